This design comes from an exercise in tuning for small area and a short achievable clock period on the open sky130 flow, not from production work. At most, simulation tests tie the RTL to the original design; equivalence was not proved. Runs are listed by start time; runs that overlapped did not see each other's results, and the first one shown may already differ from the original design. Some runs may be left out. An edit can pass the tests and still lose a function that they never use. The RTL of runs 10 and 11 was laid out without a check of its function. No activity file was given, so power comes from the tool's default toggle rates.

--- flow/constraint.sdc ---
create_clock -name core_clock -period 6.5 [get_ports {clk}]
set_input_delay 1.3000 -clock core_clock [delete_from_list [all_inputs] [get_ports {clk}]]
set_output_delay 1.3000 -clock core_clock [all_outputs]
set_load 0.01 [all_outputs]
--- flow/config.mk ---
export PLATFORM = sky130hd
export DESIGN_NAME = dcache_hit_path
export DESIGN_NICKNAME = dcache_hit_path
export VERILOG_FILES = /design/flow/design.v
export SDC_FILE = /design/flow/constraint.sdc
export NUM_CORES = 4
export LEC_CHECK = 0
export CAP_MARGIN = 20
export CORE_MARGIN = 2
export CORE_UTILIZATION = 30
export SETUP_SLACK_MARGIN = 0.2
export SLEW_MARGIN = 20
--- flow/design.v ---
package cache_pkg;
  parameter ADDR_WIDTH      = 40;  
  parameter DATA_WIDTH      = 64;  
  parameter CACHE_SIZE      = 64;  
  parameter CACHE_WAY_N     = 4;
  parameter CACHE_WAY_IDX_W = $clog2(CACHE_WAY_N);
  parameter CACHE_BANK_N    = 8;
  parameter LINE_SIZE       = 512;   
  parameter CACHE_BANK_W    = 64;
  parameter CACHE_SET_N     = CACHE_SIZE*1024/(LINE_SIZE/8)/CACHE_WAY_N;
  parameter BYTE_OFFSET     = $clog2(DATA_WIDTH/8);   
  parameter BANK_OFFSET     = $clog2(CACHE_BANK_N);       
  parameter LINE_OFFSET     = $clog2(LINE_SIZE/8);   
  parameter LINE_ADDR_WIDTH = ADDR_WIDTH-LINE_OFFSET;    
  parameter CACHE_IDX_W     = $clog2(CACHE_SET_N);
  parameter CACHE_TAG_PA_W  = ADDR_WIDTH-LINE_OFFSET-CACHE_IDX_W;
  parameter BANK_LSB        = BYTE_OFFSET;
  parameter BANK_MSB        = BYTE_OFFSET+BANK_OFFSET-1;
  parameter IDX_LSB         = LINE_OFFSET;
  parameter IDX_MSB         = IDX_LSB+CACHE_IDX_W-1;
  parameter TAG_LSB         = IDX_MSB+1;
  parameter TAG_MSB         = ADDR_WIDTH-1;
  typedef struct packed {
    logic   dirty;
    logic   valid;
    logic[CACHE_TAG_PA_W-1:0] addr;
  } cache_tag_t;
  parameter CACHE_TAG_W = CACHE_TAG_PA_W+2;   
  parameter TAG_ECC_W   = 7;                  
  parameter BANK_ECC_W  = 8;                  
  typedef enum logic[1:0] {BYTE, HALFWORD, WORD, DWORD} inst_size_t;
  function automatic logic[63:0] load_data_gen(logic[2:0]  addr_offset,
                                               logic       inst_signed,
                                               logic[1:0]  inst_size,
                                               logic[63:0] data_in);
    logic[63:0] data_gen;
    unique case(inst_size)
      2'd0: begin   
        unique case(addr_offset)
          3'h0: data_gen = {{56{data_in[7]  & inst_signed}}, data_in[7:0]};
          3'h1: data_gen = {{56{data_in[15] & inst_signed}}, data_in[15:8]};
          3'h2: data_gen = {{56{data_in[23] & inst_signed}}, data_in[23:16]};
          3'h3: data_gen = {{56{data_in[31] & inst_signed}}, data_in[31:24]};
          3'h4: data_gen = {{56{data_in[39] & inst_signed}}, data_in[39:32]};
          3'h5: data_gen = {{56{data_in[47] & inst_signed}}, data_in[47:40]};
          3'h6: data_gen = {{56{data_in[55] & inst_signed}}, data_in[55:48]};
          3'h7: data_gen = {{56{data_in[63] & inst_signed}}, data_in[63:56]};
          default: data_gen = 64'b0;
        endcase
      end
      2'd1: begin   
        unique case(addr_offset[2:1])
          2'h0: data_gen = {{48{data_in[15] & inst_signed}}, data_in[15:0]};
          2'h1: data_gen = {{48{data_in[31] & inst_signed}}, data_in[31:16]};
          2'h2: data_gen = {{48{data_in[47] & inst_signed}}, data_in[47:32]};
          2'h3: data_gen = {{48{data_in[63] & inst_signed}}, data_in[63:48]};
          default: data_gen = 64'b0;
        endcase
      end
      2'd2: begin   
        unique case(addr_offset[2])
          1'b0: data_gen = {{32{data_in[31] & inst_signed}}, data_in[31:0]};
          1'b1: data_gen = {{32{data_in[63] & inst_signed}}, data_in[63:32]};
          default: data_gen = 64'b0;
        endcase
      end
      2'd3: begin   
        data_gen = data_in;
      end
      default: data_gen = 64'b0;
    endcase
    load_data_gen = data_gen;
  endfunction
endpackage
module oh_logic_mux #(
  parameter NUM   = 0,
  parameter WIDTH = 0
)(
  input  logic[NUM-1:0]    oh_sel_i,
  input  logic[NUM-1:0][WIDTH-1:0] data_i,
  output logic[WIDTH-1:0]  data_o
);
  logic[WIDTH-1:0][NUM-1:0] matrix;
  generate
    for(genvar i=0; i<WIDTH; i++) begin: g_matrix_i
      for(genvar j=0; j<NUM; j++) begin: g_matrix_j
        assign matrix[i][j] = data_i[j][i];
      end
      assign data_o[i] = |(oh_sel_i & matrix[i]);
    end
  endgenerate
endmodule
module sec_ded_decoder_28(
  input  logic[27:0]  data_i,
  input  logic[6:0]   ecc_i,
  output logic[27:0]  corrected_data_o,
  output logic        single_error_o,
  output logic        double_error_o
);
  logic[5:0]  syndrome;
  logic       parity_bit;
  logic[33:0] error_mask;
  logic[33:0] data_i_plus_parity;
  logic[33:0] dout_plus_parity;
  assign syndrome[0] = ecc_i[0]^data_i[0]^data_i[1]^data_i[3]^data_i[4]^data_i[6]^data_i[8]^data_i[10]^data_i[11]^data_i[13]^data_i[15]^data_i[17]^data_i[19]^data_i[21]^data_i[23]^data_i[25]^data_i[26];
  assign syndrome[1] = ecc_i[1]^data_i[0]^data_i[2]^data_i[3]^data_i[5]^data_i[6]^data_i[9]^data_i[10]^data_i[12]^data_i[13]^data_i[16]^data_i[17]^data_i[20]^data_i[21]^data_i[24]^data_i[25]^data_i[27];
  assign syndrome[2] = ecc_i[2]^data_i[1]^data_i[2]^data_i[3]^data_i[7]^data_i[8]^data_i[9]^data_i[10]^data_i[14]^data_i[15]^data_i[16]^data_i[17]^data_i[22]^data_i[23]^data_i[24]^data_i[25];
  assign syndrome[3] = ecc_i[3]^data_i[4]^data_i[5]^data_i[6]^data_i[7]^data_i[8]^data_i[9]^data_i[10]^data_i[18]^data_i[19]^data_i[20]^data_i[21]^data_i[22]^data_i[23]^data_i[24]^data_i[25];
  assign syndrome[4] = ecc_i[4]^data_i[11]^data_i[12]^data_i[13]^data_i[14]^data_i[15]^data_i[16]^data_i[17]^data_i[18]^data_i[19]^data_i[20]^data_i[21]^data_i[22]^data_i[23]^data_i[24]^data_i[25];
  assign syndrome[5] = ecc_i[5]^data_i[26]^data_i[27];
  assign parity_bit = (^data_i) ^ (^ecc_i);
  assign single_error_o = parity_bit;
  assign double_error_o = ~parity_bit & (syndrome != 0);   
  generate
    for(genvar i=1; i<35; i++) begin: g_error_mask
      assign error_mask[i-1] = (syndrome == i);
    end
  endgenerate
  assign data_i_plus_parity = {data_i[27:26], ecc_i[5], data_i[25:11], ecc_i[4], data_i[10:4], ecc_i[3], data_i[3:1], ecc_i[2], data_i[0], ecc_i[1:0]};
  assign dout_plus_parity = single_error_o ? (error_mask ^ data_i_plus_parity) : data_i_plus_parity;
  assign corrected_data_o = {dout_plus_parity[33:32], dout_plus_parity[30:16], dout_plus_parity[14:8], dout_plus_parity[6:4], dout_plus_parity[2]};
endmodule
module sec_ded_daec_decoder_64(
  input  logic        clk,
  input  logic[63:0]  data_i,
  input  logic[7:0]   ecc_i,
  output logic[63:0]  corrected_data_o,
  output logic        uncorrectable_error_o
);
  logic[7:0]  syndrome;
  logic[7:0]  syndrome_next;
  logic[63:0] data_next;
  logic[63:0] error_mask;
  assign syndrome[0] = ecc_i[0]^data_i[0]^data_i[3]^data_i[5]^data_i[7]^data_i[8]^data_i[9]^data_i[11]^data_i[13]^data_i[14]^data_i[17]^data_i[19]^data_i[22]^data_i[25]^data_i[30]^data_i[32]^data_i[33]^data_i[37]^data_i[40]^data_i[41]^data_i[44]^data_i[48]^data_i[49]^data_i[51]^data_i[56]^data_i[57]^data_i[58];
  assign syndrome[1] = ecc_i[1]^data_i[0]^data_i[2]^data_i[3]^data_i[4]^data_i[7]^data_i[8]^data_i[14]^data_i[16]^data_i[18]^data_i[21]^data_i[24]^data_i[29]^data_i[31]^data_i[32]^data_i[36]^data_i[39]^data_i[40]^data_i[43]^data_i[47]^data_i[48]^data_i[50]^data_i[55]^data_i[56]^data_i[57]^data_i[63];
  assign syndrome[2] = ecc_i[2]^data_i[1]^data_i[2]^data_i[4]^data_i[6]^data_i[8]^data_i[10]^data_i[11]^data_i[12]^data_i[14]^data_i[16]^data_i[17]^data_i[20]^data_i[23]^data_i[28]^data_i[30]^data_i[31]^data_i[35]^data_i[38]^data_i[39]^data_i[42]^data_i[46]^data_i[47]^data_i[49]^data_i[54]^data_i[55]^data_i[56]^data_i[62]^data_i[63];
  assign syndrome[3] = ecc_i[3]^data_i[0]^data_i[1]^data_i[2]^data_i[3]^data_i[5]^data_i[6]^data_i[9]^data_i[11]^data_i[12]^data_i[15]^data_i[16]^data_i[19]^data_i[22]^data_i[24]^data_i[27]^data_i[29]^data_i[30]^data_i[34]^data_i[37]^data_i[38]^data_i[41]^data_i[45]^data_i[46]^data_i[48]^data_i[53]^data_i[54]^data_i[61]^data_i[62]^data_i[63];
  assign syndrome[4] = ecc_i[4]^data_i[0]^data_i[3]^data_i[5]^data_i[6]^data_i[10]^data_i[11]^data_i[12]^data_i[13]^data_i[15]^data_i[16]^data_i[18]^data_i[21]^data_i[23]^data_i[26]^data_i[28]^data_i[29]^data_i[33]^data_i[36]^data_i[37]^data_i[40]^data_i[44]^data_i[45]^data_i[52]^data_i[53]^data_i[55]^data_i[60]^data_i[61]^data_i[62];
  assign syndrome[5] = ecc_i[5]^data_i[0]^data_i[1]^data_i[2]^data_i[4]^data_i[5]^data_i[8]^data_i[9]^data_i[10]^data_i[11]^data_i[12]^data_i[13]^data_i[15]^data_i[16]^data_i[17]^data_i[20]^data_i[22]^data_i[25]^data_i[27]^data_i[28]^data_i[32]^data_i[35]^data_i[36]^data_i[43]^data_i[44]^data_i[47]^data_i[51]^data_i[52]^data_i[54]^data_i[59]^data_i[60]^data_i[61];
  assign syndrome[6] = ecc_i[6]^data_i[1]^data_i[2]^data_i[4]^data_i[6]^data_i[7]^data_i[9]^data_i[10]^data_i[12]^data_i[13]^data_i[14]^data_i[15]^data_i[19]^data_i[21]^data_i[24]^data_i[26]^data_i[27]^data_i[34]^data_i[35]^data_i[39]^data_i[42]^data_i[43]^data_i[46]^data_i[50]^data_i[51]^data_i[53]^data_i[58]^data_i[59]^data_i[60];
  assign syndrome[7] = ecc_i[7]^data_i[1]^data_i[3]^data_i[4]^data_i[5]^data_i[6]^data_i[8]^data_i[9]^data_i[10]^data_i[13]^data_i[14]^data_i[15]^data_i[18]^data_i[20]^data_i[23]^data_i[25]^data_i[26]^data_i[31]^data_i[33]^data_i[34]^data_i[38]^data_i[41]^data_i[42]^data_i[45]^data_i[49]^data_i[50]^data_i[52]^data_i[57]^data_i[58]^data_i[59];
  always_ff @(posedge clk) begin
    syndrome_next <= syndrome;
    data_next     <= data_i;
  end
  always_comb begin
    error_mask = 64'b0;
    uncorrectable_error_o = 1'b0;
    unique case(syndrome_next)
      8'b00111011: error_mask = 64'b0000_0000_0000_0000_0000_0000_0000_0000_0000_0000_0000_0000_0000_0000_0000_0001;
      8'b11101100: error_mask = 64'b0000_0000_0000_0000_0000_0000_0000_0000_0000_0000_0000_0000_0000_0000_0000_0010;
      8'b01101110: error_mask = 64'b0000_0000_0000_0000_0000_0000_0000_0000_0000_0000_0000_0000_0000_0000_0000_0100;
      8'b10011011: error_mask = 64'b0000_0000_0000_0000_0000_0000_0000_0000_0000_0000_0000_0000_0000_0000_0000_1000;
      8'b11100110: error_mask = 64'b0000_0000_0000_0000_0000_0000_0000_0000_0000_0000_0000_0000_0000_0000_0001_0000;
      8'b10111001: error_mask = 64'b0000_0000_0000_0000_0000_0000_0000_0000_0000_0000_0000_0000_0000_0000_0010_0000;
      8'b11011100: error_mask = 64'b0000_0000_0000_0000_0000_0000_0000_0000_0000_0000_0000_0000_0000_0000_0100_0000;
      8'b01000011: error_mask = 64'b0000_0000_0000_0000_0000_0000_0000_0000_0000_0000_0000_0000_0000_0000_1000_0000;
      8'b10100111: error_mask = 64'b0000_0000_0000_0000_0000_0000_0000_0000_0000_0000_0000_0000_0000_0001_0000_0000;
      8'b11101001: error_mask = 64'b0000_0000_0000_0000_0000_0000_0000_0000_0000_0000_0000_0000_0000_0010_0000_0000;
      8'b11110100: error_mask = 64'b0000_0000_0000_0000_0000_0000_0000_0000_0000_0000_0000_0000_0000_0100_0000_0000;
      8'b00111101: error_mask = 64'b0000_0000_0000_0000_0000_0000_0000_0000_0000_0000_0000_0000_0000_1000_0000_0000;
      8'b01111100: error_mask = 64'b0000_0000_0000_0000_0000_0000_0000_0000_0000_0000_0000_0000_0001_0000_0000_0000;
      8'b11110001: error_mask = 64'b0000_0000_0000_0000_0000_0000_0000_0000_0000_0000_0000_0000_0010_0000_0000_0000;
      8'b11000111: error_mask = 64'b0000_0000_0000_0000_0000_0000_0000_0000_0000_0000_0000_0000_0100_0000_0000_0000;
      8'b11111000: error_mask = 64'b0000_0000_0000_0000_0000_0000_0000_0000_0000_0000_0000_0000_1000_0000_0000_0000;
      8'b00111110: error_mask = 64'b0000_0000_0000_0000_0000_0000_0000_0000_0000_0000_0000_0001_0000_0000_0000_0000;
      8'b00100101: error_mask = 64'b0000_0000_0000_0000_0000_0000_0000_0000_0000_0000_0000_0010_0000_0000_0000_0000;
      8'b10010010: error_mask = 64'b0000_0000_0000_0000_0000_0000_0000_0000_0000_0000_0000_0100_0000_0000_0000_0000;
      8'b01001001: error_mask = 64'b0000_0000_0000_0000_0000_0000_0000_0000_0000_0000_0000_1000_0000_0000_0000_0000;
      8'b10100100: error_mask = 64'b0000_0000_0000_0000_0000_0000_0000_0000_0000_0000_0001_0000_0000_0000_0000_0000;
      8'b01010010: error_mask = 64'b0000_0000_0000_0000_0000_0000_0000_0000_0000_0000_0010_0000_0000_0000_0000_0000;
      8'b00101001: error_mask = 64'b0000_0000_0000_0000_0000_0000_0000_0000_0000_0000_0100_0000_0000_0000_0000_0000;
      8'b10010100: error_mask = 64'b0000_0000_0000_0000_0000_0000_0000_0000_0000_0000_1000_0000_0000_0000_0000_0000;
      8'b01001010: error_mask = 64'b0000_0000_0000_0000_0000_0000_0000_0000_0000_0001_0000_0000_0000_0000_0000_0000;
      8'b10100001: error_mask = 64'b0000_0000_0000_0000_0000_0000_0000_0000_0000_0010_0000_0000_0000_0000_0000_0000;
      8'b11010000: error_mask = 64'b0000_0000_0000_0000_0000_0000_0000_0000_0000_0100_0000_0000_0000_0000_0000_0000;
      8'b01101000: error_mask = 64'b0000_0000_0000_0000_0000_0000_0000_0000_0000_1000_0000_0000_0000_0000_0000_0000;
      8'b00110100: error_mask = 64'b0000_0000_0000_0000_0000_0000_0000_0000_0001_0000_0000_0000_0000_0000_0000_0000;
      8'b00011010: error_mask = 64'b0000_0000_0000_0000_0000_0000_0000_0000_0010_0000_0000_0000_0000_0000_0000_0000;
      8'b00001101: error_mask = 64'b0000_0000_0000_0000_0000_0000_0000_0000_0100_0000_0000_0000_0000_0000_0000_0000;
      8'b10000110: error_mask = 64'b0000_0000_0000_0000_0000_0000_0000_0000_1000_0000_0000_0000_0000_0000_0000_0000;
      8'b00100011: error_mask = 64'b0000_0000_0000_0000_0000_0000_0000_0001_0000_0000_0000_0000_0000_0000_0000_0000;
      8'b10010001: error_mask = 64'b0000_0000_0000_0000_0000_0000_0000_0010_0000_0000_0000_0000_0000_0000_0000_0000;
      8'b11001000: error_mask = 64'b0000_0000_0000_0000_0000_0000_0000_0100_0000_0000_0000_0000_0000_0000_0000_0000;
      8'b01100100: error_mask = 64'b0000_0000_0000_0000_0000_0000_0000_1000_0000_0000_0000_0000_0000_0000_0000_0000;
      8'b00110010: error_mask = 64'b0000_0000_0000_0000_0000_0000_0001_0000_0000_0000_0000_0000_0000_0000_0000_0000;
      8'b00011001: error_mask = 64'b0000_0000_0000_0000_0000_0000_0010_0000_0000_0000_0000_0000_0000_0000_0000_0000;
      8'b10001100: error_mask = 64'b0000_0000_0000_0000_0000_0000_0100_0000_0000_0000_0000_0000_0000_0000_0000_0000;
      8'b01000110: error_mask = 64'b0000_0000_0000_0000_0000_0000_1000_0000_0000_0000_0000_0000_0000_0000_0000_0000;
      8'b00010011: error_mask = 64'b0000_0000_0000_0000_0000_0001_0000_0000_0000_0000_0000_0000_0000_0000_0000_0000;
      8'b10001001: error_mask = 64'b0000_0000_0000_0000_0000_0010_0000_0000_0000_0000_0000_0000_0000_0000_0000_0000;
      8'b11000100: error_mask = 64'b0000_0000_0000_0000_0000_0100_0000_0000_0000_0000_0000_0000_0000_0000_0000_0000;
      8'b01100010: error_mask = 64'b0000_0000_0000_0000_0000_1000_0000_0000_0000_0000_0000_0000_0000_0000_0000_0000;
      8'b00110001: error_mask = 64'b0000_0000_0000_0000_0001_0000_0000_0000_0000_0000_0000_0000_0000_0000_0000_0000;
      8'b10011000: error_mask = 64'b0000_0000_0000_0000_0010_0000_0000_0000_0000_0000_0000_0000_0000_0000_0000_0000;
      8'b01001100: error_mask = 64'b0000_0000_0000_0000_0100_0000_0000_0000_0000_0000_0000_0000_0000_0000_0000_0000;
      8'b00100110: error_mask = 64'b0000_0000_0000_0000_1000_0000_0000_0000_0000_0000_0000_0000_0000_0000_0000_0000;
      8'b00001011: error_mask = 64'b0000_0000_0000_0001_0000_0000_0000_0000_0000_0000_0000_0000_0000_0000_0000_0000;
      8'b10000101: error_mask = 64'b0000_0000_0000_0010_0000_0000_0000_0000_0000_0000_0000_0000_0000_0000_0000_0000;
      8'b11000010: error_mask = 64'b0000_0000_0000_0100_0000_0000_0000_0000_0000_0000_0000_0000_0000_0000_0000_0000;
      8'b01100001: error_mask = 64'b0000_0000_0000_1000_0000_0000_0000_0000_0000_0000_0000_0000_0000_0000_0000_0000;
      8'b10110000: error_mask = 64'b0000_0000_0001_0000_0000_0000_0000_0000_0000_0000_0000_0000_0000_0000_0000_0000;
      8'b01011000: error_mask = 64'b0000_0000_0010_0000_0000_0000_0000_0000_0000_0000_0000_0000_0000_0000_0000_0000;
      8'b00101100: error_mask = 64'b0000_0000_0100_0000_0000_0000_0000_0000_0000_0000_0000_0000_0000_0000_0000_0000;
      8'b00010110: error_mask = 64'b0000_0000_1000_0000_0000_0000_0000_0000_0000_0000_0000_0000_0000_0000_0000_0000;
      8'b00000111: error_mask = 64'b0000_0001_0000_0000_0000_0000_0000_0000_0000_0000_0000_0000_0000_0000_0000_0000;
      8'b10000011: error_mask = 64'b0000_0010_0000_0000_0000_0000_0000_0000_0000_0000_0000_0000_0000_0000_0000_0000;
      8'b11000001: error_mask = 64'b0000_0100_0000_0000_0000_0000_0000_0000_0000_0000_0000_0000_0000_0000_0000_0000;
      8'b11100000: error_mask = 64'b0000_1000_0000_0000_0000_0000_0000_0000_0000_0000_0000_0000_0000_0000_0000_0000;
      8'b01110000: error_mask = 64'b0001_0000_0000_0000_0000_0000_0000_0000_0000_0000_0000_0000_0000_0000_0000_0000;
      8'b00111000: error_mask = 64'b0010_0000_0000_0000_0000_0000_0000_0000_0000_0000_0000_0000_0000_0000_0000_0000;
      8'b00011100: error_mask = 64'b0100_0000_0000_0000_0000_0000_0000_0000_0000_0000_0000_0000_0000_0000_0000_0000;
      8'b00001110: error_mask = 64'b1000_0000_0000_0000_0000_0000_0000_0000_0000_0000_0000_0000_0000_0000_0000_0000;
      8'b11010111: error_mask = 64'b0000_0000_0000_0000_0000_0000_0000_0000_0000_0000_0000_0000_0000_0000_0000_0011;
      8'b10000010: error_mask = 64'b0000_0000_0000_0000_0000_0000_0000_0000_0000_0000_0000_0000_0000_0000_0000_0110;
      8'b11110101: error_mask = 64'b0000_0000_0000_0000_0000_0000_0000_0000_0000_0000_0000_0000_0000_0000_0000_1100;
      8'b01111101: error_mask = 64'b0000_0000_0000_0000_0000_0000_0000_0000_0000_0000_0000_0000_0000_0000_0001_1000;
      8'b01011111: error_mask = 64'b0000_0000_0000_0000_0000_0000_0000_0000_0000_0000_0000_0000_0000_0000_0011_0000;
      8'b01100101: error_mask = 64'b0000_0000_0000_0000_0000_0000_0000_0000_0000_0000_0000_0000_0000_0000_0110_0000;
      8'b10011111: error_mask = 64'b0000_0000_0000_0000_0000_0000_0000_0000_0000_0000_0000_0000_0000_0000_1100_0000;
      8'b11100100: error_mask = 64'b0000_0000_0000_0000_0000_0000_0000_0000_0000_0000_0000_0000_0000_0001_1000_0000;
      8'b01001110: error_mask = 64'b0000_0000_0000_0000_0000_0000_0000_0000_0000_0000_0000_0000_0000_0011_0000_0000;
      8'b00011101: error_mask = 64'b0000_0000_0000_0000_0000_0000_0000_0000_0000_0000_0000_0000_0000_0110_0000_0000;
      8'b11001001: error_mask = 64'b0000_0000_0000_0000_0000_0000_0000_0000_0000_0000_0000_0000_0000_1100_0000_0000;
      8'b01000001: error_mask = 64'b0000_0000_0000_0000_0000_0000_0000_0000_0000_0000_0000_0000_0001_1000_0000_0000;
      8'b10001101: error_mask = 64'b0000_0000_0000_0000_0000_0000_0000_0000_0000_0000_0000_0000_0011_0000_0000_0000;
      8'b00110110: error_mask = 64'b0000_0000_0000_0000_0000_0000_0000_0000_0000_0000_0000_0000_0110_0000_0000_0000;
      8'b00111111: error_mask = 64'b0000_0000_0000_0000_0000_0000_0000_0000_0000_0000_0000_0000_1100_0000_0000_0000;
      8'b11000110: error_mask = 64'b0000_0000_0000_0000_0000_0000_0000_0000_0000_0000_0000_0001_1000_0000_0000_0000;
      8'b00011011: error_mask = 64'b0000_0000_0000_0000_0000_0000_0000_0000_0000_0000_0000_0011_0000_0000_0000_0000;
      8'b10110111: error_mask = 64'b0000_0000_0000_0000_0000_0000_0000_0000_0000_0000_0000_0110_0000_0000_0000_0000;
      8'b11011011: error_mask = 64'b0000_0000_0000_0000_0000_0000_0000_0000_0000_0000_0000_1100_0000_0000_0000_0000;
      8'b11101101: error_mask = 64'b0000_0000_0000_0000_0000_0000_0000_0000_0000_0000_0001_1000_0000_0000_0000_0000;
      8'b11110110: error_mask = 64'b0000_0000_0000_0000_0000_0000_0000_0000_0000_0000_0011_0000_0000_0000_0000_0000;
      8'b01111011: error_mask = 64'b0000_0000_0000_0000_0000_0000_0000_0000_0000_0000_0110_0000_0000_0000_0000_0000;
      8'b10111101: error_mask = 64'b0000_0000_0000_0000_0000_0000_0000_0000_0000_0000_1100_0000_0000_0000_0000_0000;
      8'b11011110: error_mask = 64'b0000_0000_0000_0000_0000_0000_0000_0000_0000_0001_1000_0000_0000_0000_0000_0000;
      8'b11101011: error_mask = 64'b0000_0000_0000_0000_0000_0000_0000_0000_0000_0011_0000_0000_0000_0000_0000_0000;
      8'b01110001: error_mask = 64'b0000_0000_0000_0000_0000_0000_0000_0000_0000_0110_0000_0000_0000_0000_0000_0000;
      8'b10111000: error_mask = 64'b0000_0000_0000_0000_0000_0000_0000_0000_0000_1100_0000_0000_0000_0000_0000_0000;
      8'b01011100: error_mask = 64'b0000_0000_0000_0000_0000_0000_0000_0000_0001_1000_0000_0000_0000_0000_0000_0000;
      8'b00101110: error_mask = 64'b0000_0000_0000_0000_0000_0000_0000_0000_0011_0000_0000_0000_0000_0000_0000_0000;
      8'b00010111: error_mask = 64'b0000_0000_0000_0000_0000_0000_0000_0000_0110_0000_0000_0000_0000_0000_0000_0000;
      8'b10001011: error_mask = 64'b0000_0000_0000_0000_0000_0000_0000_0000_1100_0000_0000_0000_0000_0000_0000_0000;
      8'b10100101: error_mask = 64'b0000_0000_0000_0000_0000_0000_0000_0001_1000_0000_0000_0000_0000_0000_0000_0000;
      8'b10110010: error_mask = 64'b0000_0000_0000_0000_0000_0000_0000_0011_0000_0000_0000_0000_0000_0000_0000_0000;
      8'b01011001: error_mask = 64'b0000_0000_0000_0000_0000_0000_0000_0110_0000_0000_0000_0000_0000_0000_0000_0000;
      8'b10101100: error_mask = 64'b0000_0000_0000_0000_0000_0000_0000_1100_0000_0000_0000_0000_0000_0000_0000_0000;
      8'b01010110: error_mask = 64'b0000_0000_0000_0000_0000_0000_0001_1000_0000_0000_0000_0000_0000_0000_0000_0000;
      8'b00101011: error_mask = 64'b0000_0000_0000_0000_0000_0000_0011_0000_0000_0000_0000_0000_0000_0000_0000_0000;
      8'b10010101: error_mask = 64'b0000_0000_0000_0000_0000_0000_0110_0000_0000_0000_0000_0000_0000_0000_0000_0000;
      8'b11001010: error_mask = 64'b0000_0000_0000_0000_0000_0000_1100_0000_0000_0000_0000_0000_0000_0000_0000_0000;
      8'b01010101: error_mask = 64'b0000_0000_0000_0000_0000_0001_1000_0000_0000_0000_0000_0000_0000_0000_0000_0000;
      8'b10011010: error_mask = 64'b0000_0000_0000_0000_0000_0011_0000_0000_0000_0000_0000_0000_0000_0000_0000_0000;
      8'b01001101: error_mask = 64'b0000_0000_0000_0000_0000_0110_0000_0000_0000_0000_0000_0000_0000_0000_0000_0000;
      8'b10100110: error_mask = 64'b0000_0000_0000_0000_0000_1100_0000_0000_0000_0000_0000_0000_0000_0000_0000_0000;
      8'b01010011: error_mask = 64'b0000_0000_0000_0000_0001_1000_0000_0000_0000_0000_0000_0000_0000_0000_0000_0000;
      8'b10101001: error_mask = 64'b0000_0000_0000_0000_0011_0000_0000_0000_0000_0000_0000_0000_0000_0000_0000_0000;
      8'b11010100: error_mask = 64'b0000_0000_0000_0000_0110_0000_0000_0000_0000_0000_0000_0000_0000_0000_0000_0000;
      8'b01101010: error_mask = 64'b0000_0000_0000_0000_1100_0000_0000_0000_0000_0000_0000_0000_0000_0000_0000_0000;
      8'b00101101: error_mask = 64'b0000_0000_0000_0001_1000_0000_0000_0000_0000_0000_0000_0000_0000_0000_0000_0000;
      8'b10001110: error_mask = 64'b0000_0000_0000_0011_0000_0000_0000_0000_0000_0000_0000_0000_0000_0000_0000_0000;
      8'b01000111: error_mask = 64'b0000_0000_0000_0110_0000_0000_0000_0000_0000_0000_0000_0000_0000_0000_0000_0000;
      8'b10100011: error_mask = 64'b0000_0000_0000_1100_0000_0000_0000_0000_0000_0000_0000_0000_0000_0000_0000_0000;
      8'b11010001: error_mask = 64'b0000_0000_0001_1000_0000_0000_0000_0000_0000_0000_0000_0000_0000_0000_0000_0000;
      8'b11101000: error_mask = 64'b0000_0000_0011_0000_0000_0000_0000_0000_0000_0000_0000_0000_0000_0000_0000_0000;
      8'b01110100: error_mask = 64'b0000_0000_0110_0000_0000_0000_0000_0000_0000_0000_0000_0000_0000_0000_0000_0000;
      8'b00111010: error_mask = 64'b0000_0000_1100_0000_0000_0000_0000_0000_0000_0000_0000_0000_0000_0000_0000_0000;
      8'b00010001: error_mask = 64'b0000_0001_1000_0000_0000_0000_0000_0000_0000_0000_0000_0000_0000_0000_0000_0000;
      8'b10000100: error_mask = 64'b0000_0011_0000_0000_0000_0000_0000_0000_0000_0000_0000_0000_0000_0000_0000_0000;
      8'b01000010: error_mask = 64'b0000_0110_0000_0000_0000_0000_0000_0000_0000_0000_0000_0000_0000_0000_0000_0000;
      8'b00100001: error_mask = 64'b0000_1100_0000_0000_0000_0000_0000_0000_0000_0000_0000_0000_0000_0000_0000_0000;
      8'b10010000: error_mask = 64'b0001_1000_0000_0000_0000_0000_0000_0000_0000_0000_0000_0000_0000_0000_0000_0000;
      8'b01001000: error_mask = 64'b0011_0000_0000_0000_0000_0000_0000_0000_0000_0000_0000_0000_0000_0000_0000_0000;
      8'b00100100: error_mask = 64'b0110_0000_0000_0000_0000_0000_0000_0000_0000_0000_0000_0000_0000_0000_0000_0000;
      8'b00010010: error_mask = 64'b1100_0000_0000_0000_0000_0000_0000_0000_0000_0000_0000_0000_0000_0000_0000_0000;
      default: begin
        error_mask = 64'b0;
        uncorrectable_error_o = (syndrome_next == 8'b0) ? 1'b0 : 1'b1;
      end
    endcase
  end
  assign corrected_data_o = data_next ^ error_mask;
endmodule
import cache_pkg::*;
module dcache_hit_path(
    input  logic                              clk,
    input  logic [CACHE_TAG_PA_W-1:0]         req_tag_i,       
    input  logic [BYTE_OFFSET-1:0]            req_offset_i,    
    input  logic [1:0]                        req_size_i,      
    input  logic                              req_signed_i,
    input  logic [CACHE_WAY_N*CACHE_TAG_W-1:0]  tag_i,
    input  logic [CACHE_WAY_N*TAG_ECC_W-1:0]    tag_ecc_i,
    input  logic [CACHE_WAY_N*CACHE_BANK_W-1:0] data_i,
    input  logic [CACHE_WAY_N*BANK_ECC_W-1:0]   data_ecc_i,
    output logic                              hit_o,
    output logic [CACHE_WAY_N-1:0]            hit_way_o,
    output logic [CACHE_WAY_N-1:0]            way_valid_o,
    output logic [CACHE_WAY_N-1:0]            way_dirty_o,
    output logic [CACHE_TAG_W-1:0]            hit_tag_o,
    output logic [CACHE_WAY_N-1:0]            tag_single_err_o,
    output logic [CACHE_WAY_N-1:0]            tag_double_err_o,
    output logic [CACHE_WAY_N-1:0]            data_uncorr_err_o,
    output logic [DATA_WIDTH-1:0]             load_data_o
);
  logic [CACHE_WAY_N-1:0][CACHE_TAG_W-1:0] tag_rd;
  logic [CACHE_WAY_N-1:0][TAG_ECC_W-1:0]    tag_ecc_rd;
  logic [CACHE_WAY_N-1:0][CACHE_BANK_W-1:0] data_rd;
  logic [CACHE_WAY_N-1:0][BANK_ECC_W-1:0]   data_ecc_rd;
  logic [CACHE_WAY_N-1:0][CACHE_TAG_W-1:0] corrected_tag;   
  logic [CACHE_WAY_N-1:0][CACHE_BANK_W-1:0] corrected_data;
  logic [CACHE_WAY_N-1:0]  tag_single_error;
  logic [CACHE_WAY_N-1:0]  tag_double_error;
  logic [CACHE_WAY_N-1:0]  data_uncorrectable_error;
  logic [CACHE_WAY_N-1:0]  tag_match;
  logic [CACHE_WAY_N-1:0]  cache_line_valid;
  logic [CACHE_WAY_N-1:0]  cache_line_dirty;
  logic [CACHE_WAY_N-1:0]  cache_hit_way_tc0;
  logic                    cache_hit_tc0;
  logic [CACHE_TAG_W-1:0]  cache_hit_tag;
  logic [CACHE_BANK_W-1:0] cache_hit_data;
  logic [CACHE_WAY_N-1:0]  cache_hit_way_r;
  logic                    cache_hit_r;
  logic [CACHE_WAY_N-1:0]  cache_line_valid_r;
  logic [CACHE_WAY_N-1:0]  cache_line_dirty_r;
  logic [CACHE_TAG_W-1:0]  cache_hit_tag_r;
  logic [CACHE_WAY_N-1:0]  tag_single_error_r;
  logic [CACHE_WAY_N-1:0]  tag_double_error_r;
  logic [BYTE_OFFSET-1:0]  req_offset_r;
  logic [1:0]              req_size_r;
  logic                    req_signed_r;
  generate
    for(genvar i=0; i<CACHE_WAY_N; i++) begin: g_unpack
      assign tag_rd[i]      = tag_i[i*CACHE_TAG_W +: CACHE_TAG_W];
      assign tag_ecc_rd[i]  = tag_ecc_i[i*TAG_ECC_W +: TAG_ECC_W];
      assign data_rd[i]     = data_i[i*CACHE_BANK_W +: CACHE_BANK_W];
      assign data_ecc_rd[i] = data_ecc_i[i*BANK_ECC_W +: BANK_ECC_W];
    end
  endgenerate
  generate
    for(genvar i=0; i<CACHE_WAY_N; i++) begin: g_tag_ecc_decoder
     sec_ded_decoder_28 u_tag_ecc_decoder(
            .data_i           (tag_rd[i]),
            .ecc_i            (tag_ecc_rd[i]),
            .corrected_data_o (corrected_tag[i]),
            .single_error_o   (tag_single_error[i]),
            .double_error_o   (tag_double_error[i])
     );
    end
  endgenerate
  generate
      for(genvar i= 0;i<CACHE_WAY_N;i++) begin:g_hit
        assign tag_match[i] = (corrected_tag[i][CACHE_TAG_PA_W-1:0] == req_tag_i);
        assign cache_line_valid[i] = corrected_tag[i][CACHE_TAG_PA_W];
        assign cache_line_dirty[i] = corrected_tag[i][CACHE_TAG_PA_W+1];
      end
  endgenerate
  assign cache_hit_way_tc0 = tag_match & cache_line_valid;
  assign cache_hit_tc0 = |cache_hit_way_tc0;
  oh_logic_mux #(
    .NUM(CACHE_WAY_N),
    .WIDTH(CACHE_TAG_W)
  ) tag_hit_oh_logic_mux(
    .oh_sel_i(cache_hit_way_tc0),
    .data_i(corrected_tag),
    .data_o(cache_hit_tag)
  );
  always_ff @(posedge clk) begin
    cache_hit_way_r    <= cache_hit_way_tc0;
    cache_hit_r        <= cache_hit_tc0;
    cache_line_dirty_r <= cache_line_dirty;
    cache_hit_tag_r    <= cache_hit_tag;
    cache_line_valid_r <= cache_line_valid;
    tag_single_error_r <= tag_single_error;
    tag_double_error_r <= tag_double_error;
    req_offset_r       <= req_offset_i;
    req_size_r         <= req_size_i;
    req_signed_r       <= req_signed_i;
  end
  generate
    for(genvar i=0; i<CACHE_WAY_N; i++) begin: g_data_ecc_decoder
     sec_ded_daec_decoder_64 u_data_ecc_decoder(
            .clk                   (clk),
            .data_i                (data_rd[i]),
            .ecc_i                 (data_ecc_rd[i]),
            .corrected_data_o      (corrected_data[i]),
            .uncorrectable_error_o (data_uncorrectable_error[i])
     );
    end
  endgenerate
  oh_logic_mux #(
    .NUM(CACHE_WAY_N),
    .WIDTH(CACHE_BANK_W)
  ) data_oh_logic_mux(
    .oh_sel_i(cache_hit_way_r),
    .data_i(corrected_data),
    .data_o(cache_hit_data)
  );
  assign load_data_o = cache_pkg::load_data_gen(req_offset_r,
                                     req_signed_r,
                                     req_size_r,
                                     cache_hit_data);
  assign hit_o             = cache_hit_r;
  assign hit_way_o         = cache_hit_way_r;
  assign way_valid_o       = cache_line_valid_r;
  assign way_dirty_o       = cache_line_dirty_r;
  assign hit_tag_o         = cache_hit_tag_r;
  assign tag_single_err_o  = tag_single_error_r;
  assign tag_double_err_o  = tag_double_error_r;
  assign data_uncorr_err_o = data_uncorrectable_error;
endmodule
--- flow/run.sh ---
#!/bin/bash
# synth_recipe.tcl (not shown) runs the flow's synth.tcl, then flattens the netlist and writes it again
# the make line also repeats each setting of config.mk as NAME=value (left out here)
make -C /OpenROAD-flow-scripts/flow DESIGN_CONFIG=/design/flow/config.mk WORK_HOME=/design/flow/orfs CLKGATE_MAP_FILE= SYNTH_SCRIPT=/design/flow/synth_recipe.tcl finish
==> flow_results.xml, run 1 <==
<?xml version="1.0" encoding="UTF-8"?>
<metrics>
  <group name="finish">
    <metric name="area_growth_syn_to_layout" unit="%">28.7</metric>
    <metric name="drive_above_1_share" unit="">0.101</metric>
    <metric name="final_net_count" unit="">5375</metric>
    <metric name="post-route-cell-area" unit="um^2">45200</metric>
    <metric name="layout_fillers" unit="">12000</metric>
  </group>
  <group name="timing">
    <metric name="timing_max_transition_violations_final" unit="">0</metric>
    <metric name="min_period_over_period" unit="">0.961</metric>
    <metric name="fmaxAchievable" unit="MHz">160</metric>
    <metric name="final_hold_viol_count" unit="">0</metric>
    <metric name="tns" unit="ps">0</metric>
    <metric name="max-slew-margin-rel" unit="">0.231</metric>
    <metric name="timing.final.crit_period" unit="ps">6250</metric>
    <metric name="setup_viol" unit="">0</metric>
    <metric name="slew_of_the_pin_with_the_lowest_slew_margin" unit="ps">1150</metric>
    <metric name="grt_setup_unrepaired" unit="">true</metric>
  </group>
  <group name="yosys">
    <metric name="yosys-mux-area-fraction" unit="">0.0185</metric>
    <metric name="synth_compound_area_frac" unit="">0.167</metric>
    <metric name="postSynthCellCount" unit="">4388</metric>
    <metric name="ys_types" unit="">97</metric>
    <metric name="number_of_warnings_printed_during_yosys_synthesis" unit="">2</metric>
    <metric name="mappedNetlistArea" unit="um^2">35100</metric>
    <metric name="basic_gate_share_of_the_synthesized_area_counting_and_or_nand_and_nor_cells" unit="">0.225</metric>
    <metric name="synth_xor_xnor_area_share" unit="">0.344</metric>
    <metric name="dominant_combinational_cell_family_by_area_after_synthesis" unit="">XOR/XNOR gates</metric>
    <metric name="synthAdderAreaFrac" unit="">0</metric>
    <metric name="synth_async_sr_flop_share" unit="">0</metric>
    <metric name="avgSynthCellArea" unit="um^2">8.00</metric>
    <metric name="synth.net_count" unit="">4849</metric>
    <metric name="synth-seq-area-share" unit="">0.196</metric>
    <metric name="number_of_enable_type_register_cells_in_the_synthesized_netlist" unit="">0</metric>
    <metric name="dominantRegCellSynth" unit="">dfxtp_1</metric>
    <metric name="flops_latches_synth" unit="">343</metric>
  </group>
  <group name="floorplan">
    <metric name="rows" unit="">125</metric>
    <metric name="die_x" unit="um">346</metric>
    <metric name="die_height" unit="um">346</metric>
    <metric name="floorplan.core_area" unit="um^2">116000</metric>
    <metric name="start_util" unit="">0.302</metric>
    <metric name="die_area" unit="um^2">120000</metric>
    <metric name="io_pins" unit="">578</metric>
  </group>
  <group name="power">
    <metric name="post-layout-total-power" unit="W">0.0149</metric>
    <metric name="power.clock.fraction" unit="">0.178</metric>
    <metric name="power.static_leakage" unit="nW">15.9</metric>
    <metric name="combinationalPowerShare" unit="">0.635</metric>
    <metric name="p_per_area" unit="nW/um^2">329</metric>
    <metric name="internal_cell_power" unit="W">0.00749</metric>
    <metric name="sequential_cell_fraction_of_total_power" unit="">0.187</metric>
    <metric name="vdd.ir_drop.worst" unit="V">0.000279</metric>
    <metric name="power.switching" unit="W">0.00739</metric>
    <metric name="switching_share" unit="">0.497</metric>
  </group>
  <group name="global_routing">
    <metric name="grt-ovfl-total" unit="">0</metric>
    <metric name="maximum_number_of_pins_on_one_net_before_global_route_repair" unit="">49</metric>
    <metric name="grt_util_all_layers" unit="">0.334</metric>
    <metric name="antenna_found_initial" unit="">30</metric>
    <metric name="grt_pass1_vias" unit="">36100</metric>
    <metric name="grt_first_pass_wirelength" unit="mm">287</metric>
  </group>
  <group name="run">
    <metric name="drv_cap" unit="">0</metric>
  </group>
  <group name="placed_design">
    <metric name="final_hpwl_from_detailed_placement" unit="mm">171</metric>
    <metric name="gp_routability_congestion" unit="">1.06</metric>
    <metric name="portBuffers" unit="">577</metric>
    <metric name="detailed_place.area" unit="um^2">43300</metric>
  </group>
  <group name="min_path">
    <metric name="min-delay-path-class" unit="">input port to flop</metric>
  </group>
  <group name="setup_path">
    <metric name="max_stage_delay" unit="ps">880</metric>
    <metric name="max_fo_critical_path" unit="">13</metric>
    <metric name="critical_path.endpoint_type" unit="">primary output</metric>
    <metric name="critPathRequiredTime" unit="ps">5200</metric>
    <metric name="slowest_stage" unit="">nor3_1</metric>
    <metric name="worst_ep_arrival_time" unit="ps">4950</metric>
    <metric name="startpoint_type" unit="">flop</metric>
    <metric name="crit_chain" unit="">buf_4, nand2b_1, nor3_1, a21oi_1, xnor2_1, a22oi_1, nand2_1, mux4_2, o211ai_1, o21ai_0, clkdlybuf4s50_1</metric>
    <metric name="timing_worst_setup_path_type" unit="">flop to primary output</metric>
  </group>
  <group name="routing">
    <metric name="detail-route-antenna-nets" unit="">0</metric>
    <metric name="routed_wirelength_normalized_by_instance_count" unit="um">32.5</metric>
    <metric name="post_drt_via_cell_ratio" unit="">5.91</metric>
    <metric name="detail_route.first_pass.iterations" unit="">8</metric>
    <metric name="routed_wirelength" unit="mm">211</metric>
    <metric name="first_iter_violations" unit="">5756</metric>
    <metric name="drt_drc_violations_left" unit="">0</metric>
    <metric name="via_count" unit="">38200</metric>
  </group>
  <group name="clocking">
    <metric name="path_clk_slew" unit="ps">60</metric>
    <metric name="tritoncts.num_buffers" unit="">45</metric>
    <metric name="clock_tree.htree_level_count" unit="">2</metric>
    <metric name="clockBufferDepth" unit="">3</metric>
    <metric name="cts.root.buffer_cell" unit="">clkbuf_16</metric>
    <metric name="cts_num_sinks" unit="">343</metric>
    <metric name="tritoncts" unit="">yes</metric>
    <metric name="hold_buffers" unit="">0</metric>
  </group>
  <group name="outcome">
    <metric name="outcome" unit="">complete, no violations</metric>
  </group>
</metrics>
## synthesized netlist by cell type, types with 36 or more instances
| master | number | area (um^2) |
|---|---|---|
| nand2_1 | 198 | 743 |
| clkbuf_1 | 281 | 1050 |
| nor2_1 | 470 | 1760 |
| nor4_1 | 88 | 551 |
| xnor2_1 | 919 | 8050 |
| a21oi_1 | 169 | 846 |
| nand4b_1 | 37 | 324 |
| nand4bb_1 | 44 | 495 |
| dfxtp_1 | 343 | 6870 |
| nand4_1 | 57 | 357 |
| xor2_1 | 198 | 1730 |
| buf_2 | 47 | 235 |
| a22oi_1 | 97 | 728 |
| o221ai_1 | 36 | 315 |
| o22ai_1 | 121 | 757 |
| o21ai_0 | 165 | 826 |
| or3_1 | 42 | 263 |
| nand3_1 | 135 | 676 |
| xnor3_1 | 75 | 1690 |
| nor3_1 | 144 | 721 |
| inv_1 | 52 | 195 |
| nand2b_1 | 49 | 307 |
## cell usage in the layout (no fill, tap or decap), types with 28 or more instances in the layout
cell type	Yosys	routed
a21oi_1	169	169
a22oi_1	97	93
a31oi_1	29	29
a41oi_1	28	28
buf_4	11	273
clkbuf_16	0	46
clkdlybuf4s50_1	0	545
dfxtp_1	343	324
inv_1	52	52
mux2i_1	34	33
nand2_1	198	198
nand2b_1	49	49
nand3_1	135	135
nand4_1	57	57
nand4b_1	37	37
nand4bb_1	44	43
nor2_1	470	468
nor3_1	144	143
nor4_1	88	87
o211ai_1	30	30
o21ai_0	165	164
o221ai_1	36	36
o22ai_1	121	119
or3_1	42	42
xnor2_1	919	917
xnor3_1	75	75
xor2_1	198	198
## state kept, by name (all words and copies together) (netlist names), 2 cells and up
register                                             flops
cache_line_valid_r                                       4
cache_hit_way_r                                          4
g_data_ecc_decoder.u_data_ecc_decoder.syndrome_next     32
cache_hit_tag_r                                         28
cache_line_dirty_r                                       4
g_data_ecc_decoder.u_data_ecc_decoder.data_next        256
tag_double_error_r                                       4
tag_single_error_r                                       4
req_size_r                                               2
req_offset_r                                             3
## worst max-delay path: cells and delay by family (launching register included)
kind	cells	cell delay (ps)
xor gates and xnor gates	1	260
DFF	1	400
AOI/OAI and AO/OA	4	1110
and+or+nand+nor	3	1220
muxes	1	560
buffers and inverters	2	730
## repair_timing
action	4_1_cts	5_1_grt
pin swaps	1	5
setup buffers	2	6
gates resized for setup	30	53
setup endpoints to repair	63	64
cloned	0	3
hold endpoints to repair	0	0
## worst paths after layout
| kind | endpoint | startpoint | slack [ps] | cells after the start |
|---|---|---|---|---|
| worst max-delay path | load_data_o[4] | flop | 250 | 11 |
| worst min-delay path | req_size_r[1] | req_size_i[1] | 1080 | 1 |
## metal layers
| layer | share of wire | wire length (um) | up-vias | GRT usage |
|---|---|---|---|---|
| met2 | 0.42 | 87900 | 2695 | 0.495 |
| met3 | 0.12 | 24800 | 473 | 0.0940 |
| met5 | 0.00098 | 207 | - | 0 |
| met1 | 0.41 | 86300 | 18300 | 0.448 |
| li1 | - | - | 16700 | - |
| met4 | 0.054 | 11400 | 34 | 0.150 |
## power by group through the flow
stage / clock (W) / combinational [W] / sequential, W
2_1_floorplan: 0 / 0.00601 / 0.00253
3_3_place_gp: 0 / 0.00918 / 0.00277
3_5_place_dp: 0 / 0.00906 / 0.00277
6_report: 0.00265 / 0.00945 / 0.00278
5_1_grt: 0.00277 / 0.00986 / 0.00280
4_1_cts: 0.00269 / 0.00915 / 0.00274
## stage by stage
stage	std cells	setup slack [ps]	hold WS [ps]	utilization
6_report	6477	253	1080	0.389
5_1_grt	6473	183	1060	0.389
4_1_cts	6462	176	1050	0.386
3_5_place_dp	6380	352	1760	0.373
3_3_place_gp	6380	244	1760	0.373
2_1_floorplan	4388	1500	1330	-
## area by class of cell
cell class,count,area (um^2),share of cell area
Antenna cell,6,15.0,0.000332
Clock inverter,26,335,0.00742
Inverter,54,203,0.00448
Tap cell,1524,1910,0.0422
Sequential cell,343,6900,0.153
Multi-Input combinational cell,3612,26600,0.590
Clock buffer,54,1200,0.0265
Timing Repair Buffer,858,7990,0.177
## logic make-up after synthesis
logic type | after synthesis
AO/OA/AOI/OAI | 870
AND/OR/NAND/NOR | 1468
multiplexers | 54
XOR/XNOR | 1220
buffers and inverters | 433
flip-flops | 343
==> run 2, diff against run 1 <==
==> flow/design.v (replaced) <==
package cache_pkg;
  parameter ADDR_WIDTH      = 40;  
  parameter DATA_WIDTH      = 64;  
  parameter CACHE_SIZE      = 64;  
  parameter CACHE_WAY_N     = 4;
  parameter CACHE_WAY_IDX_W = $clog2(CACHE_WAY_N);
  parameter CACHE_BANK_N    = 8;
  parameter LINE_SIZE       = 512;   
  parameter CACHE_BANK_W    = 64;
  parameter CACHE_SET_N     = CACHE_SIZE*1024/(LINE_SIZE/8)/CACHE_WAY_N;
  parameter BYTE_OFFSET     = $clog2(DATA_WIDTH/8);   
  parameter BANK_OFFSET     = $clog2(CACHE_BANK_N);       
  parameter LINE_OFFSET     = $clog2(LINE_SIZE/8);   
  parameter LINE_ADDR_WIDTH = ADDR_WIDTH-LINE_OFFSET;    
  parameter CACHE_IDX_W     = $clog2(CACHE_SET_N);
  parameter CACHE_TAG_PA_W  = ADDR_WIDTH-LINE_OFFSET-CACHE_IDX_W;
  parameter BANK_LSB        = BYTE_OFFSET;
  parameter BANK_MSB        = BYTE_OFFSET+BANK_OFFSET-1;
  parameter IDX_LSB         = LINE_OFFSET;
  parameter IDX_MSB         = IDX_LSB+CACHE_IDX_W-1;
  parameter TAG_LSB         = IDX_MSB+1;
  parameter TAG_MSB         = ADDR_WIDTH-1;
  typedef struct packed {
    logic   dirty;
    logic   valid;
    logic[CACHE_TAG_PA_W-1:0] addr;
  } cache_tag_t;
  parameter CACHE_TAG_W = CACHE_TAG_PA_W+2;   
  parameter TAG_ECC_W   = 7;                  
  parameter BANK_ECC_W  = 8;                  
  localparam logic [511:0] COL = {
    8'h0e, 8'h1c, 8'h38, 8'h70, 8'he0, 8'hc1, 8'h83, 8'h07,
    8'h16, 8'h2c, 8'h58, 8'hb0, 8'h61, 8'hc2, 8'h85, 8'h0b,
    8'h26, 8'h4c, 8'h98, 8'h31, 8'h62, 8'hc4, 8'h89, 8'h13,
    8'h46, 8'h8c, 8'h19, 8'h32, 8'h64, 8'hc8, 8'h91, 8'h23,
    8'h86, 8'h0d, 8'h1a, 8'h34, 8'h68, 8'hd0, 8'ha1, 8'h4a,
    8'h94, 8'h29, 8'h52, 8'ha4, 8'h49, 8'h92, 8'h25, 8'h3e,
    8'hf8, 8'hc7, 8'hf1, 8'h7c, 8'h3d, 8'hf4, 8'he9, 8'ha7,
    8'h43, 8'hdc, 8'hb9, 8'he6, 8'h9b, 8'h6e, 8'hec, 8'h3b};
  localparam logic [255:0] CORRECTABLE =
    256'h01723b51589307d6238512fa8d377a7c38134536936c77ceed567a7a3ece6881;
  typedef enum logic[1:0] {BYTE, HALFWORD, WORD, DWORD} inst_size_t;
  function automatic logic[63:0] load_data_gen(logic[2:0]  addr_offset,
                                               logic       inst_signed,
                                               logic[1:0]  inst_size,
                                               logic[63:0] data_in);
    logic[63:0] data_gen;
    unique case(inst_size)
      2'd0: begin   
        unique case(addr_offset)
          3'h0: data_gen = {{56{data_in[7]  & inst_signed}}, data_in[7:0]};
          3'h1: data_gen = {{56{data_in[15] & inst_signed}}, data_in[15:8]};
          3'h2: data_gen = {{56{data_in[23] & inst_signed}}, data_in[23:16]};
          3'h3: data_gen = {{56{data_in[31] & inst_signed}}, data_in[31:24]};
          3'h4: data_gen = {{56{data_in[39] & inst_signed}}, data_in[39:32]};
          3'h5: data_gen = {{56{data_in[47] & inst_signed}}, data_in[47:40]};
          3'h6: data_gen = {{56{data_in[55] & inst_signed}}, data_in[55:48]};
          3'h7: data_gen = {{56{data_in[63] & inst_signed}}, data_in[63:56]};
          default: data_gen = 64'b0;
        endcase
      end
      2'd1: begin   
        unique case(addr_offset[2:1])
          2'h0: data_gen = {{48{data_in[15] & inst_signed}}, data_in[15:0]};
          2'h1: data_gen = {{48{data_in[31] & inst_signed}}, data_in[31:16]};
          2'h2: data_gen = {{48{data_in[47] & inst_signed}}, data_in[47:32]};
          2'h3: data_gen = {{48{data_in[63] & inst_signed}}, data_in[63:48]};
          default: data_gen = 64'b0;
        endcase
      end
      2'd2: begin   
        unique case(addr_offset[2])
          1'b0: data_gen = {{32{data_in[31] & inst_signed}}, data_in[31:0]};
          1'b1: data_gen = {{32{data_in[63] & inst_signed}}, data_in[63:32]};
          default: data_gen = 64'b0;
        endcase
      end
      2'd3: begin   
        data_gen = data_in;
      end
      default: data_gen = 64'b0;
    endcase
    load_data_gen = data_gen;
  endfunction
endpackage
module oh_logic_mux #(
  parameter NUM   = 0,
  parameter WIDTH = 0
)(
  input  logic[NUM-1:0]    oh_sel_i,
  input  logic[NUM-1:0][WIDTH-1:0] data_i,
  output logic[WIDTH-1:0]  data_o
);
  logic[WIDTH-1:0][NUM-1:0] matrix;
  generate
    for(genvar i=0; i<WIDTH; i++) begin: g_matrix_i
      for(genvar j=0; j<NUM; j++) begin: g_matrix_j
        assign matrix[i][j] = data_i[j][i];
      end
      assign data_o[i] = |(oh_sel_i & matrix[i]);
    end
  endgenerate
endmodule
module sec_ded_decoder_28(
  input  logic[27:0]  data_i,
  input  logic[6:0]   ecc_i,
  input  logic[25:0]  req_tag_i,
  output logic        match_o,       
  output logic        valid_o,       
  output logic        dirty_o,       
  output logic        single_error_o,
  output logic        double_error_o
);
  logic[5:0]  syndrome;
  logic       parity_bit;
  logic[33:0] error_mask;
  logic[33:0] data_i_plus_parity;
  logic[33:0] dout_plus_parity;
  logic[27:0] corrected;
  assign syndrome[0] = ecc_i[0]^data_i[0]^data_i[1]^data_i[3]^data_i[4]^data_i[6]^data_i[8]^data_i[10]^data_i[11]^data_i[13]^data_i[15]^data_i[17]^data_i[19]^data_i[21]^data_i[23]^data_i[25]^data_i[26];
  assign syndrome[1] = ecc_i[1]^data_i[0]^data_i[2]^data_i[3]^data_i[5]^data_i[6]^data_i[9]^data_i[10]^data_i[12]^data_i[13]^data_i[16]^data_i[17]^data_i[20]^data_i[21]^data_i[24]^data_i[25]^data_i[27];
  assign syndrome[2] = ecc_i[2]^data_i[1]^data_i[2]^data_i[3]^data_i[7]^data_i[8]^data_i[9]^data_i[10]^data_i[14]^data_i[15]^data_i[16]^data_i[17]^data_i[22]^data_i[23]^data_i[24]^data_i[25];
  assign syndrome[3] = ecc_i[3]^data_i[4]^data_i[5]^data_i[6]^data_i[7]^data_i[8]^data_i[9]^data_i[10]^data_i[18]^data_i[19]^data_i[20]^data_i[21]^data_i[22]^data_i[23]^data_i[24]^data_i[25];
  assign syndrome[4] = ecc_i[4]^data_i[11]^data_i[12]^data_i[13]^data_i[14]^data_i[15]^data_i[16]^data_i[17]^data_i[18]^data_i[19]^data_i[20]^data_i[21]^data_i[22]^data_i[23]^data_i[24]^data_i[25];
  assign syndrome[5] = ecc_i[5]^data_i[26]^data_i[27];
  assign parity_bit = (^data_i) ^ (^ecc_i);
  assign single_error_o = parity_bit;
  assign double_error_o = ~parity_bit & (syndrome != 0);
  generate
    for(genvar i=1; i<35; i++) begin: g_error_mask
      assign error_mask[i-1] = (syndrome == i);
    end
  endgenerate
  assign data_i_plus_parity = {data_i[27:26], ecc_i[5], data_i[25:11], ecc_i[4], data_i[10:4], ecc_i[3], data_i[3:1], ecc_i[2], data_i[0], ecc_i[1:0]};
  assign dout_plus_parity = parity_bit ? (error_mask ^ data_i_plus_parity) : data_i_plus_parity;
  assign corrected = {dout_plus_parity[33:32], dout_plus_parity[30:16], dout_plus_parity[14:8], dout_plus_parity[6:4], dout_plus_parity[2]};
  assign match_o = (corrected[25:0] == req_tag_i);
  assign valid_o = corrected[26];
  assign dirty_o = corrected[27];
endmodule
module sec_ded_daec_decoder_64(
  input  logic[63:0]  data_i,
  input  logic[7:0]   ecc_i,
  output logic[7:0]   syndrome_o,
  output logic        uncorrectable_error_o
);
  logic[7:0]  syndrome;
  assign syndrome[0] = ecc_i[0]^data_i[0]^data_i[3]^data_i[5]^data_i[7]^data_i[8]^data_i[9]^data_i[11]^data_i[13]^data_i[14]^data_i[17]^data_i[19]^data_i[22]^data_i[25]^data_i[30]^data_i[32]^data_i[33]^data_i[37]^data_i[40]^data_i[41]^data_i[44]^data_i[48]^data_i[49]^data_i[51]^data_i[56]^data_i[57]^data_i[58];
  assign syndrome[1] = ecc_i[1]^data_i[0]^data_i[2]^data_i[3]^data_i[4]^data_i[7]^data_i[8]^data_i[14]^data_i[16]^data_i[18]^data_i[21]^data_i[24]^data_i[29]^data_i[31]^data_i[32]^data_i[36]^data_i[39]^data_i[40]^data_i[43]^data_i[47]^data_i[48]^data_i[50]^data_i[55]^data_i[56]^data_i[57]^data_i[63];
  assign syndrome[2] = ecc_i[2]^data_i[1]^data_i[2]^data_i[4]^data_i[6]^data_i[8]^data_i[10]^data_i[11]^data_i[12]^data_i[14]^data_i[16]^data_i[17]^data_i[20]^data_i[23]^data_i[28]^data_i[30]^data_i[31]^data_i[35]^data_i[38]^data_i[39]^data_i[42]^data_i[46]^data_i[47]^data_i[49]^data_i[54]^data_i[55]^data_i[56]^data_i[62]^data_i[63];
  assign syndrome[3] = ecc_i[3]^data_i[0]^data_i[1]^data_i[2]^data_i[3]^data_i[5]^data_i[6]^data_i[9]^data_i[11]^data_i[12]^data_i[15]^data_i[16]^data_i[19]^data_i[22]^data_i[24]^data_i[27]^data_i[29]^data_i[30]^data_i[34]^data_i[37]^data_i[38]^data_i[41]^data_i[45]^data_i[46]^data_i[48]^data_i[53]^data_i[54]^data_i[61]^data_i[62]^data_i[63];
  assign syndrome[4] = ecc_i[4]^data_i[0]^data_i[3]^data_i[5]^data_i[6]^data_i[10]^data_i[11]^data_i[12]^data_i[13]^data_i[15]^data_i[16]^data_i[18]^data_i[21]^data_i[23]^data_i[26]^data_i[28]^data_i[29]^data_i[33]^data_i[36]^data_i[37]^data_i[40]^data_i[44]^data_i[45]^data_i[52]^data_i[53]^data_i[55]^data_i[60]^data_i[61]^data_i[62];
  assign syndrome[5] = ecc_i[5]^data_i[0]^data_i[1]^data_i[2]^data_i[4]^data_i[5]^data_i[8]^data_i[9]^data_i[10]^data_i[11]^data_i[12]^data_i[13]^data_i[15]^data_i[16]^data_i[17]^data_i[20]^data_i[22]^data_i[25]^data_i[27]^data_i[28]^data_i[32]^data_i[35]^data_i[36]^data_i[43]^data_i[44]^data_i[47]^data_i[51]^data_i[52]^data_i[54]^data_i[59]^data_i[60]^data_i[61];
  assign syndrome[6] = ecc_i[6]^data_i[1]^data_i[2]^data_i[4]^data_i[6]^data_i[7]^data_i[9]^data_i[10]^data_i[12]^data_i[13]^data_i[14]^data_i[15]^data_i[19]^data_i[21]^data_i[24]^data_i[26]^data_i[27]^data_i[34]^data_i[35]^data_i[39]^data_i[42]^data_i[43]^data_i[46]^data_i[50]^data_i[51]^data_i[53]^data_i[58]^data_i[59]^data_i[60];
  assign syndrome[7] = ecc_i[7]^data_i[1]^data_i[3]^data_i[4]^data_i[5]^data_i[6]^data_i[8]^data_i[9]^data_i[10]^data_i[13]^data_i[14]^data_i[15]^data_i[18]^data_i[20]^data_i[23]^data_i[25]^data_i[26]^data_i[31]^data_i[33]^data_i[34]^data_i[38]^data_i[41]^data_i[42]^data_i[45]^data_i[49]^data_i[50]^data_i[52]^data_i[57]^data_i[58]^data_i[59];
  assign syndrome_o = syndrome;
  assign uncorrectable_error_o = ~cache_pkg::CORRECTABLE[syndrome];
endmodule
module daec_correct_64(
  input  logic[63:0]  data_i,
  input  logic[7:0]   syndrome_i,
  output logic[63:0]  corrected_data_o
);
  logic[63:0] error_mask;
  generate
    for(genvar k=0; k<64; k++) begin: g_mask
      if (k == 0) begin: g_lo
        assign error_mask[k] = (syndrome_i == cache_pkg::COL[(k)*8 +: 8]) |
                               (syndrome_i == (cache_pkg::COL[(k)*8 +: 8] ^ cache_pkg::COL[(k+1)*8 +: 8]));
      end else if (k == 63) begin: g_hi
        assign error_mask[k] = (syndrome_i == cache_pkg::COL[(k)*8 +: 8]) |
                               (syndrome_i == (cache_pkg::COL[(k-1)*8 +: 8] ^ cache_pkg::COL[(k)*8 +: 8]));
      end else begin: g_mid
        assign error_mask[k] = (syndrome_i == cache_pkg::COL[(k)*8 +: 8]) |
                               (syndrome_i == (cache_pkg::COL[(k)*8 +: 8] ^ cache_pkg::COL[(k+1)*8 +: 8])) |
                               (syndrome_i == (cache_pkg::COL[(k-1)*8 +: 8] ^ cache_pkg::COL[(k)*8 +: 8]));
      end
    end
  endgenerate
  assign corrected_data_o = data_i ^ error_mask;
endmodule
import cache_pkg::*;
module dcache_hit_path(
    input  logic                              clk,
    input  logic [CACHE_TAG_PA_W-1:0]         req_tag_i,       
    input  logic [BYTE_OFFSET-1:0]            req_offset_i,    
    input  logic [1:0]                        req_size_i,      
    input  logic                              req_signed_i,
    input  logic [CACHE_WAY_N*CACHE_TAG_W-1:0]  tag_i,
    input  logic [CACHE_WAY_N*TAG_ECC_W-1:0]    tag_ecc_i,
    input  logic [CACHE_WAY_N*CACHE_BANK_W-1:0] data_i,
    input  logic [CACHE_WAY_N*BANK_ECC_W-1:0]   data_ecc_i,
    output logic                              hit_o,
    output logic [CACHE_WAY_N-1:0]            hit_way_o,
    output logic [CACHE_WAY_N-1:0]            way_valid_o,
    output logic [CACHE_WAY_N-1:0]            way_dirty_o,
    output logic [CACHE_TAG_W-1:0]            hit_tag_o,
    output logic [CACHE_WAY_N-1:0]            tag_single_err_o,
    output logic [CACHE_WAY_N-1:0]            tag_double_err_o,
    output logic [CACHE_WAY_N-1:0]            data_uncorr_err_o,
    output logic [DATA_WIDTH-1:0]             load_data_o
);
  logic [CACHE_WAY_N-1:0][CACHE_BANK_W-1:0] data_rd;
  logic [CACHE_WAY_N-1:0][BANK_ECC_W-1:0]   data_syndrome;
  logic [CACHE_WAY_N-1:0]  tag_match;
  logic [CACHE_WAY_N-1:0]  cache_line_valid;
  logic [CACHE_WAY_N-1:0]  cache_line_dirty;
  logic [CACHE_WAY_N-1:0]  tag_single_error;
  logic [CACHE_WAY_N-1:0]  tag_double_error;
  logic [CACHE_WAY_N-1:0]  data_uncorrectable_error;
  logic [CACHE_WAY_N-1:0]  cache_hit_way_tc0;
  logic [CACHE_BANK_W-1:0] hit_data_raw;
  logic [BANK_ECC_W-1:0]   hit_data_syndrome;
  logic [CACHE_BANK_W-1:0] cache_hit_data;
  logic [DATA_WIDTH-1:0]   load_data;
  logic [CACHE_WAY_N-1:0]    cache_hit_way_r;
  logic [CACHE_WAY_N-1:0]    cache_line_valid_r;
  logic [CACHE_WAY_N-1:0]    cache_line_dirty_r;
  logic [CACHE_WAY_N-1:0]    tag_single_error_r;
  logic [CACHE_WAY_N-1:0]    tag_double_error_r;
  logic [CACHE_WAY_N-1:0]    data_uncorrectable_error_r;
  logic [CACHE_TAG_PA_W-1:0] req_tag_r;
  logic [DATA_WIDTH-1:0]     load_data_r;
  assign data_rd = data_i;
  generate
    for(genvar i=0; i<CACHE_WAY_N; i++) begin: g_way
      sec_ded_decoder_28 u_tag_ecc_decoder(
        .data_i         (tag_i[i*CACHE_TAG_W +: CACHE_TAG_W]),
        .ecc_i          (tag_ecc_i[i*TAG_ECC_W +: TAG_ECC_W]),
        .req_tag_i      (req_tag_i),
        .match_o        (tag_match[i]),
        .valid_o        (cache_line_valid[i]),
        .dirty_o        (cache_line_dirty[i]),
        .single_error_o (tag_single_error[i]),
        .double_error_o (tag_double_error[i])
      );
      sec_ded_daec_decoder_64 u_data_ecc_decoder(
        .data_i                (data_rd[i]),
        .ecc_i                 (data_ecc_i[i*BANK_ECC_W +: BANK_ECC_W]),
        .syndrome_o            (data_syndrome[i]),
        .uncorrectable_error_o (data_uncorrectable_error[i])
      );
    end
  endgenerate
  assign cache_hit_way_tc0 = tag_match & cache_line_valid;
  oh_logic_mux #(
    .NUM(CACHE_WAY_N),
    .WIDTH(CACHE_BANK_W)
  ) data_oh_logic_mux(
    .oh_sel_i(cache_hit_way_tc0),
    .data_i(data_rd),
    .data_o(hit_data_raw)
  );
  oh_logic_mux #(
    .NUM(CACHE_WAY_N),
    .WIDTH(BANK_ECC_W)
  ) syndrome_oh_logic_mux(
    .oh_sel_i(cache_hit_way_tc0),
    .data_i(data_syndrome),
    .data_o(hit_data_syndrome)
  );
  daec_correct_64 u_data_correct(
    .data_i           (hit_data_raw),
    .syndrome_i       (hit_data_syndrome),
    .corrected_data_o (cache_hit_data)
  );
  assign load_data = cache_pkg::load_data_gen(req_offset_i,
                                              req_signed_i,
                                              req_size_i,
                                              cache_hit_data);
  always_ff @(posedge clk) begin
    cache_hit_way_r            <= cache_hit_way_tc0;
    cache_line_valid_r         <= cache_line_valid;
    cache_line_dirty_r         <= cache_line_dirty;
    tag_single_error_r         <= tag_single_error;
    tag_double_error_r         <= tag_double_error;
    data_uncorrectable_error_r <= data_uncorrectable_error;
    req_tag_r                  <= req_tag_i;
    load_data_r                <= load_data;
  end
  assign hit_o             = |cache_hit_way_r;
  assign hit_way_o         = cache_hit_way_r;
  assign way_valid_o       = cache_line_valid_r;
  assign way_dirty_o       = cache_line_dirty_r;
  assign hit_tag_o         = {|(cache_hit_way_r & cache_line_dirty_r), hit_o,
                              req_tag_r & {CACHE_TAG_PA_W{hit_o}}};
  assign tag_single_err_o  = tag_single_error_r;
  assign tag_double_err_o  = tag_double_error_r;
  assign data_uncorr_err_o = data_uncorrectable_error_r;
  assign load_data_o       = load_data_r;
endmodule
==> flow_results.xml, run 2 <==
<?xml version="1.0" encoding="UTF-8"?>
<metrics>
  <group name="outcome">
    <metric name="outcome" unit="">failed layout checks</metric>
    <metric name="so.violations" unit="">negative setup slack</metric>
  </group>
  <group name="yosys">
    <metric name="synth_top_cells_by_area" unit="">xnor2_1, dfxtp_1, xor2_1</metric>
    <metric name="synth_largest_type_area_fraction" unit="">0.273</metric>
    <metric name="dominantRegCellSynth" unit="">dfxtp_1</metric>
    <metric name="ys_types" unit="">104</metric>
    <metric name="number_of_enable_type_register_cells_in_the_synthesized_netlist" unit="">0</metric>
    <metric name="synth-seq-area-share" unit="">0.0990</metric>
    <metric name="synth_common_cells" unit="">xnor2_1, nand2_1, xor2_1</metric>
    <metric name="postSynthCellCount" unit="">2906</metric>
    <metric name="post-synth-top-count-cell" unit="">xnor2_1</metric>
    <metric name="number_of_warnings_printed_during_yosys_synthesis" unit="">1</metric>
    <metric name="synth_area_leader_cell" unit="">xnor2_1</metric>
    <metric name="avgSynthCellArea" unit="um^2">7.94</metric>
    <metric name="flops_latches_synth" unit="">114</metric>
    <metric name="mappedNetlistArea" unit="um^2">23100</metric>
    <metric name="synth.net_count" unit="">3395</metric>
    <metric name="synth_async_sr_flop_share" unit="">0</metric>
  </group>
  <group name="min_path">
    <metric name="timing.hold.worst.start" unit="">tag_i[111]</metric>
    <metric name="min_delay_path_depth" unit="">3</metric>
    <metric name="hold_path_end" unit="">cache_line_dirty_r[3]</metric>
    <metric name="min-delay-path-class" unit="">input port to flop</metric>
  </group>
  <group name="placed_design">
    <metric name="portBuffers" unit="">577</metric>
    <metric name="gp_routability_congestion" unit="">1.06</metric>
    <metric name="placement.setup.worst_slack" unit="ps">-1250</metric>
    <metric name="final_hpwl_from_detailed_placement" unit="mm">112</metric>
  </group>
  <group name="power">
    <metric name="p_per_area" unit="nW/um^2">365</metric>
    <metric name="vdd.ir_drop.worst" unit="V">0.000340</metric>
    <metric name="post-layout-total-power" unit="W">0.0148</metric>
    <metric name="power.static_leakage" unit="nW">17.1</metric>
  </group>
  <group name="routing">
    <metric name="detail-route-antenna-nets" unit="">0</metric>
    <metric name="via_count" unit="">29600</metric>
    <metric name="routed_wirelength_normalized_by_instance_count" unit="um">25.8</metric>
    <metric name="post_drt_via_cell_ratio" unit="">5.52</metric>
    <metric name="drt_drc_violations_left" unit="">0</metric>
    <metric name="routed_wirelength" unit="mm">138</metric>
    <metric name="first_iter_violations" unit="">3631</metric>
    <metric name="detail_route.first_pass.iterations" unit="">9</metric>
  </group>
  <group name="global_routing">
    <metric name="grt_pass1_vias" unit="">28500</metric>
    <metric name="antenna_found_initial" unit="">6</metric>
    <metric name="grt_first_pass_wirelength" unit="mm">192</metric>
    <metric name="grt-ovfl-total" unit="">0</metric>
    <metric name="grt_util_all_layers" unit="">0.332</metric>
    <metric name="maximum_number_of_pins_on_one_net_before_global_route_repair" unit="">36</metric>
  </group>
  <group name="finish">
    <metric name="drive_above_1_share" unit="">0.332</metric>
    <metric name="final_net_count" unit="">4794</metric>
    <metric name="area_growth_syn_to_layout" unit="%">75.9</metric>
    <metric name="biggestRegsByFlops" unit="">load_data_r: 64 flops, req_tag_r: 26 flops</metric>
    <metric name="max_flop_register" unit="">load_data_r</metric>
    <metric name="layout_commonest_cell" unit="">buf_4</metric>
    <metric name="highest_count_cells_in_the_layout_ignoring_fill_and_taps" unit="">buf_4, xnor2_1, clkdlybuf4s50_1, nand2_1, xor2_1</metric>
    <metric name="utilization" unit="">0.533</metric>
    <metric name="flip_flop_count_of_the_largest_register_after_layout" unit="">64</metric>
  </group>
  <group name="run">
    <metric name="drv_cap" unit="">0</metric>
  </group>
  <group name="clocking">
    <metric name="clock_tree.htree_level_count" unit="">4</metric>
    <metric name="cts_num_sinks" unit="">114</metric>
    <metric name="cts.root.buffer_cell" unit="">clkbuf_16</metric>
    <metric name="tritoncts.num_buffers" unit="">17</metric>
    <metric name="clockBufferDepth" unit="">2</metric>
    <metric name="path_clk_slew" unit="ps">80</metric>
    <metric name="tritoncts" unit="">yes</metric>
  </group>
  <group name="floorplan">
    <metric name="io_pins" unit="">578</metric>
    <metric name="rows" unit="">101</metric>
    <metric name="start_util" unit="">0.303</metric>
    <metric name="die_area" unit="um^2">79100</metric>
    <metric name="die_height" unit="um">281</metric>
    <metric name="die_x" unit="um">281</metric>
    <metric name="floorplan.core_area" unit="um^2">76100</metric>
  </group>
  <group name="timing">
    <metric name="max-slew-margin-rel" unit="">0.285</metric>
    <metric name="setup_viol" unit="">64</metric>
    <metric name="timing_max_transition_violations_final" unit="">0</metric>
    <metric name="min_period_over_period" unit="">1.09</metric>
    <metric name="final_hold_viol_count" unit="">0</metric>
    <metric name="postLayoutSetupSlackWorst" unit="ps">-589</metric>
    <metric name="grt_setup_unrepaired" unit="">true</metric>
    <metric name="tns" unit="ps">-31450</metric>
    <metric name="timing.final.crit_period" unit="ps">7090</metric>
    <metric name="fmaxAchievable" unit="MHz">141</metric>
    <metric name="slew_of_the_pin_with_the_lowest_slew_margin" unit="ps">1070</metric>
  </group>
  <group name="setup_path">
    <metric name="timing_worst_setup_path_type" unit="">input port to flop</metric>
    <metric name="critical_path.endpoint_type" unit="">flop</metric>
    <metric name="max_fo_critical_path" unit="">7</metric>
    <metric name="startpoint_type" unit="">input port</metric>
    <metric name="worst_ep_arrival_time" unit="ps">7410</metric>
    <metric name="critical_path.startpoint" unit="">tag_i[100]</metric>
    <metric name="critPathRequiredTime" unit="ps">6820</metric>
  </group>
</metrics>
[run 2: cells by family (layout without fill, tap and decap cells)]
| family | Yosys count | after routing | synth area share |
|---|---|---|---|
| xor gates and xnor gates | 1013 | 1013 | 0.428 |
| and+or+nand+nor | 855 | 856 | 0.181 |
| AOI/OAI and AO/OA | 601 | 601 | 0.199 |
| buffers and inverters | 221 | 1632 | 0.0403 |
| DFF | 114 | 114 | 0.0990 |
| muxes | 74 | 74 | 0.0372 |
| adders and majority gates | 28 | 28 | 0.0152 |
| other | 0 | 10 | 0 |
[run 2: critical path: stages]
cell	delay, ps
dlygate4sd2_1	260
xnor3_2	480
xnor2_4	260
xnor2_1	180
buf_4	200
nor3_2	240
or2_2	190
o2111a_1	230
o22ai_2	120
or4_4	590
or4b_4	610
buf_4	190
o32ai_4	280
nor2_2	100
buf_4	190
nor4_4	280
a222oi_1	140
xor2_1	310
nor3_2	100
a21o_1	220
o311ai_4	320
buf_4	170
buf_8	140
clkbuf_16	170
o2111ai_1	120
[run 2: final cells by class]
type                            count  area, um^2
Multi-Input combinational cell   2572       22400
Fill cell                        7023       35500
Clock inverter                     15         164
Inverter                           54         203
Tap cell                         1030        1290
Antenna cell                       10        25.0
Timing Repair Buffer             1546       13800
Clock buffer                       17         425
Sequential cell                   114        2280
[run 2: report_power, final]
part	total (W)	switching (W)	internal, W
sequential	0.000813	0.0000292	0.000784
clock	0.00103	0.000484	0.000545
combinational	0.0129	0.00705	0.00589
total	0.0148	0.00756	0.00722
[run 2: how the worst max path moves through the flow]
| stage | endpoint | slack, ps | cells after the start |
|---|---|---|---|
| floorplan | load_data_r[61] | -310 | 23 |
| global placement | load_data_r[49] | -1290 | 20 |
| detailed placement | load_data_r[59] | -1250 | 20 |
| CTS | load_data_r[59] | -440 | 25 |
| global route | load_data_r[35] | -810 | 25 |
| finish | load_data_r[49] | -590 | 25 |
[run 2: what timing repair did]
action                     4_1_cts  5_1_grt
resized for setup              251      362
setup endpoints to repair       64       64
hold buffers                     0        0
gates cloned                    12        4
buffers inserted                76       97
pin swaps                      111      198
hold endpoints to repair         0        0
[run 2: stage by stage]
| step | hold slack [ps] | instances | instance area (um^2) |
|---|---|---|---|
| after floorplan | 1330 | 2906 | 23400 |
| after global placement | 1920 | 5127 | 35800 |
| after detailed placement | 1940 | 5127 | 35800 |
| after CTS | 1250 | 5247 | 38100 |
| after global routing | 1200 | 5353 | 40500 |
| final | 1190 | 5358 | 40600 |
[run 2: metal layers]
metal,vias up,global-route usage,part of all wire
met5,-,0,0
met3,431,0.0453,0.078
met1,14100,0.398,0.38
met4,0,0.189,0.070
met2,1722,0.566,0.47
li1,13300,-,-
==> run 3, diff against run 2 <==
--- a/flow/design.v
+++ b/flow/design.v
@@ -101,22 +101,37 @@
     end
   endgenerate
 endmodule
+module tag_req_syndrome(
+  input  logic[25:0]  req_tag_i,
+  output logic[5:0]   syndrome_o
+);
+  assign syndrome_o[0] = req_tag_i[0]^req_tag_i[1]^req_tag_i[3]^req_tag_i[4]^req_tag_i[6]^req_tag_i[8]^req_tag_i[10]^req_tag_i[11]^req_tag_i[13]^req_tag_i[15]^req_tag_i[17]^req_tag_i[19]^req_tag_i[21]^req_tag_i[23]^req_tag_i[25];
+  assign syndrome_o[1] = req_tag_i[0]^req_tag_i[2]^req_tag_i[3]^req_tag_i[5]^req_tag_i[6]^req_tag_i[9]^req_tag_i[10]^req_tag_i[12]^req_tag_i[13]^req_tag_i[16]^req_tag_i[17]^req_tag_i[20]^req_tag_i[21]^req_tag_i[24]^req_tag_i[25];
+  assign syndrome_o[2] = req_tag_i[1]^req_tag_i[2]^req_tag_i[3]^req_tag_i[7]^req_tag_i[8]^req_tag_i[9]^req_tag_i[10]^req_tag_i[14]^req_tag_i[15]^req_tag_i[16]^req_tag_i[17]^req_tag_i[22]^req_tag_i[23]^req_tag_i[24]^req_tag_i[25];
+  assign syndrome_o[3] = req_tag_i[4]^req_tag_i[5]^req_tag_i[6]^req_tag_i[7]^req_tag_i[8]^req_tag_i[9]^req_tag_i[10]^req_tag_i[18]^req_tag_i[19]^req_tag_i[20]^req_tag_i[21]^req_tag_i[22]^req_tag_i[23]^req_tag_i[24]^req_tag_i[25];
+  assign syndrome_o[4] = req_tag_i[11]^req_tag_i[12]^req_tag_i[13]^req_tag_i[14]^req_tag_i[15]^req_tag_i[16]^req_tag_i[17]^req_tag_i[18]^req_tag_i[19]^req_tag_i[20]^req_tag_i[21]^req_tag_i[22]^req_tag_i[23]^req_tag_i[24]^req_tag_i[25];
+  assign syndrome_o[5] = 1'b0;
+endmodule
 module sec_ded_decoder_28(
   input  logic[27:0]  data_i,
   input  logic[6:0]   ecc_i,
   input  logic[25:0]  req_tag_i,
-  output logic        match_o,       
-  output logic        valid_o,       
-  output logic        dirty_o,       
+  input  logic[5:0]   req_syndrome_i,   
+  output logic        hit_o,           
+  output logic        valid_o,         
+  output logic        dirty_o,         
   output logic        single_error_o,
   output logic        double_error_o
 );
   logic[5:0]  syndrome;
+  logic[5:0]  sigma;
   logic       parity_bit;
-  logic[33:0] error_mask;
-  logic[33:0] data_i_plus_parity;
-  logic[33:0] dout_plus_parity;
-  logic[27:0] corrected;
+  logic[25:0] diff;
+  logic       diff_zero;
+  logic       diff_one;
+  logic       sigma_flips_addr;
+  logic       hit_parity_ok;
+  logic       hit_parity_fail;
   assign syndrome[0] = ecc_i[0]^data_i[0]^data_i[1]^data_i[3]^data_i[4]^data_i[6]^data_i[8]^data_i[10]^data_i[11]^data_i[13]^data_i[15]^data_i[17]^data_i[19]^data_i[21]^data_i[23]^data_i[25]^data_i[26];
   assign syndrome[1] = ecc_i[1]^data_i[0]^data_i[2]^data_i[3]^data_i[5]^data_i[6]^data_i[9]^data_i[10]^data_i[12]^data_i[13]^data_i[16]^data_i[17]^data_i[20]^data_i[21]^data_i[24]^data_i[25]^data_i[27];
   assign syndrome[2] = ecc_i[2]^data_i[1]^data_i[2]^data_i[3]^data_i[7]^data_i[8]^data_i[9]^data_i[10]^data_i[14]^data_i[15]^data_i[16]^data_i[17]^data_i[22]^data_i[23]^data_i[24]^data_i[25];
@@ -126,17 +141,66 @@
   assign parity_bit = (^data_i) ^ (^ecc_i);
   assign single_error_o = parity_bit;
   assign double_error_o = ~parity_bit & (syndrome != 0);
-  generate
-    for(genvar i=1; i<35; i++) begin: g_error_mask
-      assign error_mask[i-1] = (syndrome == i);
+  assign valid_o = data_i[26] ^ (parity_bit & (syndrome == 6'd33));
+  assign dirty_o = data_i[27] ^ (parity_bit & (syndrome == 6'd34));
+  assign sigma[0] = req_syndrome_i[0] ^ ecc_i[0] ^ data_i[26];
+  assign sigma[1] = req_syndrome_i[1] ^ ecc_i[1] ^ data_i[27];
+  assign sigma[2] = req_syndrome_i[2] ^ ecc_i[2];
+  assign sigma[3] = req_syndrome_i[3] ^ ecc_i[3];
+  assign sigma[4] = req_syndrome_i[4] ^ ecc_i[4];
+  assign sigma[5] = req_syndrome_i[5] ^ ecc_i[5] ^ data_i[26] ^ data_i[27];
+  assign sigma_flips_addr = (sigma[5] == 1'b0) & (sigma[4:0] != 5'd0) &
+                            (sigma[4:0] != 5'd1) & (sigma[4:0] != 5'd2) &
+                            (sigma[4:0] != 5'd4) & (sigma[4:0] != 5'd8) &
+                            (sigma[4:0] != 5'd16);
+  assign diff = data_i[25:0] ^ req_tag_i;
+  one_hot_26 u_one_hot(
+    .d_i    (diff),
+    .zero_o (diff_zero),
+    .one_o  (diff_one)
+  );
+  assign hit_parity_ok   = diff_zero & data_i[26];
+  assign hit_parity_fail = (diff_zero & ~sigma_flips_addr & (data_i[26] ^ (sigma == 6'd33))) |
+                           (diff_one & (sigma == 6'd0) & data_i[26]);
+  assign hit_o = parity_bit ? hit_parity_fail : hit_parity_ok;
+endmodule
+module one_hot_26(
+  input  logic[25:0]  d_i,
+  output logic        zero_o,
+  output logic        one_o
+);
+  logic[12:0] any2, two2;
+  logic[6:0]  any4, two4;
+  logic[3:0]  any8, two8;
+  logic[1:0]  any16, two16;
+  for (genvar i=0; i<13; i++) begin: g2
+    assign any2[i] = d_i[2*i] | d_i[2*i+1];
+    assign two2[i] = d_i[2*i] & d_i[2*i+1];
+  end
+  for (genvar i=0; i<7; i++) begin: g4
+    if (2*i+1 < 13) begin: g_pair
+      assign any4[i] = any2[2*i] | any2[2*i+1];
+      assign two4[i] = two2[2*i] | two2[2*i+1] | (any2[2*i] & any2[2*i+1]);
+    end else begin: g_single
+      assign any4[i] = any2[2*i];
+      assign two4[i] = two2[2*i];
     end
-  endgenerate
-  assign data_i_plus_parity = {data_i[27:26], ecc_i[5], data_i[25:11], ecc_i[4], data_i[10:4], ecc_i[3], data_i[3:1], ecc_i[2], data_i[0], ecc_i[1:0]};
-  assign dout_plus_parity = parity_bit ? (error_mask ^ data_i_plus_parity) : data_i_plus_parity;
-  assign corrected = {dout_plus_parity[33:32], dout_plus_parity[30:16], dout_plus_parity[14:8], dout_plus_parity[6:4], dout_plus_parity[2]};
-  assign match_o = (corrected[25:0] == req_tag_i);
-  assign valid_o = corrected[26];
-  assign dirty_o = corrected[27];
+  end
+  for (genvar i=0; i<4; i++) begin: g8
+    if (2*i+1 < 7) begin: g_pair
+      assign any8[i] = any4[2*i] | any4[2*i+1];
+      assign two8[i] = two4[2*i] | two4[2*i+1] | (any4[2*i] & any4[2*i+1]);
+    end else begin: g_single
+      assign any8[i] = any4[2*i];
+      assign two8[i] = two4[2*i];
+    end
+  end
+  for (genvar i=0; i<2; i++) begin: g16
+    assign any16[i] = any8[2*i] | any8[2*i+1];
+    assign two16[i] = two8[2*i] | two8[2*i+1] | (any8[2*i] & any8[2*i+1]);
+  end
+  assign zero_o = ~(any16[0] | any16[1]);
+  assign one_o  = (any16[0] ^ any16[1]) & ~two16[0] & ~two16[1];
 endmodule
 module sec_ded_daec_decoder_64(
   input  logic[63:0]  data_i,
@@ -202,7 +266,7 @@
 );
   logic [CACHE_WAY_N-1:0][CACHE_BANK_W-1:0] data_rd;
   logic [CACHE_WAY_N-1:0][BANK_ECC_W-1:0]   data_syndrome;
-  logic [CACHE_WAY_N-1:0]  tag_match;
+  logic [5:0]              req_tag_syndrome;
   logic [CACHE_WAY_N-1:0]  cache_line_valid;
   logic [CACHE_WAY_N-1:0]  cache_line_dirty;
   logic [CACHE_WAY_N-1:0]  tag_single_error;
@@ -220,15 +284,24 @@
   logic [CACHE_WAY_N-1:0]    tag_double_error_r;
   logic [CACHE_WAY_N-1:0]    data_uncorrectable_error_r;
   logic [CACHE_TAG_PA_W-1:0] req_tag_r;
-  logic [DATA_WIDTH-1:0]     load_data_r;
+  logic [CACHE_BANK_W-1:0]   hit_data_raw_r;
+  logic [BANK_ECC_W-1:0]     hit_data_syndrome_r;
+  logic [BYTE_OFFSET-1:0]    req_offset_r;
+  logic [1:0]                req_size_r;
+  logic                      req_signed_r;
   assign data_rd = data_i;
+  tag_req_syndrome u_req_syndrome(
+    .req_tag_i  (req_tag_i),
+    .syndrome_o (req_tag_syndrome)
+  );
   generate
     for(genvar i=0; i<CACHE_WAY_N; i++) begin: g_way
       sec_ded_decoder_28 u_tag_ecc_decoder(
         .data_i         (tag_i[i*CACHE_TAG_W +: CACHE_TAG_W]),
         .ecc_i          (tag_ecc_i[i*TAG_ECC_W +: TAG_ECC_W]),
         .req_tag_i      (req_tag_i),
-        .match_o        (tag_match[i]),
+        .req_syndrome_i (req_tag_syndrome),
+        .hit_o          (cache_hit_way_tc0[i]),
         .valid_o        (cache_line_valid[i]),
         .dirty_o        (cache_line_dirty[i]),
         .single_error_o (tag_single_error[i]),
@@ -242,7 +315,6 @@
       );
     end
   endgenerate
-  assign cache_hit_way_tc0 = tag_match & cache_line_valid;
   oh_logic_mux #(
     .NUM(CACHE_WAY_N),
     .WIDTH(CACHE_BANK_W)
@@ -259,15 +331,6 @@
     .data_i(data_syndrome),
     .data_o(hit_data_syndrome)
   );
-  daec_correct_64 u_data_correct(
-    .data_i           (hit_data_raw),
-    .syndrome_i       (hit_data_syndrome),
-    .corrected_data_o (cache_hit_data)
-  );
-  assign load_data = cache_pkg::load_data_gen(req_offset_i,
-                                              req_signed_i,
-                                              req_size_i,
-                                              cache_hit_data);
   always_ff @(posedge clk) begin
     cache_hit_way_r            <= cache_hit_way_tc0;
     cache_line_valid_r         <= cache_line_valid;
@@ -276,8 +339,21 @@
     tag_double_error_r         <= tag_double_error;
     data_uncorrectable_error_r <= data_uncorrectable_error;
     req_tag_r                  <= req_tag_i;
-    load_data_r                <= load_data;
+    hit_data_raw_r             <= hit_data_raw;
+    hit_data_syndrome_r        <= hit_data_syndrome;
+    req_offset_r               <= req_offset_i;
+    req_size_r                 <= req_size_i;
+    req_signed_r               <= req_signed_i;
   end
+  daec_correct_64 u_data_correct(
+    .data_i           (hit_data_raw_r),
+    .syndrome_i       (hit_data_syndrome_r),
+    .corrected_data_o (cache_hit_data)
+  );
+  assign load_data = cache_pkg::load_data_gen(req_offset_r,
+                                              req_signed_r,
+                                              req_size_r,
+                                              cache_hit_data);
   assign hit_o             = |cache_hit_way_r;
   assign hit_way_o         = cache_hit_way_r;
   assign way_valid_o       = cache_line_valid_r;
@@ -287,5 +363,5 @@
   assign tag_single_err_o  = tag_single_error_r;
   assign tag_double_err_o  = tag_double_error_r;
   assign data_uncorr_err_o = data_uncorrectable_error_r;
-  assign load_data_o       = load_data_r;
+  assign load_data_o       = load_data;
 endmodule
==> flow_results.xml, run 3 <==
<?xml version="1.0" encoding="UTF-8"?>
<metrics>
  <group name="outcome">
    <metric name="outcome" unit="">complete, no violations</metric>
  </group>
  <group name="timing">
    <metric name="max-slew-margin-rel" unit="">0.310</metric>
    <metric name="final_hold_viol_count" unit="">0</metric>
    <metric name="timing_max_transition_violations_final" unit="">0</metric>
    <metric name="setup_viol" unit="">0</metric>
    <metric name="min_period_over_period" unit="">0.912</metric>
    <metric name="slew_of_the_pin_with_the_lowest_slew_margin" unit="ps">1030</metric>
    <metric name="hold-worst-slack" unit="ps">1270</metric>
    <metric name="fmaxAchievable" unit="MHz">169</metric>
    <metric name="grt_setup_unrepaired" unit="">false</metric>
    <metric name="timing.final.crit_period" unit="ps">5930</metric>
    <metric name="tns" unit="ps">0</metric>
  </group>
  <group name="power">
    <metric name="p_per_area" unit="nW/um^2">412</metric>
    <metric name="vdd.ir_drop.worst" unit="V">0.000410</metric>
    <metric name="power.static_leakage" unit="nW">11.0</metric>
  </group>
  <group name="yosys">
    <metric name="avgSynthCellArea" unit="um^2">8.25</metric>
    <metric name="ys_types" unit="">97</metric>
    <metric name="dominantRegCellSynth" unit="">dfxtp_1</metric>
    <metric name="flops_latches_synth" unit="">128</metric>
    <metric name="postSynthCellCount" unit="">2708</metric>
    <metric name="synth_largest_type_area_fraction" unit="">0.274</metric>
    <metric name="post-synth-top-count-cell" unit="">xnor2_1</metric>
    <metric name="synth_common_cells" unit="">xnor2_1, nand2_1, nor2_1</metric>
    <metric name="synth_top_cells_by_area" unit="">xnor2_1, dfxtp_1, xnor3_1</metric>
    <metric name="synth_area_leader_cell" unit="">xnor2_1</metric>
    <metric name="synth_async_sr_flop_share" unit="">0</metric>
    <metric name="mappedNetlistArea" unit="um^2">22300</metric>
    <metric name="number_of_warnings_printed_during_yosys_synthesis" unit="">1</metric>
    <metric name="synth-seq-area-share" unit="">0.115</metric>
    <metric name="synth.net_count" unit="">3189</metric>
    <metric name="number_of_enable_type_register_cells_in_the_synthesized_netlist" unit="">0</metric>
  </group>
  <group name="finish">
    <metric name="multiInputGateArea" unit="um^2">18900</metric>
    <metric name="area_growth_syn_to_layout" unit="%">33.6</metric>
    <metric name="utilization" unit="">0.403</metric>
    <metric name="layout_fillers" unit="">7632</metric>
    <metric name="biggestRegsByFlops" unit="">hit_data_raw_r: 64 flops, req_tag_r: 26 flops, hit_data_syndrome_r: 8 flops</metric>
    <metric name="post-route-cell-area" unit="um^2">29900</metric>
    <metric name="final_net_count" unit="">3691</metric>
    <metric name="highest_count_cells_in_the_layout_ignoring_fill_and_taps" unit="">xnor2_1, clkdlybuf4s50_1, nand2_1, nor2_1, xor2_1</metric>
    <metric name="layout_commonest_cell" unit="">xnor2_1</metric>
    <metric name="drive_above_1_share" unit="">0.0717</metric>
    <metric name="sequential_cell_area" unit="um^2">2560</metric>
    <metric name="flip_flop_count_of_the_largest_register_after_layout" unit="">64</metric>
    <metric name="max_flop_register" unit="">hit_data_raw_r</metric>
  </group>
  <group name="setup_path">
    <metric name="slowest_stage" unit="">or4b_2</metric>
    <metric name="max_fo_critical_path" unit="">16</metric>
    <metric name="max_stage_delay" unit="ps">860</metric>
    <metric name="crit_end" unit="">load_data_o[27]</metric>
    <metric name="crit_chain" unit="">or4b_2, nor2_1, nor3_1, xnor2_1, mux2_2, a21oi_1, o21ai_0, o2111ai_1, and2_0, nand2_1, clkdlybuf4s50_1</metric>
    <metric name="critPathRequiredTime" unit="ps">5200</metric>
    <metric name="critical_path.startpoint" unit="">hit_data_syndrome_r[2]</metric>
    <metric name="timing_worst_setup_path_type" unit="">flop to primary output</metric>
    <metric name="critical_path.endpoint_type" unit="">primary output</metric>
    <metric name="startpoint_type" unit="">flop</metric>
    <metric name="worst_ep_arrival_time" unit="ps">4630</metric>
  </group>
  <group name="run">
    <metric name="drv_cap" unit="">0</metric>
  </group>
  <group name="clocking">
    <metric name="cts.repair_timing.setup_buffer_count" unit="">0</metric>
    <metric name="tritoncts.num_buffers" unit="">17</metric>
    <metric name="cts.root.buffer_cell" unit="">clkbuf_16</metric>
    <metric name="cts_resized" unit="">0</metric>
    <metric name="clockBufferDepth" unit="">2</metric>
    <metric name="path_clk_slew" unit="ps">70</metric>
    <metric name="cts_num_sinks" unit="">128</metric>
    <metric name="tritoncts" unit="">yes</metric>
    <metric name="hold_buffers" unit="">0</metric>
    <metric name="clock_tree.htree_level_count" unit="">4</metric>
  </group>
  <group name="placed_design">
    <metric name="detailed_place.area" unit="um^2">29200</metric>
    <metric name="final_hpwl_from_detailed_placement" unit="mm">108</metric>
    <metric name="gp_routability_congestion" unit="">1.02</metric>
    <metric name="portBuffers" unit="">577</metric>
  </group>
  <group name="floorplan">
    <metric name="die_x" unit="um">277</metric>
    <metric name="die_height" unit="um">277</metric>
    <metric name="io_pins" unit="">578</metric>
    <metric name="rows" unit="">100</metric>
    <metric name="floorplan.core_area" unit="um^2">74100</metric>
    <metric name="die_area" unit="um^2">76700</metric>
    <metric name="start_util" unit="">0.302</metric>
  </group>
  <group name="routing">
    <metric name="detail-route-antenna-nets" unit="">0</metric>
    <metric name="via_count" unit="">23600</metric>
    <metric name="routed_wirelength" unit="mm">127</metric>
    <metric name="drt_drc_violations_left" unit="">0</metric>
    <metric name="detail_route.first_pass.iterations" unit="">6</metric>
    <metric name="post_drt_via_cell_ratio" unit="">5.61</metric>
    <metric name="routed_wirelength_normalized_by_instance_count" unit="um">30.3</metric>
    <metric name="first_iter_violations" unit="">2698</metric>
  </group>
  <group name="global_routing">
    <metric name="grt-ovfl-total" unit="">0</metric>
    <metric name="antenna_found_initial" unit="">25</metric>
    <metric name="grt_pass1_vias" unit="">22900</metric>
    <metric name="maximum_number_of_pins_on_one_net_before_global_route_repair" unit="">63</metric>
    <metric name="grt_first_pass_wirelength" unit="mm">176</metric>
    <metric name="grt_util_all_layers" unit="">0.322</metric>
  </group>
  <group name="min_path">
    <metric name="min-delay-path-class" unit="">input port to flop</metric>
    <metric name="min_delay_path_depth" unit="">1</metric>
  </group>
</metrics>
## run 3: cell types whose count changed after synthesis, sizes merged, moves of 42 or more
| cell | previous run | this run |
|---|---|---|
| a222oi | 105 | 1 |
| a22oi | 8 | 92 |
| nand4 | 20 | 73 |
| xor2 | 221 | 179 |
| nand3 | 55 | 152 |
| nand2 | 302 | 215 |
## run 3: how the worst min path moves through the flow
stage,startpoint,to
4_1_cts,req_offset_i[2],req_offset_r[2]
3_5_place_dp,req_offset_i[2],req_offset_r[2]
6_report,req_offset_i[2],req_offset_r[2]
2_1_floorplan,req_offset_i[0],req_offset_r[0]
3_3_place_gp,req_offset_i[1],req_offset_r[1]
5_1_grt,req_offset_i[2],req_offset_r[2]
## run 3: cell families after synthesis
| kind of cell | share of synthesized area |
|---|---|
| compound gates | 0.157 |
| buf+inv | 0.0418 |
| xor+xnor | 0.463 |
| flops | 0.115 |
| simple gates | 0.180 |
| fa+ha+maj | 0.0135 |
| mux | 0.0302 |
## run 3: metal layers
metal  global-route usage  share of wire  wire (um)
met5                    0         0.0018        230
met3               0.0888          0.098      12500
met1                0.387           0.39      48900
met4                0.161          0.058       7410
met2                0.525           0.46      58000
## run 3: power breakdown
part,internal (W),switching [W]
sequential,0.000932,0.000139
clock,0.000592,0.000493
combinational,0.00406,0.00608
total,0.00559,0.00672
## run 3: worst max-delay path, delay by kind of cell, from the launching register on
family,cells,cell delay [ps]
compound gates,3,550
xor+xnor,1,160
buf+inv,1,520
flops,1,670
mux,1,290
simple gates,5,1940
## run 3: final cells by class
type	count	share of cell area
Antenna cell	6	0.000503
Clock buffer	17	0.0142
Clock inverter	15	0.00721
Inverter	46	0.00583
Multi-Input combinational cell	2372	0.633
Sequential cell	128	0.0859
Tap cell	969	0.0406
Timing Repair Buffer	645	0.213
## run 3: per-stage QoR
| step | total power, W | instances | setup WS [ps] |
|---|---|---|---|
| floorplan | 0.00814 | 2708 | 2140 |
| global placement | 0.0110 | 4160 | 489 |
| detailed placement | 0.0110 | 4160 | 506 |
| CTS | 0.0121 | 4192 | 591 |
| global route | 0.0131 | 4193 | 250 |
| finish | 0.0123 | 4198 | 572 |
==> run 4, diff against run 3 <==
==> flow/flow/run.sh (new file) <==
#!/bin/bash
# The standard layout, with plain buffers on the ports instead of the
# delay-cell buffers that buffer_ports picks by default, and a power-recovery
# pass that downsizes gates off the critical paths.
set -euo pipefail
bash standard.sh \
  "BUFFER_PORTS_ARGS=-buffer_cell sky130_fd_sc_hd__buf_1" \
  RECOVER_POWER=100 \
  finish > standard_make.log 2>&1
==> flow/standard.sh (new file) <==
#!/bin/bash
# synth_recipe.tcl (not shown) runs the flow's synth.tcl, then flattens the netlist and writes it again
# the make line also repeats each setting of config.mk as NAME=value (left out here)
make -C /OpenROAD-flow-scripts/flow DESIGN_CONFIG=/design/flow/config.mk WORK_HOME=/design/flow/orfs CLKGATE_MAP_FILE= SYNTH_SCRIPT=/design/flow/synth_recipe.tcl "${@:-finish}"
--- a/flow/config.mk
+++ b/flow/config.mk
@@ -7,6 +7,6 @@
 export LEC_CHECK = 0
 export CAP_MARGIN = 20
 export CORE_MARGIN = 2
-export CORE_UTILIZATION = 30
-export SETUP_SLACK_MARGIN = 0.2
+export CORE_UTILIZATION = 50
+export SETUP_SLACK_MARGIN = 1.5
 export SLEW_MARGIN = 20
removed: flow/run.sh
==> flow_results.xml, run 4 <==
<?xml version="1.0" encoding="UTF-8"?>
<metrics>
  <group name="finish">
    <metric name="biggestRegsByFlops" unit="">hit_data_raw_r: 64 flops, req_tag_r: 26 flops, hit_data_syndrome_r: 8 flops</metric>
    <metric name="post-route-cell-area" unit="um^2">25700</metric>
    <metric name="drive_above_1_share" unit="">0.0614</metric>
    <metric name="area_growth_syn_to_layout" unit="%">14.8</metric>
    <metric name="final_net_count" unit="">3694</metric>
    <metric name="finalNonFillerCells" unit="">3843</metric>
    <metric name="flip_flop_count_of_the_largest_register_after_layout" unit="">64</metric>
    <metric name="layout_commonest_cell" unit="">xnor2_1</metric>
    <metric name="max_flop_register" unit="">hit_data_raw_r</metric>
    <metric name="highest_count_cells_in_the_layout_ignoring_fill_and_taps" unit="">xnor2_1, buf_1, nand2_1, nor2_1, xor2_1</metric>
    <metric name="utilization" unit="">0.581</metric>
  </group>
  <group name="timing">
    <metric name="slew_of_the_pin_with_the_lowest_slew_margin" unit="ps">1940</metric>
    <metric name="final_hold_viol_count" unit="">0</metric>
    <metric name="setup_viol" unit="">0</metric>
    <metric name="timing.final.crit_period" unit="ps">5680</metric>
    <metric name="fmaxAchievable" unit="MHz">176</metric>
    <metric name="grt_setup_unrepaired" unit="">true</metric>
    <metric name="postLayoutSetupSlackWorst" unit="ps">824</metric>
    <metric name="timing_max_transition_violations_final" unit="">17</metric>
    <metric name="tns" unit="ps">0</metric>
    <metric name="max-slew-margin-rel" unit="">-0.305</metric>
    <metric name="min_period_over_period" unit="">0.873</metric>
  </group>
  <group name="global_routing">
    <metric name="grt_first_pass_wirelength" unit="mm">162</metric>
    <metric name="grt_pass1_vias" unit="">23300</metric>
    <metric name="grt_util_met1" unit="">0.608</metric>
    <metric name="gr-usage-met2" unit="">0.710</metric>
    <metric name="antenna_found_initial" unit="">31</metric>
    <metric name="maximum_number_of_pins_on_one_net_before_global_route_repair" unit="">63</metric>
    <metric name="grtUsageMet3" unit="">0.163</metric>
    <metric name="grt_util_all_layers" unit="">0.483</metric>
    <metric name="grt-ovfl-total" unit="">0</metric>
    <metric name="grt_most_used_layer" unit="">met2</metric>
  </group>
  <group name="floorplan">
    <metric name="die_area" unit="um^2">46400</metric>
    <metric name="floorplan.core_area" unit="um^2">44100</metric>
    <metric name="start_util" unit="">0.506</metric>
    <metric name="die_height" unit="um">215</metric>
    <metric name="die_x" unit="um">215</metric>
    <metric name="io_pins" unit="">578</metric>
    <metric name="rows" unit="">77</metric>
  </group>
  <group name="placed_design">
    <metric name="gp_routability_congestion" unit="">1.14</metric>
    <metric name="detailed_place.area" unit="um^2">24900</metric>
    <metric name="final_hpwl_from_detailed_placement" unit="mm">97.4</metric>
    <metric name="portBuffers" unit="">577</metric>
    <metric name="place_inst" unit="">3764</metric>
    <metric name="placement.setup.worst_slack" unit="ps">1200</metric>
  </group>
  <group name="setup_path">
    <metric name="max_fo_critical_path" unit="">62</metric>
    <metric name="worst_ep_arrival_time" unit="ps">6070</metric>
    <metric name="startpoint_type" unit="">input port</metric>
    <metric name="timing_worst_setup_path_type" unit="">input port to flop</metric>
    <metric name="critical_path.endpoint_type" unit="">flop</metric>
    <metric name="critical_path.startpoint" unit="">tag_i[26]</metric>
    <metric name="critPathRequiredTime" unit="ps">6900</metric>
  </group>
  <group name="power">
    <metric name="p_per_area" unit="nW/um^2">475</metric>
    <metric name="power.switching" unit="W">0.00696</metric>
    <metric name="power.clock.fraction" unit="">0.088</metric>
    <metric name="switching_share" unit="">0.571</metric>
    <metric name="internal_cell_power" unit="W">0.00523</metric>
    <metric name="power.static_leakage" unit="nW">9.43</metric>
    <metric name="combinationalPowerShare" unit="">0.823</metric>
    <metric name="vdd.ir_drop.worst" unit="V">0.000336</metric>
    <metric name="sequential_cell_fraction_of_total_power" unit="">0.089</metric>
  </group>
  <group name="yosys">
    <metric name="ys_types" unit="">97</metric>
    <metric name="postSynthCellCount" unit="">2708</metric>
    <metric name="synth-seq-area-share" unit="">0.115</metric>
    <metric name="synth.net_count" unit="">3189</metric>
    <metric name="post-synth-top-count-cell" unit="">xnor2_1</metric>
    <metric name="number_of_enable_type_register_cells_in_the_synthesized_netlist" unit="">0</metric>
    <metric name="dominantRegCellSynth" unit="">dfxtp_1</metric>
    <metric name="synth_top_cells_by_area" unit="">xnor2_1, dfxtp_1, xnor3_1</metric>
    <metric name="number_of_warnings_printed_during_yosys_synthesis" unit="">1</metric>
    <metric name="flops_latches_synth" unit="">128</metric>
    <metric name="synth_common_cells" unit="">xnor2_1, nand2_1, nor2_1</metric>
    <metric name="synth_async_sr_flop_share" unit="">0</metric>
    <metric name="avgSynthCellArea" unit="um^2">8.25</metric>
    <metric name="mappedNetlistArea" unit="um^2">22300</metric>
    <metric name="synth_area_leader_cell" unit="">xnor2_1</metric>
    <metric name="synth_largest_type_area_fraction" unit="">0.274</metric>
  </group>
  <group name="routing">
    <metric name="drt_drc_violations_left" unit="">0</metric>
    <metric name="via_count" unit="">24900</metric>
    <metric name="routed_wirelength_normalized_by_instance_count" unit="um">30.2</metric>
    <metric name="routed_wirelength" unit="mm">116</metric>
    <metric name="detail-route-antenna-nets" unit="">0</metric>
    <metric name="post_drt_via_cell_ratio" unit="">6.48</metric>
    <metric name="detail_route.first_pass.iterations" unit="">12</metric>
    <metric name="first_iter_violations" unit="">4244</metric>
  </group>
  <group name="clocking">
    <metric name="tritoncts.num_buffers" unit="">17</metric>
    <metric name="cts.root.buffer_cell" unit="">clkbuf_16</metric>
    <metric name="clockBufferDepth" unit="">2</metric>
    <metric name="clock_tree.htree_level_count" unit="">4</metric>
    <metric name="hold_buffers" unit="">0</metric>
    <metric name="path_clk_slew" unit="ps">60</metric>
    <metric name="cts_num_sinks" unit="">128</metric>
    <metric name="tritoncts" unit="">yes</metric>
  </group>
  <group name="min_path">
    <metric name="timing.hold.worst.start" unit="">req_size_i[1]</metric>
    <metric name="min-delay-path-class" unit="">input port to flop</metric>
  </group>
  <group name="outcome">
    <metric name="outcome" unit="">failed layout checks</metric>
    <metric name="so.violations" unit="">max-capacitance violations, max-slew violations</metric>
  </group>
  <group name="run">
    <metric name="drv_cap" unit="">1</metric>
  </group>
</metrics>
## run 4: cell counts after synthesis
Identical to the previous run, type by type.
## run 4: path summary, 6_finish.rpt
kind | slack [ps] | depth (start not counted) | end
worst max-delay path | 820 | 12 | hit_data_raw_r[18]
worst min-delay path | 920 | 1 | req_size_r[1]
## run 4: critical path, stage by stage
cell,delay [ps]
clkbuf_1,440
xor2_1,430
xnor3_1,530
xnor3_1,390
xor2_1,160
xnor2_1,670
and2_0,220
a32oi_1,160
o22ai_4,250
clkbuf_2,850
nand3_1,420
nand3_1,210
## run 4: metal layers
metal,up-vias,share of wire
li1,10500,-
met1,11700,0.37
met2,2208,0.41
met3,497,0.15
met4,18,0.072
met5,-,0.0023
## run 4: stage by stage
| step | hold WS (ps) | total power (W) |
|---|---|---|
| CTS | 910 | 0.0118 |
| global route | 925 | 0.0128 |
| floorplan | 1330 | 0.00814 |
| finish | 924 | 0.0122 |
| detailed placement | 1400 | 0.0106 |
| global placement | 1400 | 0.0105 |
## run 4: what timing repair did
item                       in CTS  in global routing
resized for setup              16                 15
pin swaps                       5                  4
setup endpoints to repair      53                102
setup buffers                  14                  8
## run 4: cell type report
type | instances | area (um^2)
Inverter | 46 | 174
Sequential cell | 128 | 2580
Fill cell | 4198 | 18500
Tap cell | 592 | 741
Timing Repair Buffer | 648 | 2720
Antenna cell | 25 | 62.6
Multi-Input combinational cell | 2372 | 18800
Clock inverter | 14 | 194
Clock buffer | 18 | 429
## run 4: kinds of logic after synthesis
kind of cell / count (synthesis) / share of synthesized area
xor+xnor: 997 / 0.463
simple gates: 830 / 0.180
compound gates: 458 / 0.157
buf+inv: 208 / 0.0418
flops: 128 / 0.115
mux: 62 / 0.0302
fa+ha+maj: 25 / 0.0135
## run 4: power by group through the flow
stage / clock network [W] / logic [W] / registers (W)
global placement: 0 / 0.00941 / 0.00108
global route: 0.00109 / 0.0106 / 0.00108
detailed placement: 0 / 0.00957 / 0.00108
CTS: 0.00107 / 0.00964 / 0.00107
floorplan: 0 / 0.00712 / 0.00102
finish: 0.00107 / 0.0100 / 0.00108
==> run 5, diff against run 4 <==
==> flow/run.sh (new file) <==
#!/bin/bash
# synth_recipe.tcl (not shown) runs the flow's synth.tcl, then flattens the netlist and writes it again
# the make line also repeats each setting of config.mk as NAME=value (left out here)
make -C /OpenROAD-flow-scripts/flow DESIGN_CONFIG=/design/flow/config.mk WORK_HOME=/design/flow/orfs CLKGATE_MAP_FILE= SYNTH_SCRIPT=/design/flow/synth_recipe.tcl finish
removed: flow/flow/run.sh
removed: flow/standard.sh
==> flow_results.xml, run 5 <==
<?xml version="1.0" encoding="UTF-8"?>
<metrics>
  <group name="setup_path">
    <metric name="worst_ep_arrival_time" unit="ps">5350</metric>
    <metric name="timing_worst_setup_path_type" unit="">input port to flop</metric>
    <metric name="critPathRequiredTime" unit="ps">6780</metric>
    <metric name="max_fo_critical_path" unit="">36</metric>
    <metric name="startpoint_type" unit="">input port</metric>
    <metric name="critical_path.endpoint_type" unit="">flop</metric>
  </group>
  <group name="power">
    <metric name="power.clock.fraction" unit="">0.081</metric>
    <metric name="switching_share" unit="">0.549</metric>
    <metric name="vdd.ir_drop.worst" unit="V">0.000446</metric>
    <metric name="p_per_area" unit="nW/um^2">417</metric>
    <metric name="post-layout-total-power" unit="W">0.0126</metric>
    <metric name="sequential_cell_fraction_of_total_power" unit="">0.086</metric>
    <metric name="internal_cell_power" unit="W">0.00569</metric>
    <metric name="power.static_leakage" unit="nW">11.9</metric>
    <metric name="combinationalPowerShare" unit="">0.833</metric>
    <metric name="power.switching" unit="W">0.00692</metric>
  </group>
  <group name="timing">
    <metric name="max-slew-margin-rel" unit="">0.277</metric>
    <metric name="timing_max_transition_violations_final" unit="">0</metric>
    <metric name="final_hold_viol_count" unit="">0</metric>
    <metric name="min_period_over_period" unit="">0.779</metric>
    <metric name="setup_viol" unit="">0</metric>
    <metric name="timing.final.crit_period" unit="ps">5070</metric>
    <metric name="postLayoutSetupSlackWorst" unit="ps">1430</metric>
    <metric name="grt_setup_unrepaired" unit="">true</metric>
    <metric name="fmaxAchievable" unit="MHz">197</metric>
    <metric name="slew_of_the_pin_with_the_lowest_slew_margin" unit="ps">1090</metric>
    <metric name="tns" unit="ps">0</metric>
  </group>
  <group name="finish">
    <metric name="final_net_count" unit="">3729</metric>
    <metric name="layout_commonest_cell" unit="">xnor2_1</metric>
    <metric name="biggestRegsByFlops" unit="">hit_data_raw_r: 64 flops, req_tag_r: 26 flops, hit_data_syndrome_r: 8 flops</metric>
    <metric name="max_flop_register" unit="">hit_data_raw_r</metric>
    <metric name="layout_fillers" unit="">3588</metric>
    <metric name="flip_flop_count_of_the_largest_register_after_layout" unit="">64</metric>
    <metric name="highest_count_cells_in_the_layout_ignoring_fill_and_taps" unit="">xnor2_1, clkdlybuf4s50_1, nand2_1, nor2_1, xor2_1</metric>
    <metric name="area_growth_syn_to_layout" unit="%">35.3</metric>
    <metric name="drive_above_1_share" unit="">0.107</metric>
  </group>
  <group name="yosys">
    <metric name="ys_types" unit="">97</metric>
    <metric name="synth.net_count" unit="">3189</metric>
    <metric name="avgSynthCellArea" unit="um^2">8.25</metric>
    <metric name="yosys-mux-area-fraction" unit="">0.0302</metric>
    <metric name="flops_latches_synth" unit="">128</metric>
    <metric name="synth_area_leader_cell" unit="">xnor2_1</metric>
    <metric name="synth_top_cells_by_area" unit="">xnor2_1, dfxtp_1, xnor3_1</metric>
    <metric name="synth-seq-area-share" unit="">0.115</metric>
    <metric name="number_of_warnings_printed_during_yosys_synthesis" unit="">1</metric>
    <metric name="dominant_combinational_cell_family_by_area_after_synthesis" unit="">XOR/XNOR gates</metric>
    <metric name="mappedNetlistArea" unit="um^2">22300</metric>
    <metric name="synth_async_sr_flop_share" unit="">0</metric>
    <metric name="synth_xor_xnor_area_share" unit="">0.463</metric>
    <metric name="number_of_enable_type_register_cells_in_the_synthesized_netlist" unit="">0</metric>
    <metric name="synth_compound_area_frac" unit="">0.157</metric>
    <metric name="post-synth-top-count-cell" unit="">xnor2_1</metric>
    <metric name="postSynthCellCount" unit="">2708</metric>
    <metric name="synthAdderAreaFrac" unit="">0.0135</metric>
    <metric name="basic_gate_share_of_the_synthesized_area_counting_and_or_nand_and_nor_cells" unit="">0.180</metric>
    <metric name="synth_largest_type_area_fraction" unit="">0.274</metric>
    <metric name="synth_common_cells" unit="">xnor2_1, nand2_1, nor2_1</metric>
    <metric name="dominantRegCellSynth" unit="">dfxtp_1</metric>
  </group>
  <group name="routing">
    <metric name="via_count" unit="">25700</metric>
    <metric name="routed_wirelength_normalized_by_instance_count" unit="um">29.9</metric>
    <metric name="post_drt_via_cell_ratio" unit="">6.62</metric>
    <metric name="detail_route.first_pass.iterations" unit="">14</metric>
    <metric name="drt_drc_violations_left" unit="">0</metric>
    <metric name="detail-route-antenna-nets" unit="">0</metric>
    <metric name="routed_wirelength" unit="mm">116</metric>
    <metric name="first_iter_violations" unit="">5035</metric>
  </group>
  <group name="placed_design">
    <metric name="gp_routability_congestion" unit="">1.14</metric>
    <metric name="portBuffers" unit="">577</metric>
    <metric name="placement.setup.worst_slack" unit="ps">531</metric>
    <metric name="final_hpwl_from_detailed_placement" unit="mm">95.1</metric>
  </group>
  <group name="clocking">
    <metric name="clockBufferDepth" unit="">2</metric>
    <metric name="clock_tree.htree_level_count" unit="">4</metric>
    <metric name="cts.root.buffer_cell" unit="">clkbuf_16</metric>
    <metric name="tritoncts" unit="">yes</metric>
    <metric name="path_clk_slew" unit="ps">60</metric>
    <metric name="cts_num_sinks" unit="">128</metric>
    <metric name="hold_buffers" unit="">0</metric>
    <metric name="tritoncts.num_buffers" unit="">17</metric>
  </group>
  <group name="floorplan">
    <metric name="start_util" unit="">0.506</metric>
    <metric name="floorplan.core_area" unit="um^2">44100</metric>
    <metric name="die_height" unit="um">215</metric>
    <metric name="rows" unit="">77</metric>
    <metric name="die_area" unit="um^2">46400</metric>
    <metric name="io_pins" unit="">578</metric>
    <metric name="die_x" unit="um">215</metric>
  </group>
  <group name="global_routing">
    <metric name="grt_util_all_layers" unit="">0.472</metric>
    <metric name="grt_first_pass_wirelength" unit="mm">160</metric>
    <metric name="grt_pass1_vias" unit="">23800</metric>
    <metric name="antenna_found_initial" unit="">27</metric>
    <metric name="grtUsageMet3" unit="">0.184</metric>
    <metric name="grt_most_used_layer" unit="">met2</metric>
    <metric name="grt_util_met1" unit="">0.587</metric>
    <metric name="grt-ovfl-total" unit="">0</metric>
    <metric name="gr-usage-met2" unit="">0.691</metric>
    <metric name="maximum_number_of_pins_on_one_net_before_global_route_repair" unit="">73</metric>
  </group>
  <group name="min_path">
    <metric name="min-delay-path-class" unit="">input port to flop</metric>
  </group>
  <group name="run">
    <metric name="drv_cap" unit="">0</metric>
  </group>
  <group name="outcome">
    <metric name="outcome" unit="">complete, no violations</metric>
  </group>
</metrics>
## run 5: changes by cell type in the layout (fill, tap and decap cells not counted), sizes merged, moves of 4 or more
| cell | change |
|---|---|
| clkbuf | -26 |
| clkdlybuf4s50 | +531 |
| dlygate4sd2 | +5 |
| buf | -512 |
| dlymetal6s2s | +33 |
| inv | -4 |
## run 5: worst max-delay path, stage by stage
cell and delay [ps]:
dlygate4sd2_1 580, xnor3_1 340, xnor3_1 360, xnor3_2 510, xnor2_1 210, nor3_2 320, nand3b_1 230, a221oi_2 390
a221oi_4 120, clkbuf_16 260, a22oi_2 420, o221ai_1 290
## run 5: stage by stage
stage          hold WS [ps]  area [um^2]   util  std cells
2_1_floorplan          1330        22300      -       2708
3_3_place_gp           1760        28600  0.647       3767
3_5_place_dp           1760        28600  0.647       3767
4_1_cts                1270        29500  0.669       3827
5_1_grt                1130        30200  0.685       3878
6_report               1150        30200  0.685       3879
## run 5: kinds of logic after synthesis
| kind of cell | count (synthesis) |
|---|---|
| XOR/XNOR | 997 |
| AND/OR/NAND/NOR | 830 |
| AO/OA/AOI/OAI | 458 |
| buffers and inverters | 208 |
| flip-flops | 128 |
| multiplexers | 62 |
| adder cells (fa/ha/maj) | 25 |
## run 5: area by class of cell
class,count,area [um^2],share of cell area
Sequential cell,128,2590,0.0857
Timing Repair inverter,1,5.00,0.000166
Inverter,46,190,0.00629
Clock buffer,19,433,0.0143
Clock inverter,13,155,0.00513
Multi-Input combinational cell,2375,19300,0.640
Antenna cell,26,65.1,0.00215
Timing Repair Buffer,679,6700,0.222
Tap cell,592,741,0.0245
## run 5: timing repair
item                                    CTS  global route
cloned                                    1             4
pin swaps                                11            15
endpoints found under the setup margin  134           141
buffers inserted                         27            22
gates resized for setup                  54           124
## run 5: routing by layer
| layer | part of all wire | up-vias |
|---|---|---|
| li1 | - | 10600 |
| met1 | 0.35 | 11900 |
| met2 | 0.41 | 2540 |
| met3 | 0.16 | 639 |
| met4 | 0.076 | 6 |
| met5 | 0.00040 | - |
## run 5: power by group through the flow
stage / Combinational [W] / Clock (W) / Sequential (W)
finish: 0.0105 / 0.00102 / 0.00108
global route: 0.0110 / 0.00104 / 0.00109
CTS: 0.00990 / 0.00101 / 0.00106
detailed placement: 0.00978 / 0 / 0.00107
global placement: 0.00958 / 0 / 0.00106
floorplan: 0.00712 / 0 / 0.00102
## run 5: final timing paths
path                  slack, ps  cells past startpoint                endpoint          start
worst max-delay path       1430                     12  hit_data_syndrome_r[5]  req_tag_i[21]
worst min-delay path       1150                      1           req_tag_r[18]  req_tag_i[18]
==> run 6, diff against run 5 <==
==> flow/flow/run.sh (new file) <==
#!/bin/bash
# The standard layout, with plain buffers on the ports instead of the
# delay-cell buffers that buffer_ports picks by default.
set -euo pipefail
bash standard.sh \
  "BUFFER_PORTS_ARGS=-buffer_cell sky130_fd_sc_hd__buf_1" \
  finish > standard_make.log 2>&1
==> flow/standard.sh (new file) <==
#!/bin/bash
# synth_recipe.tcl (not shown) runs the flow's synth.tcl, then flattens the netlist and writes it again
# the make line also repeats each setting of config.mk as NAME=value (left out here)
make -C /OpenROAD-flow-scripts/flow DESIGN_CONFIG=/design/flow/config.mk WORK_HOME=/design/flow/orfs CLKGATE_MAP_FILE= SYNTH_SCRIPT=/design/flow/synth_recipe.tcl "${@:-finish}"
removed: flow/run.sh
==> flow_results.xml, run 6 <==
<?xml version="1.0" encoding="UTF-8"?>
<metrics>
  <group name="finish">
    <metric name="layout_fillers" unit="">4150</metric>
    <metric name="highest_count_cells_in_the_layout_ignoring_fill_and_taps" unit="">xnor2_1, buf_1, nand2_1, nor2_1, xor2_1</metric>
    <metric name="max_flop_register" unit="">hit_data_raw_r</metric>
    <metric name="flip_flop_count_of_the_largest_register_after_layout" unit="">64</metric>
    <metric name="final_net_count" unit="">3694</metric>
    <metric name="biggestRegsByFlops" unit="">hit_data_raw_r: 64 flops, req_tag_r: 26 flops, hit_data_syndrome_r: 8 flops</metric>
    <metric name="area_growth_syn_to_layout" unit="%">16.0</metric>
    <metric name="layout_commonest_cell" unit="">xnor2_1</metric>
    <metric name="utilization" unit="">0.587</metric>
    <metric name="drive_above_1_share" unit="">0.0778</metric>
  </group>
  <group name="yosys">
    <metric name="synth_top_cells_by_area" unit="">xnor2_1, dfxtp_1, xnor3_1</metric>
    <metric name="synth.net_count" unit="">3189</metric>
    <metric name="flops_latches_synth" unit="">128</metric>
    <metric name="postSynthCellCount" unit="">2708</metric>
    <metric name="dominantRegCellSynth" unit="">dfxtp_1</metric>
    <metric name="synth_area_leader_cell" unit="">xnor2_1</metric>
    <metric name="synth_common_cells" unit="">xnor2_1, nand2_1, nor2_1</metric>
    <metric name="avgSynthCellArea" unit="um^2">8.25</metric>
    <metric name="number_of_enable_type_register_cells_in_the_synthesized_netlist" unit="">0</metric>
    <metric name="ys_types" unit="">97</metric>
    <metric name="synth_async_sr_flop_share" unit="">0</metric>
    <metric name="synth_largest_type_area_fraction" unit="">0.274</metric>
    <metric name="mappedNetlistArea" unit="um^2">22300</metric>
    <metric name="synth-seq-area-share" unit="">0.115</metric>
    <metric name="post-synth-top-count-cell" unit="">xnor2_1</metric>
    <metric name="number_of_warnings_printed_during_yosys_synthesis" unit="">1</metric>
  </group>
  <group name="power">
    <metric name="p_per_area" unit="nW/um^2">474</metric>
    <metric name="vdd.ir_drop.worst" unit="V">0.000341</metric>
    <metric name="post-layout-total-power" unit="W">0.0123</metric>
    <metric name="power.static_leakage" unit="nW">9.51</metric>
  </group>
  <group name="setup_path">
    <metric name="max_fo_critical_path" unit="">16</metric>
    <metric name="timing_worst_setup_path_type" unit="">input port to flop</metric>
    <metric name="worst_ep_arrival_time" unit="ps">5420</metric>
    <metric name="startpoint_type" unit="">input port</metric>
    <metric name="critPathRequiredTime" unit="ps">6900</metric>
    <metric name="critical_path.endpoint_type" unit="">flop</metric>
  </group>
  <group name="timing">
    <metric name="slew_of_the_pin_with_the_lowest_slew_margin" unit="ps">1150</metric>
    <metric name="setup_viol" unit="">0</metric>
    <metric name="fmaxAchievable" unit="MHz">199</metric>
    <metric name="grt_setup_unrepaired" unit="">true</metric>
    <metric name="min_period_over_period" unit="">0.773</metric>
    <metric name="timing.final.crit_period" unit="ps">5030</metric>
    <metric name="tns" unit="ps">0</metric>
    <metric name="max-slew-margin-rel" unit="">0.229</metric>
    <metric name="timing_max_transition_violations_final" unit="">0</metric>
    <metric name="final_hold_viol_count" unit="">0</metric>
  </group>
  <group name="floorplan">
    <metric name="floorplan.core_area" unit="um^2">44100</metric>
    <metric name="start_util" unit="">0.506</metric>
    <metric name="rows" unit="">77</metric>
    <metric name="io_pins" unit="">578</metric>
    <metric name="die_height" unit="um">215</metric>
    <metric name="die_area" unit="um^2">46400</metric>
    <metric name="die_x" unit="um">215</metric>
  </group>
  <group name="placed_design">
    <metric name="portBuffers" unit="">577</metric>
    <metric name="gp_routability_congestion" unit="">1.14</metric>
    <metric name="final_hpwl_from_detailed_placement" unit="mm">97.4</metric>
  </group>
  <group name="clocking">
    <metric name="clock_tree.htree_level_count" unit="">4</metric>
    <metric name="clockBufferDepth" unit="">2</metric>
    <metric name="cts.root.buffer_cell" unit="">clkbuf_16</metric>
    <metric name="hold_buffers" unit="">0</metric>
    <metric name="path_clk_slew" unit="ps">60</metric>
    <metric name="tritoncts.num_buffers" unit="">17</metric>
    <metric name="tritoncts" unit="">yes</metric>
    <metric name="cts_num_sinks" unit="">128</metric>
  </group>
  <group name="routing">
    <metric name="via_count" unit="">25000</metric>
    <metric name="routed_wirelength_normalized_by_instance_count" unit="um">30.3</metric>
    <metric name="drt_drc_violations_left" unit="">0</metric>
    <metric name="detail-route-antenna-nets" unit="">0</metric>
    <metric name="post_drt_via_cell_ratio" unit="">6.51</metric>
    <metric name="detail_route.first_pass.iterations" unit="">9</metric>
    <metric name="first_iter_violations" unit="">4374</metric>
    <metric name="routed_wirelength" unit="mm">116</metric>
  </group>
  <group name="global_routing">
    <metric name="grt_first_pass_wirelength" unit="mm">162</metric>
    <metric name="grt_util_all_layers" unit="">0.483</metric>
    <metric name="grt_pass1_vias" unit="">23300</metric>
    <metric name="grt-ovfl-total" unit="">0</metric>
    <metric name="maximum_number_of_pins_on_one_net_before_global_route_repair" unit="">63</metric>
    <metric name="antenna_found_initial" unit="">28</metric>
  </group>
  <group name="run">
    <metric name="drv_cap" unit="">0</metric>
  </group>
  <group name="outcome">
    <metric name="outcome" unit="">complete, no violations</metric>
  </group>
  <group name="min_path">
    <metric name="min-delay-path-class" unit="">input port to flop</metric>
  </group>
</metrics>
-- run 6: final timing paths --
kind | depth (start not counted) | endpoint | slack, ps | start
setup / recovery | 10 | data_uncorrectable_error_r[2] | 1470 | data_i[132]
hold / removal | 1 | req_size_r[1] | 920 | req_size_i[1]
-- run 6: report_power, final --
group / internal (W) / switching, W
Combinational: 0.00370 / 0.00641
Sequential: 0.000935 / 0.000151
Clock: 0.000617 / 0.000459
-- run 6: cells by family (layout without fill, tap and decap cells) --
kind of cell,count (synthesis),after routing,synth area share
simple gates,830,830,0.180
xor+xnor,997,997,0.463
buf+inv,208,726,0.0418
flops,128,128,0.115
mux,62,62,0.0302
fa+ha+maj,25,25,0.0135
compound gates,458,458,0.157
other cells,0,26,0
-- run 6: through the flow --
stage / area (um^2) / std cells / hold slack (ps) / setup WS, ps
2_1_floorplan: 22300 / 2708 / 1330 / 2140
3_3_place_gp: 24900 / 3764 / 1400 / 1260
3_5_place_dp: 24900 / 3764 / 1400 / 1200
4_1_cts: 25700 / 3810 / 910 / 1520
5_1_grt: 25900 / 3837 / 925 / 1430
6_report: 25900 / 3844 / 923 / 1470
-- run 6: what timing repair did --
action,CTS,global route
buffers inserted,14,8
pin swaps,5,4
gates resized for setup,16,15
endpoints found under the setup margin,53,102
-- run 6: cell type report --
type                            count  area, um^2  share of cell area
Sequential cell                   128        2580              0.0995
Timing Repair Buffer              648        2750               0.106
Multi-Input combinational cell   2372       19000               0.733
Clock inverter                     14         194             0.00748
Inverter                           46         174             0.00671
Clock buffer                       18         429              0.0166
Antenna cell                       26        65.1             0.00251
Tap cell                          592         741              0.0286
-- run 6: metal layers --
layer | wire, um | track usage | vias up
met2 | 47900 | 0.710 | 2252
li1 | - | - | 10500
met5 | 213 | 0.0229 | -
met1 | 42800 | 0.608 | 11700
met4 | 8180 | 0.291 | 16
met3 | 17300 | 0.163 | 489
-- run 6: critical path, stage by stage --
cell and delay, ps:
buf_1 500, xnor3_1 550, xnor3_1 460, xor3_1 510, xnor2_2 910, nor3_1 120
o21a_1 220, o311ai_0 560, a211oi_1 100, a31oi_1 180
==> run 7, diff against run 6 <==
==> flow/flow/run.sh (replaced) <==
#!/bin/bash
# The standard layout with two changes:
#  - plain buffers on the ports instead of the delay-cell buffers that
#    buffer_ports picks by default;
#  - the three-input XOR/XNOR cells are kept out of synthesis, so that the
#    parity trees map onto faster and smaller two-input XOR/XNOR cells.
set -euo pipefail
DU="$(make -s -C "$FLOW_HOME" DESIGN_CONFIG="$PWD/config.mk" WORK_HOME="$PWD/orfs" print-DONT_USE_CELLS 2>/dev/null | sed -n 's/^DONT_USE_CELLS: //p')"
test -n "$DU"
for c in xnor3_1 xnor3_2 xnor3_4 xor3_1 xor3_2 xor3_4; do DU="$DU sky130_fd_sc_hd__$c"; done
bash standard.sh \
  "DONT_USE_CELLS=$DU" \
  "BUFFER_PORTS_ARGS=-buffer_cell sky130_fd_sc_hd__buf_1" \
  finish > standard_make.log 2>&1
==> flow_results.xml, run 7 <==
<?xml version="1.0" encoding="UTF-8"?>
<metrics>
  <group name="outcome">
    <metric name="outcome" unit="">complete, no violations</metric>
  </group>
  <group name="timing">
    <metric name="grt_setup_unrepaired" unit="">true</metric>
    <metric name="final_hold_viol_count" unit="">0</metric>
    <metric name="timing_max_transition_violations_final" unit="">0</metric>
    <metric name="postLayoutSetupSlackWorst" unit="ps">1510</metric>
    <metric name="max-slew-margin-rel" unit="">0.266</metric>
    <metric name="fmaxAchievable" unit="MHz">200</metric>
    <metric name="tns" unit="ps">0</metric>
    <metric name="slew_of_the_pin_with_the_lowest_slew_margin" unit="ps">1090</metric>
    <metric name="setup_viol" unit="">0</metric>
    <metric name="hold-worst-slack" unit="ps">935</metric>
    <metric name="min_period_over_period" unit="">0.767</metric>
    <metric name="timing.final.crit_period" unit="ps">4990</metric>
  </group>
  <group name="placed_design">
    <metric name="portBuffers" unit="">577</metric>
    <metric name="final_hpwl_from_detailed_placement" unit="mm">90.7</metric>
    <metric name="place_inst" unit="">3689</metric>
    <metric name="gp_routability_congestion" unit="">1.10</metric>
    <metric name="placement.setup.worst_slack" unit="ps">939</metric>
  </group>
  <group name="floorplan">
    <metric name="die_area" unit="um^2">43400</metric>
    <metric name="start_util" unit="">0.509</metric>
    <metric name="io_pins" unit="">578</metric>
    <metric name="die_height" unit="um">208</metric>
    <metric name="floorplan.core_area" unit="um^2">41000</metric>
    <metric name="rows" unit="">74</metric>
    <metric name="die_x" unit="um">208</metric>
  </group>
  <group name="finish">
    <metric name="biggestRegsByFlops" unit="">hit_data_raw_r: 64 flops, req_tag_r: 26 flops, hit_data_syndrome_r: 8 flops</metric>
    <metric name="drive_above_1_share" unit="">0.0626</metric>
    <metric name="layout_fillers" unit="">3814</metric>
    <metric name="finalNonFillerCells" unit="">3731</metric>
    <metric name="layout_commonest_cell" unit="">xnor2_1</metric>
    <metric name="area_growth_syn_to_layout" unit="%">16.5</metric>
    <metric name="max_flop_register" unit="">hit_data_raw_r</metric>
    <metric name="final_net_count" unit="">3665</metric>
    <metric name="highest_count_cells_in_the_layout_ignoring_fill_and_taps" unit="">xnor2_1, buf_1, nand2_1, xor2_1, nor2_1</metric>
    <metric name="flip_flop_count_of_the_largest_register_after_layout" unit="">64</metric>
  </group>
  <group name="yosys">
    <metric name="synth-seq-area-share" unit="">0.123</metric>
    <metric name="synth_largest_type_area_fraction" unit="">0.363</metric>
    <metric name="synth_top_cells_by_area" unit="">xnor2_1, dfxtp_1, xor2_1</metric>
    <metric name="avgSynthCellArea" unit="um^2">7.80</metric>
    <metric name="post-synth-top-count-cell" unit="">xnor2_1</metric>
    <metric name="dominantRegCellSynth" unit="">dfxtp_1</metric>
    <metric name="synth.net_count" unit="">3160</metric>
    <metric name="flops_latches_synth" unit="">128</metric>
    <metric name="ys_types" unit="">82</metric>
    <metric name="postSynthCellCount" unit="">2679</metric>
    <metric name="number_of_enable_type_register_cells_in_the_synthesized_netlist" unit="">0</metric>
    <metric name="mappedNetlistArea" unit="um^2">20900</metric>
    <metric name="number_of_warnings_printed_during_yosys_synthesis" unit="">1</metric>
    <metric name="synth_async_sr_flop_share" unit="">0</metric>
    <metric name="synth_area_leader_cell" unit="">xnor2_1</metric>
    <metric name="synth_common_cells" unit="">xnor2_1, nand2_1, xor2_1</metric>
  </group>
  <group name="global_routing">
    <metric name="antenna_found_initial" unit="">4</metric>
    <metric name="maximum_number_of_pins_on_one_net_before_global_route_repair" unit="">69</metric>
    <metric name="grt_first_pass_wirelength" unit="mm">156</metric>
    <metric name="grt_util_all_layers" unit="">0.487</metric>
    <metric name="grt_pass1_vias" unit="">22800</metric>
    <metric name="grt-ovfl-total" unit="">0</metric>
  </group>
  <group name="setup_path">
    <metric name="critPathRequiredTime" unit="ps">5200</metric>
    <metric name="worst_ep_arrival_time" unit="ps">3690</metric>
    <metric name="max_stage_delay" unit="ps">660</metric>
    <metric name="critical_path.endpoint_type" unit="">primary output</metric>
    <metric name="slowest_stage" unit="">nand4bb_1</metric>
    <metric name="max_fo_critical_path" unit="">10</metric>
    <metric name="crit_chain" unit="">nand4bb_1, nor2_1, nor3_1, xnor2_1, mux2_2, a21oi_1, o211ai_1, o21ai_0, a222oi_1, buf_1</metric>
    <metric name="startpoint_type" unit="">flop</metric>
    <metric name="timing_worst_setup_path_type" unit="">flop to primary output</metric>
    <metric name="critical_path.startpoint" unit="">hit_data_syndrome_r[5]</metric>
  </group>
  <group name="routing">
    <metric name="via_count" unit="">24300</metric>
    <metric name="routed_wirelength_normalized_by_instance_count" unit="um">29.6</metric>
    <metric name="drt_drc_violations_left" unit="">0</metric>
    <metric name="first_iter_violations" unit="">3968</metric>
    <metric name="post_drt_via_cell_ratio" unit="">6.51</metric>
    <metric name="routed_wirelength" unit="mm">111</metric>
    <metric name="detail-route-antenna-nets" unit="">0</metric>
    <metric name="detail_route.first_pass.iterations" unit="">9</metric>
  </group>
  <group name="clocking">
    <metric name="clockBufferDepth" unit="">2</metric>
    <metric name="hold_buffers" unit="">0</metric>
    <metric name="path_clk_slew" unit="ps">60</metric>
    <metric name="cts.root.buffer_cell" unit="">clkbuf_16</metric>
    <metric name="clock_tree.htree_level_count" unit="">4</metric>
    <metric name="cts_num_sinks" unit="">128</metric>
    <metric name="tritoncts" unit="">yes</metric>
    <metric name="tritoncts.num_buffers" unit="">17</metric>
  </group>
  <group name="power">
    <metric name="sequential_cell_fraction_of_total_power" unit="">0.096</metric>
    <metric name="power.static_leakage" unit="nW">8.18</metric>
    <metric name="combinationalPowerShare" unit="">0.820</metric>
    <metric name="power.switching" unit="W">0.00649</metric>
    <metric name="switching_share" unit="">0.566</metric>
    <metric name="power.clock.fraction" unit="">0.084</metric>
    <metric name="vdd.ir_drop.worst" unit="V">0.000449</metric>
    <metric name="internal_cell_power" unit="W">0.00498</metric>
    <metric name="p_per_area" unit="nW/um^2">471</metric>
    <metric name="post-layout-total-power" unit="W">0.0115</metric>
  </group>
  <group name="run">
    <metric name="drv_cap" unit="">0</metric>
  </group>
  <group name="min_path">
    <metric name="min-delay-path-class" unit="">input port to flop</metric>
    <metric name="timing.hold.worst.start" unit="">req_size_i[1]</metric>
  </group>
</metrics>
[run 7: cell count changes after synthesis, sizes merged, moves of 15 or more]
| cell | previous run | this run |
|---|---|---|
| xor2 | 179 | 221 |
| buf | 82 | 56 |
| nand4 | 73 | 19 |
| nand3 | 152 | 49 |
| a22oi | 92 | 25 |
| a22o | 3 | 69 |
| xnor3 | 100 | 0 |
| a221o | 3 | 71 |
| nand2 | 215 | 231 |
| o21ai | 83 | 68 |
| xnor2 | 706 | 878 |
[run 7: cell families (layout without fill, tap and decap cells)]
family	Yosys count	count (layout)	share of synthesized area
xor+xnor	1099	1099	0.466
simple gates	689	689	0.151
compound gates	496	496	0.180
buf+inv	185	703	0.0385
flops	128	128	0.123
mux	56	56	0.0277
fa+ha+maj	26	26	0.0149
other cells	0	2	0
[run 7: final cells by class]
| type | count | area (um^2) | share of cell area |
|---|---|---|---|
| Clock inverter | 12 | 100 | 0.00411 |
| Sequential cell | 128 | 2570 | 0.106 |
| Multi-Input combinational cell | 2366 | 17800 | 0.730 |
| Inverter | 40 | 161 | 0.00663 |
| Timing Repair Buffer | 631 | 2630 | 0.108 |
| Tap cell | 532 | 666 | 0.0273 |
| Antenna cell | 2 | 5.00 | 0.000206 |
| Clock buffer | 20 | 447 | 0.0183 |
[run 7: power groups by stage]
stage / Sequential [W] / Clock (W) / Combinational (W)
2_1_floorplan: 0.00101 / 0 / 0.00652
3_3_place_gp: 0.00110 / 0 / 0.00880
3_5_place_dp: 0.00110 / 0 / 0.00892
4_1_cts: 0.00108 / 0.000959 / 0.00897
5_1_grt: 0.00110 / 0.000990 / 0.0100
6_report: 0.00110 / 0.000968 / 0.00940
[run 7: layer usage]
layer	global-route usage	routed length (um)	up-vias
met5	0	25	-
met4	0.289	8320	4
met3	0.145	15300	496
met2	0.718	45900	2054
met1	0.625	40900	11500
li1	-	-	10200
[run 7: what timing repair did]
item | 4_1_cts | 5_1_grt
pin swaps | 0 | 2
setup endpoints to repair | 118 | 134
gates resized for setup | 13 | 50
buffers inserted | 1 | 7
[run 7: worst paths after layout]
path | to | slack (ps) | cells past startpoint
max | load_data_o[6] | 1510 | 10
min | req_size_r[1] | 930 | 1
[run 7: stage by stage]
| step | utilization | cell area, um^2 |
|---|---|---|
| 2_1_floorplan | - | 20900 |
| 3_3_place_gp | 0.572 | 23500 |
| 3_5_place_dp | 0.572 | 23500 |
| 4_1_cts | 0.588 | 24100 |
| 5_1_grt | 0.593 | 24300 |
| 6_report | 0.594 | 24300 |
[run 7: worst max-delay path, delay by kind of cell (launching register included)]
| family | cells | cell delay, ps |
|---|---|---|
| mux | 1 | 240 |
| simple gates | 3 | 1090 |
| xor+xnor | 1 | 410 |
| buf+inv | 1 | 210 |
| compound gates | 4 | 860 |
| flops | 1 | 410 |
==> run 8, diff against run 7 <==
--- a/flow/design.v
+++ b/flow/design.v
@@ -40,6 +40,53 @@
   localparam logic [255:0] CORRECTABLE =
     256'h01723b51589307d6238512fa8d377a7c38134536936c77ceed567a7a3ece6881;
   typedef enum logic[1:0] {BYTE, HALFWORD, WORD, DWORD} inst_size_t;
+  parameter LOAD_ALIGN_W = 26;
+  function automatic logic[LOAD_ALIGN_W-1:0] load_align_gen(logic[2:0]  addr_offset,
+                                                 logic       inst_signed,
+                                                 logic[1:0]  inst_size);
+    logic[LOAD_ALIGN_W-1:0] a;
+    logic[2:0]   first;   
+    logic[2:0]   last;    
+    first = (inst_size == 2'd0) ? addr_offset :
+            (inst_size == 2'd1) ? {addr_offset[2:1], 1'b0} :
+            (inst_size == 2'd2) ? {addr_offset[2], 2'b0} : 3'd0;
+    last  = first | ((inst_size == 2'd0) ? 3'd0 :
+                     (inst_size == 2'd1) ? 3'd1 :
+                     (inst_size == 2'd2) ? 3'd3 : 3'd7);
+    for (int i=0; i<8; i++) begin
+      a[i] = (first == i);
+      a[18+i]  = inst_signed & (inst_size != 2'd3) & (last == i);
+    end
+    for (int i=0; i<4; i++) begin
+      a[8+i] = (inst_size != 2'd0) & (first == 2*i);
+    end
+    a[12] = inst_size[1] & (first == 3'd0);
+    a[13] = inst_size[1] & (first == 3'd4);
+    a[14]    = (inst_size == 2'd3);
+    a[15]     = (inst_size == 2'd0);
+    a[16]    = ~inst_size[1];
+    a[17]    = (inst_size != 2'd3);
+    load_align_gen = a;
+  endfunction
+  function automatic logic[63:0] load_align_apply(logic[LOAD_ALIGN_W-1:0] a, logic[63:0] d);
+    logic       ext;
+    logic[7:0]  b0, b1;
+    logic[15:0] b23;
+    ext = 1'b0;
+    b0  = 8'b0;
+    b1  = 8'b0;
+    for (int i=0; i<8; i++) begin
+      ext = ext | (a[18+i] & d[8*i+7]);
+      b0  = b0 | ({8{a[i]}} & d[8*i +: 8]);
+    end
+    for (int i=0; i<4; i++) begin
+      b1 = b1 | ({8{a[8+i]}} & d[16*i+8 +: 8]);
+    end
+    b1  = b1 | {8{a[15] & ext}};
+    b23 = ({16{a[12]}} & d[31:16]) | ({16{a[13]}} & d[63:48]) |
+          {16{a[16] & ext}};
+    load_align_apply = {({32{a[14]}} & d[63:32]) | {32{a[17] & ext}}, b23, b1, b0};
+  endfunction
   function automatic logic[63:0] load_data_gen(logic[2:0]  addr_offset,
                                                logic       inst_signed,
                                                logic[1:0]  inst_size,
@@ -286,9 +333,8 @@
   logic [CACHE_TAG_PA_W-1:0] req_tag_r;
   logic [CACHE_BANK_W-1:0]   hit_data_raw_r;
   logic [BANK_ECC_W-1:0]     hit_data_syndrome_r;
-  logic [BYTE_OFFSET-1:0]    req_offset_r;
-  logic [1:0]                req_size_r;
-  logic                      req_signed_r;
+  logic [LOAD_ALIGN_W-1:0]   load_align;
+  logic [LOAD_ALIGN_W-1:0]   load_align_r;
   assign data_rd = data_i;
   tag_req_syndrome u_req_syndrome(
     .req_tag_i  (req_tag_i),
@@ -341,19 +387,15 @@
     req_tag_r                  <= req_tag_i;
     hit_data_raw_r             <= hit_data_raw;
     hit_data_syndrome_r        <= hit_data_syndrome;
-    req_offset_r               <= req_offset_i;
-    req_size_r                 <= req_size_i;
-    req_signed_r               <= req_signed_i;
+    load_align_r               <= load_align;
   end
   daec_correct_64 u_data_correct(
     .data_i           (hit_data_raw_r),
     .syndrome_i       (hit_data_syndrome_r),
     .corrected_data_o (cache_hit_data)
   );
-  assign load_data = cache_pkg::load_data_gen(req_offset_r,
-                                              req_signed_r,
-                                              req_size_r,
-                                              cache_hit_data);
+  assign load_align = cache_pkg::load_align_gen(req_offset_i, req_signed_i, req_size_i);
+  assign load_data  = cache_pkg::load_align_apply(load_align_r, cache_hit_data);
   assign hit_o             = |cache_hit_way_r;
   assign hit_way_o         = cache_hit_way_r;
   assign way_valid_o       = cache_line_valid_r;
==> flow_results.xml, run 8 <==
<?xml version="1.0" encoding="UTF-8"?>
<metrics>
  <group name="global_routing">
    <metric name="grt_most_used_layer" unit="">met2</metric>
    <metric name="grt_util_met1" unit="">0.618</metric>
    <metric name="maximum_number_of_pins_on_one_net_before_global_route_repair" unit="">74</metric>
    <metric name="grt_util_all_layers" unit="">0.467</metric>
    <metric name="grt-ovfl-total" unit="">0</metric>
    <metric name="antenna_found_initial" unit="">11</metric>
    <metric name="gr-usage-met2" unit="">0.669</metric>
    <metric name="grt_first_pass_wirelength" unit="mm">145</metric>
    <metric name="grt_pass1_vias" unit="">21600</metric>
    <metric name="grtUsageMet3" unit="">0.156</metric>
  </group>
  <group name="floorplan">
    <metric name="die_area" unit="um^2">42800</metric>
    <metric name="start_util" unit="">0.506</metric>
    <metric name="die_height" unit="um">207</metric>
    <metric name="die_x" unit="um">207</metric>
    <metric name="floorplan.core_area" unit="um^2">40700</metric>
    <metric name="rows" unit="">74</metric>
    <metric name="io_pins" unit="">578</metric>
  </group>
  <group name="timing">
    <metric name="setup_viol" unit="">0</metric>
    <metric name="timing.final.crit_period" unit="ps">4940</metric>
    <metric name="postLayoutSetupSlackWorst" unit="ps">1560</metric>
    <metric name="fmaxAchievable" unit="MHz">202</metric>
    <metric name="slew_of_the_pin_with_the_lowest_slew_margin" unit="ps">1110</metric>
    <metric name="final_hold_viol_count" unit="">0</metric>
    <metric name="tns" unit="ps">0</metric>
    <metric name="timing_max_transition_violations_final" unit="">0</metric>
    <metric name="max-slew-margin-rel" unit="">0.256</metric>
    <metric name="min_period_over_period" unit="">0.760</metric>
    <metric name="grt_setup_unrepaired" unit="">false</metric>
  </group>
  <group name="routing">
    <metric name="detail_route.first_pass.iterations" unit="">7</metric>
    <metric name="detail-route-antenna-nets" unit="">0</metric>
    <metric name="routed_wirelength" unit="mm">104</metric>
    <metric name="drt_drc_violations_left" unit="">0</metric>
    <metric name="first_iter_violations" unit="">3465</metric>
    <metric name="via_count" unit="">23100</metric>
    <metric name="routed_wirelength_normalized_by_instance_count" unit="um">28.6</metric>
    <metric name="post_drt_via_cell_ratio" unit="">6.36</metric>
  </group>
  <group name="yosys">
    <metric name="postSynthCellCount" unit="">2551</metric>
    <metric name="synth_top_cells_by_area" unit="">xnor2_1, dfxtp_1, xor2_1</metric>
    <metric name="ys_types" unit="">73</metric>
    <metric name="synth_area_leader_cell" unit="">xnor2_1</metric>
    <metric name="synth-seq-area-share" unit="">0.144</metric>
    <metric name="post-synth-top-count-cell" unit="">xnor2_1</metric>
    <metric name="synth.net_count" unit="">3032</metric>
    <metric name="synth_largest_type_area_fraction" unit="">0.381</metric>
    <metric name="number_of_enable_type_register_cells_in_the_synthesized_netlist" unit="">0</metric>
    <metric name="flops_latches_synth" unit="">148</metric>
    <metric name="synth_common_cells" unit="">xnor2_1, nor2_1, xor2_1</metric>
    <metric name="synth_async_sr_flop_share" unit="">0</metric>
    <metric name="dominantRegCellSynth" unit="">dfxtp_1</metric>
    <metric name="avgSynthCellArea" unit="um^2">8.08</metric>
    <metric name="mappedNetlistArea" unit="um^2">20600</metric>
    <metric name="number_of_warnings_printed_during_yosys_synthesis" unit="">1</metric>
  </group>
  <group name="power">
    <metric name="p_per_area" unit="nW/um^2">578</metric>
    <metric name="vdd.ir_drop.worst" unit="V">0.000448</metric>
    <metric name="power.static_leakage" unit="nW">8.08</metric>
  </group>
  <group name="outcome">
    <metric name="outcome" unit="">complete, no violations</metric>
  </group>
  <group name="min_path">
    <metric name="min_delay_path_depth" unit="">1</metric>
    <metric name="min-delay-path-class" unit="">input port to flop</metric>
  </group>
  <group name="finish">
    <metric name="flip_flop_count_of_the_largest_register_after_layout" unit="">64</metric>
    <metric name="multiInputGateArea" unit="um^2">17100</metric>
    <metric name="layout_fillers" unit="">3823</metric>
    <metric name="drive_above_1_share" unit="">0.0543</metric>
    <metric name="highest_count_cells_in_the_layout_ignoring_fill_and_taps" unit="">xnor2_1, buf_1, nor2_1, xor2_1, dfxtp_1</metric>
    <metric name="finalNonFillerCells" unit="">3635</metric>
    <metric name="utilization" unit="">0.594</metric>
    <metric name="sequential_cell_area" unit="um^2">2960</metric>
    <metric name="area_growth_syn_to_layout" unit="%">17.4</metric>
    <metric name="layout_commonest_cell" unit="">xnor2_1</metric>
    <metric name="max_flop_register" unit="">hit_data_raw_r</metric>
    <metric name="final_net_count" unit="">3560</metric>
    <metric name="biggestRegsByFlops" unit="">hit_data_raw_r: 64 flops, load_align_r: 26 flops, req_tag_r: 26 flops</metric>
  </group>
  <group name="setup_path">
    <metric name="critical_path.endpoint_type" unit="">primary output</metric>
    <metric name="max_fo_critical_path" unit="">32</metric>
    <metric name="startpoint_type" unit="">flop</metric>
    <metric name="worst_ep_arrival_time" unit="ps">3640</metric>
    <metric name="critPathRequiredTime" unit="ps">5200</metric>
    <metric name="timing_worst_setup_path_type" unit="">flop to primary output</metric>
  </group>
  <group name="placed_design">
    <metric name="portBuffers" unit="">577</metric>
    <metric name="gp_routability_congestion" unit="">1.18</metric>
    <metric name="placement.setup.worst_slack" unit="ps">1020</metric>
    <metric name="final_hpwl_from_detailed_placement" unit="mm">86.4</metric>
    <metric name="place_inst" unit="">3587</metric>
  </group>
  <group name="clocking">
    <metric name="tritoncts" unit="">yes</metric>
    <metric name="clock_tree.htree_level_count" unit="">4</metric>
    <metric name="clockBufferDepth" unit="">2</metric>
    <metric name="cts.root.buffer_cell" unit="">clkbuf_16</metric>
    <metric name="path_clk_slew" unit="ps">70</metric>
    <metric name="hold_buffers" unit="">0</metric>
    <metric name="cts_num_sinks" unit="">148</metric>
    <metric name="tritoncts.num_buffers" unit="">17</metric>
  </group>
  <group name="run">
    <metric name="drv_cap" unit="">0</metric>
  </group>
</metrics>
-- run 8: per-layer routing --
metal	routed length, um	part of all wire
met5	52	0.00050
met4	5990	0.058
met3	14700	0.14
met2	43200	0.42
met1	40000	0.38
-- run 8: final cells by class --
type	count	share of cell area
Antenna cell	11	0.00114
Clock buffer	17	0.0176
Clock inverter	15	0.00755
Inverter	32	0.00497
Multi-Input combinational cell	2240	0.707
Sequential cell	148	0.123
Tap cell	532	0.0275
Timing Repair Buffer	640	0.112
-- run 8: critical path: stages (launching register included) --
cell	delay, ps
dfxtp_1	510
nor2b_2	340
nand3_2	260
o21ai_0	290
nand3b_1	210
xnor2_4	330
a22oi_1	130
and4_1	280
nor2b_2	130
buf_4	330
a21o_1	180
buf_1	160
-- run 8: final timing paths --
check | endpoint | start | slack [ps]
hold / removal | req_tag_r[6] | req_tag_i[6] | 1120
setup / recovery | load_data_o[32] | hit_data_syndrome_r[1] | 1560
-- run 8: what timing repair did --
item                       CTS  global route
setup endpoints to repair   56           129
pin swaps                    0             1
gates cloned                 0             1
hold endpoints to repair     0             0
resized for setup            4            30
setup buffers                0             4
-- run 8: power by group --
part	leakage, nW	internal, W	switching [W]
Clock	0.295	0.000581	0.000490
Combinational	6.55	0.00441	0.00692
Sequential	1.23	0.00124	0.000342
-- run 8: cells by family (layout without fill, tap and decap cells) --
group,Yosys count,after routing,synth area share
AO/OA/AOI/OAI,518,518,0.195
AND/OR/NAND/NOR,585,585,0.132
XOR/XNOR,1099,1099,0.472
adder cells (fa/ha/maj),24,24,0.0141
flip-flops,148,148,0.144
multiplexers,14,14,0.00893
other,0,11,0
buffers and inverters,163,704,0.0348
-- run 8: per-stage QoR --
step	area (um^2)	total power (W)	hold slack [ps]
final	24200	0.0140	1120
after global routing	24200	0.0147	1120
after CTS	24000	0.0134	1090
after detailed placement	23300	0.0123	1600
after global placement	23300	0.0123	1590
after floorplan	20600	0.00922	1330
==> run 9, diff against run 8 <==
--- a/flow/config.mk
+++ b/flow/config.mk
@@ -8,5 +8,6 @@
 export CAP_MARGIN = 20
 export CORE_MARGIN = 2
 export CORE_UTILIZATION = 50
-export SETUP_SLACK_MARGIN = 1.5
+export SETUP_SLACK_MARGIN = 2.2
 export SLEW_MARGIN = 20
+export TNS_END_PERCENT = 10
==> flow_results.xml, run 9 <==
<?xml version="1.0" encoding="UTF-8"?>
<metrics>
  <group name="outcome">
    <metric name="outcome" unit="">complete, no violations</metric>
  </group>
  <group name="timing">
    <metric name="timing_max_transition_violations_final" unit="">0</metric>
    <metric name="slew_of_the_pin_with_the_lowest_slew_margin" unit="ps">1050</metric>
    <metric name="max-slew-margin-rel" unit="">0.299</metric>
    <metric name="tns" unit="ps">0</metric>
    <metric name="setup_viol" unit="">0</metric>
    <metric name="timing.final.crit_period" unit="ps">4360</metric>
    <metric name="grt_setup_unrepaired" unit="">true</metric>
    <metric name="min_period_over_period" unit="">0.671</metric>
    <metric name="postLayoutSetupSlackWorst" unit="ps">2140</metric>
    <metric name="fmaxAchievable" unit="MHz">229</metric>
    <metric name="hold-worst-slack" unit="ps">980</metric>
    <metric name="final_hold_viol_count" unit="">0</metric>
  </group>
  <group name="global_routing">
    <metric name="antenna_found_initial" unit="">22</metric>
    <metric name="grt-ovfl-total" unit="">0</metric>
    <metric name="grt_util_all_layers" unit="">0.488</metric>
    <metric name="grt_first_pass_wirelength" unit="mm">150</metric>
    <metric name="maximum_number_of_pins_on_one_net_before_global_route_repair" unit="">74</metric>
    <metric name="grt_pass1_vias" unit="">22200</metric>
  </group>
  <group name="routing">
    <metric name="routed_wirelength_normalized_by_instance_count" unit="um">29.9</metric>
    <metric name="drt_drc_violations_left" unit="">0</metric>
    <metric name="post_drt_via_cell_ratio" unit="">6.53</metric>
    <metric name="first_iter_violations" unit="">3956</metric>
    <metric name="via_count" unit="">24400</metric>
    <metric name="detail-route-antenna-nets" unit="">0</metric>
    <metric name="detail_route.first_pass.iterations" unit="">9</metric>
    <metric name="routed_wirelength" unit="mm">112</metric>
  </group>
  <group name="finish">
    <metric name="multiInputGateArea" unit="um^2">18200</metric>
    <metric name="sequential_cell_area" unit="um^2">2990</metric>
    <metric name="highest_count_cells_in_the_layout_ignoring_fill_and_taps" unit="">xnor2_1, buf_1, nor2_1, xor2_1, dfxtp_1</metric>
    <metric name="flip_flop_count_of_the_largest_register_after_layout" unit="">64</metric>
    <metric name="final_net_count" unit="">3651</metric>
    <metric name="drive_above_1_share" unit="">0.134</metric>
    <metric name="max_flop_register" unit="">hit_data_raw_r</metric>
    <metric name="biggestRegsByFlops" unit="">hit_data_raw_r: 64 flops, load_align_r: 26 flops, req_tag_r: 26 flops</metric>
    <metric name="layout_commonest_cell" unit="">xnor2_1</metric>
    <metric name="layout_fillers" unit="">3697</metric>
    <metric name="finalNonFillerCells" unit="">3735</metric>
    <metric name="area_growth_syn_to_layout" unit="%">27.1</metric>
  </group>
  <group name="placed_design">
    <metric name="place_inst" unit="">3583</metric>
    <metric name="final_hpwl_from_detailed_placement" unit="mm">88.9</metric>
    <metric name="portBuffers" unit="">577</metric>
    <metric name="gp_routability_congestion" unit="">1.16</metric>
    <metric name="placement.setup.worst_slack" unit="ps">796</metric>
  </group>
  <group name="floorplan">
    <metric name="io_pins" unit="">578</metric>
    <metric name="start_util" unit="">0.506</metric>
    <metric name="floorplan.core_area" unit="um^2">40700</metric>
    <metric name="die_x" unit="um">207</metric>
    <metric name="die_height" unit="um">207</metric>
    <metric name="die_area" unit="um^2">42800</metric>
    <metric name="rows" unit="">74</metric>
  </group>
  <group name="yosys">
    <metric name="synth.net_count" unit="">3032</metric>
    <metric name="synth_top_cells_by_area" unit="">xnor2_1, dfxtp_1, xor2_1</metric>
    <metric name="dominantRegCellSynth" unit="">dfxtp_1</metric>
    <metric name="postSynthCellCount" unit="">2551</metric>
    <metric name="synth-seq-area-share" unit="">0.144</metric>
    <metric name="number_of_enable_type_register_cells_in_the_synthesized_netlist" unit="">0</metric>
    <metric name="synth_largest_type_area_fraction" unit="">0.381</metric>
    <metric name="ys_types" unit="">73</metric>
    <metric name="mappedNetlistArea" unit="um^2">20600</metric>
    <metric name="number_of_warnings_printed_during_yosys_synthesis" unit="">1</metric>
    <metric name="synth_area_leader_cell" unit="">xnor2_1</metric>
    <metric name="synth_async_sr_flop_share" unit="">0</metric>
    <metric name="flops_latches_synth" unit="">148</metric>
    <metric name="avgSynthCellArea" unit="um^2">8.08</metric>
    <metric name="post-synth-top-count-cell" unit="">xnor2_1</metric>
    <metric name="synth_common_cells" unit="">xnor2_1, nor2_1, xor2_1</metric>
  </group>
  <group name="clocking">
    <metric name="tritoncts" unit="">yes</metric>
    <metric name="tritoncts.num_buffers" unit="">17</metric>
    <metric name="clockBufferDepth" unit="">2</metric>
    <metric name="clock_tree.htree_level_count" unit="">4</metric>
    <metric name="path_clk_slew" unit="ps">70</metric>
    <metric name="cts.root.buffer_cell" unit="">clkbuf_16</metric>
    <metric name="cts_num_sinks" unit="">148</metric>
  </group>
  <group name="min_path">
    <metric name="min_delay_path_depth" unit="">1</metric>
    <metric name="min-delay-path-class" unit="">input port to flop</metric>
  </group>
  <group name="run">
    <metric name="drv_cap" unit="">0</metric>
  </group>
  <group name="setup_path">
    <metric name="timing_worst_setup_path_type" unit="">flop to primary output</metric>
    <metric name="worst_ep_arrival_time" unit="ps">3060</metric>
    <metric name="critical_path.endpoint_type" unit="">primary output</metric>
    <metric name="startpoint_type" unit="">flop</metric>
    <metric name="max_fo_critical_path" unit="">9</metric>
    <metric name="critPathRequiredTime" unit="ps">5200</metric>
  </group>
  <group name="power">
    <metric name="power.static_leakage" unit="nW">9.17</metric>
    <metric name="post-layout-total-power" unit="W">0.0152</metric>
    <metric name="vdd.ir_drop.worst" unit="V">0.000596</metric>
    <metric name="p_per_area" unit="nW/um^2">580</metric>
  </group>
</metrics>
## run 9: cell counts after synthesis
No cell type changed its count.
## run 9: final cells by class
cell class,count,share of cell area
Multi-Input combinational cell,2245,0.694
Timing Repair Buffer,726,0.137
Sequential cell,148,0.114
Tap cell,532,0.0254
Clock buffer,19,0.0169
Clock inverter,13,0.00525
Inverter,32,0.00478
Antenna cell,20,0.00191
## run 9: logic make-up (layout without fill, tap and decap cells)
group                    Yosys count  in the layout  synth area share
XOR/XNOR                        1099           1100             0.472
AND/OR/NAND/NOR                  585            586             0.132
AO/OA/AOI/OAI                    518            521             0.195
buffers and inverters            163            790            0.0348
flip-flops                       148            148             0.144
adder cells (fa/ha/maj)           24             24            0.0141
multiplexers                      14             14           0.00893
other                              0             20                 0
## run 9: through the flow
stage,utilization,cell area [um^2]
2_1_floorplan,-,20800
3_3_place_gp,0.572,23300
3_5_place_dp,0.573,23300
4_1_cts,0.603,24600
5_1_grt,0.642,26200
6_report,0.643,26200
## run 9: repair_timing
action / 4_1_cts / 5_1_grt
pin swaps: 7 / 45
buffers inserted: 12 / 74
cloned: 3 / 11
setup endpoints to repair: 134 / 139
hold buffers: 0 / 0
resized for setup: 132 / 155
## run 9: metal layers
layer	global-route usage	vias up	wire length, um
met5	0	-	99
met4	0.266	12	7720
met3	0.183	555	17100
met2	0.697	2241	45800
met1	0.632	11500	40900
li1	-	10100	-
## run 9: worst max-delay path: stages (launching register included)
cell and delay, ps:
dfxtp_4 390, nor2b_4 160, buf_4 140, nand2_1 380, nor2_1 120, nor3_1 520, xnor2_1 220, a22oi_1 330
nand4_1 130, buf_1 160
## run 9: path summary, 6_finish.rpt
kind	end	startpoint	slack, ps
max	load_data_o[3]	hit_data_syndrome_r[3]	2140
min	req_tag_r[11]	req_tag_i[11]	980
## run 9: power breakdown
group / internal [W] / switching [W]
registers: 0.00125 / 0.000357
logic: 0.00505 / 0.00749
clock network: 0.000550 / 0.000498
total: 0.00685 / 0.00834
==> run 10, diff against run 9 <==
--- a/flow/design.v
+++ b/flow/design.v
@@ -216,38 +216,25 @@
   output logic        zero_o,
   output logic        one_o
 );
-  logic[12:0] any2, two2;
+  logic[27:0] d;
   logic[6:0]  any4, two4;
-  logic[3:0]  any8, two8;
-  logic[1:0]  any16, two16;
-  for (genvar i=0; i<13; i++) begin: g2
-    assign any2[i] = d_i[2*i] | d_i[2*i+1];
-    assign two2[i] = d_i[2*i] & d_i[2*i+1];
+  logic       two_groups;
+  assign d = {2'b00, d_i};
+  for (genvar g=0; g<7; g++) begin: g_group
+    logic a, b, c, e;
+    assign {e, c, b, a} = d[4*g +: 4];
+    assign any4[g] = a | b | c | e;
+    assign two4[g] = (a & b) | (c & e) | ((a | b) & (c | e));
   end
-  for (genvar i=0; i<7; i++) begin: g4
-    if (2*i+1 < 13) begin: g_pair
-      assign any4[i] = any2[2*i] | any2[2*i+1];
-      assign two4[i] = two2[2*i] | two2[2*i+1] | (any2[2*i] & any2[2*i+1]);
-    end else begin: g_single
-      assign any4[i] = any2[2*i];
-      assign two4[i] = two2[2*i];
-    end
-  end
-  for (genvar i=0; i<4; i++) begin: g8
-    if (2*i+1 < 7) begin: g_pair
-      assign any8[i] = any4[2*i] | any4[2*i+1];
-      assign two8[i] = two4[2*i] | two4[2*i+1] | (any4[2*i] & any4[2*i+1]);
-    end else begin: g_single
-      assign any8[i] = any4[2*i];
-      assign two8[i] = two4[2*i];
-    end
-  end
-  for (genvar i=0; i<2; i++) begin: g16
-    assign any16[i] = any8[2*i] | any8[2*i+1];
-    assign two16[i] = two8[2*i] | two8[2*i+1] | (any8[2*i] & any8[2*i+1]);
-  end
-  assign zero_o = ~(any16[0] | any16[1]);
-  assign one_o  = (any16[0] ^ any16[1]) & ~two16[0] & ~two16[1];
+  logic any_lo, any_hi, two_lo, two_hi;
+  assign any_lo = any4[0] | any4[1] | any4[2];
+  assign any_hi = any4[3] | any4[4] | any4[5] | any4[6];
+  assign two_lo = (any4[0] & any4[1]) | (any4[2] & (any4[0] | any4[1]));
+  assign two_hi = (any4[3] & any4[4]) | (any4[5] & any4[6]) |
+                  ((any4[3] | any4[4]) & (any4[5] | any4[6]));
+  assign two_groups = two_lo | two_hi | (any_lo & any_hi);
+  assign zero_o = ~|any4;
+  assign one_o  = |any4 & ~|two4 & ~two_groups;
 endmodule
 module sec_ded_daec_decoder_64(
   input  logic[63:0]  data_i,
==> flow/flow/run.sh (replaced) <==
#!/bin/bash
# The standard layout with two changes:
#  - plain buffers on the ports instead of the delay-cell buffers that
#    buffer_ports picks by default;
#  - the three-input XOR/XNOR cells and the four-input OR cells are kept out
#    of synthesis: the parity trees then map onto faster and smaller
#    two-input XOR/XNOR cells, and the wide ORs onto faster NAND/NOR forms.
set -euo pipefail
DU="$(make -s -C "$FLOW_HOME" DESIGN_CONFIG="$PWD/config.mk" WORK_HOME="$PWD/orfs" print-DONT_USE_CELLS 2>/dev/null | sed -n 's/^DONT_USE_CELLS: //p')"
test -n "$DU"
for c in xnor3_1 xnor3_2 xnor3_4 xor3_1 xor3_2 xor3_4 \
         or4_1 or4_2 or4_4 or4b_1 or4b_2 or4b_4 or4bb_1 or4bb_2 or4bb_4; do
  DU="$DU sky130_fd_sc_hd__$c"
done
bash standard.sh \
  "DONT_USE_CELLS=$DU" \
  "BUFFER_PORTS_ARGS=-buffer_cell sky130_fd_sc_hd__buf_1" \
  finish > standard_make.log 2>&1
--- a/flow/config.mk
+++ b/flow/config.mk
@@ -8,6 +8,6 @@
 export CAP_MARGIN = 20
 export CORE_MARGIN = 2
 export CORE_UTILIZATION = 50
-export SETUP_SLACK_MARGIN = 2.2
+export SETUP_SLACK_MARGIN = 1.9
 export SLEW_MARGIN = 20
 export TNS_END_PERCENT = 10
==> flow_results.xml, run 10 <==
<?xml version="1.0" encoding="UTF-8"?>
<metrics>
  <group name="setup_path">
    <metric name="max_stage_delay" unit="ps">490</metric>
    <metric name="timing_worst_setup_path_type" unit="">input port to flop</metric>
    <metric name="crit_chain" unit="">buf_1, xnor2_1, xnor2_1, xnor2_1, xnor2_1, xnor2_2, xor2_1, nor4b_1, a21oi_1, o32ai_4, buf_12, nand2_1, o2111ai_1</metric>
    <metric name="worst_ep_arrival_time" unit="ps">5070</metric>
    <metric name="critical_path.endpoint_type" unit="">flop</metric>
    <metric name="startpoint_type" unit="">input port</metric>
    <metric name="max_fo_critical_path" unit="">73</metric>
    <metric name="slowest_stage" unit="">xnor2_2</metric>
    <metric name="worst_path_most_repeated_cell" unit="">xnor2_1</metric>
    <metric name="critPathRequiredTime" unit="ps">6890</metric>
  </group>
  <group name="clocking">
    <metric name="cts_num_sinks" unit="">148</metric>
    <metric name="path_clk_slew" unit="ps">70</metric>
    <metric name="hold_buffers" unit="">0</metric>
    <metric name="tritoncts.num_buffers" unit="">17</metric>
    <metric name="cts.root.buffer_cell" unit="">clkbuf_16</metric>
    <metric name="clock_tree.htree_level_count" unit="">4</metric>
    <metric name="clockBufferDepth" unit="">2</metric>
    <metric name="tritoncts" unit="">yes</metric>
  </group>
  <group name="finish">
    <metric name="drive_above_1_share" unit="">0.0536</metric>
    <metric name="final_net_count" unit="">3768</metric>
    <metric name="post-route-cell-area" unit="um^2">24700</metric>
    <metric name="max_flop_register" unit="">hit_data_raw_r</metric>
    <metric name="highest_count_cells_in_the_layout_ignoring_fill_and_taps" unit="">xnor2_1, buf_1, nand2_1, xor2_1, dfxtp_1</metric>
    <metric name="finalNonFillerCells" unit="">3851</metric>
    <metric name="area_growth_syn_to_layout" unit="%">17.2</metric>
    <metric name="layout_commonest_cell" unit="">xnor2_1</metric>
    <metric name="biggestRegsByFlops" unit="">hit_data_raw_r: 64 flops, load_align_r: 26 flops, req_tag_r: 26 flops</metric>
    <metric name="utilization" unit="">0.591</metric>
    <metric name="flip_flop_count_of_the_largest_register_after_layout" unit="">64</metric>
  </group>
  <group name="timing">
    <metric name="min_period_over_period" unit="">0.720</metric>
    <metric name="timing.final.crit_period" unit="ps">4680</metric>
    <metric name="tns" unit="ps">0</metric>
    <metric name="fmaxAchievable" unit="MHz">214</metric>
    <metric name="max-slew-margin-rel" unit="">0.266</metric>
    <metric name="slew_of_the_pin_with_the_lowest_slew_margin" unit="ps">1100</metric>
    <metric name="grt_setup_unrepaired" unit="">true</metric>
    <metric name="setup_viol" unit="">0</metric>
    <metric name="timing_max_transition_violations_final" unit="">0</metric>
    <metric name="final_hold_viol_count" unit="">0</metric>
  </group>
  <group name="global_routing">
    <metric name="grt_util_all_layers" unit="">0.476</metric>
    <metric name="antenna_found_initial" unit="">23</metric>
    <metric name="maximum_number_of_pins_on_one_net_before_global_route_repair" unit="">74</metric>
    <metric name="grt-ovfl-total" unit="">0</metric>
    <metric name="grt_pass1_vias" unit="">22900</metric>
    <metric name="grt_first_pass_wirelength" unit="mm">152</metric>
  </group>
  <group name="yosys">
    <metric name="dominantRegCellSynth" unit="">dfxtp_1</metric>
    <metric name="synth_top_cells_by_area" unit="">xnor2_1, dfxtp_1, xor2_1</metric>
    <metric name="postSynthCellCount" unit="">2752</metric>
    <metric name="flops_latches_synth" unit="">148</metric>
    <metric name="number_of_warnings_printed_during_yosys_synthesis" unit="">1</metric>
    <metric name="number_of_enable_type_register_cells_in_the_synthesized_netlist" unit="">0</metric>
    <metric name="synth-seq-area-share" unit="">0.141</metric>
    <metric name="synth_async_sr_flop_share" unit="">0</metric>
    <metric name="synth_common_cells" unit="">xnor2_1, nand2_1, xor2_1</metric>
    <metric name="avgSynthCellArea" unit="um^2">7.66</metric>
    <metric name="synth_largest_type_area_fraction" unit="">0.357</metric>
    <metric name="synth_area_leader_cell" unit="">xnor2_1</metric>
    <metric name="ys_types" unit="">80</metric>
    <metric name="synth.net_count" unit="">3229</metric>
    <metric name="mappedNetlistArea" unit="um^2">21100</metric>
    <metric name="post-synth-top-count-cell" unit="">xnor2_1</metric>
  </group>
  <group name="power">
    <metric name="p_per_area" unit="nW/um^2">434</metric>
    <metric name="vdd.ir_drop.worst" unit="V">0.000274</metric>
    <metric name="switching_share" unit="">0.534</metric>
    <metric name="internal_cell_power" unit="W">0.00499</metric>
    <metric name="post-layout-total-power" unit="W">0.0107</metric>
    <metric name="power.static_leakage" unit="nW">8.89</metric>
    <metric name="combinationalPowerShare" unit="">0.796</metric>
    <metric name="power.clock.fraction" unit="">0.108</metric>
    <metric name="power.switching" unit="W">0.00572</metric>
    <metric name="sequential_cell_fraction_of_total_power" unit="">0.096</metric>
  </group>
  <group name="run">
    <metric name="drv_cap" unit="">0</metric>
  </group>
  <group name="floorplan">
    <metric name="die_height" unit="um">209</metric>
    <metric name="die_x" unit="um">209</metric>
    <metric name="rows" unit="">75</metric>
    <metric name="io_pins" unit="">578</metric>
    <metric name="floorplan.core_area" unit="um^2">41800</metric>
    <metric name="die_area" unit="um^2">43800</metric>
    <metric name="start_util" unit="">0.505</metric>
  </group>
  <group name="routing">
    <metric name="routed_wirelength_normalized_by_instance_count" unit="um">28.1</metric>
    <metric name="post_drt_via_cell_ratio" unit="">6.14</metric>
    <metric name="via_count" unit="">23600</metric>
    <metric name="drt_drc_violations_left" unit="">0</metric>
    <metric name="first_iter_violations" unit="">3007</metric>
    <metric name="detail-route-antenna-nets" unit="">0</metric>
    <metric name="detail_route.first_pass.iterations" unit="">7</metric>
    <metric name="routed_wirelength" unit="mm">108</metric>
  </group>
  <group name="placed_design">
    <metric name="place_inst" unit="">3801</metric>
    <metric name="portBuffers" unit="">577</metric>
    <metric name="gp_routability_congestion" unit="">1.12</metric>
    <metric name="detailed_place.area" unit="um^2">23800</metric>
    <metric name="final_hpwl_from_detailed_placement" unit="mm">89.9</metric>
  </group>
  <group name="min_path">
    <metric name="min-delay-path-class" unit="">input port to flop</metric>
    <metric name="min_delay_path_depth" unit="">1</metric>
    <metric name="timing.hold.worst.start" unit="">req_tag_i[23]</metric>
    <metric name="hold_path_end" unit="">req_tag_r[23]</metric>
  </group>
  <group name="outcome">
    <metric name="outcome" unit="">complete, no violations</metric>
  </group>
</metrics>
## run 10: worst max-delay path by stage
stage | from | end | slack (ps) | depth (start not counted)
after floorplan | data_i[57] | data_uncorrectable_error_r[0] | 2270 | 14
after CTS | hit_data_syndrome_r[5] | load_data_o[45] | 1890 | 11
after detailed placement | data_i[30] | data_uncorrectable_error_r[0] | 1470 | 15
after global routing | req_tag_i[14] | hit_data_raw_r[29] | 1730 | 13
final | req_tag_i[14] | hit_data_raw_r[24] | 1820 | 13
after global placement | data_i[30] | data_uncorrectable_error_r[0] | 1380 | 15
## run 10: per-stage QoR
step | hold slack (ps) | setup WS (ps)
floorplan | 1330 | 2270
global placement | 1590 | 1380
detailed placement | 1620 | 1470
CTS | 1090 | 1890
global route | 1100 | 1730
finish | 1100 | 1820
## run 10: cell type report
| type | count | area (um^2) |
|---|---|---|
| multi-input combinational | 2378 | 17200 |
| clock inverter | 11 | 199 |
| sequential | 148 | 2980 |
| fill | 4062 | 17100 |
| tap | 539 | 674 |
| timing repair buffer | 645 | 2740 |
| inverter | 101 | 379 |
| clock buffer | 21 | 460 |
| antenna | 8 | 20.0 |
## run 10: critical path, delay by kind of cell
| family | cells | cell delay (ps) |
|---|---|---|
| xor gates and xnor gates | 6 | 1520 |
| buffers and inverters | 2 | 790 |
| and+or+nand+nor | 2 | 710 |
| AOI/OAI and AO/OA | 3 | 690 |
## run 10: layer usage
layer	GRT usage	part of all wire
met5	0	0.0017
met4	0.404	0.10
met3	0.158	0.12
met2	0.751	0.43
met1	0.519	0.34
## run 10: cells by family after synthesis
logic type | Yosys count | synth area share
buf+inv | 226 | 0.0503
compound gates | 447 | 0.159
flops | 148 | 0.141
xor+xnor | 1089 | 0.457
fa+ha+maj | 24 | 0.0134
mux | 19 | 0.0104
simple gates | 799 | 0.169
## run 10: repair_timing
item | CTS | global route
setup buffers | 5 | 5
resized for setup | 29 | 16
setup endpoints to repair | 57 | 131
hold endpoints to repair | 0 | 0
pin swaps | 3 | 3
## run 10: power groups by stage
stage	sequential, W	clock [W]	combinational, W
6_report	0.00103	0.00116	0.00852
3_5_place_dp	0.00105	0	0.00816
3_3_place_gp	0.00105	0	0.00806
2_1_floorplan	0.00105	0	0.00600
5_1_grt	0.00103	0.00118	0.00911
4_1_cts	0.00103	0.00115	0.00821
==> run 11, diff against run 10 <==
--- a/flow/config.mk
+++ b/flow/config.mk
@@ -8,6 +8,6 @@
 export CAP_MARGIN = 20
 export CORE_MARGIN = 2
 export CORE_UTILIZATION = 50
-export SETUP_SLACK_MARGIN = 1.9
+export SETUP_SLACK_MARGIN = 2.4
 export SLEW_MARGIN = 20
 export TNS_END_PERCENT = 10
==> flow_results.xml, run 11 <==
<?xml version="1.0" encoding="UTF-8"?>
<metrics>
  <group name="setup_path">
    <metric name="max_fo_critical_path" unit="">8</metric>
    <metric name="worst_ep_arrival_time" unit="ps">3120</metric>
    <metric name="critical_path.endpoint_type" unit="">primary output</metric>
    <metric name="crit_chain" unit="">nand2b_4, buf_4, nor3_4, a21oi_2, nor4_4, xor2_2, a22oi_1, and3_4, nor2b_4, bufbuf_16, a21o_1, buf_1</metric>
    <metric name="critPathRequiredTime" unit="ps">5200</metric>
    <metric name="slowest_stage" unit="">dfxtp_4</metric>
    <metric name="startpoint_type" unit="">flop</metric>
    <metric name="max_stage_delay" unit="ps">360</metric>
    <metric name="timing_worst_setup_path_type" unit="">flop to primary output</metric>
  </group>
  <group name="timing">
    <metric name="final_hold_viol_count" unit="">0</metric>
    <metric name="fmaxAchievable" unit="MHz">226</metric>
    <metric name="min_period_over_period" unit="">0.680</metric>
    <metric name="setup_viol" unit="">0</metric>
    <metric name="grt_setup_unrepaired" unit="">true</metric>
    <metric name="timing_max_transition_violations_final" unit="">0</metric>
    <metric name="slew_of_the_pin_with_the_lowest_slew_margin" unit="ps">1170</metric>
    <metric name="hold-worst-slack" unit="ps">1090</metric>
    <metric name="timing.final.crit_period" unit="ps">4420</metric>
    <metric name="postLayoutSetupSlackWorst" unit="ps">2080</metric>
    <metric name="tns" unit="ps">0</metric>
    <metric name="max-slew-margin-rel" unit="">0.220</metric>
  </group>
  <group name="global_routing">
    <metric name="grt_first_pass_wirelength" unit="mm">159</metric>
    <metric name="grt-ovfl-total" unit="">0</metric>
    <metric name="grt_util_all_layers" unit="">0.502</metric>
    <metric name="maximum_number_of_pins_on_one_net_before_global_route_repair" unit="">74</metric>
    <metric name="grt_pass1_vias" unit="">23600</metric>
    <metric name="antenna_found_initial" unit="">16</metric>
  </group>
  <group name="run">
    <metric name="drv_cap" unit="">0</metric>
  </group>
  <group name="clocking">
    <metric name="hold_buffers" unit="">0</metric>
    <metric name="tritoncts.num_buffers" unit="">17</metric>
    <metric name="tritoncts" unit="">yes</metric>
    <metric name="cts.root.buffer_cell" unit="">clkbuf_16</metric>
    <metric name="clock_tree.htree_level_count" unit="">4</metric>
    <metric name="cts_num_sinks" unit="">148</metric>
    <metric name="clockBufferDepth" unit="">2</metric>
    <metric name="path_clk_slew" unit="ps">60</metric>
  </group>
  <group name="yosys">
    <metric name="synth_area_leader_cell" unit="">xnor2_1</metric>
    <metric name="synth.net_count" unit="">3229</metric>
    <metric name="number_of_enable_type_register_cells_in_the_synthesized_netlist" unit="">0</metric>
    <metric name="mappedNetlistArea" unit="um^2">21100</metric>
    <metric name="ys_types" unit="">80</metric>
    <metric name="flops_latches_synth" unit="">148</metric>
    <metric name="synth-seq-area-share" unit="">0.141</metric>
    <metric name="synth_async_sr_flop_share" unit="">0</metric>
    <metric name="postSynthCellCount" unit="">2752</metric>
    <metric name="dominantRegCellSynth" unit="">dfxtp_1</metric>
    <metric name="synth_common_cells" unit="">xnor2_1, nand2_1, xor2_1</metric>
    <metric name="post-synth-top-count-cell" unit="">xnor2_1</metric>
    <metric name="number_of_warnings_printed_during_yosys_synthesis" unit="">1</metric>
    <metric name="synth_top_cells_by_area" unit="">xnor2_1, dfxtp_1, xor2_1</metric>
    <metric name="avgSynthCellArea" unit="um^2">7.66</metric>
    <metric name="synth_largest_type_area_fraction" unit="">0.357</metric>
  </group>
  <group name="min_path">
    <metric name="timing.hold.worst.start" unit="">req_tag_i[16]</metric>
    <metric name="min-delay-path-class" unit="">input port to flop</metric>
    <metric name="hold_path_end" unit="">req_tag_r[16]</metric>
    <metric name="min_delay_path_depth" unit="">1</metric>
  </group>
  <group name="routing">
    <metric name="drt_drc_violations_left" unit="">0</metric>
    <metric name="routed_wirelength" unit="mm">116</metric>
    <metric name="via_count" unit="">24800</metric>
    <metric name="routed_wirelength_normalized_by_instance_count" unit="um">29.2</metric>
    <metric name="detail-route-antenna-nets" unit="">0</metric>
    <metric name="first_iter_violations" unit="">3678</metric>
    <metric name="post_drt_via_cell_ratio" unit="">6.26</metric>
    <metric name="detail_route.first_pass.iterations" unit="">9</metric>
  </group>
  <group name="finish">
    <metric name="post-route-cell-area" unit="um^2">26600</metric>
    <metric name="max_flop_register" unit="">hit_data_raw_r</metric>
    <metric name="sequential_cell_area" unit="um^2">2990</metric>
    <metric name="layout_commonest_cell" unit="">xnor2_1</metric>
    <metric name="flip_flop_count_of_the_largest_register_after_layout" unit="">64</metric>
    <metric name="layout_fillers" unit="">3694</metric>
    <metric name="area_growth_syn_to_layout" unit="%">26.4</metric>
    <metric name="biggestRegsByFlops" unit="">hit_data_raw_r: 64 flops, load_align_r: 26 flops, req_tag_r: 26 flops</metric>
    <metric name="multiInputGateArea" unit="um^2">18100</metric>
    <metric name="highest_count_cells_in_the_layout_ignoring_fill_and_taps" unit="">xnor2_1, buf_1, nand2_1, xor2_1, buf_4</metric>
    <metric name="final_net_count" unit="">3875</metric>
    <metric name="drive_above_1_share" unit="">0.132</metric>
  </group>
  <group name="outcome">
    <metric name="outcome" unit="">complete, no violations</metric>
  </group>
  <group name="power">
    <metric name="power.static_leakage" unit="nW">10.1</metric>
    <metric name="vdd.ir_drop.worst" unit="V">0.000385</metric>
    <metric name="p_per_area" unit="nW/um^2">436</metric>
  </group>
  <group name="floorplan">
    <metric name="floorplan.core_area" unit="um^2">41800</metric>
    <metric name="io_pins" unit="">578</metric>
    <metric name="start_util" unit="">0.505</metric>
    <metric name="die_x" unit="um">209</metric>
    <metric name="die_area" unit="um^2">43800</metric>
    <metric name="die_height" unit="um">209</metric>
    <metric name="rows" unit="">75</metric>
  </group>
  <group name="placed_design">
    <metric name="detailed_place.area" unit="um^2">23900</metric>
    <metric name="placement.setup.worst_slack" unit="ps">1200</metric>
    <metric name="gp_routability_congestion" unit="">1.09</metric>
    <metric name="final_hpwl_from_detailed_placement" unit="mm">92.7</metric>
    <metric name="portBuffers" unit="">577</metric>
  </group>
</metrics>
==> run 11: cell counts after synthesis <==
Identical to the previous run, type by type.
==> run 11: report_power, final <==
group / internal (W) / switching [W] / total (W) / leakage [nW]
combinational: 0.00379 / 0.00562 / 0.00941 / 8.57
sequential: 0.000984 / 0.0000387 / 0.00102 / 1.22
clock: 0.000729 / 0.000445 / 0.00117 / 0.322
==> run 11: stage by stage <==
step | std cells | util | power [W]
floorplan | 2752 | - | 0.00705
global placement | 3825 | 0.573 | 0.00910
detailed placement | 3825 | 0.573 | 0.00923
CTS | 3889 | 0.607 | 0.0105
global route | 3956 | 0.638 | 0.0122
finish | 3960 | 0.638 | 0.0116
==> run 11: critical path: cells and delay by family, from the launching register on <==
kind / cells / cell delay, ps
and+or+nand+nor: 5 / 950
buffers and inverters: 3 / 630
AOI/OAI and AO/OA: 3 / 370
DFF: 1 / 360
xor gates and xnor gates: 1 / 340
==> run 11: worst max-delay path by stage <==
stage | cells past startpoint | startpoint | to | slack [ps]
after global placement | 14 | req_tag_i[15] | hit_data_raw_r[5] | 1240
after CTS | 13 | data_i[233] | data_uncorrectable_error_r[3] | 2120
final | 12 | hit_data_syndrome_r[0] | load_data_o[60] | 2080
after floorplan | 13 | data_i[128] | data_uncorrectable_error_r[2] | 2370
after global routing | 12 | hit_data_syndrome_r[0] | load_data_o[60] | 2090
after detailed placement | 14 | req_tag_i[15] | hit_data_raw_r[5] | 1200
==> run 11: layout make-up <==
class	instances	area share
flip-flops and latches	148	0.112
repair buffers	751	0.143
well taps	539	0.0253
clock buffers	23	0.0187
inverters	101	0.0148
diodes	11	0.00103
clock inverters	8	0.00639
multi-input cells	2379	0.678
==> run 11: per-layer routing <==
metal	global-route usage	part of all wire	wire, um
met5	0	0.00072	83
met4	0.432	0.11	12400
met3	0.152	0.13	15000
met1	0.562	0.34	38900
met2	0.781	0.42	49100
==> run 11: timing repair <==
item / in CTS / in global routing
hold endpoints to repair: 0 / 0
resized for setup: 108 / 171
setup endpoints to repair: 144 / 143
buffers inserted: 30 / 56
pin swaps: 15 / 33
gates cloned: 3 / 4
==> run 11: cells by family after synthesis <==
group,count (synthesis),share of synthesized area
XOR/XNOR,1089,0.457
AND/OR/NAND/NOR,799,0.169
AO/OA/AOI/OAI,447,0.159
buffers and inverters,226,0.0503
flip-flops,148,0.141
adder cells (fa/ha/maj),24,0.0134
multiplexers,19,0.0104
==> run 12, diff against run 11 <==
--- a/flow/design.v
+++ b/flow/design.v
@@ -216,25 +216,38 @@
   output logic        zero_o,
   output logic        one_o
 );
-  logic[27:0] d;
+  logic[12:0] any2, two2;
   logic[6:0]  any4, two4;
-  logic       two_groups;
-  assign d = {2'b00, d_i};
-  for (genvar g=0; g<7; g++) begin: g_group
-    logic a, b, c, e;
-    assign {e, c, b, a} = d[4*g +: 4];
-    assign any4[g] = a | b | c | e;
-    assign two4[g] = (a & b) | (c & e) | ((a | b) & (c | e));
+  logic[3:0]  any8, two8;
+  logic[1:0]  any16, two16;
+  for (genvar i=0; i<13; i++) begin: g2
+    assign any2[i] = d_i[2*i] | d_i[2*i+1];
+    assign two2[i] = d_i[2*i] & d_i[2*i+1];
   end
-  logic any_lo, any_hi, two_lo, two_hi;
-  assign any_lo = any4[0] | any4[1] | any4[2];
-  assign any_hi = any4[3] | any4[4] | any4[5] | any4[6];
-  assign two_lo = (any4[0] & any4[1]) | (any4[2] & (any4[0] | any4[1]));
-  assign two_hi = (any4[3] & any4[4]) | (any4[5] & any4[6]) |
-                  ((any4[3] | any4[4]) & (any4[5] | any4[6]));
-  assign two_groups = two_lo | two_hi | (any_lo & any_hi);
-  assign zero_o = ~|any4;
-  assign one_o  = |any4 & ~|two4 & ~two_groups;
+  for (genvar i=0; i<7; i++) begin: g4
+    if (2*i+1 < 13) begin: g_pair
+      assign any4[i] = any2[2*i] | any2[2*i+1];
+      assign two4[i] = two2[2*i] | two2[2*i+1] | (any2[2*i] & any2[2*i+1]);
+    end else begin: g_single
+      assign any4[i] = any2[2*i];
+      assign two4[i] = two2[2*i];
+    end
+  end
+  for (genvar i=0; i<4; i++) begin: g8
+    if (2*i+1 < 7) begin: g_pair
+      assign any8[i] = any4[2*i] | any4[2*i+1];
+      assign two8[i] = two4[2*i] | two4[2*i+1] | (any4[2*i] & any4[2*i+1]);
+    end else begin: g_single
+      assign any8[i] = any4[2*i];
+      assign two8[i] = two4[2*i];
+    end
+  end
+  for (genvar i=0; i<2; i++) begin: g16
+    assign any16[i] = any8[2*i] | any8[2*i+1];
+    assign two16[i] = two8[2*i] | two8[2*i+1] | (any8[2*i] & any8[2*i+1]);
+  end
+  assign zero_o = ~(any16[0] | any16[1]);
+  assign one_o  = (any16[0] ^ any16[1]) & ~two16[0] & ~two16[1];
 endmodule
 module sec_ded_daec_decoder_64(
   input  logic[63:0]  data_i,
==> flow/flow/run.sh (replaced) <==
#!/bin/bash
# The standard layout with two changes:
#  - plain buffers on the ports instead of the delay-cell buffers that
#    buffer_ports picks by default;
#  - the three-input XOR/XNOR cells are kept out of synthesis, so that the
#    parity trees map onto faster and smaller two-input XOR/XNOR cells.
set -euo pipefail
DU="$(make -s -C "$FLOW_HOME" DESIGN_CONFIG="$PWD/config.mk" WORK_HOME="$PWD/orfs" print-DONT_USE_CELLS 2>/dev/null | sed -n 's/^DONT_USE_CELLS: //p')"
test -n "$DU"
for c in xnor3_1 xnor3_2 xnor3_4 xor3_1 xor3_2 xor3_4; do DU="$DU sky130_fd_sc_hd__$c"; done
bash standard.sh \
  "DONT_USE_CELLS=$DU" \
  "BUFFER_PORTS_ARGS=-buffer_cell sky130_fd_sc_hd__buf_1" \
  finish > standard_make.log 2>&1
--- a/flow/config.mk
+++ b/flow/config.mk
@@ -7,7 +7,7 @@
 export LEC_CHECK = 0
 export CAP_MARGIN = 20
 export CORE_MARGIN = 2
-export CORE_UTILIZATION = 50
-export SETUP_SLACK_MARGIN = 2.4
+export CORE_UTILIZATION = 58
+export SETUP_SLACK_MARGIN = 2.2
 export SLEW_MARGIN = 20
 export TNS_END_PERCENT = 10
==> flow_results.xml, run 12 <==
<?xml version="1.0" encoding="UTF-8"?>
<metrics>
  <group name="floorplan">
    <metric name="die_x" unit="um">192</metric>
    <metric name="start_util" unit="">0.583</metric>
    <metric name="die_area" unit="um^2">37000</metric>
    <metric name="die_height" unit="um">192</metric>
    <metric name="rows" unit="">69</metric>
    <metric name="io_pins" unit="">578</metric>
    <metric name="floorplan.core_area" unit="um^2">35300</metric>
  </group>
  <group name="power">
    <metric name="vdd.ir_drop.worst" unit="V">0.000652</metric>
    <metric name="p_per_area" unit="nW/um^2">580</metric>
    <metric name="power.static_leakage" unit="nW">8.65</metric>
  </group>
  <group name="finish">
    <metric name="utilization" unit="">0.716</metric>
    <metric name="flip_flop_count_of_the_largest_register_after_layout" unit="">64</metric>
    <metric name="finalNonFillerCells" unit="">3604</metric>
    <metric name="biggestRegsByFlops" unit="">hit_data_raw_r: 64 flops, load_align_r: 26 flops, req_tag_r: 26 flops</metric>
    <metric name="area_growth_syn_to_layout" unit="%">22.7</metric>
    <metric name="layout_commonest_cell" unit="">xnor2_1</metric>
    <metric name="highest_count_cells_in_the_layout_ignoring_fill_and_taps" unit="">xnor2_1, buf_1, nor2_1, xor2_1, dfxtp_1</metric>
    <metric name="max_flop_register" unit="">hit_data_raw_r</metric>
    <metric name="final_net_count" unit="">3592</metric>
    <metric name="drive_above_1_share" unit="">0.0996</metric>
  </group>
  <group name="yosys">
    <metric name="synth_largest_type_area_fraction" unit="">0.381</metric>
    <metric name="synth_area_leader_cell" unit="">xnor2_1</metric>
    <metric name="flops_latches_synth" unit="">148</metric>
    <metric name="post-synth-top-count-cell" unit="">xnor2_1</metric>
    <metric name="ys_types" unit="">73</metric>
    <metric name="number_of_enable_type_register_cells_in_the_synthesized_netlist" unit="">0</metric>
    <metric name="postSynthCellCount" unit="">2551</metric>
    <metric name="mappedNetlistArea" unit="um^2">20600</metric>
    <metric name="number_of_warnings_printed_during_yosys_synthesis" unit="">1</metric>
    <metric name="synth_top_cells_by_area" unit="">xnor2_1, dfxtp_1, xor2_1</metric>
    <metric name="synth.net_count" unit="">3032</metric>
    <metric name="synth_common_cells" unit="">xnor2_1, nor2_1, xor2_1</metric>
    <metric name="synth-seq-area-share" unit="">0.144</metric>
    <metric name="dominantRegCellSynth" unit="">dfxtp_1</metric>
    <metric name="avgSynthCellArea" unit="um^2">8.08</metric>
    <metric name="synth_async_sr_flop_share" unit="">0</metric>
  </group>
  <group name="outcome">
    <metric name="outcome" unit="">complete, no violations</metric>
  </group>
  <group name="timing">
    <metric name="fmaxAchievable" unit="MHz">214</metric>
    <metric name="hold-worst-slack" unit="ps">1040</metric>
    <metric name="postLayoutSetupSlackWorst" unit="ps">1830</metric>
    <metric name="grt_setup_unrepaired" unit="">true</metric>
    <metric name="final_hold_viol_count" unit="">0</metric>
    <metric name="timing_max_transition_violations_final" unit="">0</metric>
    <metric name="max-slew-margin-rel" unit="">0.234</metric>
    <metric name="setup_viol" unit="">0</metric>
    <metric name="min_period_over_period" unit="">0.718</metric>
    <metric name="timing.final.crit_period" unit="ps">4670</metric>
    <metric name="slew_of_the_pin_with_the_lowest_slew_margin" unit="ps">1140</metric>
    <metric name="tns" unit="ps">0</metric>
  </group>
  <group name="clocking">
    <metric name="tritoncts" unit="">yes</metric>
    <metric name="cts.root.buffer_cell" unit="">clkbuf_16</metric>
    <metric name="clock_tree.htree_level_count" unit="">4</metric>
    <metric name="clockBufferDepth" unit="">2</metric>
    <metric name="tritoncts.num_buffers" unit="">17</metric>
    <metric name="path_clk_slew" unit="ps">80</metric>
    <metric name="cts_num_sinks" unit="">148</metric>
  </group>
  <group name="routing">
    <metric name="detail_route.first_pass.iterations" unit="">9</metric>
    <metric name="post_drt_via_cell_ratio" unit="">6.84</metric>
    <metric name="first_iter_violations" unit="">5174</metric>
    <metric name="drt_drc_violations_left" unit="">0</metric>
    <metric name="via_count" unit="">24700</metric>
    <metric name="detail-route-antenna-nets" unit="">0</metric>
    <metric name="routed_wirelength_normalized_by_instance_count" unit="um">29.7</metric>
    <metric name="routed_wirelength" unit="mm">107</metric>
  </group>
  <group name="global_routing">
    <metric name="antenna_found_initial" unit="">19</metric>
    <metric name="grt-ovfl-total" unit="">0</metric>
    <metric name="grt_util_all_layers" unit="">0.535</metric>
    <metric name="grt_pass1_vias" unit="">22300</metric>
    <metric name="maximum_number_of_pins_on_one_net_before_global_route_repair" unit="">74</metric>
    <metric name="grt_first_pass_wirelength" unit="mm">144</metric>
  </group>
  <group name="setup_path">
    <metric name="max_fo_critical_path" unit="">13</metric>
    <metric name="max_stage_delay" unit="ps">680</metric>
    <metric name="timing.critical_path.buf_inv" unit="">3</metric>
    <metric name="worst_path_dominant_cell_family" unit="">XOR/XNOR gates</metric>
    <metric name="timing_worst_setup_path_type" unit="">input port to flop</metric>
    <metric name="startpoint_type" unit="">input port</metric>
    <metric name="critPathRequiredTime" unit="ps">6850</metric>
    <metric name="crit_chain" unit="">buf_1, xnor2_1, xnor2_1, xnor2_1, xnor2_1, buf_4, clkinv_1, ha_1, or2_2, mux4_2, a21oi_1, o32ai_1, nor4_1</metric>
    <metric name="critical_path.endpoint_type" unit="">flop</metric>
    <metric name="worst_path_most_repeated_cell" unit="">xnor2_1</metric>
    <metric name="worst_ep_arrival_time" unit="ps">5020</metric>
    <metric name="slowest_stage" unit="">xnor2_1</metric>
  </group>
  <group name="placed_design">
    <metric name="final_hpwl_from_detailed_placement" unit="mm">84.1</metric>
    <metric name="placement.setup.worst_slack" unit="ps">1010</metric>
    <metric name="portBuffers" unit="">577</metric>
    <metric name="gp_routability_congestion" unit="">1.18</metric>
    <metric name="place_inst" unit="">3497</metric>
  </group>
  <group name="min_path">
    <metric name="min-delay-path-class" unit="">input port to flop</metric>
  </group>
  <group name="run">
    <metric name="drv_cap" unit="">0</metric>
  </group>
</metrics>
## run 12: cell types whose count changed after synthesis, moves of 27 or more
cell	before	now
a221o_1	18	88
xor2_1	219	192
xnor2_1	859	896
nand2_1	414	105
inv_1	97	28
a22o_1	6	77
o2111ai_1	81	8
nor2_1	114	227
## run 12: path summary, 6_finish.rpt
check	from	endpoint	slack, ps	cells past startpoint
worst min-delay path	req_tag_i[11]	req_tag_r[11]	1040	1
worst max-delay path	data_i[208]	data_uncorrectable_error_r[3]	1830	13
## run 12: what timing repair did
action	4_1_cts	5_1_grt
pin swaps	9	28
gates cloned	1	13
resized for setup	106	91
setup buffers	19	23
setup endpoints to repair	137	136
hold buffers	0	0
## run 12: power by group
part | switching, W | leakage (nW) | internal, W
Combinational | 0.00733 | 7.14 | 0.00469
Clock | 0.000499 | 0.273 | 0.000539
Sequential | 0.000364 | 1.24 | 0.00124
## run 12: per-stage QoR
step                      total power [W]  cell area [um^2]
after floorplan                   0.00922             20800
after global placement             0.0120             23100
after detailed placement           0.0121             23100
after CTS                          0.0135             24300
after global routing               0.0152             25300
final                              0.0147             25300
## run 12: layout make-up
type                    count  area, um^2
clock inverters            14         144
repair buffers            670        3220
diodes                     19        47.5
inverters                  32         123
multi-input cells        2242       17800
flip-flops and latches    148        2990
fillers                  2830       10000
clock buffers              18         429
well taps                 461         577
## run 12: routing by layer
metal,vias to the layer above,GRT usage,routed length (um)
met5,-,0.0453,215
met4,10,0.330,9420
met3,759,0.204,18200
met2,2581,0.761,42500
met1,11300,0.672,36800
li1,9990,-,-
## run 12: cells by family after synthesis
| group | Yosys count | synth area share |
|---|---|---|
| DFF | 148 | 0.144 |
| muxes | 14 | 0.00893 |
| buffers and inverters | 163 | 0.0348 |
| and+or+nand+nor | 585 | 0.132 |
| AOI/OAI and AO/OA | 518 | 0.195 |
| adders and majority gates | 24 | 0.0141 |
| xor gates and xnor gates | 1099 | 0.472 |

==> static timing again, ports no longer ideal <==
How much do the figures lean on ideal ports? The routed layouts below were timed once more, with nothing changed but the port constraints. Step 1 sets driving cells, clkbuf_16 on the clock port and buf_2 on the other inputs (assumed; they add their load-dependent delay and slew). Step 2 times the ports against the registers' clock, not the clock port: input delays grow and output delays shrink by t, the midpoint of the rising clock arrivals with the driver on. Slacks: no drivers / after step 1 / after step 2; pairs: no drivers / after step 1.
run	t (ns)	slack for setup (ns)	latest minus earliest clock arrival (ns)	pins driven straight from the clock port
run 1	0.726	0.253 / 0.178 / 0.191	0.034 / 0.034	1
run 2	0.548	-0.589 / -0.586 / -1.134	0.030 / 0.031	1
run 3	0.548	0.572 / 0.509 / 0.311	0.017 / 0.017	1
run 4	0.540	0.824 / 0.793 / 0.318	0.018 / 0.019	1
run 5	0.548	1.433 / 1.395 / 0.922	0.015 / 0.016	1
run 6	0.542	1.475 / 1.425 / 0.970	0.016 / 0.016	1
run 7	0.516	1.512 / 1.454 / 1.186	0.015 / 0.015	1
run 8	0.528	1.561 / 1.506 / 1.112	0.014 / 0.013	1
run 9	0.550	2.136 / 2.081 / 1.629	0.017 / 0.017	1
run 10	0.530	1.822 / 1.825 / 1.327	0.014 / 0.015	1
run 11	0.532	2.080 / 2.020 / 1.646	0.011 / 0.011	1
run 12	0.524	1.832 / 1.795 / 1.271	0.013 / 0.012	1
For run 12, which loses most, drivers alone change the setup slack by -0.037 ns; drivers and shift together by -0.561 ns.
